This is an optimization exercise on Yosys and OpenROAD, whose aim is small area, not a production implementation. RTL that was checked went through simulation tests only; none was proved equivalent to the original. The runs stand in the order in which they began. Some may have run side by side, so a run need not build on the results above it, and the first need not be the original design. Some runs may be left out. An edit can pass the tests and still lose a function that they never use. Only the layout flow was run in run 1; the RTL was not checked for function there. No driver is modelled on the clock port, so clocking that relies on it looks cheaper here than on a real chip.

## design/flow/run.sh

```bash
#!/bin/bash
# synth_recipe.tcl (not shown) runs the flow's synth.tcl, then flattens the netlist and writes it again
# the make line also repeats each setting of config.mk as NAME=value (left out here)
make -C /OpenROAD-flow-scripts/flow DESIGN_CONFIG=/design/flow/config.mk WORK_HOME=/design/flow/orfs CLKGATE_MAP_FILE= SYNTH_SCRIPT=/design/flow/synth_recipe.tcl finish
```

## design/flow/config.mk

```make
export PLATFORM = sky130hd
export DESIGN_NAME = uart_main
export DESIGN_NICKNAME = uart_main
export VERILOG_FILES = /design/flow/design.v
export SDC_FILE = /design/flow/constraint.sdc
export NUM_CORES = 4
export LEC_CHECK = 0
export CAP_MARGIN = 20
export CORE_MARGIN = 2
export CORE_UTILIZATION = 40
export SLEW_MARGIN = 20
export SYNTH_MEMORY_MAX_BITS = 4096
```

## design/flow/constraint.sdc

```tcl
create_clock -name core_clock -period 10.0 [get_ports {sys_clk}]
set_input_delay 2.0000 -clock core_clock [delete_from_list [all_inputs] [get_ports {sys_clk}]]
set_output_delay 2.0000 -clock core_clock [all_outputs]
set_load 0.01 [all_outputs]
```

## design/flow/design.v

```verilog
module uart_receiver
#(
        parameter UART_BAUD_RATE = 115200
) (
        input             i_sys_clk,
        input             i_rst,
        input             i_UART_RX,
        output reg        o_uart_done,
        output reg [7:0]  o_rx_byte
);
localparam UART_EDGE_CYCLES = 50_000_000/UART_BAUD_RATE;
localparam uart_IDLE      = 4'b0000;
localparam uart_START_BIT = 4'b0001;
localparam uart_RECEIVE   = 4'b0010;
localparam uart_STOP_BIT  = 4'b0011;
localparam uart_NOTIFY    = 4'b0100;
reg        rx_pin0;
reg        uart_rx;
reg [4:0]  receiver_state;
reg [15:0] uart_cycles;
reg [2:0]  uart_bit;
always @(posedge i_sys_clk)
begin
        if (i_rst)
        begin
                rx_pin0 <= 1'b1;
                uart_rx <= 1'b1;
        end
        else
        begin
                rx_pin0 <= i_UART_RX;
                uart_rx <= rx_pin0;
        end
end
always @(posedge i_sys_clk)
begin
        if (i_rst)
        begin
                receiver_state <= uart_IDLE;
                uart_cycles    <= 16'b0;
                uart_bit       <= 3'b0;
                o_uart_done    <= 1'b0;
                o_rx_byte      <= 8'h00;
        end
        else
        case (receiver_state)
        uart_IDLE:
        begin
                o_uart_done <= 1'b0;
                uart_cycles <= 16'b0;
                uart_bit    <= 3'b0;
                o_rx_byte   <= 8'b0;
                if (uart_rx == 1'b0)
                        receiver_state <= uart_START_BIT;
                else
                        receiver_state <= uart_IDLE;
        end
        uart_START_BIT:
        begin
                if (uart_cycles == (UART_EDGE_CYCLES - 1)/2)
                begin
                        if (uart_rx == 1'b0)
                        begin
                                receiver_state <= uart_RECEIVE;
                                uart_cycles <= 16'b0;
                        end
                        else
                                receiver_state <= uart_IDLE;
                end
                else
                        uart_cycles <= uart_cycles + 16'b1;
        end
        uart_RECEIVE:
        begin
                if (uart_cycles == UART_EDGE_CYCLES - 1)
                begin
                        if (uart_rx == 1'b1)
                                o_rx_byte <= o_rx_byte | (8'b1 << uart_bit);
                        if (uart_bit == 3'd7)
                        begin
                                uart_bit <= 0;
                                receiver_state <= uart_STOP_BIT;
                        end
                        uart_bit <= uart_bit + 1'b1;
                        uart_cycles <= 16'b0;
                end
                else
                        uart_cycles <= uart_cycles + 16'b1;
        end
        uart_STOP_BIT:
        begin
                if (uart_cycles == UART_EDGE_CYCLES - 1)
                begin
                        receiver_state <= uart_NOTIFY;
                        uart_cycles <= 16'b0;
                end
                else
                        uart_cycles <= uart_cycles + 16'b1;
        end
        uart_NOTIFY:
        begin
                o_uart_done <= 1'b1;
                receiver_state <= uart_IDLE;
        end
        endcase
end
endmodule
module uart_transmitter
#(
        parameter UART_BAUD_RATE = 115200
) (
        input       i_sys_clk,
        input       i_rst,
        input [7:0] i_tx_byte,
        input       i_activate,
        output reg  o_uart_tx,
        output reg  o_uart_done
);
localparam UART_EDGE_CYCLES = 50_000_000/UART_BAUD_RATE;
localparam uart_IDLE      = 4'b0000;
localparam uart_START_BIT = 4'b0001;
localparam uart_TRANSMIT  = 4'b0010;
localparam uart_STOP_BIT  = 4'b0011;
localparam uart_NOTIFY    = 4'b0100;
reg [4:0]  transmitter_state;
reg [15:0] uart_cycles;
reg [2:0]  uart_bit;
reg [7:0]  uart_data;
reg activate_idle;
always @(posedge i_sys_clk)
begin
        if (i_rst)
        begin
                transmitter_state <= uart_IDLE;
                uart_cycles       <= 16'b0;
                uart_bit          <= 3'b0;
                uart_data         <= 8'b0;
                activate_idle     <= 1'b0;
                o_uart_tx         <= 1'b1;
                o_uart_done       <= 1'b0;
        end
        else
        case (transmitter_state)
        uart_IDLE:
        begin
                o_uart_done <= 1'b0;
                uart_cycles <= 16'b0;
                uart_bit    <= 3'b0;
                uart_data   <= 8'b0;
                o_uart_tx   <= 1'b1;
                if (i_activate != activate_idle)
                begin
                        transmitter_state <= uart_START_BIT;
                        uart_data <= i_tx_byte;
                end
                else
                        transmitter_state <= uart_IDLE;
        end
        uart_START_BIT:
        begin
                if (uart_cycles == (UART_EDGE_CYCLES - 1))
                begin
                        transmitter_state <= uart_TRANSMIT;
                        uart_cycles <= 16'b0;
                end
                else
                begin
                        o_uart_tx <= 1'b0;
                        uart_cycles <= uart_cycles + 16'b1;
                end
        end
        uart_TRANSMIT:
        begin
                if (uart_cycles == UART_EDGE_CYCLES - 1)
                begin
                        if (uart_bit == 3'd7)
                        begin
                                uart_bit <= 0;
                                transmitter_state <= uart_STOP_BIT;
                        end
                        uart_bit <= uart_bit + 1'b1;
                        uart_cycles <= 16'b0;
                end
                else
                begin
                        if (uart_data & (8'b1 << uart_bit))
                                o_uart_tx <= 1'b1;
                        else
                                o_uart_tx <= 1'b0;
                        uart_cycles <= uart_cycles + 16'b1;
                end
        end
        uart_STOP_BIT:
        begin
                if (uart_cycles == UART_EDGE_CYCLES - 1)
                begin
                        transmitter_state <= uart_NOTIFY;
                        uart_cycles <= 16'b0;
                end
                else
                begin
                        uart_cycles <= uart_cycles + 16'b1;
                        o_uart_tx <= 1'b1;
                end
        end
        uart_NOTIFY:
        begin
                activate_idle <= ~activate_idle;
                o_uart_done <= 1'b1;
                transmitter_state <= uart_IDLE;
        end
        endcase
end
endmodule
module crc16_check
#(
        parameter POLYNOMIAL = 16'h4002
) (
        input             i_sys_clk,
        input             i_rst,
        input [7:0]       i_byte_in,
        input             i_take,
        input             i_reset,
        output reg        o_ready,
        output reg [15:0] o_crc16
);
localparam crc_IDLE   = 2'b00;
localparam crc_LOAD   = 2'b01;
localparam crc_NOTIFY = 2'b10;
reg [1:0] crc_state;
reg [7:0] raw_byte;
reg i_take_idle;
reg i_reset_idle;
reg [2:0] bit_num;
always @(posedge i_sys_clk)
begin
        if (i_rst)
        begin
                crc_state    <= crc_IDLE;
                raw_byte     <= 8'b0;
                i_take_idle  <= 1'b0;
                i_reset_idle <= 1'b0;
                bit_num      <= 3'b0;
                o_ready      <= 1'b0;
                o_crc16      <= 16'd0;
        end
        else
        case (crc_state)
        crc_IDLE:
        begin
                o_ready <= 1'b0;
                if (i_reset != i_reset_idle)
                begin
                        i_reset_idle <= i_reset;
                        o_crc16 <= 16'hFFFF;
                        o_ready <= 1'b0;
                end
                if (i_take != i_take_idle)
                begin
                        if (i_reset == i_reset_idle)
                        begin
                                i_take_idle <= i_take;
                                raw_byte <= i_byte_in;
                                bit_num <= 3'd7;
                                crc_state <= crc_LOAD;
                        end
                end
        end
        crc_LOAD:
        begin
                o_crc16[0]  <= raw_byte[bit_num] ^ o_crc16[15];
                o_crc16[1]  <= o_crc16[0];
                o_crc16[2]  <= o_crc16[1];
                o_crc16[3]  <= o_crc16[2];
                o_crc16[4]  <= o_crc16[3];
                o_crc16[5]  <= o_crc16[4] ^ raw_byte[bit_num] ^ o_crc16[15];
                o_crc16[6]  <= o_crc16[5];
                o_crc16[7]  <= o_crc16[6];
                o_crc16[8]  <= o_crc16[7];
                o_crc16[9]  <= o_crc16[8];
                o_crc16[10] <= o_crc16[9];
                o_crc16[11] <= o_crc16[10];
                o_crc16[12] <= o_crc16[11] ^ raw_byte[bit_num] ^ o_crc16[15];
                o_crc16[13] <= o_crc16[12];
                o_crc16[14] <= o_crc16[13];
                o_crc16[15] <= o_crc16[14];
                if (bit_num == 3'd0)
                begin
                        crc_state <= crc_NOTIFY;
                end
                else
                begin
                        bit_num <= bit_num - 3'd1;
                end
        end
        crc_NOTIFY:
        begin
                o_ready <= 1'b1;
                crc_state <= crc_IDLE;
        end
        endcase
end
endmodule
module chatter_button
(
        input       i_sys_clk,
        input       i_rst,
        input       i_key,
        output wire o_signal
);
reg PB_sync_0;
reg PB_sync_1;
reg PB_state;
reg [11:0] PB_cnt;
wire PB_cnt_max   = &PB_cnt;
assign o_signal = PB_state;
always @(posedge i_sys_clk) PB_sync_0 <= i_rst ? 1'b0 : i_key;
always @(posedge i_sys_clk) PB_sync_1 <= i_rst ? 1'b0 : PB_sync_0;
always @(posedge i_sys_clk)
begin
        if (i_rst)
        begin
                PB_cnt   <= 12'd0;
                PB_state <= 1'b0;
        end
        else
        if (PB_sync_1 == PB_state)
                PB_cnt <= 0;
        else
        begin
                PB_cnt <= PB_cnt + 12'd1;
                if (PB_cnt_max)
                        PB_state <= ~PB_state;
        end
end
endmodule
module spi_transceiver
#(
        parameter SPI_SPEED_HZ = 8_000_000
) (
        input            i_sys_clk,
        input            i_rst,
        input [7:0]      i_byte,
        input            i_activate,
        input            i_spi_miso,
        output reg       o_byte_done,
        output reg [7:0] o_byte,
        output reg       o_spi_sck,
        output reg       o_spi_mosi
);
localparam SPI_EDGE_CYCLES = 50_000_000/SPI_SPEED_HZ;
localparam spi_IDLE             = 4'b0000;
localparam spi_PRERAISE_SCK     = 4'b0001;
localparam spi_RAISE_SCK        = 4'b0010;
localparam spi_POSTRAISE_SCK    = 4'b0011;
localparam spi_NOTIFY           = 4'b0100;
reg [4:0] transmitter_state;
reg [15:0] spi_cycles;
reg [2:0]  spi_bit;
reg [7:0]  spi_data;
reg activate_idle;
reg [7:0] spi_out_reg;
reg miso_pin0;
reg spi_miso;
always @(posedge i_sys_clk)
begin
        if (i_rst)
        begin
                miso_pin0 <= 1'b0;
                spi_miso  <= 1'b0;
        end
        else
        begin
                miso_pin0 <= i_spi_miso;
                spi_miso  <= miso_pin0;
        end
end
always @(posedge i_sys_clk)
begin
        if (i_rst)
        begin
                transmitter_state <= spi_IDLE;
                spi_cycles        <= 16'b0;
                spi_bit           <= 3'd7;
                spi_data          <= 8'b0;
                activate_idle     <= 1'b0;
                spi_out_reg       <= 8'b0;
                o_byte_done       <= 1'b0;
                o_byte            <= 8'd0;
                o_spi_sck         <= 1'b0;
                o_spi_mosi        <= 1'b0;
        end
        else
        case (transmitter_state)
        spi_IDLE:
        begin
                spi_cycles <= 16'b0;
                spi_bit <= 3'd7;
                o_byte_done <= 1'b0;
                if (i_activate != activate_idle)
                begin
                        spi_data <= i_byte;
                        transmitter_state <= spi_PRERAISE_SCK;
                        o_spi_sck <= 1'b0;
                end
        end
        spi_PRERAISE_SCK:
        begin
                if (spi_cycles < SPI_EDGE_CYCLES / 2)
                begin
                        o_spi_mosi <= spi_data[spi_bit];
                        o_spi_sck <= 1'b0;
                        spi_cycles <= spi_cycles + 16'b1;
                end
                else
                        transmitter_state <= spi_RAISE_SCK;
        end
        spi_RAISE_SCK:
        begin
                if (spi_cycles == (SPI_EDGE_CYCLES / 2))
                begin
                        o_spi_sck <= 1'b1;
                        spi_out_reg[spi_bit] <= spi_miso;
                        spi_cycles <= spi_cycles + 16'b1;
                end
                else
                        transmitter_state <= spi_POSTRAISE_SCK;
        end
        spi_POSTRAISE_SCK:
        begin
                if (spi_cycles == SPI_EDGE_CYCLES - 1)
                begin
                        spi_cycles <= 16'b0;
                        if (spi_bit == 3'd0)
                                transmitter_state <= spi_NOTIFY;
                        else
                        begin
                                spi_bit <= spi_bit - 3'b1;
                                transmitter_state <= spi_PRERAISE_SCK;
                        end
                        o_spi_sck <= 1'b0;
                end
                else
                        spi_cycles <= spi_cycles + 16'b1;
        end
        spi_NOTIFY:
        begin
                activate_idle <= ~activate_idle;
                o_byte_done <= 1'b1;
                transmitter_state <= spi_IDLE;
                o_byte <= spi_out_reg;
        end
        endcase
end
endmodule
module mmc_driver (
        input            i_sys_clk,
        input            i_rst,
        input [15:0]     i_address,
        input [7:0]      i_in,
        input            i_rw,
        input            i_activate,
        input            i_spi_miso,
        output reg [7:0] o_out,
        output wire      o_spi_mosi,
        output wire      o_spi_sck,
        output reg       o_spi_ss,
        output reg       o_done
);
localparam mmc_1MS       = 4'd0;
localparam mmc_ENTER_SPI = 4'd1;
localparam mmc_CMD0      = 4'd2;
localparam mmc_IDLE      = 4'd3;
localparam mmc_CMD17     = 4'd4;
localparam mmc_READ      = 4'd5;
localparam mmc_SPI_WAIT  = 4'd6;
localparam mmc_TX_DELAY  = 4'd7;
localparam mmc_CMD1      = 4'd8;
localparam mmc_CMD58     = 4'd9;
localparam mmc_CMD24     = 4'd10;
localparam mmc_NOTIFY    = 4'd11;
reg [4:0] mmc_state;
reg [4:0] mmc_tx_ret;
reg [7:0]  spi_tx_byte;
reg        spi_switch;
wire       spi_tx_done;
wire [7:0] spi_rx_byte;
reg [8:0]  counter;
reg [7:0]  pulse_counter;
reg [5:0]  tx_wait;
reg [7:0]  ocr_reg[3:0];
reg [7:0]  status_reg;
reg [7:0]  resp_counter;
reg [9:0]  byte_block;
reg        old_activate;
reg [15:0] mmc_address;
reg [7:0]  mmc_byte;
reg [7:0]  cmd1_retry;
always @(posedge i_sys_clk)
begin
        if (i_rst)
        begin
                mmc_state     <= mmc_1MS;
                mmc_tx_ret    <= mmc_1MS;
                spi_tx_byte   <= 8'd0;
                spi_switch    <= 1'b0;
                counter       <= 9'd0;
                pulse_counter <= 8'd0;
                tx_wait       <= 6'd0;
                status_reg    <= 8'd0;
                resp_counter  <= 8'd0;
                byte_block    <= 10'd0;
                old_activate  <= 1'b0;
                mmc_address   <= 16'd0;
                mmc_byte      <= 8'd0;
                cmd1_retry    <= 8'd0;
                o_out         <= 8'd0;
                o_spi_ss      <= 1'b1;
                o_done        <= 1'b0;
        end
        else
        case (mmc_state)
        mmc_1MS:
        begin
                counter <= counter + 9'd1;
                if (counter > 9'd100)
                begin
                        mmc_state <= mmc_ENTER_SPI;
                        counter <= 9'd0;
                        o_spi_ss <= 1'b1;
                end
        end
        mmc_ENTER_SPI:
        begin
                if (counter != 9'd10)
                begin
                        mmc_state <= mmc_SPI_WAIT;
                        mmc_tx_ret <= mmc_ENTER_SPI;
                        spi_tx_byte <= 8'hFF;
                        spi_switch <= ~spi_switch;
                        counter <= counter + 9'd1;
                end
                else
                begin
                        mmc_state <= mmc_CMD0;
                        counter <= 9'd0;
                        o_spi_ss <= 1'b0;
                end
        end
        mmc_CMD0:
        begin
                case (counter)
                (9'd0):
                begin
                        mmc_state <= mmc_SPI_WAIT;
                        mmc_tx_ret <= mmc_CMD0;
                        spi_tx_byte <= 8'h40;
                        spi_switch <= ~spi_switch;
                        counter <= counter + 9'd1;
                end
                (9'd1):
                begin
                        mmc_state <= mmc_SPI_WAIT;
                        mmc_tx_ret <= mmc_CMD0;
                        spi_tx_byte <= 8'h00;
                        spi_switch <= ~spi_switch;
                        counter <= counter + 9'd1;
                end
                (9'd2):
                begin
                        mmc_state <= mmc_SPI_WAIT;
                        mmc_tx_ret <= mmc_CMD0;
                        spi_tx_byte <= 8'h00;
                        spi_switch <= ~spi_switch;
                        counter <= counter + 9'd1;
                end
                (9'd3):
                begin
                        mmc_state <= mmc_SPI_WAIT;
                        mmc_tx_ret <= mmc_CMD0;
                        spi_tx_byte <= 8'h00;
                        spi_switch <= ~spi_switch;
                        counter <= counter + 9'd1;
                end
                (9'd4):
                begin
                        mmc_state <= mmc_SPI_WAIT;
                        mmc_tx_ret <= mmc_CMD0;
                        spi_tx_byte <= 8'h00;
                        spi_switch <= ~spi_switch;
                        counter <= counter + 9'd1;
                end
                (9'd5):
                begin
                        mmc_state <= mmc_SPI_WAIT;
                        mmc_tx_ret <= mmc_CMD0;
                        spi_tx_byte <= 8'h95;
                        spi_switch <= ~spi_switch;
                        counter <= counter + 9'd1;
                end
                (9'd6):
                begin
                        if (spi_rx_byte == 8'h1)
                        begin
                                pulse_counter <= 8'h00;
                                mmc_state <= mmc_TX_DELAY;
                                mmc_tx_ret <= mmc_CMD1;
                                o_spi_ss <= 1'b1;
                                counter <= 9'd0;
                        end
                        else
                        if (pulse_counter == 8'hFF)
                        begin
                                pulse_counter <= 8'h00;
                                mmc_state <= mmc_1MS;
                                o_spi_ss <= 1'b1;
                                counter <= 9'd0;
                        end
                        else
                        begin
                                mmc_tx_ret <= mmc_CMD0;
                                mmc_state <= mmc_SPI_WAIT;
                                spi_tx_byte <= 8'hFF;
                                spi_switch <= ~spi_switch;
                                pulse_counter <= pulse_counter + 8'd1;
                        end
                end
                endcase
        end
        mmc_CMD1:
        begin
                case (counter)
                (9'd0):
                begin
                        o_spi_ss <= 1'b0;
                        mmc_state <= mmc_SPI_WAIT;
                        mmc_tx_ret <= mmc_CMD1;
                        spi_tx_byte <= 8'h41;
                        spi_switch <= ~spi_switch;
                        counter <= counter + 9'd1;
                end
                (9'd1):
                begin
                        mmc_state <= mmc_SPI_WAIT;
                        mmc_tx_ret <= mmc_CMD1;
                        spi_tx_byte <= 8'h00;
                        spi_switch <= ~spi_switch;
                        counter <= counter + 9'd1;
                end
                (9'd2):
                begin
                        mmc_state <= mmc_SPI_WAIT;
                        mmc_tx_ret <= mmc_CMD1;
                        spi_tx_byte <= 8'h00;
                        spi_switch <= ~spi_switch;
                        counter <= counter + 9'd1;
                end
                (9'd3):
                begin
                        mmc_state <= mmc_SPI_WAIT;
                        mmc_tx_ret <= mmc_CMD1;
                        spi_tx_byte <= 8'h00;
                        spi_switch <= ~spi_switch;
                        counter <= counter + 9'd1;
                end
                (9'd4):
                begin
                        mmc_state <= mmc_SPI_WAIT;
                        mmc_tx_ret <= mmc_CMD1;
                        spi_tx_byte <= 8'h00;
                        spi_switch <= ~spi_switch;
                        counter <= counter + 9'd1;
                end
                (9'd5):
                begin
                        mmc_state <= mmc_SPI_WAIT;
                        mmc_tx_ret <= mmc_CMD1;
                        spi_tx_byte <= 8'hFF;
                        spi_switch <= ~spi_switch;
                        counter <= counter + 9'd1;
                end
                (9'd6):
                begin
                        if (spi_rx_byte == 8'h00)
                        begin
                                mmc_tx_ret <= mmc_CMD58;
                                mmc_state <= mmc_TX_DELAY;
                                pulse_counter <= 8'h00;
                                o_spi_ss <= 1'b1;
                                counter <= 9'd0;
                        end
                        else
                        if (pulse_counter == 8'hFF)
                        begin
                                if (cmd1_retry == 8'h10)
                                begin
                                        mmc_state <= mmc_1MS;
                                        cmd1_retry <= 8'd0;
                                end
                                else
                                begin
                                        mmc_tx_ret <= mmc_CMD1;
                                        mmc_state <= mmc_TX_DELAY;
                                        cmd1_retry <= cmd1_retry + 8'd1;
                                end
                                pulse_counter <= 8'h00;
                                o_spi_ss <= 1'b1;
                                counter <= 9'd0;
                        end
                        else
                        begin
                                mmc_tx_ret <= mmc_CMD1;
                                mmc_state <= mmc_SPI_WAIT;
                                spi_tx_byte <= 8'hFF;
                                spi_switch <= ~spi_switch;
                                pulse_counter <= pulse_counter + 8'd1;
                        end
                end
                endcase
        end
        mmc_CMD58:
        begin
                case (counter)
                (9'd0):
                begin
                        o_spi_ss <= 1'b0;
                        mmc_state <= mmc_SPI_WAIT;
                        mmc_tx_ret <= mmc_CMD58;
                        spi_tx_byte <= 8'h7A;
                        spi_switch <= ~spi_switch;
                        counter <= counter + 9'd1;
                end
                (9'd1):
                begin
                        mmc_state <= mmc_SPI_WAIT;
                        mmc_tx_ret <= mmc_CMD58;
                        spi_tx_byte <= 8'h00;
                        spi_switch <= ~spi_switch;
                        counter <= counter + 9'd1;
                end
                (9'd2):
                begin
                        mmc_state <= mmc_SPI_WAIT;
                        mmc_tx_ret <= mmc_CMD58;
                        spi_tx_byte <= 8'h00;
                        spi_switch <= ~spi_switch;
                        counter <= counter + 9'd1;
                end
                (9'd3):
                begin
                        mmc_state <= mmc_SPI_WAIT;
                        mmc_tx_ret <= mmc_CMD58;
                        spi_tx_byte <= 8'h00;
                        spi_switch <= ~spi_switch;
                        counter <= counter + 9'd1;
                end
                (9'd4):
                begin
                        mmc_state <= mmc_SPI_WAIT;
                        mmc_tx_ret <= mmc_CMD58;
                        spi_tx_byte <= 8'h00;
                        spi_switch <= ~spi_switch;
                        counter <= counter + 9'd1;
                end
                (9'd5):
                begin
                        mmc_state <= mmc_SPI_WAIT;
                        mmc_tx_ret <= mmc_CMD58;
                        spi_tx_byte <= 8'hFF;
                        spi_switch <= ~spi_switch;
                        counter <= counter + 9'd1;
                end
                (9'd6):
                begin
                        if (spi_rx_byte != 8'hFF)
                        begin
                                counter <= counter + 9'd1;
                                mmc_state <= mmc_CMD58;
                        end
                        else
                        if (pulse_counter == 8'hFF)
                        begin
                                mmc_state <= mmc_1MS;
                                pulse_counter <= 8'h00;
                                o_spi_ss <= 1'b1;
                                counter <= 9'd0;
                        end
                        else
                        begin
                                mmc_tx_ret <= mmc_CMD58;
                                mmc_state <= mmc_SPI_WAIT;
                                spi_tx_byte <= 8'hFF;
                                spi_switch <= ~spi_switch;
                                pulse_counter <= pulse_counter + 8'd1;
                        end
                end
                (9'd7):
                begin
                        if (resp_counter == 8'd0)
                        begin
                                status_reg <= spi_rx_byte;
                                resp_counter <= resp_counter + 8'd1;
                                mmc_tx_ret <= mmc_CMD58;
                                mmc_state <= mmc_SPI_WAIT;
                                spi_tx_byte <= 8'hFF;
                                spi_switch <= ~spi_switch;
                        end
                        else
                        begin
                                ocr_reg[resp_counter] <= spi_rx_byte;
                                if (resp_counter != 8'd4)
                                begin
                                        resp_counter <= resp_counter + 8'd1;
                                        mmc_tx_ret <= mmc_CMD58;
                                        mmc_state <= mmc_SPI_WAIT;
                                        spi_tx_byte <= 8'hFF;
                                        spi_switch <= ~spi_switch;
                                end
                                else
                                begin
                                        mmc_tx_ret <= mmc_IDLE;
                                        mmc_state <= mmc_TX_DELAY;
                                        resp_counter <= 8'd0;
                                        pulse_counter <= 8'h00;
                                        o_spi_ss <= 1'b1;
                                        counter <= 9'd0;
                                end
                        end
                end
                endcase
        end
        mmc_IDLE:
        begin
                o_done <= 1'b0;
                if (i_activate != old_activate)
                begin
                        mmc_address <= i_address;
                        mmc_byte <= i_in;
                        if (i_rw)
                                mmc_state <= mmc_CMD24;
                        else
                                mmc_state <= mmc_CMD17;
                end
                else
                        mmc_state <= mmc_CMD58;
        end
        mmc_CMD17:
        begin
                case (counter)
                (9'd0):
                begin
                        o_spi_ss <= 1'b0;
                        mmc_state <= mmc_SPI_WAIT;
                        mmc_tx_ret <= mmc_CMD17;
                        spi_tx_byte <= 8'h51;
                        spi_switch <= ~spi_switch;
                        counter <= counter + 9'd1;
                end
                (9'd1):
                begin
                        mmc_state <= mmc_SPI_WAIT;
                        mmc_tx_ret <= mmc_CMD17;
                        spi_tx_byte <= 8'h00;
                        spi_switch <= ~spi_switch;
                        counter <= counter + 9'd1;
                end
                (9'd2):
                begin
                        mmc_state <= mmc_SPI_WAIT;
                        mmc_tx_ret <= mmc_CMD17;
                        spi_tx_byte <= 8'h00;
                        spi_switch <= ~spi_switch;
                        counter <= counter + 9'd1;
                end
                (9'd3):
                begin
                        mmc_state <= mmc_SPI_WAIT;
                        mmc_tx_ret <= mmc_CMD17;
                        spi_tx_byte <= mmc_address[15:8] & 8'hFE;
                        spi_switch <= ~spi_switch;
                        counter <= counter + 9'd1;
                end
                (9'd4):
                begin
                        mmc_state <= mmc_SPI_WAIT;
                        mmc_tx_ret <= mmc_CMD17;
                        spi_tx_byte <= 8'h00;
                        spi_switch <= ~spi_switch;
                        counter <= counter + 9'd1;
                end
                (9'd5):
                begin
                        mmc_state <= mmc_SPI_WAIT;
                        mmc_tx_ret <= mmc_CMD17;
                        spi_tx_byte <= 8'hFF;
                        spi_switch <= ~spi_switch;
                        counter <= counter + 9'd1;
                end
                (9'd6):
                begin
                        if (spi_rx_byte == 8'hFE)
                        begin
                                counter <= counter + 9'd1;
                                mmc_state <= mmc_SPI_WAIT;
                                mmc_tx_ret <= mmc_CMD17;
                                spi_tx_byte <= 8'hFF;
                                spi_switch <= ~spi_switch;
                        end
                        else
                        if (pulse_counter == 8'hFF)
                        begin
                                mmc_state <= mmc_1MS;
                                pulse_counter <= 8'h00;
                                o_spi_ss <= 1'b1;
                                counter <= 9'd0;
                        end
                        else
                        begin
                                mmc_tx_ret <= mmc_CMD17;
                                mmc_state <= mmc_SPI_WAIT;
                                spi_tx_byte <= 8'hFF;
                                spi_switch <= ~spi_switch;
                                pulse_counter <= pulse_counter + 8'd1;
                        end
                end
                (9'd7):
                begin
                        if (byte_block == mmc_address[8:0])
                                o_out <= spi_rx_byte;
                        if (byte_block <= 10'h200)
                        begin
                                mmc_tx_ret <= mmc_CMD17;
                                mmc_state <= mmc_SPI_WAIT;
                                spi_tx_byte <= 8'hFF;
                                spi_switch <= ~spi_switch;
                                byte_block <= byte_block + 10'd1;
                        end
                        else
                        begin
                                o_spi_ss <= 1'b1;
                                counter <= 10'd0;
                                byte_block <= 10'd0;
                                mmc_state <= mmc_NOTIFY;
                        end
                end
                endcase
        end
        mmc_CMD24:
        begin
                mmc_state <= mmc_NOTIFY;
        end
        mmc_NOTIFY:
        begin
                old_activate <= ~old_activate;
                o_done <= 1'b1;
                mmc_state <= mmc_IDLE;
        end
        mmc_SPI_WAIT:
        begin
                if (spi_tx_done == 1'b1)
                        mmc_state <= mmc_TX_DELAY;
        end
        mmc_TX_DELAY:
        begin
                tx_wait <= tx_wait + 6'd1;
                if (tx_wait == 6'd63)
                begin
                        mmc_state <= mmc_tx_ret;
                        tx_wait <= 6'd0;
                end
        end
        endcase
end
spi_transceiver #(.SPI_SPEED_HZ(6_250_000)) spi_rxtx(
        .i_sys_clk(i_sys_clk),
        .i_rst(i_rst),
        .i_byte(spi_tx_byte),
        .i_activate(spi_switch),
        .i_spi_miso(i_spi_miso),
        .o_byte_done(spi_tx_done),
        .o_byte(spi_rx_byte),
        .o_spi_sck(o_spi_sck),
        .o_spi_mosi(o_spi_mosi));
endmodule
module mem_reg
#(
        parameter BASE_ADDRESS = 16'h4900
) (
        input              i_sys_clk,
        input              i_rst,
        input              i_apulse,
        input              i_regmem,
        input              i_rw,
        input [15:0]       i_address,
        input [7:0]        i_byte,
        input [3:0]        i_key,
        input              i_spi_miso,
        output reg  [7:0]  o_byte,
        output wire [15:0] o_digit,
        output wire [3:0]  o_led,
        output reg         o_ready,
        output wire        o_spi_mosi,
        output wire        o_spi_sck,
        output wire        o_spi_ss
);
localparam dev_REG      = 1'b0;
localparam dev_MEM      = 1'b1;
localparam mode_READ    = 1'b0;
localparam mode_WRITE   = 1'b1;
localparam mem_IDLE     = 4'd0;
localparam mem_PROCESS  = 4'd1;
localparam mem_MEMORY   = 4'd2;
localparam mem_REG      = 4'd3;
localparam mem_NOTIFY   = 4'd4;
localparam mem_MEMWAIT  = 4'd5;
reg [3:0] fsm_memory;
reg [15:0] digit;
assign o_digit   = digit;
reg [3:0] led;
assign o_led     = ~led;
wire [3:0] key;
reg dev;
reg mode;
reg [15:0] address;
reg [7:0] byte_r;
reg apulse_old;
reg [15:0] mmc_address;
reg mmc_rw;
wire [7:0] mmc_out;
reg [7:0] mmc_in;
reg mmc_on;
wire mmc_done;
always @(posedge i_sys_clk)
begin
        if (i_rst)
        begin
                fsm_memory  <= mem_IDLE;
                digit       <= 16'd0;
                led         <= 4'd0;
                dev         <= dev_REG;
                mode        <= mode_READ;
                address     <= BASE_ADDRESS;
                byte_r        <= 8'b0;
                apulse_old  <= 1'b0;
                mmc_address <= 16'd0;
                mmc_rw      <= 1'b0;
                mmc_in      <= 8'd0;
                mmc_on      <= 1'b0;
                o_byte      <= 8'h00;
                o_ready     <= 1'b0;
        end
        else
        case (fsm_memory)
        mem_IDLE:
        begin
                o_ready <= 1'b0;
                if (i_apulse != apulse_old)
                begin
                        apulse_old <= i_apulse;
                        dev <= i_regmem;
                        mode <= i_rw;
                        address <= i_address;
                        byte_r <= byte_r;
                        fsm_memory <= mem_PROCESS;
                        o_byte <= 8'h00;
                end
        end
        mem_PROCESS:
        begin
                if (dev == dev_REG)
                begin
                        fsm_memory <= mem_REG;
                end
                else
                begin
                        fsm_memory <= mem_MEMORY;
                end
        end
        mem_MEMORY:
        begin
                mmc_address <= address - BASE_ADDRESS;
                mmc_rw <= i_rw;
                mmc_in <= i_byte;
                mmc_on <= ~mmc_on;
                fsm_memory <= mem_MEMWAIT;
        end
        mem_MEMWAIT:
        begin
                if (mmc_done == 1'b1)
                begin
                        if (!i_rw)
                                o_byte <= mmc_out;
                        fsm_memory <= mem_NOTIFY;
                end
        end
        mem_REG:
        begin
                if (i_rw == mode_READ)
                begin
                        case (address - BASE_ADDRESS)
                        16'h0000:
                        begin
                                o_byte[3:0] <= led;
                        end
                        16'h0001:
                        begin
                                o_byte <= digit[15:8];
                        end
                        16'h0002:
                        begin
                                o_byte <= digit[7:0];
                        end
                        16'h0003:
                        begin
                                o_byte[3:0] <= ~key;
                        end
                        endcase
                end
                else
                begin
                        case (address - BASE_ADDRESS)
                        16'h0000:
                        begin
                                led <= i_byte[3:0];
                        end
                        16'h0001:
                        begin
                                digit[15:8] <= i_byte;
                        end
                        16'h0002:
                        begin
                                digit[7:0] <= i_byte;
                        end
                        endcase
                end
                fsm_memory <= mem_NOTIFY;
        end
        mem_NOTIFY:
        begin
                o_ready <= 1'b1;
                fsm_memory <= mem_IDLE;
        end
        endcase
end
chatter_button key1(
        .i_sys_clk(i_sys_clk),
        .i_rst(i_rst),
        .i_key(i_key[0]),
        .o_signal(key[0]));
chatter_button key2(
        .i_sys_clk(i_sys_clk),
        .i_rst(i_rst),
        .i_key(i_key[1]),
        .o_signal(key[1]));
chatter_button key3(
        .i_sys_clk(i_sys_clk),
        .i_rst(i_rst),
        .i_key(i_key[2]),
        .o_signal(key[2]));
chatter_button key4(
        .i_sys_clk(i_sys_clk),
        .i_rst(i_rst),
        .i_key(i_key[3]),
        .o_signal(key[3]));
mmc_driver sd_driver(
        .i_sys_clk(i_sys_clk),
        .i_rst(i_rst),
        .i_address(mmc_address),
        .i_in(mmc_in),
        .i_rw(mmc_rw),
        .i_activate(mmc_on),
        .i_spi_miso(i_spi_miso),
        .o_out(mmc_out),
        .o_spi_mosi(o_spi_mosi),
        .o_spi_sck(o_spi_sck),
        .o_spi_ss(o_spi_ss),
        .o_done(mmc_done));
endmodule
module seven_seg
(
        input            i_sys_clk,
        input            i_rst,
        input [15:0]     i_digit,
        output reg [3:0] o_scathod,
        output reg [6:0] o_ssegment
);
reg [3:0] out_seg;
reg [11:0] dyn_indic_count;
reg [1:0] showing_digit;
always @(posedge i_sys_clk)
begin
        if (i_rst)
        begin
                out_seg         <= 4'd0;
                dyn_indic_count <= 12'd0;
                showing_digit   <= 2'd0;
                o_scathod       <= 4'b1111;
        end
        else
        begin
        dyn_indic_count <= dyn_indic_count + 12'd1;
        if (dyn_indic_count == 12'b1111_1111_1111)
        begin
                showing_digit <= showing_digit + 2'd1;
        end
        case (showing_digit)
        2'b00:
        begin
                out_seg <= i_digit[3:0];
                o_scathod <= 4'b0111;
        end
        2'b01:
        begin
                out_seg <= i_digit[7:4];
                o_scathod <= 4'b1011;
        end
        2'b10:
        begin
                out_seg <= i_digit[11:8];
                o_scathod <= 4'b1101;
        end
        2'b11:
        begin
                out_seg <= i_digit[15:12];
                o_scathod <= 4'b1110;
        end
        endcase
        end
end
always @(*)
begin
        case (out_seg)
        4'h0: o_ssegment <= ~7'b0111111;
        4'h1: o_ssegment <= ~7'b0000110;
        4'h2: o_ssegment <= ~7'b1011011;
        4'h3: o_ssegment <= ~7'b1001111;
        4'h4: o_ssegment <= ~7'b1100110;
        4'h5: o_ssegment <= ~7'b1101101;
        4'h6: o_ssegment <= ~7'b1111101;
        4'h7: o_ssegment <= ~7'b0000111;
        4'h8: o_ssegment <= ~7'b1111111;
        4'h9: o_ssegment <= ~7'b1101111;
        4'ha: o_ssegment <= ~7'b1110111;
        4'hb: o_ssegment <= ~7'b1111100;
        4'hc: o_ssegment <= ~7'b0111001;
        4'hd: o_ssegment <= ~7'b1011110;
        4'he: o_ssegment <= ~7'b1111001;
        4'hf: o_ssegment <= ~7'b1110001;
        endcase
end
endmodule
module uart_main(
        input             sys_clk,
        input             rst,
        input [3:0]       key,
        input             UART_RX,
        input             SPI_MISO,
        output wire [3:0] scathod,
        output wire [6:0] ssegment,
        output wire [3:0] led,
        output wire       UART_TX,
        output wire       SPI_SCK,
        output wire       SPI_MOSI,
        output wire       SPI_SS
);
localparam MAX_BYTE      = 8'hFF;
localparam BASE_ADDR     = 16'h4900;
localparam main_NULL     = 8'd0;
localparam main_WAIT_RX  = 8'd1;
localparam main_UART_RX  = 8'd2;
localparam main_UART_TX  = 8'd3;
localparam main_WAIT_TX  = 8'd4;
localparam main_TAKE2CRC = 8'd5;
localparam main_WAIT_CRC = 8'd6;
localparam main_COMMAND  = 8'd7;
localparam main_LENGTH   = 8'd8;
localparam main_ADDRESS  = 8'd9;
localparam main_DATA     = 8'd10;
localparam main_CRC      = 8'd11;
localparam main_CHECKCRC = 8'd12;
localparam main_ERRSEND  = 8'd13;
localparam main_CONFMEM  = 8'd14;
localparam main_READDEV  = 8'd15;
localparam main_WRITEDEV = 8'd16;
localparam main_SENDCOM  = 8'd17;
localparam main_SENDADR  = 8'd18;
localparam main_SENDDAT  = 8'd19;
localparam main_SENDCRC  = 8'd20;
localparam main_OPTCHK   = 8'd21;
localparam main_SENDLEN  = 8'd22;
localparam errno_NOERROR  = 8'hFF;
localparam errno_CRCERROR = 8'hFE;
localparam errno_INVCOM   = 8'hFD;
localparam errno_INVADDR  = 8'hFC;
localparam errno_INVLEN   = 8'hFB;
localparam com_WRITEREG = 8'h00;
localparam com_READREG  = 8'h80;
localparam com_WRITEMEM = 8'h01;
localparam com_READMEM  = 8'h81;
reg [7:0]  f_state_mach;
reg [7:0]  fsm_process;
reg [7:0]  crc_ret;
reg [7:0]  tx_ret;
reg [7:0]  received_byte;
reg [7:0]  command;
reg [7:0]  data_len;
reg [15:0] address;
reg [1:0]  addr_byte_num;
reg [7:0]  data[0:MAX_BYTE];
reg [8:0]  data_byte_num;
reg [1:0]  crc_byte_num;
reg [7:0]  errno;
wire [15:0] digit_wire;
wire uart_done_rx;
wire uart_done_tx;
wire [7:0] uart_packet;
reg  [7:0] tx_data;
reg  uart_tx_pulse;
reg [7:0] crc_byte_next;
reg crc_pulse;
reg crc_reset;
wire crc_done;
wire [15:0] crc_out;
reg mem_pulse;
reg mem_regmem;
reg mem_rw;
reg [15:0] mem_addr;
reg [7:0] mem_in;
wire mem_done;
wire [7:0] mem_out;
always @(posedge sys_clk)
begin
        if (rst)
        begin
                f_state_mach  <= main_WAIT_RX;
                fsm_process   <= main_COMMAND;
                crc_ret       <= main_WAIT_RX;
                tx_ret        <= main_WAIT_RX;
                received_byte <= 8'd0;
                command       <= 8'd0;
                data_len      <= 8'd0;
                address       <= 16'd0;
                addr_byte_num <= 2'd0;
                data_byte_num <= 8'd0;
                crc_byte_num  <= 2'd0;
                errno         <= errno_NOERROR;
                tx_data       <= 8'b0;
                uart_tx_pulse <= 1'b0;
                crc_byte_next <= 8'd0;
                crc_pulse     <= 1'b0;
                crc_reset     <= 1'b0;
                mem_pulse     <= 1'b0;
                mem_regmem    <= 1'b0;
                mem_rw        <= 1'b0;
                mem_addr      <= 16'h0000;
                mem_in        <= 8'h00;
        end
        else
        case (f_state_mach)
        main_WAIT_RX:
        begin
                if (uart_done_rx)
                begin
                        f_state_mach <= fsm_process;
                        received_byte <= uart_packet;
                end
        end
        main_COMMAND:
        begin
                crc_reset <= ~crc_reset;
                data_byte_num <= 8'd0;
                addr_byte_num <= 2'd0;
                crc_byte_num <= 2'd0;
                command <= received_byte;
                fsm_process <= main_LENGTH;
                f_state_mach <= main_TAKE2CRC;
        end
        main_LENGTH:
        begin
                data_len <= received_byte;
                fsm_process <= main_ADDRESS;
                f_state_mach <= main_TAKE2CRC;
        end
        main_ADDRESS:
        begin
                if (addr_byte_num == 2'b01)
                begin
                        address[7:0] <= received_byte;
                        fsm_process <= main_DATA;
                end
                else
                begin
                        address[15:8] <= received_byte;
                        addr_byte_num <= addr_byte_num + 2'b01;
                end
                f_state_mach <= main_TAKE2CRC;
        end
        main_DATA:
        begin
                if (data_byte_num < data_len && command != com_READREG &&
                    command != com_READMEM)
                begin
                        data[data_byte_num] <= received_byte;
                        data_byte_num <= data_byte_num + 8'b1;
                        f_state_mach <= main_TAKE2CRC;
                end
                else
                begin
                        f_state_mach <= main_CRC;
                end
        end
        main_CRC:
        begin
                if (crc_byte_num == 2'd1)
                begin
                        crc_ret <= main_CHECKCRC;
                end
                else
                begin
                        crc_byte_num <= crc_byte_num + 2'd1;
                        crc_ret <= main_WAIT_RX;
                        fsm_process <= main_CRC;
                end
                f_state_mach <= main_TAKE2CRC;
        end
        main_CHECKCRC:
        begin
                if (crc_out != 16'd0)
                begin
                        errno <= errno_CRCERROR;
                        f_state_mach <= main_ERRSEND;
                end
                else
                begin
                        f_state_mach <= main_OPTCHK;
                end
        end
        main_ERRSEND:
        begin
                tx_data <= errno;
                f_state_mach <= main_UART_TX;
                fsm_process <= main_COMMAND;
                tx_ret <= main_WAIT_RX;
                crc_ret <= main_WAIT_RX;
        end
        main_OPTCHK:
        begin
                if (data_len > MAX_BYTE || address < BASE_ADDR ||
                    address >= BASE_ADDR + 16'h00FF)
                begin
                        if (data_len > MAX_BYTE)
                                errno <= errno_INVLEN;
                        else
                                errno <= errno_INVADDR;
                        f_state_mach <= main_ERRSEND;
                end
                else
                        f_state_mach <= main_CONFMEM;
        end
        main_CONFMEM:
        begin
                case (command)
                com_WRITEREG:
                begin
                        mem_regmem <= 1'b0;
                        mem_rw <= 1'b1;
                        f_state_mach <= main_WRITEDEV;
                end
                com_READREG:
                begin
                        mem_regmem <= 1'b0;
                        mem_rw <= 1'b0;
                        f_state_mach <= main_READDEV;
                end
                com_WRITEMEM:
                begin
                        mem_regmem <= 1'b1;
                        mem_rw <= 1'b1;
                        f_state_mach <= main_WRITEDEV;
                end
                com_READMEM:
                begin
                        mem_regmem <= 1'b1;
                        mem_rw <= 1'b0;
                        f_state_mach <= main_READDEV;
                end
                default:
                begin
                        errno <= errno_INVCOM;
                        f_state_mach <= main_ERRSEND;
                end
                endcase
                data_byte_num <= 8'h00;
        end
        main_READDEV:
        begin
                if (mem_done || data_byte_num == 8'h00)
                begin
                        if (data_byte_num != 8'h00)
                        begin
                                data[data_byte_num - 8'h01] <= mem_out;
                        end
                        if (data_byte_num < data_len)
                        begin
                                mem_addr <= address + data_byte_num;
                                mem_pulse <= ~mem_pulse;
                        end
                        data_byte_num <= data_byte_num + 8'h01;
                end
                if (data_byte_num > data_len)
                begin
                        f_state_mach <= main_SENDCOM;
                end
        end
        main_WRITEDEV:
        begin
                if (data_len == 8'h00)
                begin
                        f_state_mach <= main_SENDCOM;
                end
                else if (mem_done || data_byte_num == 8'h00)
                begin
                        if (data_byte_num == data_len)
                        begin
                                f_state_mach <= main_SENDCOM;
                        end
                        else
                        begin
                                mem_in <= data[data_byte_num];
                                mem_addr <= address + data_byte_num;
                                mem_pulse <= ~mem_pulse;
                                data_byte_num <= data_byte_num + 8'h01;
                        end
                end
        end
        main_SENDCOM:
        begin
                crc_reset <= ~crc_reset;
                received_byte <= command;
                tx_data <= command;
                crc_ret <= main_SENDLEN;
                tx_ret <= main_TAKE2CRC;
                f_state_mach <= main_UART_TX;
                data_byte_num <= 8'h00;
                crc_byte_num <= 2'b00;
                addr_byte_num <= 2'b00;
        end
        main_SENDLEN:
        begin
                received_byte <= data_len;
                tx_data <= data_len;
                crc_ret <= main_SENDADR;
                tx_ret <= main_TAKE2CRC;
                f_state_mach <= main_UART_TX;
        end
        main_SENDADR:
        begin
                if (addr_byte_num == 2'b01)
                begin
                        received_byte <= address[7:0];
                        tx_data <= address[7:0];
                        crc_ret <= main_SENDDAT;
                end
                else
                begin
                        received_byte <= address[15:8];
                        tx_data <= address[15:8];
                        crc_ret <= main_SENDADR;
                        addr_byte_num <= addr_byte_num + 2'b01;
                end
                f_state_mach <= main_UART_TX;
                tx_ret <= main_TAKE2CRC;
        end
        main_SENDDAT:
        begin
                if (data_byte_num < data_len && command != com_WRITEREG &&
                    command != com_WRITEMEM)
                begin
                        received_byte <= data[data_byte_num];
                        tx_data <= data[data_byte_num];
                        crc_ret <= main_SENDDAT;
                        tx_ret <= main_TAKE2CRC;
                        f_state_mach <= main_UART_TX;
                        data_byte_num <= data_byte_num + 8'b1;
                end
                else
                begin
                        f_state_mach <= main_SENDCRC;
                end
        end
        main_SENDCRC:
        begin
                if (crc_byte_num == 2'd1)
                begin
                        tx_data <= crc_out[7:0];
                        tx_ret <= main_WAIT_RX;
                        crc_ret <= main_WAIT_RX;
                        fsm_process <= main_COMMAND;
                end
                else
                begin
                        tx_data <= crc_out[15:8];
                        tx_ret <= main_SENDCRC;
                        crc_byte_num <= crc_byte_num + 2'd1;
                end
                f_state_mach <= main_UART_TX;
        end
        main_TAKE2CRC:
        begin
                crc_byte_next <= received_byte;
                crc_pulse <= ~crc_pulse;
                f_state_mach <= main_WAIT_CRC;
        end
        main_WAIT_CRC:
        begin
                if (crc_done == 1'b1)
                begin
                        f_state_mach <= crc_ret;
                end
        end
        main_UART_TX:
        begin
                uart_tx_pulse <= ~uart_tx_pulse;
                f_state_mach <= main_WAIT_TX;
        end
        main_WAIT_TX:
        begin
                if (uart_done_tx)
                begin
                        f_state_mach <= tx_ret;
                end
        end
        endcase
end
uart_receiver #(.UART_BAUD_RATE(3_125_000)) u_receiver(
        .i_sys_clk(sys_clk),
        .i_rst(rst),
        .i_UART_RX(UART_RX),
        .o_uart_done(uart_done_rx),
        .o_rx_byte(uart_packet));
uart_transmitter #(.UART_BAUD_RATE(3_125_000)) u_transmitter(
        .i_sys_clk(sys_clk),
        .i_rst(rst),
        .i_tx_byte(tx_data),
        .i_activate(uart_tx_pulse),
        .o_uart_tx(UART_TX),
        .o_uart_done(uart_done_tx));
crc16_check #(.POLYNOMIAL(16'h1021)) u_crc16(
        .i_sys_clk(sys_clk),
        .i_rst(rst),
        .i_byte_in(crc_byte_next),
        .i_take(crc_pulse),
        .i_reset(crc_reset),
        .o_ready(crc_done),
        .o_crc16(crc_out));
mem_reg #(.BASE_ADDRESS(BASE_ADDR)) peripheral(
        .i_sys_clk(sys_clk),
        .i_rst(rst),
        .i_apulse(mem_pulse),
        .i_regmem(mem_regmem),
        .i_rw(mem_rw),
        .i_address(mem_addr),
        .i_byte(mem_in),
        .i_key(key),
        .i_spi_miso(SPI_MISO),
        .o_byte(mem_out),
        .o_digit(digit_wire),
        .o_led(led),
        .o_ready(mem_done),
        .o_spi_mosi(SPI_MOSI),
        .o_spi_sck(SPI_SCK),
        .o_spi_ss(SPI_SS));
seven_seg digit_display(
        .i_sys_clk(sys_clk),
        .i_rst(rst),
        .i_digit(digit_wire),
        .o_scathod(scathod),
        .o_ssegment(ssegment));
endmodule
```

==> results of run 1 <==
synth_stat cells, types with 10 or more instances:
cell | count | area [sq um]
and4_1 | 12 | 105.1
ha_1 | 75 | 938.4
a22o_1 | 12 | 105.1
edfxtp_1 | 2048 | 61500
nand3_1 | 149 | 745.7
or4_1 | 11 | 82.58
nand4_1 | 40 | 250.2
a21oi_1 | 305 | 1526
buf_8 | 10 | 150.1
a31oi_1 | 27 | 168.9
a211oi_1 | 52 | 390.4
nor2b_1 | 66 | 412.9
mux2_2 | 26 | 292.8
or3_1 | 37 | 231.5
a21o_1 | 12 | 90.09
o211ai_1 | 17 | 127.6
xor2_1 | 72 | 630.6
mux2i_1 | 177 | 1772
buf_2 | 74 | 370.4
and3_1 | 47 | 294.0
buf_1 | 20 | 75.07
o22ai_1 | 57 | 356.6
nor2_1 | 740 | 2778
nor3_1 | 71 | 355.3
nand2_1 | 481 | 1805
nand3b_1 | 24 | 180.2
inv_1 | 97 | 364.1
dfxtp_1 | 521 | 10430
o21a_1 | 14 | 105.1
and2_1 | 24 | 150.1
o21ai_0 | 170 | 850.8
mux4_1 | 23 | 604.3
mux4_2 | 533 | 12000
a221oi_1 | 16 | 140.1
nand2b_1 | 42 | 262.8
a22oi_1 | 68 | 510.5
or2_2 | 12 | 75.07
xnor2_1 | 65 | 569.3
clkbuf_1 | 173 | 649.4
buf_6 | 37 | 416.7
buf_4 | 26 | 195.2
nor4_1 | 49 | 306.5
layout make-up:
cell class                 count  area [sq um]  share of cell area, %
timing repair buffer         107          1077                 0.9127
inverter                     100         375.4                 0.3180
antenna                        6         15.01                0.01272
sequential                  2569         71950                  60.96
tap                         3515          4398                  3.726
clock buffer                 365          7791                  6.601
multi-input combinational   3700         30940                  26.21
clock inverter               132          1488                  1.260
worst min-delay path: cells and delay by family, from the launching register on:
family | cells | cell delay [ns]
AOI/OAI and AO/OA | 1 | 0.05
DFF | 1 | 0.31
and+or+nand+nor | 1 | 0.06
kinds of logic (layout without fill, tap and decap cells):
family	count (synthesis)	after routing	synth area share (%)
compound gates	878	878	5.258
xor+xnor	137	137	1.141
fa+ha+maj	76	76	0.9114
buf+inv	451	704	2.308
flops	2569	2569	68.40
mux	760	760	13.96
other cells	0	6	0
simple gates	1849	1849	8.021
through the flow:
step                      worst slack (ns)  utilization, %  hold slack, ns  cell area, sq um
final                                4.060           45.04          0.4219            118000
after global routing                 3.858           45.04          0.4466            118000
after CTS                            4.170           45.03          0.4323            118000
after detailed placement             3.437           41.49          0.4237            108700
after global placement               3.493           41.49          0.4013            108700
after floorplan                      3.181               -          0.3895            105200
metal layers:
metal / part of all wire, % / wire, microns / global-route usage (%)
met2: 46 / 128600 / 32.09
met3: 8.8 / 24880 / 4.044
met4: 3.5 / 9869 / 7.026
met5: 0.098 / 276 / 0
met1: 42 / 118700 / 29.80
worst max-delay path by stage:
| stage | from | to | slack (ns) |
|---|---|---|---|
| floorplan | rst | data[0][0] | 3.18 |
| global placement | rst | data[86][1] | 3.49 |
| detailed placement | rst | data[81][3] | 3.44 |
| CTS | data_byte_num[0] | data[81][2] | 4.17 |
| global route | data_byte_num[0] | data[79][5] | 3.86 |
| finish | data_byte_num[0] | data[75][0] | 4.06 |
cell usage in the layout (no fill, tap or decap), drive strengths merged, types with 14 or more instances in the layout:
cell	instances
xor2	72
mux2	27
a31oi	27
ha	75
a21oi	306
nand3	151
and3	47
mux2i	177
a22oi	68
edfxtp	2048
nand2	483
nor2	742
o21ai	181
nand2b	42
nor3	73
a221oi	16
clkbuf	365
nand4	40
inv	107
or3	37
mux4	556
xnor2	65
nor4	51
nor2b	66
o21a	14
bufinv	31
buf	82
clkinv	83
dfxtp	521
nand3b	24
a211oi	54
clkdlybuf4s50	25
and2	26
o22ai	59
o211ai	17
==> notes.md, run 1 <==
- Cell breakdown of the critical path: inv_1 -> ha_1 -> nand2b_1 -> nor3_1 -> or4b_1 -> or3_1 -> mux2i_1 -> nand2_1 -> nor2_1
- Post-DRT Antenna Nets: 0
- Clock transition at the registers of the reported paths: 0.06 ns
- CTS H-tree depth: 5
- Number of violations of the max-capacitance limit: 0
- Number of sinks on the clock net: 2,569
- Actual transition at the worst max-transition pin: 1.193 ns
- Worst EP required: 10.56 ns
- Final routed wirelength across all metal layers: 282,300 microns
- Ports: 27
- Final worst path period share: 59.40%
- Max reg flops: 2,048
- EDFF count, synth: 2,048
- Setup-violating endpoint count in the final report: 0
- Largest fanout of any net on the critical path: 24
- Die outline area: 0.2670 sq mm
- Core Rows: 188
- Floorplan die height: 516.7 microns
- Async set-reset flop share out of synthesis: 0%
- Horiz. Die Dim: 516.7 microns
- Library cell contributing the largest single delay on the critical path: mux2i_1
- Cell count of the worst hold path: 2
- Worst rel slew slack: 19.64%
- Wire length of the first global-routing pass: 412,800 microns
- Buffer type at the clock tree root: clkbuf_16
- Unrepaired setup endpoints after global routing: false
- Detailed placer's ending HPWL: 175,400 microns
- CTS Buffer Depth: 4
- Count of non-filler cells in the finished layout: 10,494
- Worst Path Buf+Inv: 1
- Launch point of the worst reg-to-reg path: data_byte_num[0]
- Post-CTS Hold Fix Bufs: 0
- Cts repair resizes: 0
- Placed cells: 9,990
- GRT Total Usage: 20.88%
- Class of the worst hold path: reg -> reg
- Outcome: finished clean
- Category of the critical setup timing path: reg -> reg
- Detailed Routing Iterations Pass 1: 10
- Filler instances: 22,669
- Via count: 61,054
- Flop and latch count out of synthesis: 2,569
- Critical path capture point type: flip-flop
- DRC violation count after routing: 0
- Post-Syn Nets: 6,804
- Fraction of final layout cells sized beyond drive strength 1: 16.15%
- Worst hold start: peripheral.mmc_address[3]
- Worst-Skew Late Latency: 0.95 ns
- Number of distinct standard cells referenced by the synthesized netlist: 105
- FF-to-FF End: data[75][0]
- Effective utilization at floorplan: 40.13%
- Critical Path Source Type: flip-flop
- Number of warning messages in the yosys log: 9
- Largest Register: data
- WP depth: 9
- Sequential fraction of the synthesis area: 68.40%
- Cells on worst reg2reg path: 9
- Delay of the slowest critical-path stage: 0.83 ns
- Initial drt markers: 7,517
- Pin count of the biggest net entering global routing: 190
- Achievable Freq: 0.1684 GHz
- Number of buffers inserted by port buffering: 26
- Final-layout setup total negative slack: 0 ns
- Data arrival time of the critical path: 6.50 ns
- Post-Synthesis Cell Area: 0.1052 sq mm
- Synthesis-to-layout area growth: 12.24%
- Register-to-Register Setup Slack: 4.06 ns
- Post-synthesis average cell area: 15.65 sq um
- Max-slew violation count: 0
- Clock tree from TritonCTS: built
- Final global-route overflow total: 0
- Clock Skew: 0.08305 ns
- DR WL/cell: 26.90 microns
- Area of the core: 0.2620 sq mm
- Syn Inst Count: 6,720
- WHS Endpoint: peripheral.sd_driver.mmc_address[3]
- Via count of the first global-routing pass: 59,616
- Number of setup buffers added after CTS: 0
- Final Hold Viols: 0
- Net total in the final layout: 6,853
- Crit path time final: 5.940 ns
- Number of buffers created by CTS: 291
- Via count normalized by instance count: 5.818
- GPL Wtd Cong: 0.9184
- Cell family contributing the most delay on the critical path: simple AND/OR/NAND/NOR gates
- Antenna violations before repair: 8
- Most used DFF post-synth: edfxtp_1
Power of run 1 is not shown: the default activity estimate is doubtful for this run.
==> run 2: changes to the inputs <==
==> design/flow/design.v (replaced) <==
module chatter_button
(
        input       i_sys_clk,
        input       i_rst,
        input       i_key,
        output wire o_signal
);
reg PB_sync_0;
reg PB_sync_1;
reg PB_state;
reg [11:0] PB_cnt;
wire PB_cnt_max   = &PB_cnt;
assign o_signal = PB_state;
always @(posedge i_sys_clk) PB_sync_0 <= i_rst ? 1'b0 : i_key;
always @(posedge i_sys_clk) PB_sync_1 <= i_rst ? 1'b0 : PB_sync_0;
always @(posedge i_sys_clk)
begin
        if (i_rst)
        begin
                PB_cnt   <= 12'd0;
                PB_state <= 1'b0;
        end
        else
        if (PB_sync_1 == PB_state)
                PB_cnt <= 0;
        else
        begin
                PB_cnt <= PB_cnt + 12'd1;
                if (PB_cnt_max)
                        PB_state <= ~PB_state;
        end
end
endmodule
module seven_seg
(
        input            i_sys_clk,
        input            i_rst,
        input [15:0]     i_digit,
        output wire [3:0] o_scathod,
        output reg [6:0] o_ssegment
);
reg [13:0] cnt;
reg        run;
always @(posedge i_sys_clk)
begin
        if (i_rst)
        begin
                cnt <= 14'h3FFF;
                run <= 1'b0;
        end
        else
        begin
                cnt <= cnt + 14'd1;
                run <= 1'b1;
        end
end
assign o_scathod = {~run | (cnt[13:12] != 2'd0),
                    ~run | (cnt[13:12] != 2'd1),
                    ~run | (cnt[13:12] != 2'd2),
                    ~run | (cnt[13:12] != 2'd3)};
wire [3:0] out_seg = cnt[13] ? (cnt[12] ? i_digit[15:12] : i_digit[11:8])
                             : (cnt[12] ? i_digit[7:4]   : i_digit[3:0]);
always @(*)
begin
        case (out_seg)
        4'h0: o_ssegment = ~7'b0111111;
        4'h1: o_ssegment = ~7'b0000110;
        4'h2: o_ssegment = ~7'b1011011;
        4'h3: o_ssegment = ~7'b1001111;
        4'h4: o_ssegment = ~7'b1100110;
        4'h5: o_ssegment = ~7'b1101101;
        4'h6: o_ssegment = ~7'b1111101;
        4'h7: o_ssegment = ~7'b0000111;
        4'h8: o_ssegment = ~7'b1111111;
        4'h9: o_ssegment = ~7'b1101111;
        4'ha: o_ssegment = ~7'b1110111;
        4'hb: o_ssegment = ~7'b1111100;
        4'hc: o_ssegment = ~7'b0111001;
        4'hd: o_ssegment = ~7'b1011110;
        4'he: o_ssegment = ~7'b1111001;
        default: o_ssegment = ~7'b1110001;
        endcase
end
endmodule
module uart_main(
        input             sys_clk,
        input             rst,
        input [3:0]       key,
        input             UART_RX,
        input             SPI_MISO,
        output wire [3:0] scathod,
        output wire [6:0] ssegment,
        output wire [3:0] led,
        output wire       UART_TX,
        output wire       SPI_SCK,
        output wire       SPI_MOSI,
        output wire       SPI_SS
);
localparam P_CMD  = 5'd0;
localparam P_LEN  = 5'd1;
localparam P_AH   = 5'd2;
localparam P_AL   = 5'd3;
localparam P_PAY  = 5'd4;    
localparam P_CRC2 = 5'd5;
localparam R_CMD  = 5'd8;
localparam R_LEN  = 5'd9;
localparam R_AH   = 5'd10;
localparam R_AL   = 5'd11;
localparam R_DATA = 5'd12;
localparam R_CRCH = 5'd13;
localparam R_CRCL = 5'd14;
localparam R_ERR  = 5'd15;
localparam S_CMD  = 5'd16;   
localparam S_POLL = 5'd17;   
localparam S_SKIP = 5'd18;   
localparam S_DATA = 5'd19;   
reg  [4:0]  ph;
reg  [3:0]  cc;
reg  [3:0]  bc;
reg  [7:0]  sr;
reg  [15:0] crc;
reg  [7:0]  len;
reg  [7:0]  adr;
reg  [7:0]  i;
reg         rd, mem, cok, ahok;
reg         c0, inited;
reg         ss_n, sck, txr;
reg         rx0, rx1;
reg  [3:0]  led_r;
reg  [15:0] dig;
reg  [3:0]  sh_led;
reg  [7:0]  sh_dh, sh_dl;
wire [3:0] kst;
wire is_rx  = (ph[4:3] == 2'b00);
wire is_tx  = (ph[4:3] == 2'b01);
wire is_spi = ph[4];
wire [3:0] ccn = cc + 4'd1;
wire cc15 = (cc == 4'd15);
wire bc_idle = bc[3] & (bc[2:0] != 3'd0) & (bc[2:0] != 3'd7);
wire [7:0] cmp_t = (ph == S_SKIP) ? adr : len;
wire eq = (i == cmp_t);
wire [2:0] offs = {1'b0, adr[1:0]} + {1'b0, i[1:0]};
wire offv = ~|adr[7:2] & ~|i[7:2] & ~offs[2];
reg [7:0] regdata;
always @(*)
begin
        case (offs[1:0])
        2'd0: regdata = {4'b0, led_r};
        2'd1: regdata = dig[15:8];
        2'd2: regdata = dig[7:0];
        default: regdata = {4'b0, ~kst};
        endcase
        if (!offv)
                regdata = 8'h00;
end
wire crc_bad = |crc;
wire aok = ahok & ~&adr;
wire [7:0] errb = {6'b111111, crc_bad, ~crc_bad & aok};
wire [7:0] srr = {sr[0], sr[1], sr[2], sr[3], sr[4], sr[5], sr[6], sr[7]};
reg [7:0] txb;
always @(*)
begin
        case (ph[2:0])
        3'd0: txb = {rd, 6'b0, mem};
        3'd1: txb = len;
        3'd2: txb = 8'h49;
        3'd3: txb = adr;
        3'd4: txb = mem ? srr : regdata;
        3'd5: txb = crc[15:8];
        3'd6: txb = crc[7:0];
        default: txb = errb;
        endcase
end
wire [7:0] bsel = is_rx ? sr : txb;
wire [2:0] bidx = bc[3] ? ~cc[2:0] : bc[2:0];
wire bbit = bsel[bidx];
wire feed = ~cc[3] & bc[3] & (is_rx ? (bc[2:0] == 3'd0)
                                    : (bc[2:0] == 3'd7 && ph[2:0] <= 3'd4 && is_tx));
wire fb = bbit ^ crc[15];
reg [7:0] cmdb;
always @(*)
begin
        case (i[2:0])
        3'd0: cmdb = {3'b010, inited, 3'b000, c0 | inited};
        3'd5: cmdb = (c0 | inited) ? 8'hFF : 8'h95;
        default: cmdb = 8'h00;
        endcase
end
assign SPI_MOSI = (ph == S_CMD) ? cmdb[~bc[2:0]] : 1'b1;
assign SPI_SCK  = sck;
assign SPI_SS   = ss_n;
assign UART_TX  = txr;
assign led      = ~led_r;
wire rdv = cok & rd;    
always @(posedge sys_clk)
begin
        if (rst)
        begin
                ph     <= P_CMD;
                cc     <= 4'd0;
                bc     <= 4'd9;
                sr     <= 8'd0;
                crc    <= 16'hFFFF;
                len    <= 8'd0;
                adr    <= 8'd0;
                i      <= 8'd0;
                rd     <= 1'b0;
                mem    <= 1'b0;
                cok    <= 1'b0;
                ahok   <= 1'b0;
                c0     <= 1'b0;
                inited <= 1'b0;
                ss_n   <= 1'b1;
                sck    <= 1'b0;
                txr    <= 1'b1;
                rx0    <= 1'b1;
                rx1    <= 1'b1;
                led_r  <= 4'd0;
                dig    <= 16'd0;
                sh_led <= 4'd0;
                sh_dh  <= 8'd0;
                sh_dl  <= 8'd0;
        end
        else
        begin
                rx0 <= UART_RX;
                rx1 <= rx0;
                cc  <= ccn;
                sck <= is_spi & ~bc[3] & ccn[3];
                txr <= ~is_tx | (bc[3] ? (bc[2:0] != 3'd7) : bbit);
                if (cc == 4'd7 && !bc[3] && !is_tx)
                        sr <= {is_spi ? SPI_MISO : rx1, sr[7:1]};
                if (feed)
                        crc <= {crc[14:0], 1'b0} ^ (fb ? 16'h1021 : 16'h0000);
                if (is_rx)
                begin
                        if (bc_idle)
                        begin
                                if (!rx1)
                                begin
                                        bc <= 4'd15;
                                        cc <= 4'd0;
                                end
                        end
                        else if (bc == 4'd15 && cc == 4'd7 && rx1)
                                bc <= 4'd9;
                        else if (bc == 4'd8 && cc == 4'd8)
                        begin
                                bc <= 4'd9;
                                case (ph)
                                P_CMD:
                                begin
                                        rd  <= sr[7];
                                        mem <= sr[0];
                                        cok <= ~|sr[6:1];
                                        ph  <= P_LEN;
                                end
                                P_LEN:
                                begin
                                        len <= sr;
                                        ph  <= P_AH;
                                end
                                P_AH:
                                begin
                                        ahok <= (sr == 8'h49);
                                        ph   <= P_AL;
                                end
                                P_AL:
                                begin
                                        adr <= sr;
                                        i   <= 8'd0;
                                        ph  <= P_PAY;
                                end
                                P_PAY:
                                begin
                                        if (rdv || eq)
                                                ph <= P_CRC2;
                                        else
                                        begin
                                                if (offv && offs[1:0] == 2'd0)
                                                        sh_led <= sr[3:0];
                                                if (offv && offs[1:0] == 2'd1)
                                                        sh_dh <= sr;
                                                if (offv && offs[1:0] == 2'd2)
                                                        sh_dl <= sr;
                                                i <= i + 8'd1;
                                        end
                                end
                                default:  
                                begin
                                        if (!crc_bad && aok && cok)
                                        begin
                                                if (!rd && !mem && ~|adr[7:2])
                                                begin
                                                        if (adr[1:0] == 2'd0 && len != 8'd0)
                                                                led_r <= sh_led;
                                                        if ((adr[1:0] == 2'd0 && len > 8'd1) ||
                                                            (adr[1:0] == 2'd1 && len != 8'd0))
                                                                dig[15:8] <= sh_dh;
                                                        if ((adr[1:0] == 2'd0 && len > 8'd2) ||
                                                            (adr[1:0] == 2'd1 && len > 8'd1) ||
                                                            (adr[1:0] == 2'd2 && len != 8'd0))
                                                                dig[7:0] <= sh_dl;
                                                end
                                                crc <= 16'hFFFF;
                                                ph  <= R_CMD;
                                        end
                                        else
                                                ph <= R_ERR;
                                end
                                endcase
                        end
                        else if (cc15)
                                bc <= bc + 4'd1;
                end
                else if (cc15)
                begin
                        bc <= bc + 4'd1;
                        if (bc == 4'd14)
                        begin
                                if (ph == R_DATA && eq)
                                        ph <= R_CRCH;
                                if (ph == S_DATA)
                                begin
                                        if (eq)
                                        begin
                                                ss_n <= 1'b1;
                                                ph   <= R_CRCH;
                                        end
                                        else if (ss_n)
                                        begin
                                                ss_n <= 1'b0;
                                                ph   <= S_CMD;
                                                i    <= 8'd0;
                                        end
                                end
                        end
                        if (bc == 4'd8)
                        begin
                                case (ph)
                                R_CMD:  ph <= R_LEN;
                                R_LEN:  ph <= R_AH;
                                R_AH:   ph <= R_AL;
                                R_AL:   ph <= !rd ? R_CRCH : mem ? S_DATA : R_DATA;
                                R_DATA:
                                begin
                                        i  <= i + 8'd1;
                                        ph <= mem ? S_DATA : R_DATA;
                                end
                                R_CRCH: ph <= R_CRCL;
                                S_CMD:
                                begin
                                        i <= i + 8'd1;
                                        if (i[2:0] == 3'd5)
                                                ph <= S_POLL;
                                end
                                S_POLL:
                                begin
                                        if (inited)
                                        begin
                                                if (sr == 8'h7F)    
                                                begin
                                                        ph <= S_SKIP;
                                                        i  <= 8'd0;
                                                end
                                        end
                                        else if (!sr[0])            
                                        begin
                                                if (!c0)
                                                        c0 <= 1'b1;
                                                else if (sr == 8'h00)
                                                        inited <= 1'b1;
                                                ph <= S_CMD;
                                                i  <= 8'd0;
                                        end
                                end
                                S_SKIP:
                                begin
                                        if (eq)
                                        begin
                                                ph <= R_DATA;
                                                i  <= 8'd0;
                                        end
                                        else
                                                i <= i + 8'd1;
                                end
                                S_DATA: ph <= R_DATA;
                                default:  
                                begin
                                        ph  <= P_CMD;
                                        crc <= 16'hFFFF;
                                end
                                endcase
                        end
                end
        end
end
chatter_button key1(.i_sys_clk(sys_clk), .i_rst(rst), .i_key(key[0]), .o_signal(kst[0]));
chatter_button key2(.i_sys_clk(sys_clk), .i_rst(rst), .i_key(key[1]), .o_signal(kst[1]));
chatter_button key3(.i_sys_clk(sys_clk), .i_rst(rst), .i_key(key[2]), .o_signal(kst[2]));
chatter_button key4(.i_sys_clk(sys_clk), .i_rst(rst), .i_key(key[3]), .o_signal(kst[3]));
seven_seg digit_display(
        .i_sys_clk(sys_clk),
        .i_rst(rst),
        .i_digit(dig),
        .o_scathod(scathod),
        .o_ssegment(ssegment));
endmodule
==> run 2 against run 1 <==
- still clean
- clock skew shrank 0.070 ns
- die area shrank 90%
- final cell count shrank 86%
- core utilization is essentially flat
- count of clock-buffer cells in the layout shrank 348
- via count shrank 86%
- wire length shrank 91%
- global-route usage shrank 0.80 points
- flip-flop and latch count shrank 2382
- synthesized cell count shrank 82%
- design area shrank 91%
- critical endpoint is now ssegment[3]
==> notes.md, run 2 <==
- Via count normalized by instance count: 5.615
- Library cell with the highest instance count after synthesis: dfxtp_1
- Post-Syn Nets: 1,209
- DRC violation count after routing: 0
- Net total in the final layout: 1,188
- Number of warning messages in the yosys log: 3
- Pin count of the biggest net entering global routing: 93
- Post-DRT Antenna Nets: 0
- Most common cell after layout, fill and taps aside: dfxtp_1
- Category of the critical setup timing path: reg -> out
- Syn Inst Count: 1,179
- Core Rows: 57
- Antenna diodes: 0
- CTS Buffer Depth: 2
- Detailed placer's ending HPWL: 17,730 microns
- Final routed wirelength across all metal layers: 25,800 microns
- DR WL/cell: 17.26 microns
- Cell count of the worst hold path: 1
- Effective utilization at floorplan: 40.72%
- Registers with the highest flip-flop counts: crc (16), dig (16), digit_display.cnt (14)
- Largest fanout of any net on the critical path: 11
- Clock Skew: 0.01337 ns
- Critical path launch point: digit_display.cnt[12]
- Sequential fraction of the synthesis area: 37.92%
- Number of buffers inserted by port buffering: 26
- Leading area contributor after synthesis: dfxtp_1
- Max-slew violation count: 0
- Horiz. Die Dim: 161.1 microns
- Wire length of the first global-routing pass: 41,810 microns
- Number of distinct standard cells referenced by the synthesized netlist: 85
- Worst rel slew slack: 26.87%
- Post-CTS Hold Fix Bufs: 0
- Worst hold start: digit_display.cnt[0]
- Number of violations of the max-capacitance limit: 0
- GPL Wtd Cong: 0.9108
- Worst hold slack: 0.4153 ns
- Library cell contributing the largest single delay on the critical path: mux4_2
- Number of setup buffers added after CTS: 0
- Crit path time final: 5.046 ns
- Delay of the slowest critical-path stage: 0.64 ns
- Most used DFF post-synth: dfxtp_1
- Worst-Skew Late Latency: 0.45 ns
- CTS H-tree depth: 4
- Clock tree from TritonCTS: built
- Cell breakdown of the critical path: mux4_2 -> inv_1 -> ha_1 -> mux4_2 -> clkdlybuf4s50_1
- Outcome: finished clean
- Buffer type at the clock tree root: clkbuf_16
- Final worst path period share: 50.46%
- Die outline area: 0.02596 sq mm
- Data arrival time of the critical path: 3.05 ns
- Antenna violations before repair: 0
- Actual transition at the worst max-transition pin: 1.095 ns
- Number of buffers created by CTS: 17
- Ports: 27
- Cells taking the most area after synthesis: dfxtp_1 38%, mux2i_1 6.9%, nor2_1 6.4%
- Final-layout setup total negative slack: 0 ns
- Unrepaired setup endpoints after global routing: false
- Detailed Routing Iterations Pass 1: 5
- Fraction of final layout cells sized beyond drive strength 1: 7.344%
- Ranking of synthesized cells by instance count: 187 x dfxtp_1, 168 x nor2_1, 117 x nand2_1, 68 x mux2i_1, 59 x nand3_1
- Via count: 8,394
- Area fraction of the dominant cell type after synthesis: 37.92%
- Initial drt markers: 697
- Class of the worst hold path: reg -> reg
- Async set-reset flop share out of synthesis: 0%
- Via count of the first global-routing pass: 7,908
- Synthesis-to-layout area growth: 10.62%
- Cts repair resizes: 0
- Cells on worst reg2reg path: 10
- EDFF count, synth: 0
- Final global-route overflow total: 0
- Floorplan die height: 161.1 microns
- Top library cells by usage in the layout, fill and taps aside: 187 x dfxtp_1, 168 x nor2_1, 117 x nand2_1, 68 x mux2i_1, 59 x nand3_1
- Final Hold Viols: 0
- Achievable Freq: 0.1982 GHz
- Critical Path Source Type: flip-flop
- Top cell by count, worst path: mux4_2
- GRT Total Usage: 20.09%
- Setup-violating endpoint count in the final report: 0
- Launch point of the worst reg-to-reg path: adr[0]
- Post-synthesis average cell area: 8.374 sq um
- Critical path capture point type: output pin
- Worst EP required: 8.00 ns
- Number of sinks on the clock net: 187
- Flop and latch count out of synthesis: 187
- Area of the core: 0.02425 sq mm
- Clock transition at the registers of the reported paths: 0.09 ns
- Post-Synthesis Cell Area: 0.009873 sq mm
run 2: cells by family after synthesis:
family / share of synthesized area [%]
simple gates: 25.73
compound gates: 13.76
flops: 37.92
buf+inv: 4.980
mux: 9.783
xor+xnor: 4.968
fa+ha+maj: 2.864
run 2: metrics by stage:
stage	std cells	worst slack (ns)	utilization, %	instance area (sq um)
after floorplan	1179	5.916	-	9873
after global placement	1463	5.486	42.34	10270
after detailed placement	1463	5.450	42.37	10270
after CTS	1495	4.927	45.04	10920
after global routing	1495	4.811	45.04	10920
final	1495	4.954	45.04	10920
run 2: final timing paths:
path	end	slack, ns
setup / recovery	ssegment[3]	4.95
hold / removal	digit_display.cnt[0]	0.42
setup reg to reg	crc[0]	5.92
hold reg to reg	digit_display.cnt[0]	0.42
run 2: area by class of cell:
type / count / area, sq um
well taps: 324 / 405.4
flip-flops and latches: 187 / 3744
clock buffers: 17 / 425.4
clock inverters: 15 / 222.7
multi-input cells: 875 / 5649
fillers: 2432 / 13330
repair buffers: 33 / 310.3
inverters: 44 / 165.2
run 2: critical path, delay by kind of cell (launching register included):
kind | cells | cell delay [ns]
muxes | 2 | 1.11
buffers and inverters | 2 | 0.64
DFF | 1 | 0.59
adders and majority gates | 1 | 0.26
run 2: routing by layer:
metal	routed length (microns)	up-vias	share of wire (%)	track usage (%)
met5	0	-	0	0
met4	685	0	2.7	6.940
met3	1403	51	5.4	4.135
met2	11450	245	44	31.84
met1	12260	4002	48	27.30
li1	-	4096	-	-
Power of run 2 is not shown: the default activity estimate is doubtful for this run.
==> run 3: changes to the inputs <==
--- a/design/flow/design.v
+++ b/design/flow/design.v
@@ -9,6 +9,6 @@
 reg PB_sync_1;
 reg PB_state;
-reg [11:0] PB_cnt;
-wire PB_cnt_max   = &PB_cnt;
+reg [12:0] PB_cnt;
+wire PB_cnt_max = (PB_cnt == 13'h1BA4);
 assign o_signal = PB_state;
 always @(posedge i_sys_clk) PB_sync_0 <= i_rst ? 1'b0 : i_key;
@@ -16,18 +16,15 @@
 always @(posedge i_sys_clk)
 begin
+        if (PB_sync_1 == PB_state || PB_cnt_max)
+                PB_cnt <= 13'd0;
+        else
+                PB_cnt <= {PB_cnt[11:0], ~(PB_cnt[12] ^ PB_cnt[11])};
+end
+always @(posedge i_sys_clk)
+begin
         if (i_rst)
-        begin
-                PB_cnt   <= 12'd0;
                 PB_state <= 1'b0;
-        end
-        else
-        if (PB_sync_1 == PB_state)
-                PB_cnt <= 0;
-        else
-        begin
-                PB_cnt <= PB_cnt + 12'd1;
-                if (PB_cnt_max)
-                        PB_state <= ~PB_state;
-        end
+        else if (PB_sync_1 != PB_state && PB_cnt_max)
+                PB_state <= ~PB_state;
 end
 endmodule
@@ -40,17 +37,23 @@
         output reg [6:0] o_ssegment
 );
-reg [13:0] cnt;
+reg [12:0] lf;
+reg [1:0]  dsel;
 reg        run;
+wire       lf_end = (lf == 13'h1BA4);
+wire [13:0] cnt = {dsel, 12'd0};
 always @(posedge i_sys_clk)
 begin
         if (i_rst)
         begin
-                cnt <= 14'h3FFF;
-                run <= 1'b0;
+                lf   <= 13'h1BA4;
+                dsel <= 2'd3;
+                run  <= 1'b0;
         end
         else
         begin
-                cnt <= cnt + 14'd1;
-                run <= 1'b1;
+                lf   <= lf_end ? 13'd0 : {lf[11:0], ~(lf[12] ^ lf[11])};
+                if (lf_end)
+                        dsel <= dsel + 2'd1;
+                run  <= 1'b1;
         end
 end
@@ -138,6 +141,6 @@
 wire cc15 = (cc == 4'd15);
 wire bc_idle = bc[3] & (bc[2:0] != 3'd0) & (bc[2:0] != 3'd7);
-wire [7:0] cmp_t = (ph == S_SKIP) ? adr : len;
-wire eq = (i == cmp_t);
+wire eq  = (i == len);
+wire eqA = (i == adr);
 wire [2:0] offs = {1'b0, adr[1:0]} + {1'b0, i[1:0]};
 wire offv = ~|adr[7:2] & ~|i[7:2] & ~offs[2];
@@ -195,32 +198,4 @@
 always @(posedge sys_clk)
 begin
-        if (rst)
-        begin
-                ph     <= P_CMD;
-                cc     <= 4'd0;
-                bc     <= 4'd9;
-                sr     <= 8'd0;
-                crc    <= 16'hFFFF;
-                len    <= 8'd0;
-                adr    <= 8'd0;
-                i      <= 8'd0;
-                rd     <= 1'b0;
-                mem    <= 1'b0;
-                cok    <= 1'b0;
-                ahok   <= 1'b0;
-                c0     <= 1'b0;
-                inited <= 1'b0;
-                ss_n   <= 1'b1;
-                sck    <= 1'b0;
-                txr    <= 1'b1;
-                rx0    <= 1'b1;
-                rx1    <= 1'b1;
-                led_r  <= 4'd0;
-                dig    <= 16'd0;
-                sh_led <= 4'd0;
-                sh_dh  <= 8'd0;
-                sh_dl  <= 8'd0;
-        end
-        else
         begin
                 rx0 <= UART_RX;
@@ -377,5 +352,5 @@
                                 S_SKIP:
                                 begin
-                                        if (eq)
+                                        if (eqA)
                                         begin
                                                 ph <= R_DATA;
@@ -395,4 +370,19 @@
                 end
         end
+        if (rst)
+        begin
+                ph     <= P_CMD;
+                bc     <= 4'd9;
+                crc    <= 16'hFFFF;
+                c0     <= 1'b0;
+                inited <= 1'b0;
+                ss_n   <= 1'b1;
+                sck    <= 1'b0;
+                txr    <= 1'b1;
+                rx0    <= 1'b1;
+                rx1    <= 1'b1;
+                led_r  <= 4'd0;
+                dig    <= 16'd0;
+        end
 end
 chatter_button key1(.i_sys_clk(sys_clk), .i_rst(rst), .i_key(key[0]), .o_signal(kst[0]));
==> run 3 against run 2 <==
- still clean
- area after synthesis decreased by 6.8%
- hold slack worse by 0.0033 ns
- first-iteration DRC count decreased by 6.6%
==> notes.md, run 3 <==
- Via count normalized by instance count: 5.634
- Fraction of final layout cells sized beyond drive strength 1: 8.402%
- Worst-Skew Late Latency: 0.44 ns
- Final worst path period share: 49.34%
- Clock transition at the registers of the reported paths: 0.08 ns
- Unrepaired setup endpoints after global routing: false
- Number of buffers inserted by port buffering: 26
- Cts repair resizes: 0
- Number of distinct standard cells referenced by the synthesized netlist: 83
- Ranking of synthesized cells by instance count: 136 x dfxtp_1, 94 x nand2_1, 76 x nor2_1, 56 x edfxtp_1, 45 x and2_1
- Actual transition at the worst max-transition pin: 0.8557 ns
- Syn Inst Count: 943
- CTS H-tree depth: 4
- Area of the core: 0.02264 sq mm
- Number of sinks on the clock net: 192
- Post-CTS Hold Fix Bufs: 0
- Number of violations of the max-capacitance limit: 0
- Flop and latch count out of synthesis: 192
- Setup-violating endpoint count in the final report: 0
- Initial drt markers: 651
- Number of setup buffers added after CTS: 0
- Synthesis-to-layout area growth: 11.85%
- Pin count of the biggest net entering global routing: 50
- GRT Total Usage: 20.14%
- Critical Path Source Type: flip-flop
- Critical path capture point type: output pin
- Top library cells by usage in the layout, fill and taps aside: 136 x dfxtp_1, 94 x nand2_1, 76 x nor2_1, 56 x edfxtp_1, 45 x and2_1
- Async set-reset flop share out of synthesis: 0%
- Number of buffers created by CTS: 17
- Achievable Freq: 0.2027 GHz
- Post-synthesis average cell area: 9.760 sq um
- Worst hold slack: 0.4120 ns
- Final-layout setup total negative slack: 0 ns
- Number of warning messages in the yosys log: 3
- Cells taking the most area after synthesis: dfxtp_1 30%, edfxtp_1 18%, nand2_1 3.8%
- Floorplan die height: 155.7 microns
- Via count: 7,037
- Post-Syn Nets: 973
- Via count of the first global-routing pass: 6,962
- Detailed placer's ending HPWL: 16,560 microns
- Final routed wirelength across all metal layers: 23,230 microns
- Post-DRT Antenna Nets: 0
- Data arrival time of the critical path: 2.93 ns
- Net total in the final layout: 981
- Detailed Routing Iterations Pass 1: 7
- Most common cell after layout, fill and taps aside: dfxtp_1
- Most used DFF post-synth: dfxtp_1
- Post-Synthesis Cell Area: 0.009204 sq mm
- Effective utilization at floorplan: 40.65%
- CTS Buffer Depth: 2
- Clock Skew: 0.009849 ns
- Antenna violations before repair: 0
- Category of the critical setup timing path: reg -> out
- DRC violation count after routing: 0
- Largest fanout of any net on the critical path: 8
- Max-slew violation count: 0
- Class of the worst hold path: reg -> reg
- Wire length of the first global-routing pass: 38,100 microns
- Final Hold Viols: 0
- Registers with the highest flip-flop counts: crc (16), dig (16)
- Antenna diodes: 0
- Leading area contributor after synthesis: dfxtp_1
- Buffer type at the clock tree root: clkbuf_16
- Sequential fraction of the synthesis area: 47.85%
- Worst hold start: rx0
- Worst EP required: 8.00 ns
- Crit path time final: 4.934 ns
- Outcome: finished clean
- Ports: 27
- Critical path launch point: digit_display.dsel[0]
- Area fraction of the dominant cell type after synthesis: 29.58%
- Launch point of the worst reg-to-reg path: i[0]
- Die outline area: 0.02424 sq mm
- Library cell with the highest instance count after synthesis: dfxtp_1
- DR WL/cell: 18.60 microns
- Clock tree from TritonCTS: built
- Worst rel slew slack: 41.48%
- Final global-route overflow total: 0
- Core Rows: 55
- GPL Wtd Cong: 0.9590
- EDFF count, synth: 56
- Horiz. Die Dim: 155.7 microns
[run 3: cell types whose count changed in the layout (fill, tap and decap cells not counted), sizes merged, moves of 20 or more]
cell,delta
nor2,-92
edfxtp,+56
and2,+40
nand2,-23
o21ai,-20
nor2b,+20
a21oi,-25
nand3,-23
dfxtp,-51
mux2i,-40
[run 3: logic make-up after synthesis]
logic type                 count (synthesis)  share of synthesized area, %
AOI/OAI and AO/OA                        152                         11.54
xor gates and xnor gates                  29                         2.760
adders and majority gates                 22                         3.072
buffers and inverters                     78                         3.466
DFF                                      192                         47.85
muxes                                     46                         6.349
and+or+nand+nor                          424                         24.96
[run 3: final cells by class]
| type | count | area, sq um |
|---|---|---|
| fillers | 2115 | 12350 |
| clock inverters | 13 | 137.6 |
| flip-flops and latches | 192 | 4404 |
| well taps | 285 | 356.6 |
| clock buffers | 19 | 475.5 |
| inverters | 32 | 120.1 |
| multi-input cells | 673 | 4481 |
| repair buffers | 35 | 320.3 |
[run 3: final timing paths]
| kind | end | depth (start not counted) | slack [ns] |
|---|---|---|---|
| hold / removal | rx1 | 1 | 0.41 |
| setup / recovery | ssegment[3] | 8 | 5.07 |
| setup reg to reg | crc[5] | 9 | 5.92 |
| hold reg to reg | rx1 | 1 | 0.41 |
[run 3: metrics by stage]
stage / cells / setup slack (ns) / utilization, % / instance area [sq um]
floorplan: 943 / 6.027 / - / 9204
global placement: 1216 / 5.557 / 42.74 / 9677
detailed placement: 1216 / 5.507 / 42.74 / 9677
CTS: 1248 / 5.037 / 45.45 / 10290
global route: 1249 / 4.871 / 45.47 / 10290
finish: 1249 / 5.066 / 45.47 / 10290
[run 3: layer usage]
metal | part of all wire, % | global-route usage (%) | wire (microns) | vias up
li1 | - | - | - | 3410
met3 | 6.2 | 4.500 | 1449 | 57
met4 | 3.0 | 8.170 | 699 | 0
met1 | 47 | 27.98 | 10990 | 3337
met2 | 43 | 30.45 | 10100 | 233
met5 | 0 | 0 | 0 | -
[run 3: worst max-delay path, cell delays in order (launching register included)]
cell and delay [ns]:
dfxtp_1 0.62, mux4_2 0.64, inv_1 0.13, ha_1 0.17
inv_1 0.08, nor2_1 0.10, a211oi_1 0.06, a31oi_1 0.15
clkdlybuf4s50_1 0.55
Power of run 3 is not shown: the default activity estimate is doubtful for this run.
==> run 4: changes to the inputs <==
==> design/flow/flow/run.sh (new file) <==
#!/bin/bash
# Own layout flow: the standard ORFS flow (standard.sh) with three changes.
#  1. Synthesis is synth_recipe.tcl unchanged except that Yosys's abc call uses
#     flow/area.abc, an area-oriented logic mapping script, instead of ORFS's speed
#     script. Registers are mapped before abc, so they keep their names and cells.
#  2. CTS runs without dummy loads (-dont_use_dummy_load), with CTS_BUF_LIST's buffers.
#  3. Ports are buffered (as the standard flow does) with sky130_fd_sc_hd__buf_1.
# Each tool's output goes to the ORFS logs under orfs/logs; make's output to flow.log.
set -euo pipefail
W=$(pwd)
F=$W/flow
{
  printf 'proc abc {args} {\n'
  printf '  set i [lsearch $args -script]\n'
  printf '  set args [lreplace $args $i [expr {$i + 1}] -script %s]\n' "$F/area.abc"
  printf '  yosys abc {*}$args\n'
  printf '}\n'
  cat "$W/synth_recipe.tcl"
} > "$W/area_synth.tcl"
sed "s#$W/synth_recipe.tcl#$W/area_synth.tcl#g" "$W/standard.sh" > "$W/area_standard.sh"
grep -q area_synth.tcl "$W/area_standard.sh"
BUFS=sky130_fd_sc_hd__clkbuf_16
export CTS_ARGS="-sink_clustering_enable -repair_clock_nets -dont_use_dummy_load -buf_list $BUFS"
export BUFFER_PORTS_ARGS="-buffer_cell sky130_fd_sc_hd__buf_1"
bash "$W/area_standard.sh" > "$W/flow.log" 2>&1
==> design/flow/flow/area.abc (new file) <==
strash; &get -n; &st; &deepsyn -J 20 -S 1; &dch -f; &nf -R 1000; &put
==> design/flow/standard.sh (new file) <==
#!/bin/bash
# synth_recipe.tcl (not shown) runs the flow's synth.tcl, then flattens the netlist and writes it again
# the make line also repeats each setting of config.mk as NAME=value (left out here)
make -C /OpenROAD-flow-scripts/flow DESIGN_CONFIG=/design/flow/config.mk WORK_HOME=/design/flow/orfs CLKGATE_MAP_FILE= SYNTH_SCRIPT=/design/flow/synth_recipe.tcl "${@:-finish}"
removed: design/flow/run.sh
==> run 4 against run 3 <==
- first-iteration DRC count increased by 1.8%
- non-clock buffer count fell by 6
- count of clock-buffer cells in the layout is 2 lower
- synthesized cell count shrank 18%
- area after synthesis is 12% lower
- sequential share of layout area up 6.2 points
- via count shrank 14%
- die area decreased by 12%
- maximum frequency increased by 2.4%
- setup slack improved by 0.12 ns
- design area shrank 13%
- highest routed layer unchanged
==> notes.md, run 4 <==
- Post-CTS Hold Fix Bufs: 0
- GPL Wtd Cong: 0.9288
- Via count normalized by instance count: 5.575
- Number of setup buffers added after CTS: 0
- Detailed Routing Iterations Pass 1: 5
- Launch point of the worst reg-to-reg path: adr[0]
- Met2 Use GR: 29.48%
- DRC violation count after routing: 0
- Area of the core: 0.02004 sq mm
- Via count of the first global-routing pass: 5,721
- Top library cells by usage in the layout, fill and taps aside: 136 x dfxtp_1, 61 x nor2_1, 56 x edfxtp_1, 53 x nand2_1, 35 x nor3_1
- Largest fanout of any net on the critical path: 10
- Number of buffers created by CTS: 17
- Critical path launch point: digit_display.dsel[0]
- Most used DFF post-synth: dfxtp_1
- Achievable Freq: 0.2076 GHz
- Number of sinks on the clock net: 192
- Antenna diodes: 0
- Die outline area: 0.02138 sq mm
- Post-synthesis average cell area: 10.44 sq um
- Library cell with the highest instance count after synthesis: dfxtp_1
- Most congested layer reported by global routing: met2
- Number of distinct standard cells referenced by the synthesized netlist: 53
- Final worst path period share: 48.18%
- Cells taking the most area after synthesis: dfxtp_1 34%, edfxtp_1 21%, ha_1 3.2%
- Worst-Skew Late Latency: 0.43 ns
- Buffer type at the clock tree root: clkbuf_16
- Final-layout setup total negative slack: 0 ns
- Setup-violating endpoint count in the final report: 0
- FF-to-FF End: crc[5]
- Clock Skew: 0.02383 ns
- Worst setup path endpoint: ssegment[1]
- Effective utilization at floorplan: 40.37%
- Sequential fraction of the synthesis area: 54.44%
- CTS Buffer Depth: 2
- Critical Path Source Type: flip-flop
- M3 GR Usage: 3.875%
- Leading area contributor after synthesis: dfxtp_1
- Count of non-filler cells in the finished layout: 1,091
- Final Hold Viols: 0
- Antenna violations before repair: 0
- Post-Synthesis Cell Area: 0.008090 sq mm
- Cts repair resizes: 0
- GRT Total Usage: 18.85%
- Net total in the final layout: 853
- Outcome: finished clean
- Placed Area: 0.008567 sq mm
- Library cell contributing the largest single delay on the critical path: dfxtp_1
- Ranking of synthesized cells by instance count: 136 x dfxtp_1, 61 x nor2_1, 56 x edfxtp_1, 53 x nand2_1, 35 x nor3_1
- Cell family contributing the most delay on the critical path: buffers and inverters
- Class of the worst hold path: reg -> reg
- Syn Inst Count: 775
- Fraction of final layout cells sized beyond drive strength 1: 3.410%
- Unrepaired setup endpoints after global routing: false
- DR WL/cell: 18.12 microns
- Worst rel slew slack: 26.84%
- Actual transition at the worst max-transition pin: 1.087 ns
- Post-DRT Antenna Nets: 0
- Worst EP required: 8.00 ns
- Detailed placer's ending HPWL: 13,800 microns
- WP depth: 10
- Top cell by count, worst path: nand3_1
- Final non-filler cell area: 0.008999 sq mm
- Floorplan die height: 146.2 microns
- Most common cell after layout, fill and taps aside: dfxtp_1
- Number of warning messages in the yosys log: 3
- Met1 track utilization from global routing: 26.05%
- Cell breakdown of the critical path: clkinv_1 -> nand3_1 -> nand3_1 -> a31oi_1 -> clkinv_1 -> ha_1 -> nand2_1 -> nand3_1 -> o21ai_0 -> buf_1
- Via count: 6,082
- Register-to-Register Setup Slack: 5.96 ns
- Filler instances: 1,953
- Final routed wirelength across all metal layers: 19,770 microns
- Post-Syn Nets: 805
- Critical path capture point type: output pin
- Ports: 27
- Clock tree from TritonCTS: built
- Initial drt markers: 663
- Core Rows: 52
- Crit path time final: 4.818 ns
- Number of violations of the max-capacitance limit: 0
- CTS H-tree depth: 4
- Pin count of the biggest net entering global routing: 33
- Delay of the slowest critical-path stage: 0.57 ns
- Async set-reset flop share out of synthesis: 0%
- Synthesis-to-layout area growth: 11.23%
- Number of buffers inserted by port buffering: 26
- Final global-route overflow total: 0
- Registers with the highest flip-flop counts: crc (16), dig (16)
- Placed cells: 1,074
- Horiz. Die Dim: 146.2 microns
- EDFF count, synth: 56
- Flop and latch count out of synthesis: 192
- Worst Path Buf+Inv: 3
- Cells on worst reg2reg path: 13
- Clock transition at the registers of the reported paths: 0.06 ns
- Wire length of the first global-routing pass: 31,530 microns
- Max-slew violation count: 0
- Area fraction of the dominant cell type after synthesis: 33.65%
- Category of the critical setup timing path: reg -> out
- Data arrival time of the critical path: 2.82 ns
- Util after Layout: 44.91%
[run 4: logic make-up (layout without fill, tap and decap cells)]
family,after synthesis,after routing,share of synthesized area (%)
compound gates,166,166,14.57
xor+xnor,22,22,2.382
fa+ha+maj,22,22,3.495
buf+inv,29,75,1.345
flops,192,192,54.44
mux,7,7,1.670
simple gates,337,337,22.10
[run 4: through the flow]
| step | setup WS (ns) | hold WS, ns |
|---|---|---|
| 2_1_floorplan | 6.057 | 0.3909 |
| 3_3_place_gp | 5.724 | 0.4007 |
| 3_5_place_dp | 5.625 | 0.4123 |
| 4_1_cts | 5.151 | 0.4087 |
| 5_1_grt | 4.894 | 0.4434 |
| 6_report | 5.182 | 0.4063 |
[run 4: layout make-up]
type / instances / area (sq um) / area share [%]
Sequential cell: 192 / 4404 / 48.94
Multi-Input combinational cell: 554 / 3601 / 40.02
Clock buffer: 17 / 425.4 / 4.727
Tap cell: 270 / 337.8 / 3.754
Timing Repair Buffer: 29 / 121.4 / 1.349
Inverter: 29 / 108.9 / 1.210
[run 4: routing by layer]
metal | up-vias | part of all wire [%]
li1 | 2993 | -
met1 | 2872 | 46
met2 | 186 | 46
met3 | 31 | 5.5
met4 | 0 | 2.1
met5 | - | 0
[run 4: worst min path at each step]
stage | start | endpoint | slack (ns) | cells after the start
final | rx0 | rx1 | 0.41 | 1
after global routing | rx0 | rx1 | 0.44 | 1
after CTS | rx0 | rx1 | 0.41 | 1
after detailed placement | rx0 | rx1 | 0.41 | 1
after global placement | rx0 | rx1 | 0.40 | 1
after floorplan | rx0 | rx1 | 0.39 | 1
Power of run 4 is not shown: the default activity estimate is doubtful for this run.
==> run 5: changes to the inputs <==
--- a/design/flow/flow/run.sh
+++ b/design/flow/flow/run.sh
@@ -20,5 +20,5 @@
 sed "s#$W/synth_recipe.tcl#$W/area_synth.tcl#g" "$W/standard.sh" > "$W/area_standard.sh"
 grep -q area_synth.tcl "$W/area_standard.sh"
-BUFS=sky130_fd_sc_hd__clkbuf_16
+BUFS=sky130_fd_sc_hd__clkbuf_8
 export CTS_ARGS="-sink_clustering_enable -repair_clock_nets -dont_use_dummy_load -buf_list $BUFS"
 export BUFFER_PORTS_ARGS="-buffer_cell sky130_fd_sc_hd__buf_1"
==> run 5 against run 4 <==
- register-to-register slack better by 0.03 ns
- sequential share of layout area increased by 1.1 points
- core utilization shrank 0.96 points
- critical path type unchanged
- still clean
- final cell count unchanged
==> notes.md, run 5 <==
- GPL Wtd Cong: 0.9288
- Via count: 6,145
- Via count normalized by instance count: 5.632
- Number of buffers inserted by port buffering: 26
- Launch point of the worst reg-to-reg path: adr[0]
- Achievable Freq: 0.2058 GHz
- Clock transition at the registers of the reported paths: 0.09 ns
- Max-slew violation count: 0
- Final Hold Viols: 0
- Die outline area: 0.02138 sq mm
- Async set-reset flop share out of synthesis: 0%
- Library cell contributing the largest single delay on the critical path: dfxtp_1
- Final global-route overflow total: 0
- Antenna diodes: 0
- Worst setup path endpoint: ssegment[1]
- Floorplan die height: 146.2 microns
- Number of sinks on the clock net: 192
- Most used DFF post-synth: dfxtp_1
- Final-layout setup total negative slack: 0 ns
- Worst EP required: 8.00 ns
- Final routed wirelength across all metal layers: 19,740 microns
- Registers with the highest flip-flop counts: crc (16), dig (16)
- Cells taking the most area after synthesis: dfxtp_1 34%, edfxtp_1 21%, ha_1 3.2%
- Horiz. Die Dim: 146.2 microns
- Cell breakdown of the critical path: clkinv_1 -> nand3_1 -> nand3_1 -> a31oi_1 -> clkinv_1 -> ha_1 -> nand2_1 -> nand3_1 -> o21ai_0 -> buf_1
- Pin count of the biggest net entering global routing: 33
- Area fraction of the dominant cell type after synthesis: 33.65%
- Actual transition at the worst max-transition pin: 1.068 ns
- Fraction of final layout cells sized beyond drive strength 1: 3.410%
- FF-to-FF End: crc[12]
- Crit path time final: 4.860 ns
- Leading area contributor after synthesis: dfxtp_1
- Clock tree from TritonCTS: built
- Number of distinct standard cells referenced by the synthesized netlist: 53
- Initial drt markers: 548
- Ranking of synthesized cells by instance count: 136 x dfxtp_1, 61 x nor2_1, 56 x edfxtp_1, 53 x nand2_1, 35 x nor3_1
- Final worst path period share: 48.60%
- DR WL/cell: 18.09 microns
- Synthesis-to-layout area growth: 8.862%
- Worst rel slew slack: 28.16%
- Effective utilization at floorplan: 40.37%
- Detailed Routing Iterations Pass 1: 5
- Number of buffers created by CTS: 17
- Number of setup buffers added after CTS: 0
- Register-to-Register Setup Slack: 5.99 ns
- Critical path launch point: digit_display.dsel[0]
- Net total in the final layout: 853
- Number of violations of the max-capacitance limit: 0
- Post-synthesis average cell area: 10.44 sq um
- Via count of the first global-routing pass: 5,715
- EDFF count, synth: 56
- Worst Path Buf+Inv: 3
- Largest fanout of any net on the critical path: 10
- Cells on worst reg2reg path: 13
- Cell count of the worst hold path: 1
- Critical Path Source Type: flip-flop
- Most common cell after layout, fill and taps aside: dfxtp_1
- Delay of the slowest critical-path stage: 0.58 ns
- CTS Buffer Depth: 2
- Setup-violating endpoint count in the final report: 0
- Number of warning messages in the yosys log: 3
- Category of the critical setup timing path: reg -> out
- GRT Total Usage: 18.66%
- Syn Inst Count: 775
- Cell family contributing the most delay on the critical path: buffers and inverters
- Core Rows: 52
- Data arrival time of the critical path: 2.86 ns
- Ports: 27
- Worst-Skew Late Latency: 0.46 ns
- Cts repair resizes: 0
- Post-CTS Hold Fix Bufs: 0
- Library cell with the highest instance count after synthesis: dfxtp_1
- Area of the core: 0.02004 sq mm
- Detailed placer's ending HPWL: 13,800 microns
- Post-DRT Antenna Nets: 0
- Clock Skew: 0.03644 ns
- Buffer type at the clock tree root: clkbuf_8
- Top library cells by usage in the layout, fill and taps aside: 136 x dfxtp_1, 61 x nor2_1, 56 x edfxtp_1, 53 x nand2_1, 35 x nor3_1
- WP depth: 10
- Antenna violations before repair: 0
- CTS H-tree depth: 4
- Critical path capture point type: output pin
- Wire length of the first global-routing pass: 31,340 microns
- Outcome: finished clean
- DRC violation count after routing: 0
- Top cell by count, worst path: nand3_1
- Sequential fraction of the synthesis area: 54.44%
- Post-Syn Nets: 805
- Post-Synthesis Cell Area: 0.008090 sq mm
- Unrepaired setup endpoints after global routing: false
- Class of the worst hold path: reg -> reg
- Flop and latch count out of synthesis: 192
-- run 5: cell counts after synthesis --
Identical to the previous run, type by type.
-- run 5: how the worst min path moves through the flow --
stage / startpoint / to
after global placement: rx0 / rx1
final: rx0 / rx1
after global routing: key2.PB_cnt[4] / key2.PB_cnt[5]
after CTS: rx0 / rx1
after floorplan: rx0 / rx1
after detailed placement: rx0 / rx1
-- run 5: metrics by stage --
stage | cell area (sq um) | instances | utilization [%] | setup WS (ns) | hold slack (ns)
floorplan | 8090 | 775 | - | 6.057 | 0.3909
global placement | 8557 | 1074 | 42.70 | 5.724 | 0.4007
detailed placement | 8567 | 1074 | 42.75 | 5.625 | 0.4123
CTS | 8801 | 1091 | 43.92 | 5.105 | 0.4097
global route | 8807 | 1091 | 43.95 | 4.846 | 0.4466
finish | 8807 | 1091 | 43.95 | 5.140 | 0.4107
-- run 5: area by class of cell --
cell class / count / area (sq um)
Fill cell: 1990 / 11230
Sequential cell: 192 / 4404
Multi-Input combinational cell: 554 / 3601
Tap cell: 270 / 337.8
Clock buffer: 17 / 234.0
Timing Repair Buffer: 29 / 121.4
Inverter: 29 / 108.9
-- run 5: kinds of logic after synthesis --
| family | after synthesis | share of synthesized area [%] |
|---|---|---|
| and+or+nand+nor | 337 | 22.10 |
| DFF | 192 | 54.44 |
| AOI/OAI and AO/OA | 166 | 14.57 |
| buffers and inverters | 29 | 1.345 |
| xor gates and xnor gates | 22 | 2.382 |
| adders and majority gates | 22 | 3.495 |
| muxes | 7 | 1.670 |
-- run 5: per-layer routing --
metal	wire length (microns)	track usage [%]	vias to the layer above
met2	9054	29.29	211
li1	-	-	2985
met3	1170	4.000	36
met5	0	0	-
met1	9050	25.81	2913
met4	459	6.117	0
Power of run 5 is not shown: the default activity estimate is doubtful for this run.
==> run 6: changes to the inputs <==
==> design/flow/flow/run.sh (replaced) <==
#!/bin/bash
# Own layout flow: the standard ORFS flow (standard.sh) with four changes.
#  1. Synthesis is synth_recipe.tcl unchanged except that Yosys's abc call uses
#     flow/area.abc, an area-oriented logic mapping script, instead of ORFS's speed
#     script. Registers are mapped before abc, so they keep their names and cells.
#  2. CTS runs without dummy loads (-dont_use_dummy_load), with clkbuf_8 buffers.
#  3. Ports are buffered (as the standard flow does) with sky130_fd_sc_hd__buf_1.
#  4. No adder extraction before abc (ADDER_MAP_FILE empty): abc maps the adders
#     together with the rest of the logic.
# Each tool's output goes to the ORFS logs under orfs/logs; make's output to flow.log.
set -euo pipefail
W=$(pwd)
F=$W/flow
{
  printf 'proc abc {args} {\n'
  printf '  set i [lsearch $args -script]\n'
  printf '  set args [lreplace $args $i [expr {$i + 1}] -script %s]\n' "$F/area.abc"
  printf '  yosys abc {*}$args\n'
  printf '}\n'
  cat "$W/synth_recipe.tcl"
} > "$W/area_synth.tcl"
sed -e "s#$W/synth_recipe.tcl#$W/area_synth.tcl#g" -e 's#^make -C \(.*\) "\${@:-finish}"$#make -C \1 ADDER_MAP_FILE= "${@:-finish}"#' "$W/standard.sh" > "$W/area_standard.sh"
grep -q "ADDER_MAP_FILE= " "$W/area_standard.sh"
grep -q area_synth.tcl "$W/area_standard.sh"
export CTS_ARGS="-sink_clustering_enable -repair_clock_nets -dont_use_dummy_load -buf_list sky130_fd_sc_hd__clkbuf_8"
export BUFFER_PORTS_ARGS="-buffer_cell sky130_fd_sc_hd__buf_1"
bash "$W/area_standard.sh" > "$W/flow.log" 2>&1
==> run 6 against run 5 <==
- count of clock-buffer cells in the layout unchanged
- hold slack improved by 0.012 ns
- final cell count decreased by 0.18%
- core utilization increased by 0.18 points
- maximum frequency increased by 6.0%
- critical path depth decreased by 2
- sequential share of layout area increased by 1.6 points
- first-iteration DRC count increased by 22%
- non-clock buffer count increased by 2
- area after synthesis decreased by 3.2%
- global-route usage increased by 0.96 points
- critical endpoint unchanged
- largest cell class unchanged
==> notes.md, run 6 <==
- Via count normalized by instance count: 5.789
- DRC violation count after routing: 0
- Unrepaired setup endpoints after global routing: false
- Worst EP required: 8.00 ns
- Net total in the final layout: 834
- CTS H-tree depth: 4
- Buffer type at the clock tree root: clkbuf_8
- Effective utilization at floorplan: 40.50%
- Ranking of synthesized cells by instance count: 136 x dfxtp_1, 84 x nor2_1, 77 x nand2_1, 56 x edfxtp_1, 36 x o21ai_0
- Library cell contributing the largest single delay on the critical path: a222oi_1
- Number of buffers created by CTS: 17
- GPL Wtd Cong: 0.9845
- Register-to-Register Setup Slack: 6.06 ns
- Delay of the slowest critical-path stage: 0.48 ns
- Detailed placer's ending HPWL: 13,890 microns
- Area fraction of the dominant cell type after synthesis: 34.77%
- Floorplan die height: 143.9 microns
- Flop and latch count out of synthesis: 192
- Via count of the first global-routing pass: 5,865
- Cells on worst reg2reg path: 14
- Max-slew violation count: 0
- Via count: 6,304
- Final Hold Viols: 0
- Outcome: finished clean
- Cell count of the worst hold path: 1
- Most common cell after layout, fill and taps aside: dfxtp_1
- Post-DRT Antenna Nets: 0
- Clock tree from TritonCTS: built
- WHS Endpoint: key2.PB_cnt[11]
- Final routed wirelength across all metal layers: 19,780 microns
- Data arrival time of the critical path: 2.58 ns
- Crit path time final: 4.583 ns
- Critical Path Source Type: flip-flop
- Post-Synthesis Cell Area: 0.007830 sq mm
- Class of the worst hold path: reg -> reg
- Final global-route overflow total: 0
- Filler instances: 1,865
- Post-Syn Nets: 784
- Number of setup buffers added after CTS: 0
- Most used DFF post-synth: dfxtp_1
- DR WL/cell: 18.16 microns
- Area taken by multi-input logic gates: 0.003369 sq mm
- Horiz. Die Dim: 143.9 microns
- Util after Layout: 44.13%
- Cts repair resizes: 0
- Area of the core: 0.01933 sq mm
- Setup-violating endpoint count in the final report: 0
- Antenna diodes: 0
- Registers with the highest flip-flop counts: crc (16), dig (16)
- Worst Path Buf+Inv: 1
- EDFF count, synth: 56
- Clock Skew: 0.04095 ns
- Final-layout setup total negative slack: 0 ns
- Fraction of final layout cells sized beyond drive strength 1: 2.913%
- Worst-Skew Late Latency: 0.48 ns
- Post-CTS Hold Fix Bufs: 0
- Die outline area: 0.02071 sq mm
- Launch point of the worst reg-to-reg path: i[4]
- Worst hold start: key2.PB_cnt[10]
- Cells taking the most area after synthesis: dfxtp_1 35%, edfxtp_1 21%, nor2_1 4.0%
- Top cell by count, worst path: nand2_1
- Critical path capture point type: output pin
- Cell family contributing the most delay on the critical path: simple AND/OR/NAND/NOR gates
- Wire length of the first global-routing pass: 31,340 microns
- Clock transition at the registers of the reported paths: 0.11 ns
- Async set-reset flop share out of synthesis: 0%
- Top library cells by usage in the layout, fill and taps aside: 136 x dfxtp_1, 84 x nor2_1, 77 x nand2_1, 56 x edfxtp_1, 36 x o21ai_0
- Largest fanout of any net on the critical path: 9
- Post-synthesis average cell area: 10.09 sq um
- FF-to-FF End: crc[12]
- GRT Total Usage: 19.62%
- CTS Buffer Depth: 2
- Ports: 27
- Sequential cell area: 0.004404 sq mm
- Cell breakdown of the critical path: nor2_1 -> a222oi_1 -> nand2_1 -> nor2b_1 -> mux2_1 -> nand2_1 -> o21ai_0 -> buf_1
- Leading area contributor after synthesis: dfxtp_1
- Number of warning messages in the yosys log: 3
- Final worst path period share: 45.83%
- Sequential fraction of the synthesis area: 56.25%
- Category of the critical setup timing path: reg -> out
- Number of violations of the max-capacitance limit: 0
- Pin count of the biggest net entering global routing: 37
- Synthesis-to-layout area growth: 8.964%
- Number of distinct standard cells referenced by the synthesized netlist: 56
- Antenna violations before repair: 0
- Number of sinks on the clock net: 192
- Actual transition at the worst max-transition pin: 0.8736 ns
- Detailed Routing Iterations Pass 1: 8
- Worst rel slew slack: 41.55%
- Syn Inst Count: 776
- Number of buffers inserted by port buffering: 26
- Achievable Freq: 0.2182 GHz
- Library cell with the highest instance count after synthesis: dfxtp_1
- Core Rows: 51
- Initial drt markers: 667
run 6: cell types whose count changed after synthesis, moves of 6 or more:
| cell | change |
|---|---|
| nor3_1 | -6 |
| nand3_1 | -7 |
| ha_1 | -21 |
| a21oi_1 | +8 |
| o221ai_1 | +7 |
| clkinv_1 | -14 |
| nor2_1 | +23 |
| nand2_1 | +24 |
run 6: worst reg2reg max path: stages (launching register included):
cell and delay, ns:
edfxtp_1 0.47, clkinv_1 0.18, o2bb2ai_1 0.16, a2111oi_0 0.64
o2111a_1 0.30, nand2_1 0.17, o31ai_1 0.33, a21oi_1 0.11
a211oi_1 0.23, a21oi_1 0.05, o21ai_0 0.59, xnor2_1 0.20
nand3_1 0.19, nor2_1 0.06, a211oi_1 0.19
run 6: through the flow:
step | setup WS (ns) | hold WS [ns] | std cells | cell area, sq um
floorplan | 6.090 | 0.3909 | 776 | 7830
global placement | 5.910 | 0.3959 | 1072 | 8298
detailed placement | 5.772 | 0.4131 | 1072 | 8298
CTS | 5.384 | 0.4247 | 1089 | 8532
global route | 5.076 | 0.4350 | 1089 | 8532
finish | 5.417 | 0.4227 | 1089 | 8532
run 6: cell families (layout without fill, tap and decap cells):
logic type | count (synthesis) | count (layout) | share of synthesized area, %
AND/OR/NAND/NOR | 365 | 365 | 23.94
buffers and inverters | 15 | 63 | 0.7190
AO/OA/AOI/OAI | 179 | 179 | 16.03
flip-flops | 192 | 192 | 56.25
multiplexers | 5 | 5 | 0.8309
XOR/XNOR | 20 | 20 | 2.237
run 6: final cells by class:
class | count | share of cell area, %
repair buffers | 31 | 1.598
inverters | 15 | 0.6599
clock buffers | 17 | 2.742
flip-flops and latches | 192 | 51.62
multi-input cells | 569 | 39.49
well taps | 265 | 3.886
run 6: how the worst max path moves through the flow:
stage                     startpoint           to  slack, ns  cells after the start
6_report       digit_display.dsel[1]  ssegment[1]       5.42                      8
5_1_grt        digit_display.dsel[1]  ssegment[1]       5.08                      8
4_1_cts        digit_display.dsel[1]  ssegment[1]       5.38                      8
3_5_place_dp                     rst      crc[12]       5.77                      7
3_3_place_gp                     rst       crc[5]       5.91                      7
2_1_floorplan  digit_display.dsel[1]  ssegment[1]       6.09                      7
run 6: routing by layer:
layer / wire, microns / track usage [%] / vias to the layer above
met5: 0 / 0 / -
met3: 1309 / 3.799 / 48
met2: 8681 / 29.97 / 255
li1: - / - / 3007
met1: 9233 / 27.64 / 2994
met4: 551 / 7.172 / 0
Power of run 6 is not shown: the default activity estimate is doubtful for this run.
==> run 7: changes to the inputs <==
--- a/design/flow/design.v
+++ b/design/flow/design.v
@@ -9,16 +9,15 @@
 reg PB_sync_1;
 reg PB_state;
-reg [12:0] PB_cnt;
+localparam [12:0] INV = 13'h0AAA;
+reg  [12:0] PB_cnt_q;
+wire [12:0] PB_cnt = PB_cnt_q ^ INV;
 wire PB_cnt_max = (PB_cnt == 13'h1BA4);
+wire PB_clear = (PB_sync_1 == PB_state) || PB_cnt_max;
+wire [12:0] PB_cnt_next = PB_clear ? 13'd0 : {PB_cnt[11:0], ~(PB_cnt[12] ^ PB_cnt[11])};
 assign o_signal = PB_state;
 always @(posedge i_sys_clk) PB_sync_0 <= i_rst ? 1'b0 : i_key;
 always @(posedge i_sys_clk) PB_sync_1 <= i_rst ? 1'b0 : PB_sync_0;
 always @(posedge i_sys_clk)
-begin
-        if (PB_sync_1 == PB_state || PB_cnt_max)
-                PB_cnt <= 13'd0;
-        else
-                PB_cnt <= {PB_cnt[11:0], ~(PB_cnt[12] ^ PB_cnt[11])};
-end
+        PB_cnt_q <= PB_cnt_next ^ INV;
 always @(posedge i_sys_clk)
 begin
@@ -37,5 +36,7 @@
         output reg [6:0] o_ssegment
 );
-reg [12:0] lf;
+localparam [12:0] INV = 13'h0AAA;
+reg [12:0] lf_q;
+wire [12:0] lf = lf_q ^ INV;
 reg [1:0]  dsel;
 reg        run;
@@ -46,5 +47,5 @@
         if (i_rst)
         begin
-                lf   <= 13'h1BA4;
+                lf_q <= 13'h1BA4 ^ INV;
                 dsel <= 2'd3;
                 run  <= 1'b0;
@@ -52,5 +53,5 @@
         else
         begin
-                lf   <= lf_end ? 13'd0 : {lf[11:0], ~(lf[12] ^ lf[11])};
+                lf_q <= (lf_end ? 13'd0 : {lf[11:0], ~(lf[12] ^ lf[11])}) ^ INV;
                 if (lf_end)
                         dsel <= dsel + 2'd1;
==> run 7 against run 6 <==
- register-to-register slack got worse by 0.51 ns
- via count fell by 3.6%
- core utilization rose by 0.58 points
- critical path depth rose by 5
- sequential share of layout area rose by 0.69 points
- count of clock-buffer cells in the layout did not move
- design area fell by 1.3%
- hold slack got worse by 0.044 ns
- setup slack got worse by 0.37 ns
- global-route usage fell by 0.080 points
==> notes.md, run 7 <==
- Setup-violating endpoint count in the final report: 0
- Detailed Routing Iterations Pass 1: 5
- Category of the critical setup timing path: reg -> out
- Crit path time final: 4.956 ns
- Library cell contributing the largest single delay on the critical path: dfxtp_1
- Cell family contributing the most delay on the critical path: simple AND/OR/NAND/NOR gates
- Number of setup buffers added after CTS: 0
- Floorplan die height: 142.8 microns
- Final-layout setup total negative slack: 0 ns
- Class of the worst hold path: reg -> reg
- Number of sinks on the clock net: 192
- Number of warning messages in the yosys log: 3
- EDFF count, synth: 56
- Worst EP required: 8.00 ns
- Cells on worst reg2reg path: 12
- Number of buffers created by CTS: 17
- Actual transition at the worst max-transition pin: 1.041 ns
- Area taken by multi-input logic gates: 0.003214 sq mm
- Cells taking the most area after synthesis: dfxtp_1 35%, edfxtp_1 22%, nor2_1 4.9%
- Final Hold Viols: 0
- Via count normalized by instance count: 5.558
- GRT Total Usage: 19.54%
- Clock Skew: 0.03483 ns
- Die outline area: 0.02038 sq mm
- Buffer type at the clock tree root: clkbuf_8
- Antenna diodes: 0
- Number of violations of the max-capacitance limit: 0
- Library cell with the highest instance count after synthesis: dfxtp_1
- Async set-reset flop share out of synthesis: 0%
- Area of the core: 0.01883 sq mm
- Pin count of the biggest net entering global routing: 42
- Most common cell after layout, fill and taps aside: dfxtp_1
- Sequential cell area: 0.004404 sq mm
- Ports: 27
- Cts repair resizes: 0
- Outcome: finished clean
- Worst Path Buf+Inv: 2
- Worst hold slack: 0.3791 ns
- DRC violation count after routing: 0
- Register-to-Register Setup Slack: 5.55 ns
- Post-synthesis average cell area: 9.826 sq um
- Delay of the slowest critical-path stage: 0.53 ns
- Util after Layout: 44.71%
- Core Rows: 50
- Number of distinct standard cells referenced by the synthesized netlist: 49
- CTS Buffer Depth: 2
- Antenna violations before repair: 0
- WP depth: 13
- Most used DFF post-synth: dfxtp_1
- Count of non-filler cells in the finished layout: 1,094
- Worst setup path endpoint: ssegment[2]
- Worst-Skew Late Latency: 0.45 ns
- Clock tree from TritonCTS: built
- Sequential fraction of the synthesis area: 57.17%
- Max-slew violation count: 0
- Registers with the highest flip-flop counts: crc (16), dig (16)
- Unrepaired setup endpoints after global routing: false
- Flop and latch count out of synthesis: 192
- Cell breakdown of the critical path: nor2b_1 -> clkinv_1 -> o22ai_1 -> a211o_1 -> nor2_1 -> nand3b_1 -> o21ai_0 -> nor2_1 -> nand2_1 -> nand3_1 -> o21ai_0 -> a21oi_1 -> buf_1
- Area fraction of the dominant cell type after synthesis: 35.34%
- Placed cells: 1,077
- Detailed placer's ending HPWL: 13,530 microns
- Data arrival time of the critical path: 2.96 ns
- Horiz. Die Dim: 142.8 microns
- Syn Inst Count: 784
- DR WL/cell: 17.47 microns
- Filler instances: 1,871
- Net total in the final layout: 844
- Via count of the first global-routing pass: 5,770
- Effective utilization at floorplan: 40.91%
- Achievable Freq: 0.2018 GHz
- Wire length of the first global-routing pass: 31,020 microns
- Ranking of synthesized cells by instance count: 136 x dfxtp_1, 101 x nor2_1, 99 x nand2_1, 56 x edfxtp_1, 42 x o21ai_0
- CTS H-tree depth: 4
- Critical Path Source Type: flip-flop
- FF-to-FF End: crc[5]
- Post-CTS Hold Fix Bufs: 0
- Largest fanout of any net on the critical path: 11
- Synthesis-to-layout area growth: 9.290%
- Final global-route overflow total: 0
- GPL Wtd Cong: 0.9614
- Via count: 6,080
- Post-Syn Nets: 792
- Critical path capture point type: output pin
- Worst rel slew slack: 30.06%
- Number of buffers inserted by port buffering: 26
- Final worst path period share: 49.56%
- Launch point of the worst reg-to-reg path: i[1]
- Initial drt markers: 501
- Post-Synthesis Cell Area: 0.007704 sq mm
- Fraction of final layout cells sized beyond drive strength 1: 3.118%
- Top library cells by usage in the layout, fill and taps aside: 136 x dfxtp_1, 101 x nor2_1, 99 x nand2_1, 56 x edfxtp_1, 42 x o21ai_0
- Post-DRT Antenna Nets: 0
- Leading area contributor after synthesis: dfxtp_1
- Clock transition at the registers of the reported paths: 0.09 ns
- Critical path launch point: digit_display.dsel[0]
- Final routed wirelength across all metal layers: 19,110 microns
[run 7: changes by cell type after synthesis, sizes merged, moves of 4 or more]
cell    before  now
a22o        24   20
and2        31   14
and3        32    7
clkinv      15   24
nand2       77   99
nand2b       9   13
nor2        84  101
nor2b       18   14
nor3        29   34
nor3b        0    6
o21ai       36   42
o221ai       8    1
or2         10    6
xor2         8   15
[run 7: stage by stage]
step	worst slack, ns	instance area [sq um]
finish	5.044	8419
global route	4.622	8419
CTS	5.016	8414
detailed placement	5.547	8180
global placement	5.642	8180
floorplan	5.748	7704
[run 7: final cells by class]
cell class | instances | share of cell area [%]
inverters | 24 | 1.070
multi-input cells | 568 | 38.18
well taps | 260 | 3.864
repair buffers | 33 | 1.798
flip-flops and latches | 192 | 52.31
clock buffers | 17 | 2.779
[run 7: logic make-up after synthesis]
kind of cell	count (synthesis)	share of synthesized area (%)
simple gates	368	23.19
flops	192	57.17
compound gates	169	14.86
xor+xnor	26	2.956
buf+inv	24	1.169
mux	5	0.6497
[run 7: layer usage]
| layer | wire length, microns | share of wire (%) | GRT usage, % |
|---|---|---|---|
| met1 | 8946 | 47 | 26.76 |
| met2 | 8558 | 45 | 30.21 |
| met3 | 1069 | 5.6 | 4.259 |
| met4 | 538 | 2.8 | 7.712 |
| met5 | 0 | 0 | 0 |
[run 7: worst min path at each step]
stage                     startpoint  cells past startpoint                    end  slack (ns)
2_1_floorplan      key1.PB_cnt_q[10]                      1      key1.PB_cnt_q[11]        0.35
3_3_place_gp        key4.PB_cnt_q[0]                      1       key4.PB_cnt_q[1]        0.36
3_5_place_dp        key2.PB_cnt_q[4]                      1       key2.PB_cnt_q[5]        0.36
4_1_cts        digit_display.lf_q[1]                      1  digit_display.lf_q[2]        0.38
5_1_grt             key4.PB_cnt_q[0]                      1       key4.PB_cnt_q[1]        0.40
6_report            key3.PB_cnt_q[2]                      1       key3.PB_cnt_q[3]        0.38
Power of run 7 is not shown: the default activity estimate is doubtful for this run.
==> run 8: changes to the inputs <==
--- a/design/flow/config.mk
+++ b/design/flow/config.mk
@@ -8,5 +8,5 @@
 export CAP_MARGIN = 20
 export CORE_MARGIN = 2
-export CORE_UTILIZATION = 40
+export CORE_UTILIZATION = 60
 export SLEW_MARGIN = 20
 export SYNTH_MEMORY_MAX_BITS = 4096
==> run 8 against run 7 <==
- synthesized cell count stayed put
- die area decreased by 32%
- clock skew down 0.0058 ns
- area after synthesis is the same
- hold slack got worse by 0.00089 ns
- via count is 3.5% higher
- design area decreased by 1.3%
- wire length rose by 1.0%
- count of clock-buffer cells in the layout unchanged
- critical path depth did not move
==> notes.md, run 8 <==
- Core Rows: 41
- Final Hold Viols: 0
- Initial drt markers: 563
- Number of setup buffers added after CTS: 0
- Critical path capture point type: output pin
- Post-CTS Hold Fix Bufs: 0
- Pin count of the biggest net entering global routing: 42
- Final global-route overflow total: 0
- Via count: 6,294
- Unrepaired setup endpoints after global routing: false
- Final non-filler cell area: 0.008307 sq mm
- Number of buffers inserted by port buffering: 26
- Library cell with the highest instance count after synthesis: dfxtp_1
- Die outline area: 0.01376 sq mm
- Wire length of the first global-routing pass: 31,200 microns
- CTS H-tree depth: 4
- Number of buffers created by CTS: 17
- Setup-violating endpoint count in the final report: 0
- GPL Wtd Cong: 0.9918
- DRC violation count after routing: 0
- Fraction of final layout cells sized beyond drive strength 1: 3.121%
- Worst hold start: key4.PB_cnt_q[0]
- Number of violations of the max-capacitance limit: 0
- Placed Area: 0.008063 sq mm
- Syn Inst Count: 784
- Net total in the final layout: 843
- Ports: 27
- Ranking of synthesized cells by instance count: 136 x dfxtp_1, 101 x nor2_1, 99 x nand2_1, 56 x edfxtp_1, 42 x o21ai_0
- Antenna violations before repair: 0
- Max-slew violation count: 0
- Actual transition at the worst max-transition pin: 0.9971 ns
- Achievable Freq: 0.1923 GHz
- Critical path launch point: digit_display.dsel[0]
- Synthesis-to-layout area growth: 7.829%
- Detailed Routing Iterations Pass 1: 5
- Floorplan die height: 117.3 microns
- EDFF count, synth: 56
- Number of sinks on the clock net: 192
- Most common cell after layout, fill and taps aside: dfxtp_1
- Outcome: finished clean
- CTS Buffer Depth: 2
- Worst EP required: 8.00 ns
- Final routed wirelength across all metal layers: 19,300 microns
- Placed cells: 988
- GRT Total Usage: 28.60%
- Cts repair resizes: 0
- Detailed placer's ending HPWL: 13,770 microns
- Clock tree from TritonCTS: built
- Antenna diodes: 0
- Registers with the highest flip-flop counts: crc (16), dig (16)
- Area fraction of the dominant cell type after synthesis: 35.34%
- Area of the core: 0.01257 sq mm
- Critical Path Source Type: flip-flop
- Number of distinct standard cells referenced by the synthesized netlist: 49
- Most used DFF post-synth: dfxtp_1
- Worst-Skew Late Latency: 0.45 ns
- Post-Synthesis Cell Area: 0.007704 sq mm
- Worst rel slew slack: 33.02%
- Largest fanout of any net on the critical path: 11
- Flop and latch count out of synthesis: 192
- Class of the worst hold path: reg -> reg
- Final-layout setup total negative slack: 0 ns
- Via count of the first global-routing pass: 5,990
- Post-Syn Nets: 792
- Clock Skew: 0.02903 ns
- Effective utilization at floorplan: 61.29%
- Async set-reset flop share out of synthesis: 0%
- Data arrival time of the critical path: 3.20 ns
- Sequential fraction of the synthesis area: 57.17%
- Number of warning messages in the yosys log: 3
- Final worst path period share: 52.01%
- DR WL/cell: 19.21 microns
- Clock transition at the registers of the reported paths: 0.09 ns
- Top library cells by usage in the layout, fill and taps aside: 136 x dfxtp_1, 101 x nor2_1, 99 x nand2_1, 56 x edfxtp_1, 42 x o21ai_0
- Launch point of the worst reg-to-reg path: i[1]
- Post-DRT Antenna Nets: 0
- Filler instances: 1,060
- Cells taking the most area after synthesis: dfxtp_1 35%, edfxtp_1 22%, nor2_1 4.9%
- Leading area contributor after synthesis: dfxtp_1
- Count of non-filler cells in the finished layout: 1,005
- Buffer type at the clock tree root: clkbuf_8
- Horiz. Die Dim: 117.3 microns
- Via count normalized by instance count: 6.263
- Category of the critical setup timing path: reg -> out
- Crit path time final: 5.201 ns
- Post-synthesis average cell area: 9.826 sq um
[run 8: cell counts after synthesis]
No cell type changed its count.
[run 8: cell families (layout without fill, tap and decap cells)]
family / Yosys count / after routing / share of synthesized area (%)
simple gates: 368 / 368 / 23.19
flops: 192 / 192 / 57.17
compound gates: 169 / 169 / 14.86
xor+xnor: 26 / 26 / 2.956
buf+inv: 24 / 73 / 1.169
mux: 5 / 5 / 0.6497
[run 8: cell type report]
cell class / count / area (sq um) / share of cell area, %
Inverter: 24 / 90.09 / 1.085
Tap cell: 172 / 215.2 / 2.591
Clock buffer: 17 / 234.0 / 2.817
Sequential cell: 192 / 4404 / 53.02
Multi-Input combinational cell: 568 / 3219 / 38.76
Timing Repair Buffer: 32 / 143.9 / 1.732
[run 8: per-layer routing]
layer	GRT usage [%]	up-vias	routed length, microns
li1	-	2970	-
met4	12.80	0	612
met5	0	-	0
met2	45.21	266	8982
met1	38.06	3013	8303
met3	6.031	45	1405
[run 8: path summary, 6_finish.rpt]
check | endpoint | slack [ns] | depth (start not counted)
max | ssegment[2] | 4.80 | 13
min | key4.PB_cnt_q[1] | 0.38 | 1
max reg2reg | crc[5] | 5.58 | 12
min reg2reg | key4.PB_cnt_q[1] | 0.38 | 1
[run 8: per-stage QoR]
stage | setup slack (ns) | util (%) | hold WS [ns]
floorplan | 5.748 | - | 0.3527
global placement | 5.719 | 64.15 | 0.3593
detailed placement | 5.404 | 64.15 | 0.3659
CTS | 4.884 | 66.01 | 0.3755
global route | 4.487 | 66.09 | 0.3892
finish | 4.799 | 66.09 | 0.3782
[run 8: critical path, stage by stage, from the launching register on]
cell	delay [ns]
dfxtp_1	0.55
nor2b_1	0.44
clkinv_1	0.15
o22ai_1	0.18
a211o_1	0.21
nor2_1	0.11
nand3b_1	0.20
o21ai_0	0.14
nor2_1	0.10
nand2_1	0.09
nand3_1	0.09
o21ai_0	0.25
a21oi_1	0.11
buf_1	0.14
Power of run 8 is not shown: the default activity estimate is doubtful for this run.
==> run 9: changes to the inputs <==
--- a/design/flow/design.v
+++ b/design/flow/design.v
@@ -6,5 +6,4 @@
         output wire o_signal
 );
-reg PB_sync_0;
 reg PB_sync_1;
 reg PB_state;
@@ -16,6 +15,7 @@
 wire [12:0] PB_cnt_next = PB_clear ? 13'd0 : {PB_cnt[11:0], ~(PB_cnt[12] ^ PB_cnt[11])};
 assign o_signal = PB_state;
-always @(posedge i_sys_clk) PB_sync_0 <= i_rst ? 1'b0 : i_key;
-always @(posedge i_sys_clk) PB_sync_1 <= i_rst ? 1'b0 : PB_sync_0;
+reg PB_sync_0_n;
+always @(posedge i_sys_clk) PB_sync_0_n <= ~(i_rst ? 1'b0 : i_key);
+always @(posedge i_sys_clk) PB_sync_1 <= i_rst ? 1'b0 : ~PB_sync_0_n;
 always @(posedge i_sys_clk)
         PB_cnt_q <= PB_cnt_next ^ INV;
@@ -130,5 +130,5 @@
 reg         c0, inited;
 reg         ss_n, sck, txr;
-reg         rx0, rx1;
+reg         rx0_n, rx1;    
 reg  [3:0]  led_r;
 reg  [15:0] dig;
@@ -200,6 +200,6 @@
 begin
         begin
-                rx0 <= UART_RX;
-                rx1 <= rx0;
+                rx0_n <= ~UART_RX;
+                rx1   <= ~rx0_n;
                 cc  <= ccn;
                 sck <= is_spi & ~bc[3] & ccn[3];
@@ -381,5 +381,5 @@
                 sck    <= 1'b0;
                 txr    <= 1'b1;
-                rx0    <= 1'b1;
+                rx0_n  <= 1'b0;
                 rx1    <= 1'b1;
                 led_r  <= 4'd0;
==> run 9 against run 8 <==
- design area fell by 0.41%
- global-route usage is 0.16 points higher
- final cell count down 0.90%
- hold slack got worse by 0.023 ns
- critical endpoint is now ssegment[4]
- wire length fell by 0.42%
- area after synthesis about the same
- register-to-register slack improved by 0.45 ns
- still clean on timing, DRC and antenna
==> notes.md, run 9 <==
- Outcome: finished clean
- Number of warning messages in the yosys log: 3
- Post-DRT Antenna Nets: 0
- Critical path launch point: digit_display.dsel[0]
- Buffer type at the clock tree root: clkbuf_8
- Net total in the final layout: 834
- Wire length of the first global-routing pass: 30,130 microns
- Critical path capture point type: output pin
- Registers with the highest flip-flop counts: crc (16), dig (16)
- Antenna violations before repair: 0
- GPL Wtd Cong: 0.9616
- Setup-violating endpoint count in the final report: 0
- Die outline area: 0.01375 sq mm
- Sequential cell area: 0.004404 sq mm
- Pin count of the biggest net entering global routing: 31
- DR WL/cell: 19.30 microns
- Final routed wirelength across all metal layers: 19,220 microns
- Effective utilization at floorplan: 61.24%
- Number of buffers inserted by port buffering: 26
- Via count normalized by instance count: 6.319
- Crit path time final: 5.032 ns
- CTS H-tree depth: 4
- Clock tree from TritonCTS: built
- Achievable Freq: 0.1987 GHz
- Detailed Routing Iterations Pass 1: 5
- Number of distinct standard cells referenced by the synthesized netlist: 60
- Post-CTS Hold Fix Bufs: 0
- CTS Buffer Depth: 2
- Clock transition at the registers of the reported paths: 0.09 ns
- Cts repair resizes: 0
- Top library cells by usage in the layout, fill and taps aside: 136 x dfxtp_1, 106 x nor2_1, 97 x nand2_1, 56 x edfxtp_1, 37 x a21oi_1
- Detailed placer's ending HPWL: 13,900 microns
- Filler instances: 1,044
- Library cell contributing the largest single delay on the critical path: dfxtp_1
- Final global-route overflow total: 0
- Launch point of the worst reg-to-reg path: ph[2]
- Clock Skew: 0.02802 ns
- EDFF count, synth: 56
- Worst EP required: 8.00 ns
- Antenna diodes: 0
- Max-slew violation count: 0
- DRC violation count after routing: 0
- Actual transition at the worst max-transition pin: 0.9811 ns
- Syn Inst Count: 778
- Worst rel slew slack: 33.90%
- Final-layout setup total negative slack: 0 ns
- Number of sinks on the clock net: 192
- Horiz. Die Dim: 117.3 microns
- Floorplan die height: 117.3 microns
- Number of setup buffers added after CTS: 0
- Flop and latch count out of synthesis: 192
- Library cell with the highest instance count after synthesis: dfxtp_1
- Synthesis-to-layout area growth: 7.477%
- Worst-Skew Late Latency: 0.46 ns
- Worst hold start: key4.PB_sync_0_n
- Number of violations of the max-capacitance limit: 0
- Final Hold Viols: 0
- Via count of the first global-routing pass: 5,925
- Number of buffers created by CTS: 17
- Area taken by multi-input logic gates: 0.003194 sq mm
- Initial drt markers: 549
- GRT Total Usage: 28.76%
- Cells taking the most area after synthesis: dfxtp_1 35%, edfxtp_1 22%, nor2_1 5.2%
- Most used DFF post-synth: dfxtp_1
- Post-Syn Nets: 786
- Cell breakdown of the critical path: nor2_1 -> a221o_1 -> a21oi_1 -> nand2_1 -> o311ai_0 -> o21ai_0 -> buf_1
- Delay of the slowest critical-path stage: 0.57 ns
- Area of the core: 0.01257 sq mm
- Post-synthesis average cell area: 9.894 sq um
- Unrepaired setup endpoints after global routing: false
- Most common cell after layout, fill and taps aside: dfxtp_1
- Fraction of final layout cells sized beyond drive strength 1: 2.549%
- Post-Synthesis Cell Area: 0.007697 sq mm
- Category of the critical setup timing path: reg -> out
- Data arrival time of the critical path: 3.03 ns
- Critical Path Source Type: flip-flop
- Largest fanout of any net on the critical path: 13
- Async set-reset flop share out of synthesis: 0%
- Leading area contributor after synthesis: dfxtp_1
- Ports: 27
- Class of the worst hold path: reg -> reg
- Core Rows: 41
- Area fraction of the dominant cell type after synthesis: 35.37%
- Via count: 6,294
- Sequential fraction of the synthesis area: 57.22%
- Ranking of synthesized cells by instance count: 136 x dfxtp_1, 106 x nor2_1, 97 x nand2_1, 56 x edfxtp_1, 37 x a21oi_1
- Final worst path period share: 50.32%
==> run 9: cell types whose count changed after synthesis, moves of 5 or more <==
cell / delta
o21ai_0: -8
xor2_1: -5
nor2b_1: -7
and2_0: -5
nor3_1: -8
nor3b_1: -6
o221ai_1: +6
o22ai_1: +6
nor2_1: +5
a211oi_1: -6
and3_1: +5
nand2b_1: -7
==> run 9: worst max-delay path: cells and delay by family (launching register included) <==
kind            cells  cell delay (ns)
compound gates      4             1.54
simple gates        2             0.33
buf+inv             1             0.15
flops               1             0.57
==> run 9: cells by family (layout without fill, tap and decap cells) <==
| group | count (synthesis) | after routing | share of synthesized area (%) |
|---|---|---|---|
| flip-flops | 192 | 192 | 57.22 |
| buffers and inverters | 28 | 74 | 1.365 |
| multiplexers | 5 | 5 | 0.6665 |
| AO/OA/AOI/OAI | 179 | 179 | 16.13 |
| AND/OR/NAND/NOR | 349 | 349 | 21.78 |
| XOR/XNOR | 25 | 25 | 2.845 |
==> run 9: through the flow <==
stage | area (sq um) | instances | setup WS [ns] | utilization, % | hold slack (ns)
floorplan | 7697 | 778 | 5.562 | - | 0.3517
global placement | 8033 | 979 | 5.686 | 63.91 | 0.3562
detailed placement | 8033 | 979 | 5.515 | 63.91 | 0.3609
CTS | 8267 | 996 | 5.023 | 65.77 | 0.3553
global route | 8273 | 996 | 4.793 | 65.82 | 0.3536
finish | 8273 | 996 | 4.968 | 65.82 | 0.3555
==> run 9: path summary, 6_finish.rpt <==
check / end / depth (start not counted) / slack (ns)
worst min register to register: key4.PB_sync_1 / 1 / 0.36
worst max-delay path: ssegment[4] / 7 / 4.97
worst max register to register: crc[5] / 8 / 6.03
worst min-delay path: key4.PB_sync_1 / 1 / 0.36
==> run 9: layout make-up <==
| type | count | share of cell area, % |
|---|---|---|
| flip-flops and latches | 192 | 53.24 |
| multi-input cells | 558 | 38.61 |
| clock buffers | 17 | 2.828 |
| well taps | 172 | 2.601 |
| repair buffers | 29 | 1.452 |
| inverters | 28 | 1.270 |
==> run 9: metal layers <==
metal / track usage (%) / part of all wire (%)
met5: 0 / 0
met4: 10.59 / 2.4
met2: 47.93 / 48
met1: 37.33 / 43
met3: 5.716 / 7.2
Power of run 9 is not shown: the default activity estimate is doubtful for this run.
==> run 10: changes to the inputs <==
--- a/design/flow/design.v
+++ b/design/flow/design.v
@@ -128,5 +128,6 @@
 reg  [7:0]  i;
 reg         rd, mem, cok, ahok;
-reg         c0, inited;
+reg         inited;
+wire        c0 = i[7];   
 reg         ss_n, sck, txr;
 reg         rx0_n, rx1;    
@@ -196,5 +197,5 @@
 assign UART_TX  = txr;
 assign led      = ~led_r;
-wire rdv = cok & rd;    
+wire rdv = rd;          
 always @(posedge sys_clk)
 begin
@@ -227,5 +228,5 @@
                                 P_CMD:
                                 begin
-                                        rd  <= sr[7];
+                                        rd  <= sr[7] & ~|sr[6:1];
                                         mem <= sr[0];
                                         cok <= ~|sr[6:1];
@@ -343,10 +344,8 @@
                                         else if (!sr[0])            
                                         begin
-                                                if (!c0)
-                                                        c0 <= 1'b1;
-                                                else if (sr == 8'h00)
+                                                if (c0 && sr == 8'h00)
                                                         inited <= 1'b1;
                                                 ph <= S_CMD;
-                                                i  <= 8'd0;
+                                                i  <= 8'h80;
                                         end
                                 end
@@ -376,8 +375,6 @@
                 bc     <= 4'd9;
                 crc    <= 16'hFFFF;
-                c0     <= 1'b0;
                 inited <= 1'b0;
                 ss_n   <= 1'b1;
-                sck    <= 1'b0;
                 txr    <= 1'b1;
                 rx0_n  <= 1'b0;
--- a/design/flow/flow/run.sh
+++ b/design/flow/flow/run.sh
@@ -1,4 +1,4 @@
 #!/bin/bash
-# Own layout flow: the standard ORFS flow (standard.sh) with four changes.
+# Own layout flow: the standard ORFS flow (standard.sh) with five changes.
 #  1. Synthesis is synth_recipe.tcl unchanged except that Yosys's abc call uses
 #     flow/area.abc, an area-oriented logic mapping script, instead of ORFS's speed
@@ -8,4 +8,7 @@
 #  4. No adder extraction before abc (ADDER_MAP_FILE empty): abc maps the adders
 #     together with the rest of the logic.
+#  5. After CTS, flow/leafsize.tcl downsizes clock buffers (smallest fanout first)
+#     as long as every flip-flop clock pin keeps a slew of at most 115 ps
+#     (placement parasitics); the flow then goes on from the resized CTS result.
 # Each tool's output goes to the ORFS logs under orfs/logs; make's output to flow.log.
 set -euo pipefail
@@ -25,3 +28,8 @@
 export CTS_ARGS="-sink_clustering_enable -repair_clock_nets -dont_use_dummy_load -buf_list sky130_fd_sc_hd__clkbuf_8"
 export BUFFER_PORTS_ARGS="-buffer_cell sky130_fd_sc_hd__buf_1"
+bash "$W/area_standard.sh" cts > "$W/flow_to_cts.log" 2>&1
+R=$W/orfs/results/sky130hd/uart_main/base
+CTS_RESULTS=$R openroad -no_init -no_splash -exit "$F/leafsize.tcl" > "$W/leafsize.log" 2>&1
+cp "$R/4_1_cts.odb" "$R/4_cts.odb"
+touch "$R/4_cts.sdc"
 bash "$W/area_standard.sh" > "$W/flow.log" 2>&1
==> design/flow/flow/area.abc (replaced) <==
strash; &get -n; &st; &deepsyn -I 5 -J 20 -S 1; &dch -f; &nf -R 1000; &put
==> design/flow/flow/leafsize.tcl (new file) <==
# Downsize clock-tree buffers after CTS while every flip-flop clock pin keeps a slew
# (placement parasitics) at or below SLEW_CAP. Reads and rewrites the CTS result.
set P $::env(FLOW_HOME)/platforms/sky130hd
set R $::env(CTS_RESULTS)
read_lef $P/lef/sky130_fd_sc_hd.tlef
read_lef $P/lef/sky130_fd_sc_hd_merged.lef
read_liberty $P/lib/sky130_fd_sc_hd__tt_025C_1v80.lib
read_db $R/4_1_cts.odb
read_sdc $R/4_cts.sdc
source $P/setRC.tcl
set slew_cap 0.115
proc worst_ck {} {
  estimate_parasitics -placement
  set worst 0
  foreach p [get_pins -hierarchical */CLK] {
    set s [get_property $p slew_max]
    if {$s > $worst} {set worst $s}
  }
  return $worst
}
set w0 [worst_ck]
puts "leafsize: start worst clock-pin slew $w0"
set cands {}
foreach inst [get_cells clkbuf_*_sys_clk] {
  set out [get_pins -of_objects $inst -filter "direction==output"]
  set n [llength [get_pins -of_objects [get_nets -of_objects $out] -filter "direction==input"]]
  lappend cands [list $n [get_full_name $inst]]
}
set cands [lsort -integer -index 0 $cands]
set saved 0
foreach c $cands {
  set name [lindex $c 1]
  set inst [get_cells $name]
  set orig [get_property $inst ref_name]
  foreach size {sky130_fd_sc_hd__clkbuf_2 sky130_fd_sc_hd__clkbuf_4} {
    if {$size eq $orig} break
    replace_cell $inst $size
    set w [worst_ck]
    if {$w <= $slew_cap} {
      puts "leafsize: $name fanout [lindex $c 0] $orig -> $size (worst $w)"
      break
    }
    replace_cell $inst $orig
  }
}
puts "leafsize: end worst clock-pin slew [worst_ck]"
report_design_area
write_db $R/4_1_cts.odb
==> run 10 against run 9 <==
- critical path type unchanged
- area after synthesis shrank 0.33%
- critical path depth rose by 2
- core utilization down 0.69 points
- still clean
- via count shrank 1.9%
- die area down 0.32%
- hold slack gained 0.027 ns
- critical endpoint unchanged
==> notes.md, run 10 <==
- Outcome: finished clean
- Sequential fraction of the synthesis area: 57.14%
- Flop and latch count out of synthesis: 191
- Leading area contributor after synthesis: dfxtp_1
- Clock Skew: 0.03824 ns
- Max-slew violation count: 0
- Final global-route overflow total: 0
- Critical path launch point: digit_display.dsel[0]
- Final worst path period share: 46.44%
- Detailed Routing Iterations Pass 1: 6
- GPL Wtd Cong: 1.022
- Worst hold slack: 0.3822 ns
- Registers with the highest flip-flop counts: crc (16), dig (16)
- Number of setup buffers added after CTS: 0
- Clock tree from TritonCTS: built
- Via count of the first global-routing pass: 5,662
- Number of buffers inserted by port buffering: 26
- Cts repair resizes: 0
- Most congested layer reported by global routing: met2
- Ports: 27
- Core Rows: 41
- Final routed wirelength across all metal layers: 18,830 microns
- Ranking of synthesized cells by instance count: 135 x dfxtp_1, 118 x nor2_1, 108 x nand2_1, 56 x edfxtp_1, 34 x o21ai_0
- Net total in the final layout: 836
- Worst EP required: 8.00 ns
- Achievable Freq: 0.2153 GHz
- Launch point of the worst reg-to-reg path: i[1]
- M3 GR Usage: 6.076%
- Data arrival time of the critical path: 2.64 ns
- Class of the worst hold path: reg -> reg
- Worst rel slew slack: 32.84%
- Category of the critical setup timing path: reg -> out
- Die outline area: 0.01371 sq mm
- Library cell with the highest instance count after synthesis: dfxtp_1
- Number of warning messages in the yosys log: 3
- Clock transition at the registers of the reported paths: 0.11 ns
- Setup-violating endpoint count in the final report: 0
- EDFF count, synth: 56
- Effective utilization at floorplan: 61.05%
- Met2 Use GR: 46.13%
- Most used DFF post-synth: dfxtp_1
- Unrepaired setup endpoints after global routing: false
- Area of the core: 0.01257 sq mm
- Post-synthesis average cell area: 9.824 sq um
- Antenna violations before repair: 0
- Syn Inst Count: 781
- Synthesis-to-layout area growth: 6.703%
- Wire length of the first global-routing pass: 29,530 microns
- CTS H-tree depth: 4
- Buffer type at the clock tree root: clkbuf_8
- Pin count of the biggest net entering global routing: 26
- Post-Synthesis Cell Area: 0.007672 sq mm
- Final-layout setup total negative slack: 0 ns
- Initial drt markers: 856
- Floorplan die height: 117.1 microns
- Number of sinks on the clock net: 191
- Critical Path Source Type: flip-flop
- Met1 track utilization from global routing: 38.16%
- Number of distinct standard cells referenced by the synthesized netlist: 47
- Async set-reset flop share out of synthesis: 0%
- Number of violations of the max-capacitance limit: 0
- DR WL/cell: 18.85 microns
- Critical path capture point type: output pin
- GRT Total Usage: 28.59%
- Actual transition at the worst max-transition pin: 0.9982 ns
- DRC violation count after routing: 0
- CTS Buffer Depth: 2
- Top library cells by usage in the layout, fill and taps aside: 135 x dfxtp_1, 118 x nor2_1, 108 x nand2_1, 56 x edfxtp_1, 33 x o21ai_0
- Util after Layout: 65.14%
- Cells taking the most area after synthesis: dfxtp_1 35%, edfxtp_1 22%, nor2_1 5.8%
- Area fraction of the dominant cell type after synthesis: 35.23%
- Post-CTS Hold Fix Bufs: 0
- Via count normalized by instance count: 6.183
- Crit path time final: 4.644 ns
- Detailed placer's ending HPWL: 13,780 microns
- Fraction of final layout cells sized beyond drive strength 1: 2.300%
- Number of buffers created by CTS: 17
- Horiz. Die Dim: 117.1 microns
- Most common cell after layout, fill and taps aside: dfxtp_1
- Post-DRT Antenna Nets: 0
- Worst hold start: rx0_n
- Final Hold Viols: 0
- Largest fanout of any net on the critical path: 13
- Post-Syn Nets: 789
- Via count: 6,177
- Worst-Skew Late Latency: 0.58 ns
## run 10: cell count changes in the layout (fill, tap and decap cells not counted), moves of 5 or more
cell / delta
and3_1: -8
clkbuf_4: +8
a21oi_1: -10
xnor2_1: +5
nand2b_1: +10
clkbuf_8: -8
nor3_1: +5
a221oi_1: +5
nand4_1: +7
nand2_1: +11
clkinv_1: -15
o22ai_1: -6
nor2_1: +12
## run 10: cells by family after synthesis
group	after synthesis	synth area share, %
XOR/XNOR	28	3.196
flip-flops	191	57.14
multiplexers	7	0.9459
AO/OA/AOI/OAI	155	14.06
buffers and inverters	13	0.6360
AND/OR/NAND/NOR	387	24.02
## run 10: area by class of cell
class                   count  area, sq um
multi-input cells         577         3239
diodes                      1        2.502
inverters                  13        48.80
clock buffers              17        183.9
well taps                 172        215.2
repair buffers             28        112.6
fillers                  1048         4382
flip-flops and latches    191         4384
## run 10: worst paths after layout
path	to	cells past startpoint	slack, ns
setup / recovery	ssegment[4]	9	5.36
hold reg to reg	rx1	1	0.38
hold / removal	rx1	1	0.38
setup reg to reg	crc[5]	15	6.05
## run 10: through the flow
step                      cell area [sq um]  std cells  setup slack [ns]
after floorplan                        7672        781             6.255
after global placement                 8000        981             6.135
after detailed placement               8000        981             5.994
final                                  8187        999             5.356
after global routing                   8184        998             5.066
after CTS                              8234        998             5.476
## run 10: critical path, cell delays in order, from the launching register on
cell      delay [ns]
dfxtp_1         0.58
nor2_1          0.15
a222oi_1        0.46
nand2_1         0.20
nand2b_1        0.13
nand2b_1        0.17
nand2_1         0.07
nand2_1         0.10
nand3_1         0.09
buf_1           0.13
## run 10: metal layers
layer  up-vias  wire length [microns]
met5         -                      0
met4         0                    684
met1      2872                   8046
met2       290                   8681
met3        55                   1418
li1       2960                      -
Power of run 10 is not shown: the default activity estimate is doubtful for this run.
==> run 11: changes to the inputs <==
--- a/design/flow/config.mk
+++ b/design/flow/config.mk
@@ -8,5 +8,5 @@
 export CAP_MARGIN = 20
 export CORE_MARGIN = 2
-export CORE_UTILIZATION = 60
+export CORE_UTILIZATION = 75
 export SLEW_MARGIN = 20
 export SYNTH_MEMORY_MAX_BITS = 4096
==> run 11 against run 10 <==
- clock skew fell by 0.0053 ns
- register-to-register slack lost 0.06 ns
- die area decreased by 19%
==> notes.md, run 11 <==
- Outcome: finished clean
- Post-CTS Hold Fix Bufs: 0
- Library cell with the highest instance count after synthesis: dfxtp_1
- Effective utilization at floorplan: 77.78%
- Number of warning messages in the yosys log: 3
- Worst EP required: 8.00 ns
- GPL Wtd Cong: 1.013
- Die outline area: 0.01105 sq mm
- Ports: 27
- Clock Skew: 0.03295 ns
- Net total in the final layout: 836
- Initial drt markers: 836
- Filler instances: 543
- Worst rel slew slack: 28.97%
- Total length of routed met2 wires: 9615 microns
- Via count normalized by instance count: 6.713
- Category of the critical setup timing path: reg -> out
- Sequential cell area: 0.004384 sq mm
- Final global-route overflow total: 0
- Cells taking the most area after synthesis: dfxtp_1 35%, edfxtp_1 22%, nor2_1 5.8%
- Fraction of final layout cells sized beyond drive strength 1: 2.300%
- Final-layout setup total negative slack: 0 ns
- Sequential fraction of the synthesis area: 57.14%
- Number of buffers created by CTS: 17
- Clock transition at the registers of the reported paths: 0.10 ns
- Antenna violations before repair: 0
- Post-Synthesis Cell Area: 0.007672 sq mm
- Final Hold Viols: 0
- EDFF count, synth: 56
- Number of buffers inserted by port buffering: 26
- Area taken by multi-input logic gates: 0.003239 sq mm
- Detailed placer's ending HPWL: 14,150 microns
- Area of the core: 0.009864 sq mm
- Library cell contributing the largest single delay on the critical path: dfxtp_1
- Actual transition at the worst max-transition pin: 1.063 ns
- Critical path capture point type: output pin
- Worst-Skew Late Latency: 0.46 ns
- Top routing layer in use: met4
- Wire length of the first global-routing pass: 31,110 microns
- Data arrival time of the critical path: 2.58 ns
- Cell breakdown of the critical path: nor2_1 -> a222oi_1 -> nand2_1 -> nand2b_1 -> o22ai_1 -> nand2b_1 -> o22ai_1 -> buf_1
- GRT Total Usage: 36.43%
- Registers with the highest flip-flop counts: crc (16), dig (16)
- Routed metal-1 wirelength: 7285 microns
- CTS Buffer Depth: 2
- Number of sinks on the clock net: 191
- Async set-reset flop share out of synthesis: 0%
- Post-DRT Antenna Nets: 0
- Post-Syn Nets: 789
- Most used DFF post-synth: dfxtp_1
- Crit path time final: 4.577 ns
- Final worst path period share: 45.77%
- Area fraction of the dominant cell type after synthesis: 35.23%
- Synthesis-to-layout area growth: 6.034%
- Flop and latch count out of synthesis: 191
- Number of violations of the max-capacitance limit: 0
- Most common cell after layout, fill and taps aside: dfxtp_1
- Horiz. Die Dim: 105.1 microns
- Top library cells by usage in the layout, fill and taps aside: 135 x dfxtp_1, 118 x nor2_1, 108 x nand2_1, 56 x edfxtp_1, 33 x o21ai_0
- Class of the worst hold path: reg -> reg
- Via count: 6,438
- Largest fanout of any net on the critical path: 13
- Delay of the slowest critical-path stage: 0.55 ns
- Syn Inst Count: 781
- Pin count of the biggest net entering global routing: 26
- CTS H-tree depth: 4
- Via count of the first global-routing pass: 6,092
- Buffer type at the clock tree root: clkbuf_8
- Max-slew violation count: 0
- Antenna diodes: 0
- Number of distinct standard cells referenced by the synthesized netlist: 47
- Critical Path Source Type: flip-flop
- Unrepaired setup endpoints after global routing: false
- Detailed Routing Iterations Pass 1: 6
- Post-synthesis average cell area: 9.824 sq um
- Core Rows: 36
- Floorplan die height: 105.1 microns
- Ranking of synthesized cells by instance count: 135 x dfxtp_1, 118 x nor2_1, 108 x nand2_1, 56 x edfxtp_1, 34 x o21ai_0
- Cts repair resizes: 0
- Clock tree from TritonCTS: built
- Setup-violating endpoint count in the final report: 0
- Number of setup buffers added after CTS: 0
- DR WL/cell: 20.34 microns
- Register-to-Register Setup Slack: 5.99 ns
- Metal3 WL: 1864 microns
- DRC violation count after routing: 0
- Final routed wirelength across all metal layers: 19,500 microns
- Leading area contributor after synthesis: dfxtp_1
- Achievable Freq: 0.2185 GHz
run 11: changes by cell type in the layout (fill, tap and decap cells not counted):
cell | previous run | this run
diode_2 | 1 | 0
run 11: cell families (layout without fill, tap and decap cells):
kind of cell | count (synthesis) | after routing | share of synthesized area (%)
multiplexers | 7 | 7 | 0.9459
AND/OR/NAND/NOR | 387 | 387 | 24.02
flip-flops | 191 | 191 | 57.14
XOR/XNOR | 28 | 28 | 3.196
buffers and inverters | 13 | 58 | 0.6360
AO/OA/AOI/OAI | 155 | 155 | 14.06
run 11: final cells by class:
cell class | count | share of cell area, %
multi-input combinational | 577 | 39.82
timing repair buffer | 28 | 1.384
inverter | 13 | 0.5998
tap | 133 | 2.046
clock buffer | 17 | 2.261
sequential | 191 | 53.89
run 11: layer usage:
metal  global-route usage, %  vias to the layer above
li1                        -                     2962
met1                   45.05                     3011
met2                   60.58                      394
met3                   8.484                       71
met4                   17.05                        0
met5                       0                        -
run 11: path summary, 6_finish.rpt:
check / from / end / cells after the start
setup / recovery: digit_display.dsel[0] / ssegment[1] / 8
hold / removal: key3.PB_sync_0_n / key3.PB_sync_1 / 1
setup reg to reg: i[1] / crc[5] / 14
hold reg to reg: key3.PB_sync_0_n / key3.PB_sync_1 / 1
run 11: through the flow:
stage | instance area (sq um) | hold slack, ns | worst slack, ns | util, % | cells
floorplan | 7672 | 0.3517 | 6.255 | - | 781
global placement | 7951 | 0.3576 | 6.146 | 80.61 | 942
detailed placement | 7951 | 0.3598 | 5.984 | 80.61 | 942
CTS | 8185 | 0.3801 | 5.458 | 82.98 | 959
global route | 8135 | 0.3926 | 5.193 | 82.47 | 959
finish | 8135 | 0.3818 | 5.423 | 82.47 | 959
run 11: critical path: cells and delay by family (launching register included):
family	cells	cell delay, ns
simple gates	4	0.68
compound gates	3	0.71
buf+inv	1	0.18
flops	1	0.55
Power of run 11 is not shown: the default activity estimate is doubtful for this run.
==> run 12: changes to the inputs <==
--- a/design/flow/design.v
+++ b/design/flow/design.v
@@ -171,5 +171,5 @@
         3'd2: txb = 8'h49;
         3'd3: txb = adr;
-        3'd4: txb = mem ? srr : regdata;
+        3'd4: txb = regdata;
         3'd5: txb = crc[15:8];
         3'd6: txb = crc[7:0];
@@ -177,6 +177,7 @@
         endcase
 end
-wire [7:0] bsel = is_rx ? sr : txb;
-wire [2:0] bidx = bc[3] ? ~cc[2:0] : bc[2:0];
+wire use_sr = is_rx | (ph[2:0] == 3'd4 && mem);
+wire [7:0] bsel = use_sr ? srr : txb;
+wire [2:0] bidx = bc[3] ? (is_rx ? cc[2:0] : ~cc[2:0]) : bc[2:0];
 wire bbit = bsel[bidx];
 wire feed = ~cc[3] & bc[3] & (is_rx ? (bc[2:0] == 3'd0)
--- a/design/flow/config.mk
+++ b/design/flow/config.mk
@@ -8,5 +8,5 @@
 export CAP_MARGIN = 20
 export CORE_MARGIN = 2
-export CORE_UTILIZATION = 75
+export CORE_UTILIZATION = 60
 export SLEW_MARGIN = 20
 export SYNTH_MEMORY_MAX_BITS = 4096
==> run 12 against run 11 <==
- still clean on timing, DRC and antenna
- clock skew increased by 0.0040 ns
- die area up 24%
- core utilization fell by 17 points
- sequential share of layout area down 0.26 points
- flip-flop and latch count stayed put
==> notes.md, run 12 <==
- Core Rows: 41
- DRC violation count after routing: 0
- EDFF count, synth: 56
- Critical Path Source Type: flip-flop
- Max-slew violation count: 0
- Flop and latch count out of synthesis: 191
- Worst EP required: 8.00 ns
- Antenna diodes: 0
- Ports: 27
- Buffer type at the clock tree root: clkbuf_8
- Unrepaired setup endpoints after global routing: false
- Crit path time final: 5.161 ns
- Die outline area: 0.01368 sq mm
- Registers with the highest flip-flop counts: crc (16), dig (16)
- Largest fanout of any net on the critical path: 10
- Net total in the final layout: 826
- Cells taking the most area after synthesis: dfxtp_1 35%, edfxtp_1 22%, nand2_1 5.0%
- Effective utilization at floorplan: 61.18%
- Final worst path period share: 51.61%
- Clock Skew: 0.03699 ns
- Initial drt markers: 710
- Number of buffers created by CTS: 17
- Sequential fraction of the synthesis area: 57.25%
- Pin count of the biggest net entering global routing: 33
- Worst-Skew Late Latency: 0.46 ns
- Wire length of the first global-routing pass: 28,950 microns
- Achievable Freq: 0.1938 GHz
- Antenna violations before repair: 0
- Class of the worst hold path: reg -> reg
- Critical path capture point type: output pin
- Synthesis-to-layout area growth: 6.748%
- Number of warning messages in the yosys log: 3
- Clock tree from TritonCTS: built
- Post-Synthesis Cell Area: 0.007657 sq mm
- Cts repair resizes: 0
- Final-layout setup total negative slack: 0 ns
- Most common cell after layout, fill and taps aside: dfxtp_1
- CTS Buffer Depth: 2
- Outcome: finished clean
- Post-synthesis average cell area: 9.945 sq um
- DR WL/cell: 18.59 microns
- Final Hold Viols: 0
- Number of violations of the max-capacitance limit: 0
- Library cell with the highest instance count after synthesis: dfxtp_1
- Number of buffers inserted by port buffering: 26
- Number of sinks on the clock net: 191
- Horiz. Die Dim: 117.0 microns
- Worst rel slew slack: 36.84%
- Clock transition at the registers of the reported paths: 0.11 ns
- Post-DRT Antenna Nets: 0
- Post-CTS Hold Fix Bufs: 0
- Detailed placer's ending HPWL: 13,360 microns
- Ranking of synthesized cells by instance count: 135 x dfxtp_1, 103 x nand2_1, 103 x nor2_1, 56 x edfxtp_1, 43 x a21oi_1
- Number of distinct standard cells referenced by the synthesized netlist: 54
- Setup-violating endpoint count in the final report: 0
- Number of setup buffers added after CTS: 0
- Post-Syn Nets: 778
- Most used DFF post-synth: dfxtp_1
- GPL Wtd Cong: 1.012
- Detailed Routing Iterations Pass 1: 6
- Async set-reset flop share out of synthesis: 0%
- Category of the critical setup timing path: reg -> out
- Via count: 6,162
- CTS H-tree depth: 4
- Via count normalized by instance count: 6.237
- Final routed wirelength across all metal layers: 18,370 microns
- Area of the core: 0.01252 sq mm
- Top library cells by usage in the layout, fill and taps aside: 135 x dfxtp_1, 103 x nand2_1, 103 x nor2_1, 56 x edfxtp_1, 43 x a21oi_1
- Fraction of final layout cells sized beyond drive strength 1: 2.451%
- Area fraction of the dominant cell type after synthesis: 35.29%
- Actual transition at the worst max-transition pin: 0.9388 ns
- Via count of the first global-routing pass: 5,660
- Leading area contributor after synthesis: dfxtp_1
- Floorplan die height: 117.0 microns
- Data arrival time of the critical path: 3.16 ns
- Syn Inst Count: 770
- Final global-route overflow total: 0
- GRT Total Usage: 27.83%
run 12: changes by cell type after synthesis, sizes merged, moves of 4 or more:
| cell | before | now |
|---|---|---|
| a21oi | 27 | 43 |
| and3 | 4 | 13 |
| clkinv | 13 | 18 |
| nand2 | 108 | 103 |
| nand2b | 16 | 6 |
| nand4 | 13 | 5 |
| nor2 | 118 | 103 |
| o211ai | 2 | 7 |
| o21ai | 34 | 29 |
| o221ai | 7 | 2 |
| or3 | 8 | 4 |
| xnor2 | 20 | 16 |
run 12: worst max-delay path, stage by stage (launching register included):
cell      delay [ns]
dfxtp_1         0.52
nor2b_1         0.39
a222oi_1        0.16
nand2_1         0.19
clkinv_1        0.12
nor3_1          0.32
a21o_1          0.15
nor2_1          0.07
nand2_1         0.10
nand2_1         0.09
a21oi_1         0.24
nor2_1          0.07
nor2_1          0.08
nand2_1         0.06
buf_1           0.13
run 12: final cells by class:
class                           instances  area [sq um]
Sequential cell                       191          4384
Fill cell                            1045          4343
Multi-Input combinational cell        561          3206
Tap cell                              172         215.2
Clock buffer                           17         181.4
Timing Repair Buffer                   29         120.1
Inverter                               18         67.56
run 12: path summary, 6_finish.rpt:
kind | slack, ns | cells past startpoint | to | from
setup / recovery | 4.84 | 14 | ssegment[3] | digit_display.dsel[0]
hold / removal | 0.36 | 1 | key1.PB_sync_1 | key1.PB_sync_0_n
setup reg to reg | 6.18 | 14 | crc[12] | i[1]
hold reg to reg | 0.36 | 1 | key1.PB_sync_1 | key1.PB_sync_0_n
run 12: cell families after synthesis:
logic type             after synthesis  share of synthesized area (%)
AND/OR/NAND/NOR                    353                          22.06
flip-flops                         191                          57.25
AO/OA/AOI/OAI                      173                          15.65
XOR/XNOR                            27                          3.088
buffers and inverters               18                         0.8823
multiplexers                         8                          1.062
run 12: through the flow:
| step | cell area [sq um] | utilization [%] | hold WS (ns) | std cells | worst slack [ns] |
|---|---|---|---|---|---|
| floorplan | 7657 | - | 0.3517 | 770 | 5.770 |
| global placement | 7993 | 63.85 | 0.3549 | 971 | 5.745 |
| detailed placement | 7993 | 63.85 | 0.3651 | 971 | 5.453 |
| CTS | 8227 | 65.72 | 0.3630 | 988 | 4.949 |
| global route | 8174 | 65.30 | 0.3724 | 988 | 4.463 |
| finish | 8174 | 65.30 | 0.3605 | 988 | 4.839 |
run 12: per-layer routing:
layer | vias to the layer above | wire length (microns) | GRT usage (%)
met2 | 270 | 8532 | 43.70
met1 | 2900 | 8137 | 37.77
met3 | 51 | 1119 | 5.561
met4 | 0 | 580 | 12.08
met5 | - | 0 | 0
li1 | 2941 | - | -
Power of run 12 is not shown: the default activity estimate is doubtful for this run.
==> run 13: changes to the inputs <==
--- a/design/flow/design.v
+++ b/design/flow/design.v
@@ -132,5 +132,6 @@
 reg         ss_n, sck, txr;
 reg         rx0_n, rx1;    
-reg  [3:0]  led_r;
+reg  [3:0]  led_n;    
+wire [3:0]  led_r = ~led_n;
 reg  [15:0] dig;
 reg  [3:0]  sh_led;
@@ -197,5 +198,5 @@
 assign SPI_SS   = ss_n;
 assign UART_TX  = txr;
-assign led      = ~led_r;
+assign led      = led_n;
 wire rdv = rd;          
 always @(posedge sys_clk)
@@ -272,5 +273,5 @@
                                                 begin
                                                         if (adr[1:0] == 2'd0 && len != 8'd0)
-                                                                led_r <= sh_led;
+                                                                led_n <= ~sh_led;
                                                         if ((adr[1:0] == 2'd0 && len > 8'd1) ||
                                                             (adr[1:0] == 2'd1 && len != 8'd0))
@@ -381,5 +382,5 @@
                 rx0_n  <= 1'b0;
                 rx1    <= 1'b1;
-                led_r  <= 4'd0;
+                led_n  <= 4'hF;
                 dig    <= 16'd0;
         end
==> run 13 against run 12 <==
- still clean
- sequential share of layout area rose by 0.26 points
- area after synthesis fell by 0.74%
- die area fell by 0.71%
- setup slack improved by 0.44 ns
- flip-flop and latch count did not move
- synthesized cell count fell by 1.6%
- hold slack improved by 0.0062 ns
- register-to-register slack got worse by 0.23 ns
- count of clock-buffer cells in the layout did not move
- core utilization fell by 0.32 points
- first-iteration DRC count fell by 14%
- critical path depth fell by 6
==> notes.md, run 13 <==
- CTS H-tree depth: 4
- Effective utilization at floorplan: 60.73%
- Detailed Routing Iterations Pass 1: 6
- Category of the critical setup timing path: reg -> out
- Post-Syn Nets: 766
- Number of warning messages in the yosys log: 3
- Clock transition at the registers of the reported paths: 0.11 ns
- Cell family contributing the most delay on the critical path: compound AO/OA/AOI/OAI gates
- Via count: 6,146
- Buffer type at the clock tree root: clkbuf_8
- Leading area contributor after synthesis: dfxtp_1
- Cts repair resizes: 0
- Unrepaired setup endpoints after global routing: false
- Delay of the slowest critical-path stage: 0.54 ns
- Registers with the highest flip-flop counts: crc (16), dig (16)
- Initial drt markers: 610
- Post-Synthesis Cell Area: 0.007601 sq mm
- Library cell with the highest instance count after synthesis: dfxtp_1
- Number of setup buffers added after CTS: 0
- Ranking of synthesized cells by instance count: 135 x dfxtp_1, 101 x nand2_1, 97 x nor2_1, 56 x edfxtp_1, 39 x a21oi_1
- Via count of the first global-routing pass: 5,706
- Critical path capture point type: output pin
- Worst Path Buf+Inv: 1
- Floorplan die height: 116.6 microns
- Number of sinks on the clock net: 191
- Horiz. Die Dim: 116.6 microns
- DRC violation count after routing: 0
- Clock Skew: 0.04765 ns
- Achievable Freq: 0.2120 GHz
- Area of the core: 0.01252 sq mm
- Ports: 27
- Cell breakdown of the critical path: nor2_1 -> a22oi_1 -> nand3_1 -> a31oi_1 -> mux2_1 -> nand2_1 -> o21ai_0 -> buf_1
- Most used DFF post-synth: dfxtp_1
- EDFF count, synth: 56
- Launch point of the worst reg-to-reg path: ph[2]
- Final-layout setup total negative slack: 0 ns
- Data arrival time of the critical path: 2.72 ns
- Filler instances: 1,098
- Flop and latch count out of synthesis: 191
- Setup-violating endpoint count in the final report: 0
- Worst hold start: digit_display.lf_q[3]
- Wire length of the first global-routing pass: 28,990 microns
- Sequential fraction of the synthesis area: 57.68%
- Critical Path Source Type: flip-flop
- Syn Inst Count: 758
- Post-synthesis average cell area: 10.03 sq um
- Async set-reset flop share out of synthesis: 0%
- Crit path time final: 4.717 ns
- Actual transition at the worst max-transition pin: 0.9164 ns
- Number of buffers created by CTS: 17
- Class of the worst hold path: reg -> reg
- Clock tree from TritonCTS: built
- Antenna violations before repair: 0
- Top library cells by usage in the layout, fill and taps aside: 135 x dfxtp_1, 101 x nand2_1, 97 x nor2_1, 56 x edfxtp_1, 39 x a21oi_1
- GRT Total Usage: 28.04%
- Library cell contributing the largest single delay on the critical path: dfxtp_1
- Core Rows: 41
- Max-slew violation count: 0
- Area fraction of the dominant cell type after synthesis: 35.56%
- Sequential cell area: 0.004384 sq mm
- Cells taking the most area after synthesis: dfxtp_1 36%, edfxtp_1 22%, nand2_1 5.0%
- Die outline area: 0.01359 sq mm
- DR WL/cell: 18.86 microns
- Final global-route overflow total: 0
- Largest fanout of any net on the critical path: 10
- GPL Wtd Cong: 0.9465
- Pin count of the biggest net entering global routing: 31
- Post-CTS Hold Fix Bufs: 0
- Number of violations of the max-capacitance limit: 0
- Number of buffers inserted by port buffering: 26
- Worst-Skew Late Latency: 0.58 ns
- Synthesis-to-layout area growth: 7.012%
- Post-DRT Antenna Nets: 0
- Fraction of final layout cells sized beyond drive strength 1: 2.733%
- Outcome: finished clean
- Most common cell after layout, fill and taps aside: dfxtp_1
- Via count normalized by instance count: 6.284
- Net total in the final layout: 815
- Final routed wirelength across all metal layers: 18,450 microns
- Number of distinct standard cells referenced by the synthesized netlist: 52
- Final worst path period share: 47.17%
- Worst EP required: 8.00 ns
- Worst rel slew slack: 38.70%
- Final Hold Viols: 0
- Area taken by multi-input logic gates: 0.003172 sq mm
- Detailed placer's ending HPWL: 13,510 microns
- Critical path launch point: digit_display.dsel[0]
- CTS Buffer Depth: 2
run 13: cell families (layout without fill, tap and decap cells):
logic type,after synthesis,after routing,synth area share (%)
AO/OA/AOI/OAI,163,163,14.54
flip-flops,191,191,57.68
AND/OR/NAND/NOR,353,353,22.35
other,0,1,0
buffers and inverters,12,59,0.5926
multiplexers,9,9,1.383
XOR/XNOR,30,30,3.457
run 13: final timing paths:
path	depth (start not counted)	slack, ns	to
hold / removal	1	0.37	digit_display.lf_q[4]
hold reg to reg	1	0.37	digit_display.lf_q[4]
setup / recovery	8	5.28	ssegment[1]
setup reg to reg	13	5.95	crc[12]
run 13: metal layers:
layer | global-route usage, % | routed length [microns] | up-vias
met5 | 0 | 0 | -
met4 | 12.55 | 639 | 0
met3 | 5.553 | 1238 | 60
met2 | 44.34 | 8543 | 255
met1 | 37.67 | 8025 | 2931
li1 | - | - | 2900
run 13: cell type report:
class / count / area share [%]
Sequential cell: 191 / 53.90
Inverter: 12 / 0.5538
Tap cell: 172 / 2.646
Clock buffer: 17 / 2.307
Timing Repair Buffer: 30 / 1.569
Multi-Input combinational cell: 555 / 38.99
Antenna cell: 1 / 0.03076
run 13: stage by stage:
| step | instance area [sq um] | utilization, % | hold WS, ns | worst slack (ns) | instances |
|---|---|---|---|---|---|
| finish | 8134 | 64.98 | 0.3667 | 5.283 | 978 |
| detailed placement | 7944 | 63.46 | 0.3619 | 5.566 | 960 |
| global route | 8132 | 64.96 | 0.3870 | 5.061 | 977 |
| global placement | 7944 | 63.46 | 0.3600 | 5.650 | 960 |
| CTS | 8178 | 65.33 | 0.3607 | 5.492 | 977 |
| floorplan | 7601 | - | 0.3517 | 6.226 | 758 |
run 13: worst reg2reg max path: stages (launching register included):
cell       delay (ns)
dfxtp_1          0.82
clkinv_1         0.46
nor2_1           0.41
nand4_1          0.25
a31oi_1          0.29
o2111ai_1        0.21
a221oi_1         0.31
o311ai_0         0.20
a21oi_1          0.20
a31oi_1          0.11
xnor2_1          0.22
or2_0            0.27
o22ai_1          0.15
a21oi_1          0.05
Power of run 13 is not shown: the default activity estimate is doubtful for this run.

-- re-timing with driven ports --
The flow's constraints put no driver on any port. The routed layouts listed below were extracted and timed again, unchanged, in two steps. Step 1 assumes that a clkbuf_16 drives the clock port and a buf_2 every other input. Step 2 moves the port delays by t, midway between the first and last clock arrival at a register: inputs arrive t later, outputs are due t later. That takes back most of the time a late clock gives input paths. Slacks: ideal ports / drivers / drivers and shift; pairs: ideal ports / drivers.
run | shift t [ns] | setup WS [ns] | latest minus earliest clock arrival (ns) | slew at the worst register clock pin (ns)
run 1 | 0.997 | 4.060 / 4.060 / 3.392 | 0.100 / 0.099 | 0.07 / 0.07
run 2 | 0.492 | 4.954 / 4.907 / 5.399 | 0.014 / 0.014 | 0.09 / 0.09
run 3 | 0.479 | 5.066 / 5.024 / 5.503 | 0.010 / 0.010 | 0.08 / 0.08
run 4 | 0.467 | 5.182 / 5.140 / 5.606 | 0.028 / 0.027 | 0.08 / 0.08
run 5 | 0.492 | 5.140 / 5.103 / 5.594 | 0.052 / 0.051 | 0.12 / 0.12
run 6 | 0.495 | 5.417 / 5.379 / 5.778 | 0.042 / 0.042 | 0.11 / 0.11
run 7 | 0.475 | 5.044 / 5.005 / 5.480 | 0.035 / 0.035 | 0.09 / 0.09
run 8 | 0.483 | 4.799 / 4.755 / 5.238 | 0.030 / 0.030 | 0.09 / 0.09
run 9 | 0.479 | 4.968 / 4.930 / 5.409 | 0.032 / 0.032 | 0.10 / 0.10
run 10 | 0.600 | 5.356 / 5.320 / 5.920 | 0.038 / 0.038 | 0.11 / 0.11
run 11 | 0.480 | 5.423 / 5.385 / 5.865 | 0.032 / 0.033 | 0.11 / 0.11
run 12 | 0.483 | 4.839 / 4.797 / 5.280 | 0.038 / 0.039 | 0.11 / 0.11
run 13 | 0.598 | 5.283 / 5.245 / 5.540 | 0.048 / 0.048 | 0.11 / 0.11
After both steps setup and hold are still met in every run listed. For run 1, which loses most, drivers alone change the setup slack by 0.000 ns; drivers and shift together by -0.668 ns.
